This is an optimization exercise on Yosys and OpenROAD, whose aim is small area, a short achievable clock period and few clock cycles per item, not a production implementation. RTL that was checked went through simulation tests only; none was proved equivalent to the original. Runs are listed by start time; runs that overlapped did not see each other's results, and the first one shown may already differ from the original design. Not every run is shown, and edits may drop behaviour that the tests do not exercise. The RTL of runs 5 to 9, 12 and 13 was laid out without a check of its function. Power and IR drop assume default switching activity.

File: design.v
module div_control (
    input  logic       clk,
    input  logic       rst_n,
    input  logic       valid_in,
    input  logic       ready_in,
    input  logic       last,      
    input  logic       none,      
    output logic       load,
    output logic       align,
    output logic       step,
    output logic       ready_out,
    output logic       valid_out
);
    localparam logic [1:0] IDLE = 2'd0, ALIGN = 2'd1, ITER = 2'd2, DONE = 2'd3;
    logic [1:0] state, next_state;
    always_ff @(posedge clk or negedge rst_n) begin
        if (!rst_n)
            state <= IDLE;
        else
            state <= next_state;
    end
    assign ready_out = (state == IDLE) || ((state == DONE) && ready_in);
    assign load      = ready_out && valid_in;
    assign align     = (state == ALIGN);
    assign step      = (state == ITER);
    assign valid_out = (state == DONE);
    always_comb begin
        next_state = state;
        case (state)
            IDLE:  if (valid_in) next_state = ALIGN;
            ALIGN: next_state = none ? DONE : ITER;
            ITER:  if (last) next_state = DONE;
            DONE:  if (ready_in) next_state = valid_in ? ALIGN : IDLE;
        endcase
    end
endmodule
module div_datapath (
    input  logic        clk,
    input  logic        load,
    input  logic        align,
    input  logic        step,
    input  logic [31:0] dividend,
    input  logic [31:0] divisor,
    output logic        last,
    output logic        none,
    output logic [31:0] quotient,
    output logic [31:0] remainder
);
    logic [31:0] d;       
    logic [31:0] rem;     
    logic [31:0] dq;      
    logic [5:0]  cnt;     
    function automatic logic [5:0] bitlen(input logic [31:0] x);
        bitlen = 6'd0;
        for (int i = 0; i < 32; i++)
            if (x[i]) bitlen = 6'(i + 1);
    endfunction
    logic [5:0] wa, wb, k_in;
    assign wa   = bitlen(dividend);
    assign wb   = bitlen(divisor);
    assign k_in = (wb == 6'd0 || wb > wa) ? 6'd0 : wa - wb + 6'd1;
    logic [31:0] rot, lowmask;
    logic [63:0] dd;
    assign dd      = {dq, dq} >> cnt[4:0];
    assign rot     = dd[31:0];
    assign lowmask = cnt[5] ? 32'd0 : (32'hFFFF_FFFF >> cnt[4:0]);
    logic dzero;
    assign dzero = (d == 32'd0);
    logic [32:0] rs;
    logic [33:0] diff;
    logic        qbit;
    assign rs   = {rem, dq[31]};
    assign diff = {1'b0, rs} - {2'b0, d};
    assign qbit = ~diff[33];
    always_ff @(posedge clk) begin
        if (load) begin
            d   <= divisor;
            dq  <= dividend;
            cnt <= k_in;
        end else if (align) begin
            rem <= rot & lowmask;
            dq  <= (rot & ~lowmask) | {32{dzero}};
        end else if (step) begin
            rem <= qbit ? diff[31:0] : rs[31:0];
            dq  <= {dq[30:0], qbit};
            cnt <= cnt - 6'd1;
        end
    end
    assign last      = (cnt == 6'd1);
    assign none      = (cnt == 6'd0);
    assign quotient  = dq;
    assign remainder = rem;
endmodule
module div_iterative (
    input  logic        clk,
    input  logic        rst_n,
    input  logic        valid_in,
    output logic        ready_out,
    input  logic [31:0] dividend,
    input  logic [31:0] divisor,
    output logic        valid_out,
    input  logic        ready_in,
    output logic [31:0] quotient,
    output logic [31:0] remainder
);
    logic load;
    logic align;
    logic step;
    logic last;
    logic none;
    div_control ctrl (
        .clk       (clk),
        .rst_n     (rst_n),
        .valid_in  (valid_in),
        .ready_in  (ready_in),
        .last      (last),
        .none      (none),
        .load      (load),
        .align     (align),
        .step      (step),
        .ready_out (ready_out),
        .valid_out (valid_out)
    );
    div_datapath data (
        .clk       (clk),
        .load      (load),
        .align     (align),
        .step      (step),
        .dividend  (dividend),
        .divisor   (divisor),
        .last      (last),
        .none      (none),
        .quotient  (quotient),
        .remainder (remainder)
    );
endmodule
File: run.sh
#!/bin/bash
# synth_recipe.tcl (not shown) runs the flow's synth.tcl, then flattens the netlist and writes it again
# the make line also repeats each setting of config.mk as NAME=value (left out here)
make -C /OpenROAD-flow-scripts/flow DESIGN_CONFIG=/design/flow/config.mk WORK_HOME=/design/flow/orfs CLKGATE_MAP_FILE= SYNTH_SCRIPT=/design/flow/synth_recipe.tcl finish
File: config.mk
export PLATFORM = sky130hd
export DESIGN_NAME = div_iterative
export DESIGN_NICKNAME = div_iterative
export VERILOG_FILES = /design/flow/design.v
export SDC_FILE = /design/flow/constraint.sdc
export NUM_CORES = 4
export LEC_CHECK = 0
export CAP_MARGIN = 20
export CORE_MARGIN = 2
export CORE_UTILIZATION = 40
export SLEW_MARGIN = 20
File: constraint.sdc
create_clock -name core_clock -period 4.0 [get_ports {clk}]
set_input_delay 0.8000 -clock core_clock [delete_from_list [all_inputs] [get_ports {clk}]]
set_output_delay 0.8000 -clock core_clock [all_outputs]
set_load 0.01 [all_outputs]
==> results of run 1 <==
## final cells by class
type,count,share of cell area
timing repair buffer,217,0.162
inverter,78,0.0237
tap,324,0.0328
clock inverter,7,0.00718
clock buffer,9,0.0182
sequential,104,0.252
multi-input combinational,863,0.505
## worst paths after layout
kind / cells past startpoint / endpoint
max: 17 / data.cnt[4]$_DFFE_PP_
min: 1 / ctrl.state[1]$_DFFE_PN0P_
max reg2reg: 9 / data.rem[22]$_DFFE_PP_
min reg2reg: 1 / data.rem[10]$_DFFE_PP_
max in group asynchronous: 1 / ctrl.state[0]$_DFFE_PN0P_
min in group core_clock: 1 / data.rem[10]$_DFFE_PP_
## cell usage in the layout, fill, tap and decap left out, types with 6 or more instances in the layout
cell               n
mux4_2            32
dlymetal6s2s_1    10
clkbuf_16          9
xnor2_1           17
o21bai_1           6
o22ai_1           25
o21ai_1           16
mux2_2            10
o31ai_1            9
o32ai_1            6
edfxtp_1         102
inv_1             73
or4_1             10
a21o_1             9
nand4_1           12
mux2i_1           61
o21a_1            16
or3_1              6
nand2b_1           8
nor4_1            20
o211ai_1           6
a21oi_1           62
a211oi_1           9
buf_4             80
nor2_1            63
nor2b_1           10
and3_1             6
clkdlybuf4s50_1  115
o21ai_0           91
nand3_1           17
xor2_1            10
a31oi_1           14
nand2_1          144
ha_1              53
nor3_1            20
## flip-flops by register name (all words and copies together) (netlist names)
name,count
data.cnt,6
data.d,32
data.dq,32
data.rem,32
ctrl.state,2
## routing by layer
layer / share of wire / global-route usage / up-vias / wire [um]
li1: - / - / 4519 / -
met1: 0.43 / 0.369 / 4566 / 14900
met2: 0.42 / 0.380 / 488 / 14400
met3: 0.096 / 0.0602 / 79 / 3290
met4: 0.049 / 0.128 / 2 / 1680
met5: 0.00020 / 0 / - / 7
## kinds of logic after synthesis
| logic type | share of synthesized area |
|---|---|
| flip-flops | 0.316 |
| buffers and inverters | 0.0587 |
| multiplexers | 0.147 |
| XOR/XNOR | 0.0240 |
| AO/OA/AOI/OAI | 0.212 |
| adder cells (fa/ha/maj) | 0.0752 |
| AND/OR/NAND/NOR | 0.167 |
## what timing repair did
| action | 4_1_cts | 5_1_grt |
|---|---|---|
| setup buffers | 1 | 1 |
| setup endpoints to repair | 6 | 6 |
| pin swaps | 11 | 28 |
| gates resized for setup | 13 | 37 |
## through the flow
step / instances / worst slack [ns]
2_1_floorplan: 1102 / 0.367
3_3_place_gp: 1584 / -0.523
3_5_place_dp: 1584 / -0.558
4_1_cts: 1601 / 0.0155
5_1_grt: 1602 / -0.0297
6_report: 1602 / 0.164
## critical path, stage by stage
cell and delay [ns]:
clkdlybuf4s50_1 0.42, buf_4 0.15, o31ai_1 0.25, a2111oi_1 0.12, buf_4 0.14, o21a_1 0.20, o21ba_2 0.19, o21bai_1 0.20
ha_2 0.22, nor2b_1 0.05, o21a_1 0.16, o21a_1 0.16, o21a_1 0.16, o21a_1 0.19, o22ai_2 0.14, o211ai_1 0.23
o22ai_1 0.26
## cells in the mapped netlist, drive strengths merged (11+ instances only)
| cell | number | share of area |
|---|---|---|
| clkbuf | 37 | 0.014 |
| o22ai | 26 | 0.017 |
| o31ai | 11 | 0.0084 |
| edfxtp | 102 | 0.31 |
| nor2 | 67 | 0.026 |
| mux4 | 32 | 0.073 |
| a31oi | 15 | 0.010 |
| nor3 | 21 | 0.011 |
| a211oi | 12 | 0.010 |
| nor4 | 21 | 0.013 |
| o21ai | 108 | 0.055 |
| buf | 20 | 0.015 |
| nand2 | 144 | 0.055 |
| a21oi | 65 | 0.033 |
| mux2i | 61 | 0.062 |
| nor2b | 11 | 0.0070 |
| ha | 56 | 0.071 |
| nand4 | 13 | 0.0089 |
| o21a | 16 | 0.012 |
| xnor2 | 17 | 0.015 |
| inv | 76 | 0.029 |
| nand3 | 18 | 0.0097 |
==> flow_summary.rst, run 1 <==
.. list-table::
   :header-rows: 1

   * - Metric
     - Value
   * - Status
     - no timing/DRC/antenna violations
   * - H-tree level count
     - 3
   * - Final-layout fill cell count
     - roughly 2300
   * - Required time worst endpoint
     - 4.20 ns
   * - Worst hold slack across all endpoints
     - 0.568 ns
   * - Crit path kind
     - in -> reg
   * - Final critical delay including setup and external delays
     - around 3.8 ns
   * - Number of detailed-route iterations in the first pass
     - 5
   * - Drt total wl
     - 34.3 mm
   * - Vias in the first global route
     - 9185
   * - Final core utilization
     - 0.510
   * - Multi-input gate area in the final layout
     - about 0.0062 mm2
   * - Clock input transition at the sequential cells of the worst setup and hold paths
     - 0.10 ns
   * - Initial Util
     - 0.406
   * - TritonCTS clock tree
     - built
   * - Longest Clk Path Bufs
     - 2
   * - Total nets after synthesis
     - 1228
   * - Final weighted congestion in routability-driven placement
     - 0.945
   * - Slew headroom
     - 0.293
   * - Clock latency on the worst-skew pair
     - 0.38 ns
   * - Startpoint kind of the worst setup timing path
     - primary input
   * - Sum of overflow across all layers after global routing
     - 0
   * - Wire length per cell after detailed routing
     - 21.4 um
   * - Synth Instances
     - 1102
   * - Number of buffers added to fix hold violations after cts
     - 0
   * - Number of flip-flops and latches in the synthesized netlist
     - ~100
   * - Die boundary height
     - 161 um
   * - Sequential cell area
     - 0.00311 mm2
   * - Synthesized cell area
     - 0.00985 mm2
   * - Average cell area after synthesis
     - between 8 and 9 um2
   * - Number of hold violations in the final report
     - 0
   * - Die Wd
     - around 160 um
   * - Routed via count divided by cell count
     - 6.03
   * - Relative area change from synthesis to final layout
     - 25.7%
   * - Final TNS setup
     - 0 ns
   * - Maximum fanout along the worst path
     - 6
   * - Wire length of the first global-routing pass
     - 52.2 mm
   * - GR Util All Layers
     - 0.262
   * - Final setup violating endpoints
     - 0
   * - Share of layout cells above drive strength 1
     - 0.145
   * - Number of nets at the end of the flow
     - approximately 1400
   * - Yosys synthesis warning count
     - 2
   * - Dominant synthesized flop cell
     - edfxtp_1
   * - Number of standard-cell rows in the floorplan
     - 57
   * - Yosys cell types
     - 76
   * - Final clock period utilization by the worst path
     - 0.959
   * - Fraction of the yosys area taken by sequential cells
     - 0.316
   * - Die ar.
     - 0.0259 mm2
   * - 1st-iter DRT viols
     - 1276
   * - Number of enable-type register cells in the synthesized netlist
     - between 100 and 150
   * - Number of clock buffers inserted by TritonCTS
     - 9
   * - Instance area at placement
     - 0.0120 mm2
   * - Clock Tree Root
     - clkbuf_16
   * - Clock Sink Count
     - 104
   * - Slew at the pin with the worst max-slew slack
     - 1.05 ns
   * - Initial antenna violation count
     - 1
   * - Post-route antenna net violation count
     - 0
   * - CORE AREA
     - between 0.02 and 0.025 mm2
   * - Diode insertion count for antenna repair
     - 0
   * - I/O Buffers
     - 133
   * - Number of primary I/O pins
     - 134
   * - Via total after detailed routing
     - 9654
   * - Post-route clock skew
     - 0.0226 ns
   * - Origin of the critical flop-to-flop path
     - data.rem[25]$_DFFE_PP_
   * - Largest net degree at the start of global routing
     - 47
   * - Hold WC Path Type
     - in -> async
   * - Pins Over Slew Limit
     - 0
   * - Worst setup startpoint
     - divisor[6]
   * - Maximum frequency from static timing analysis
     - roughly 260 MHz
   * - Max-cap violations
     - 0
   * - Arrival time reported for the critical path endpoint
     - 4.04 ns
   * - R2R Setup Slk
     - 0.49 ns
   * - Fin area
     - 0.0124 mm2
   * - Async SR Flop Fraction
     - 0.0192
   * - Crit. End Element
     - register
   * - HPWL after DPL
     - 26.6 mm
   * - Remaining DRCs
     - 0
Testbench counts, summed over its fixed seeds: cycles 23,992, items 3,200.
Power of run 1 is not shown: the default activity estimate is doubtful for this run.
==> run 2: changes to the inputs <==
--- a/design.v
+++ b/design.v
@@ -27,10 +27,10 @@
     always_comb begin
         next_state = state;
         case (state)
-            IDLE:  if (valid_in) next_state = ALIGN;
-            ALIGN: next_state = none ? DONE : ITER;
+            IDLE:  if (valid_in) next_state = none ? DONE : ALIGN;
+            ALIGN: next_state = ITER;
             ITER:  if (last) next_state = DONE;
-            DONE:  if (ready_in) next_state = valid_in ? ALIGN : IDLE;
+            DONE:  if (ready_in) next_state = valid_in ? (none ? DONE : ALIGN) : IDLE;
         endcase
     end
 endmodule
@@ -50,44 +50,66 @@
     logic [31:0] rem;     
     logic [31:0] dq;      
     logic [5:0]  cnt;     
+    logic        nar;     
     function automatic logic [5:0] bitlen(input logic [31:0] x);
         bitlen = 6'd0;
         for (int i = 0; i < 32; i++)
             if (x[i]) bitlen = 6'(i + 1);
     endfunction
-    logic [5:0] wa, wb, k_in;
-    assign wa   = bitlen(dividend);
-    assign wb   = bitlen(divisor);
-    assign k_in = (wb == 6'd0 || wb > wa) ? 6'd0 : wa - wb + 6'd1;
+    logic [5:0] wa, wb, k_in, k4_in;
+    logic       nar_in, bz_in;
+    assign wa     = bitlen(dividend);
+    assign wb     = bitlen(divisor);
+    assign bz_in  = (wb == 6'd0);
+    assign none   = bz_in || (wb > wa);
+    assign nar_in = (wb <= 6'd8);
+    assign k_in   = wa - wb + 6'd1;
+    assign k4_in  = nar_in ? ((k_in + 6'd3) & 6'b111100) : k_in;
     logic [31:0] rot, lowmask;
     logic [63:0] dd;
     assign dd      = {dq, dq} >> cnt[4:0];
     assign rot     = dd[31:0];
     assign lowmask = cnt[5] ? 32'd0 : (32'hFFFF_FFFF >> cnt[4:0]);
-    logic dzero;
-    assign dzero = (d == 32'd0);
     logic [32:0] rs;
     logic [33:0] diff;
     logic        qbit;
     assign rs   = {rem, dq[31]};
     assign diff = {1'b0, rs} - {2'b0, d};
     assign qbit = ~diff[33];
+    logic [7:0] nr [0:4];
+    logic [3:0] nq;
+    assign nr[0] = rem[7:0];
+    for (genvar j = 0; j < 4; j++) begin : g_nar
+        logic [8:0] nrs;
+        logic [9:0] ndiff;
+        assign nrs   = {nr[j], dq[31-j]};
+        assign ndiff = {1'b0, nrs} - {2'b0, d[7:0]};
+        assign nq[3-j] = ~ndiff[9];
+        assign nr[j+1] = nq[3-j] ? ndiff[7:0] : nrs[7:0];
+    end
     always_ff @(posedge clk) begin
         if (load) begin
             d   <= divisor;
-            dq  <= dividend;
-            cnt <= k_in;
+            rem <= dividend;
+            dq  <= none ? {32{bz_in}} : dividend;
+            cnt <= k4_in;
+            nar <= nar_in;
         end else if (align) begin
             rem <= rot & lowmask;
-            dq  <= (rot & ~lowmask) | {32{dzero}};
+            dq  <= rot & ~lowmask;
         end else if (step) begin
-            rem <= qbit ? diff[31:0] : rs[31:0];
-            dq  <= {dq[30:0], qbit};
-            cnt <= cnt - 6'd1;
+            if (nar) begin
+                rem <= {24'd0, nr[4]};
+                dq  <= {dq[27:0], nq};
+                cnt <= cnt - 6'd4;
+            end else begin
+                rem <= qbit ? diff[31:0] : rs[31:0];
+                dq  <= {dq[30:0], qbit};
+                cnt <= cnt - 6'd1;
+            end
         end
     end
-    assign last      = (cnt == 6'd1);
-    assign none      = (cnt == 6'd0);
+    assign last      = nar ? (cnt == 6'd4) : (cnt == 6'd1);
     assign quotient  = dq;
     assign remainder = rem;
 endmodule
==> run 2 against run 1 <==
Against the previous run: utilization grew 5.9 points; cell area grew 40%; cell count grew 41%; sequential share of layout area shrank 7.0 points; critical endpoint is now data.rem[3]$_DFFE_PP_; now fails the layout checks on negative setup slack; first-iteration DRC count grew 3.1%; die area grew 24%; clock skew shrank 0.0059 ns; via count grew 39%; synthesized cell count grew 35%.
==> flow_summary.rst, run 2 <==
.. list-table::
   :header-rows: 1

   * - Metric
     - Value
   * - Longest Clk Path Bufs
     - 2 (unchanged)
   * - Fraction of the yosys area taken by sequential cells
     - 0.256 (-0.0602)
   * - Yosys synthesis warning count
     - 3 (+1)
   * - Total nets after synthesis
     - 1651 (+34%)
   * - Maximum frequency from static timing analysis
     - 142 MHz (-46%)
   * - Slew headroom
     - 0.428 (+0.135)
   * - Clock Tree Root
     - clkbuf_16
   * - Final critical delay including setup and external delays
     - 7.06 ns (+3.22 ns)
   * - Max-cap violations
     - 0 (unchanged)
   * - WP buf/inv
     - 2 (-1)
   * - Via total after detailed routing
     - 13429 (+39%)
   * - Crit path kind
     - reg -> reg
   * - Layout check failures
     - negative setup slack
   * - Initial antenna violation count
     - 0 (-1)
   * - Yosys cell types
     - 83 (+9.2%)
   * - H-tree level count
     - 3 (unchanged)
   * - Number of clock buffers inserted by TritonCTS
     - 9 (unchanged)
   * - HPWL after DPL
     - 38.1 mm (+44%)
   * - Startpoint kind of the worst setup timing path
     - register
   * - Worst slack at placement
     - -3.06 ns (-2.50 ns)
   * - Pins Over Slew Limit
     - 0 (unchanged)
   * - Reg-to-reg critical path endpoint
     - data.rem[3]$_DFFE_PP_
   * - Post-route clock skew
     - 0.0166 ns (-0.00593 ns)
   * - Wire length of the first global-routing pass
     - 73.8 mm (+41%)
   * - Number of primary I/O pins
     - 134 (unchanged)
   * - R2R Setup Slk
     - -3.06 ns (-3.55 ns)
   * - I/O Buffers
     - 133 (unchanged)
   * - Number of standard-cell rows in the floorplan
     - 64 (+12%)
   * - Diode insertion count for antenna repair
     - 0 (unchanged)
   * - Number of detailed-route iterations in the first pass
     - 6 (+1)
   * - Relative area change from synthesis to final layout
     - 41.0%
   * - Vias in the first global route
     - 12674 (+38%)
   * - Final TNS setup
     - -34.65 ns (-34.65 ns)
   * - Minimum setup slack in the final design
     - -3.06 ns (-3.22 ns)
   * - Maximum fanout along the worst path
     - 6 (unchanged)
   * - Number of flip-flops and latches in the synthesized netlist
     - 105 (+0.96%)
   * - Final setup violating endpoints
     - 45 (+45)
   * - Remaining DRCs
     - 0 (unchanged)
   * - Crit path depth
     - 33 (+16)
   * - 1st-iter DRT viols
     - 1316 (+3.1%)
   * - Longest individual stage delay on the worst path
     - 0.45 ns (+0.03 ns)
   * - Wire length per cell after detailed routing
     - 21.8 um (+1.9%)
   * - Most numerous cell types in the synthesized netlist
     - 200 x nand2_1, 123 x nor2_1, 103 x edfxtp_1
   * - Final weighted congestion in routability-driven placement
     - 0.955 (+1.1%)
   * - GR Util All Layers
     - 0.303 (+0.0407)
   * - Largest net degree at the start of global routing
     - 58 (+23%)
   * - Share of layout cells above drive strength 1
     - 0.277 (+0.132)
   * - Post-route antenna net violation count
     - 0 (unchanged)
   * - Cells on worst reg2reg path
     - 33 (+24)
   * - Arrival time reported for the critical path endpoint
     - 7.19 ns (+3.15 ns)
   * - Clock Sink Count
     - 105 (+0.96%)
   * - Hold WC Path Type
     - in -> async
   * - CORE AREA
     - 0.0304 mm2 (+25%)
   * - Number of nets at the end of the flow
     - 2023 (+45%)
   * - Average cell area after synthesis
     - 8.23 um2 (-7.9%)
   * - Cell with the most instances after synthesis
     - nand2_1
   * - Async SR Flop Fraction
     - 0.0190 (-0.000183)
   * - Die boundary height
     - 179 um (+11%)
   * - Sum of overflow across all layers after global routing
     - 0 (unchanged)
   * - Required time worst endpoint
     - 4.13 ns (-0.07 ns)
   * - Status
     - complete, but fails checks
   * - Origin of the critical flop-to-flop path
     - data.rem[5]$_DFFE_PP_
   * - Top-area cell type share of the netlist area
     - 0.252 (-0.0592)
   * - Drt total wl
     - 49.4 mm (+44%)
   * - Largest registers
     - data.d: 32 flops, data.dq: 32 flops, data.rem: 32 flops
   * - Die Wd
     - 179 um (+11%)
   * - Cell repeated most along the worst path
     - a21oi_2
   * - Initial Util
     - 0.404 (-0.00244)
   * - Synthesized cell area
     - 0.0123 mm2 (+25%)
   * - Clock latency on the worst-skew pair
     - 0.37 ns (about the same)
   * - Number of hold violations in the final report
     - 0 (unchanged)
   * - Top area cells in the synthesized netlist
     - edfxtp_1 25%, ha_1 8.7%, mux2i_1 7.8%
   * - Number of enable-type register cells in the synthesized netlist
     - 103 (+0.98%)
   * - Slew at the pin with the worst max-slew slack
     - 0.853 ns (-0.199 ns)
   * - Slowest stage cell, crit path
     - edfxtp_1
   * - Dominant synthesized flop cell
     - edfxtp_1
   * - Family with the most delay on the worst path
     - compound AO/OA/AOI/OAI gates
   * - Commonest non-fill, non-tap cell in the layout
     - buf_4
   * - Routed via count divided by cell count
     - 5.93 (-1.6%)
   * - TritonCTS clock tree
     - built
   * - Die ar.
     - 0.0321 mm2 (+24%)
   * - Clock input transition at the sequential cells of the worst setup and hold paths
     - 0.09 ns (about the same)
   * - Cell taking the most area after synthesis
     - edfxtp_1
   * - Commonest non-fill, non-tap cells in the layout
     - 283 x buf_4, 179 x nand2_1, 117 x nor2_1, 108 x clkdlybuf4s50_1, 103 x edfxtp_1
   * - Setup repair after global routing missed its margin
     - true
   * - Crit. End Element
     - register
   * - Final clock period utilization by the worst path
     - 1.77 (+0.806)
   * - Synth Instances
     - 1492 (+35%)
[run 2: cell count changes in the layout (fill, tap and decap cells not counted), moves of 13 or more]
cell / change
ha_1: +17
xnor2_1: +15
buf_6: +20
o22ai_1: -17
o211ai_1: +17
a21oi_1: +20
nor2_1: +54
a31oi_1: +17
buf_4: +203
mux2i_1: +32
nand3_1: +14
a22o_1: +13
nand2_1: +35
inv_1: +14
[run 2: through the flow]
stage,utilization,hold WS [ns],cell area (um2),std cells
finish,0.569,0.592,17300,2265
CTS,0.555,0.586,16900,2249
global route,0.569,0.589,17300,2265
global placement,0.529,0.642,16100,2203
detailed placement,0.529,0.645,16100,2203
floorplan,-,0.504,12500,1492
[run 2: worst max-delay path by stage]
stage / from / end
floorplan: data.rem[5]$_DFFE_PP_ / data.rem[3]$_DFFE_PP_
global placement: data.rem[5]$_DFFE_PP_ / data.rem[3]$_DFFE_PP_
detailed placement: data.rem[3]$_DFFE_PP_ / data.rem[3]$_DFFE_PP_
CTS: data.rem[5]$_DFFE_PP_ / data.rem[3]$_DFFE_PP_
global route: data.dq[31]$_DFFE_PP_ / data.rem[3]$_DFFE_PP_
finish: data.rem[5]$_DFFE_PP_ / data.rem[3]$_DFFE_PP_
[run 2: cells by family after synthesis]
family,share of synthesized area
AND/OR/NAND/NOR,0.177
AO/OA/AOI/OAI,0.243
buffers and inverters,0.0562
multiplexers,0.137
flip-flops,0.256
adder cells (fa/ha/maj),0.0964
XOR/XNOR,0.0342
[run 2: routing by layer]
metal	vias to the layer above	global-route usage	wire, um
met3	102	0.0337	3820
li1	6287	-	-
met1	6371	0.426	21300
met2	669	0.482	22500
met5	-	0	0
met4	0	0.106	1800
[run 2: cell type report]
cell class	instances	area [um2]
Clock inverter	7	70.1
Clock buffer	9	225
Fill cell	2802	13100
Inverter	98	369
Tap cell	396	495
Timing Repair Buffer	444	3830
Sequential cell	105	3140
Multi-Input combinational cell	1206	9190
[run 2: repair_timing]
action / in CTS / in global routing
setup buffers: 30 / 17
resized for setup: 120 / 72
endpoints found under the setup margin: 45 / 45
gates cloned: 1 / 0
hold buffers: 0 / 0
pin swaps: 75 / 50
Testbench counts for the RTL of run 2, summed over its fixed seeds: cycles 12,870, items 3,200.
Power of run 2 is not shown: default switching activity piles up to over one toggle a cycle in this logic, so the estimate is an artifact.
==> run 3: changes to the inputs <==
==> design.v: back to that of run 1 <==
--- a/config.mk
+++ b/config.mk
@@ -8,4 +8,5 @@
 export CAP_MARGIN = 20
 export CORE_MARGIN = 2
 export CORE_UTILIZATION = 40
+export SETUP_SLACK_MARGIN = 1.0
 export SLEW_MARGIN = 20
==> run 3 against run 2 <==
Against the previous run: now clean on timing, DRC and antenna; cell count down 28%; maximum frequency up 92%; clock skew down 0.00095 ns; setup slack better by 3.4 ns; synthesized cell count down 26%; largest cell class unchanged; highest routed layer unchanged.
==> flow_summary.rst, run 3 <==
.. list-table::
   :header-rows: 1

   * - Metric
     - Value
   * - Status
     - no timing/DRC/antenna violations
   * - H-tree level count
     - 3 (unchanged)
   * - Crit. End Element
     - register
   * - Yosys cell types
     - 76 (-8.4%)
   * - Largest net degree at the start of global routing
     - 51 (-12%)
   * - Vias in the first global route
     - 8984 (-29%)
   * - Arrival time reported for the critical path endpoint
     - 3.87 ns (-3.32 ns)
   * - Number of hold violations in the final report
     - 0 (unchanged)
   * - Number of clock buffers inserted by TritonCTS
     - 9 (unchanged)
   * - Via total after detailed routing
     - 9826 (-27%)
   * - Async SR Flop Fraction
     - 0.0192 (+0.000183)
   * - Number of buffers added to fix hold violations after cts
     - 0 (unchanged)
   * - Total nets after synthesis
     - 1228 (-26%)
   * - Sum of overflow across all layers after global routing
     - 0 (unchanged)
   * - Routed via count divided by cell count
     - 6.04 (+1.9%)
   * - Commonest non-fill, non-tap cell in the layout
     - nand2_1
   * - Clock input transition at the sequential cells of the worst setup and hold paths
     - 0.08 ns (about the same)
   * - 1st-iter DRT viols
     - 1105 (-16%)
   * - Synthesized cell area
     - 0.00985 mm2 (-20%)
   * - Final setup violating endpoints
     - 0 (-100%)
   * - GR Util All Layers
     - 0.263 (-0.0397)
   * - Clock Sink Count
     - 104 (-0.95%)
   * - Maximum fanout along the worst path
     - 6 (unchanged)
   * - Post-route antenna net violation count
     - 0 (unchanged)
   * - Top area cells in the synthesized netlist
     - edfxtp_1 31%, mux4_2 7.3%, ha_1 7.1%
   * - Average cell area after synthesis
     - 8.94 um2 (+8.5%)
   * - Initial antenna violation count
     - 0 (unchanged)
   * - TritonCTS clock tree
     - built
   * - Clock latency on the worst-skew pair
     - 0.37 ns (about the same)
   * - I/O Buffers
     - 133 (unchanged)
   * - Slew headroom
     - 0.237 (-0.191)
   * - Crit path kind
     - in -> reg
   * - Simple logic cell fraction of the synthesized area
     - 0.167 (-0.00998)
   * - Worst hold slack across all endpoints
     - 0.596 ns (+0.00389 ns)
   * - Wire length per cell after detailed routing
     - 21.9 um (+0.64%)
   * - Cell with the most instances after synthesis
     - nand2_1
   * - Clock Tree Root
     - clkbuf_16
   * - Remaining DRCs
     - 0 (unchanged)
   * - Dominant synthesized flop cell
     - edfxtp_1
   * - Number of detailed-route iterations in the first pass
     - 7 (+1)
   * - Relative area change from synthesis to final layout
     - 33.3%
   * - Final weighted congestion in routability-driven placement
     - 0.970 (+1.6%)
   * - Number of enable-type register cells in the synthesized netlist
     - 102 (-0.97%)
   * - Post-synthesis compound-gate area fraction
     - 0.212 (-0.0308)
   * - Die boundary height
     - 161 um (-10%)
   * - Max-cap violations
     - 0 (unchanged)
   * - Drt total wl
     - 35.7 mm (-28%)
   * - Startpoint kind of the worst setup timing path
     - primary input
   * - Diode insertion count for antenna repair
     - 0 (unchanged)
   * - Top-area cell type share of the netlist area
     - 0.311 (+0.0592)
   * - Area share of xor/xnor cells in the synthesized design
     - 0.0240 (-0.0102)
   * - Multiplexer fraction of the synthesized cell area
     - 0.147 (+0.00942)
   * - Setup repair after global routing missed its margin
     - true
   * - Number of nets at the end of the flow
     - 1423 (-30%)
   * - Share of layout cells above drive strength 1
     - 0.214 (-0.0623)
   * - Hold WC Path Type
     - in -> async
   * - Number of flip-flops and latches in the synthesized netlist
     - 104 (-0.95%)
   * - Die ar.
     - 0.0259 mm2 (-19%)
   * - Post-route clock skew
     - 0.0157 ns (-0.000945 ns)
   * - Longest Clk Path Bufs
     - 2 (unchanged)
   * - Pins Over Slew Limit
     - 0 (unchanged)
   * - Die Wd
     - 161 um (-10%)
   * - Synth Instances
     - 1102 (-26%)
   * - Final TNS setup
     - 0 ns (+34.65 ns)
   * - CORE AREA
     - 0.0242 mm2 (-20%)
   * - Maximum frequency from static timing analysis
     - 273 MHz (+92%)
   * - Final critical delay including setup and external delays
     - 3.67 ns (-3.39 ns)
   * - Number of standard-cell rows in the floorplan
     - 57 (-11%)
   * - Yosys synthesis warning count
     - 2 (-1)
   * - Number of primary I/O pins
     - 134 (unchanged)
   * - Required time worst endpoint
     - 4.20 ns (+0.07 ns)
   * - Largest registers
     - data.d: 32 flops, data.dq: 32 flops, data.rem: 32 flops
   * - Initial Util
     - 0.406 (+0.00244)
   * - Adder and majority gate portion of the synthesized area
     - 0.0752 (-0.0211)
   * - Commonest non-fill, non-tap cells in the layout
     - 144 x nand2_1, 105 x clkdlybuf4s50_1, 102 x edfxtp_1, 94 x buf_4, 85 x o21ai_0
   * - Wire length of the first global-routing pass
     - 52.2 mm (-29%)
   * - Cell taking the most area after synthesis
     - edfxtp_1
   * - Most numerous cell types in the synthesized netlist
     - 144 x nand2_1, 102 x edfxtp_1, 94 x o21ai_0
   * - Final clock period utilization by the worst path
     - 0.917 (-0.848)
   * - Combinational family with the most area after synthesis
     - compound AO/OA/AOI/OAI gates
   * - Fraction of the yosys area taken by sequential cells
     - 0.316 (+0.0602)
   * - Slew at the pin with the worst max-slew slack
     - 1.14 ns (+0.283 ns)
   * - HPWL after DPL
     - 27.2 mm (-29%)
## run 3: cell count changes in the layout (fill, tap and decap cells not counted), sizes merged, moves of 17 or more
cell    change
buf       -204
nand2      -56
nor2       -56
a21oi      -35
mux2i      -35
ha         -29
a31oi      -20
o211ai     -19
inv        -18
o22ai      +17
## run 3: critical path: stages
cell and delay (ns):
clkdlybuf4s50_1 0.51, o31ai_2 0.33, a211oi_2 0.11, o311ai_1 0.25, a31o_2 0.24, ha_4 0.20
nor2b_4 0.12, o21a_1 0.16, o21a_1 0.16, o21a_1 0.16, o21a_1 0.17, o22ai_2 0.15
o211ai_1 0.25, o22ai_1 0.26
## run 3: repair_timing
item                       4_1_cts  5_1_grt
setup buffers                   11       16
gates resized for setup         94       93
cloned                           0        1
pin swaps                       38       38
setup endpoints to repair       38       46
## run 3: final timing paths
check | startpoint | endpoint | slack, ns | cells after the start
max in group asynchronous | rst_n | ctrl.state[0]$_DFFE_PN0P_ | 3.28 | 1
hold reg to reg | ctrl.state[1]$_DFFE_PN0P_ | ctrl.state[1]$_DFFE_PN0P_ | 0.66 | 2
setup / recovery | dividend[14] | data.cnt[4]$_DFFE_PP_ | 0.33 | 14
hold / removal | rst_n | ctrl.state[1]$_DFFE_PN0P_ | 0.60 | 1
min in group core_clock | ctrl.state[1]$_DFFE_PN0P_ | ctrl.state[1]$_DFFE_PN0P_ | 0.66 | 2
setup reg to reg | data.d[24]$_DFFE_PP_ | data.rem[17]$_DFFE_PP_ | 0.97 | 12
## run 3: final cells by class
cell class | instances | area [um2]
fillers | 2237 | 11100
multi-input cells | 863 | 6750
flip-flops and latches | 104 | 3110
repair buffers | 241 | 2250
well taps | 324 | 405
inverters | 78 | 297
clock buffers | 9 | 225
clock inverters | 7 | 88.8
## run 3: per-stage QoR
| step | cell area (um2) | setup slack, ns | cells | utilization |
|---|---|---|---|---|
| floorplan | 9880 | 0.486 | 1102 | - |
| global placement | 12000 | -0.398 | 1582 | 0.493 |
| detailed placement | 12000 | -0.481 | 1582 | 0.493 |
| CTS | 12500 | 0.219 | 1609 | 0.517 |
| global route | 13100 | 0.166 | 1626 | 0.541 |
| finish | 13100 | 0.332 | 1626 | 0.541 |
## run 3: cells by family (layout without fill, tap and decap cells)
| family | count (synthesis) | after routing |
|---|---|---|
| multiplexers | 103 | 103 |
| adder cells (fa/ha/maj) | 58 | 58 |
| buffers and inverters | 135 | 335 |
| AND/OR/NAND/NOR | 347 | 347 |
| AO/OA/AOI/OAI | 328 | 328 |
| flip-flops | 104 | 104 |
| XOR/XNOR | 27 | 27 |
## run 3: metal layers
layer,global-route usage,part of all wire,vias to the layer above
met5,0,0,-
met4,0.0925,0.029,0
met3,0.0467,0.093,53
met2,0.400,0.44,478
met1,0.378,0.43,4727
li1,-,-,4568
Testbench counts for the RTL of run 3, summed over its fixed seeds: cycles 23,992, items 3,200.
Power of run 3 is not shown: the default activity estimate is doubtful for this run.
==> run 4: changes to the inputs <==
--- a/config.mk
+++ b/config.mk
@@ -8,5 +8,5 @@
 export CAP_MARGIN = 20
 export CORE_MARGIN = 2
 export CORE_UTILIZATION = 40
-export SETUP_SLACK_MARGIN = 1.0
+export SETUP_SLACK_MARGIN = 2.0
 export SLEW_MARGIN = 20
==> run 4 against run 3 <==
Against the previous run: hold slack worse by 0.016 ns; first-iteration DRC count increased by 62%; synthesized cell count unchanged; critical endpoint unchanged; highest routed layer is now met5; sequential share of layout area is 4.7 points lower; count of clock-buffer cells in the layout did not move; utilization is 13 points higher.
==> flow_summary.rst, run 4 <==
.. list-table::
   :header-rows: 1

   * - Metric
     - Value
   * - Status
     - no timing/DRC/antenna violations
   * - Fraction of the yosys area taken by sequential cells
     - 0.316 (unchanged)
   * - Number of clock buffers inserted by TritonCTS
     - 9 (unchanged)
   * - Most numerous cell types in the synthesized netlist
     - 144 x nand2_1, 102 x edfxtp_1, 94 x o21ai_0
   * - Sum of overflow across all layers after global routing
     - 0 (unchanged)
   * - Startpoint kind of the worst setup timing path
     - primary input
   * - Die boundary height
     - 161 um (unchanged)
   * - Cell taking the most area after synthesis
     - edfxtp_1
   * - Final TNS setup
     - 0 ns (unchanged)
   * - Die ar.
     - 0.0259 mm2 (unchanged)
   * - Number of detailed-route iterations in the first pass
     - 6 (-1)
   * - Post-route antenna net violation count
     - 0 (unchanged)
   * - I/O Buffers
     - 133 (unchanged)
   * - Pins Over Slew Limit
     - 0 (unchanged)
   * - Wire length of the first global-routing pass
     - 62.1 mm (+19%)
   * - Worst setup startpoint
     - divisor[2]
   * - Number of enable-type register cells in the synthesized netlist
     - 102 (unchanged)
   * - Maximum frequency from static timing analysis
     - 272 MHz (-0.23%)
   * - Cell repeated most along the worst path
     - o21a_1
   * - Largest net degree at the start of global routing
     - 53 (+3.9%)
   * - Final-layout fill cell count
     - 1734 (-22%)
   * - Slew headroom
     - 0.394 (+0.157)
   * - Drt total wl
     - 45.7 mm (+28%)
   * - Capture point of the critical path
     - data.cnt[4]$_DFFE_PP_
   * - Dominant synthesized flop cell
     - edfxtp_1
   * - CORE AREA
     - 0.0242 mm2 (unchanged)
   * - Worst hold slack across all endpoints
     - 0.580 ns (-0.0159 ns)
   * - Final critical delay including setup and external delays
     - 3.68 ns (+0.00832 ns)
   * - Via total after detailed routing
     - 11655 (+19%)
   * - Share of layout cells above drive strength 1
     - 0.450 (+0.235)
   * - Remaining DRCs
     - 0 (unchanged)
   * - Synth Instances
     - 1102 (unchanged)
   * - Clock Sink Count
     - 104 (unchanged)
   * - 1st-iter DRT viols
     - 1786 (+62%)
   * - Total nets after synthesis
     - 1228 (unchanged)
   * - Crit. End Element
     - register
   * - Maximum fanout along the worst path
     - 6 (unchanged)
   * - Cells on worst reg2reg path
     - 13 (+1)
   * - Top area cells in the synthesized netlist
     - edfxtp_1 31%, mux4_2 7.3%, ha_1 7.1%
   * - Number of flip-flops and latches in the synthesized netlist
     - 104 (unchanged)
   * - Relative area change from synthesis to final layout
     - 66.2%
   * - Multi-input gate area in the final layout
     - 0.00807 mm2 (+20%)
   * - Vias in the first global route
     - 10465 (+16%)
   * - Post-route clock skew
     - 0.0151 ns (-0.000632 ns)
   * - Number of hold violations in the final report
     - 0 (unchanged)
   * - Average cell area after synthesis
     - 8.94 um2 (unchanged)
   * - Global-route layer with the greatest usage
     - met2
   * - Reg-to-reg critical path endpoint
     - data.rem[22]$_DFFE_PP_
   * - Global Route met1 Usage
     - 0.433 (+0.0543)
   * - Clock latency on the worst-skew pair
     - 0.38 ns (about the same)
   * - Required time worst endpoint
     - 4.22 ns (+0.02 ns)
   * - Slowest stage cell, crit path
     - o211ai_1
   * - Longest Clk Path Bufs
     - 2 (unchanged)
   * - Worst slack at placement
     - -0.432 ns (+0.0490 ns)
   * - Final weighted congestion in routability-driven placement
     - 0.953 (-1.8%)
   * - Top-area cell type share of the netlist area
     - 0.311 (unchanged)
   * - Crit path cell chain
     - clkdlybuf4s15_1 > o21bai_1 > a21oi_2 > o31ai_4 > a2111oi_2 > buf_4 > o21a_1 > o21ba_2 > o21bai_1 > ha_2 > nor2b_4 > o21a_1 > o21a_1 > o21a_1 > o21a_1 > o22ai_1 > o211ai_1 > o22ai_1
   * - Commonest non-fill, non-tap cell in the layout
     - buf_4
   * - Clock input transition at the sequential cells of the worst setup and hold paths
     - 0.09 ns (about the same)
   * - Cell with the most instances after synthesis
     - nand2_1
   * - Global routing usage on met2
     - 0.494 (+0.0942)
   * - Max-cap violations
     - 0 (unchanged)
   * - Largest registers
     - data.d: 32 flops, data.dq: 32 flops, data.rem: 32 flops
   * - Commonest non-fill, non-tap cells in the layout
     - 181 x buf_4, 117 x nand2_1, 107 x buf_6, 102 x edfxtp_1, 59 x inv_1
   * - HPWL after DPL
     - 27.4 mm (+0.49%)
   * - Longest individual stage delay on the worst path
     - 0.26 ns (-0.25 ns)
   * - Number of buffers added to fix hold violations after cts
     - 0 (unchanged)
   * - H-tree level count
     - 3 (unchanged)
   * - Wire length per cell after detailed routing
     - 25.2 um (+15%)
   * - Number of nets at the end of the flow
     - 1609 (+13%)
   * - Number of primary I/O pins
     - 134 (unchanged)
   * - Final clock period utilization by the worst path
     - 0.919 (+0.00208)
   * - R2R Setup Slk
     - 0.88 ns (-0.09 ns)
   * - Hold WC Path Type
     - in -> async
   * - Async SR Flop Fraction
     - 0.0192 (unchanged)
   * - Die Wd
     - 161 um (unchanged)
   * - Origin of the critical flop-to-flop path
     - data.d[22]$_DFFE_PP_
   * - Final setup violating endpoints
     - 0 (unchanged)
   * - GR Util All Layers
     - 0.315 (+0.0512)
   * - Arrival time reported for the critical path endpoint
     - 3.90 ns (+0.03 ns)
   * - Clock Tree Root
     - clkbuf_16
   * - Minimum setup slack in the final design
     - 0.324 ns (-0.00832 ns)
   * - Initial Util
     - 0.406 (unchanged)
   * - Yosys cell types
     - 76 (unchanged)
   * - Initial antenna violation count
     - 1 (+1)
   * - Slew at the pin with the worst max-slew slack
     - 0.904 ns (-0.232 ns)
   * - Synthesized cell area
     - 0.00985 mm2 (unchanged)
   * - Routed via count divided by cell count
     - 6.43 (+6.4%)
   * - Yosys synthesis warning count
     - 2 (unchanged)
   * - Crit path kind
     - in -> reg
   * - Number of standard-cell rows in the floorplan
     - 57 (unchanged)
   * - Met3 capacity usage during global routing
     - 0.0576 (+0.0108)
   * - TritonCTS clock tree
     - built
   * - Setup repair after global routing missed its margin
     - true
   * - Sequential cell area
     - 0.00311 mm2 (unchanged)
[run 4: cell counts after synthesis]
Identical to the previous run, type by type.
[run 4: how the worst min path moves through the flow]
stage / from / to / slack, ns / cells after the start
after floorplan: rst_n / ctrl.state[0]$_DFFE_PN0P_ / 0.50 / 0
after global placement: ctrl.state[1]$_DFFE_PN0P_ / ctrl.state[1]$_DFFE_PN0P_ / 0.66 / 2
after detailed placement: data.rem[29]$_DFFE_PP_ / data.rem[30]$_DFFE_PP_ / 0.66 / 2
after CTS: rst_n / ctrl.state[1]$_DFFE_PN0P_ / 0.58 / 1
after global routing: rst_n / ctrl.state[1]$_DFFE_PN0P_ / 0.59 / 1
final: rst_n / ctrl.state[1]$_DFFE_PN0P_ / 0.58 / 1
[run 4: layout make-up]
| cell class | instances | area share |
|---|---|---|
| sequential | 104 | 0.190 |
| clock buffer | 9 | 0.0138 |
| inverter | 78 | 0.0187 |
| timing repair buffer | 421 | 0.254 |
| tap | 324 | 0.0248 |
| timing repair inverter | 1 | 0.000382 |
| clock inverter | 7 | 0.00527 |
| antenna | 1 | 0.000153 |
| multi-input combinational | 868 | 0.493 |
[run 4: cells by family after synthesis]
logic type,count (synthesis),synth area share
AO/OA/AOI/OAI,328,0.212
XOR/XNOR,27,0.0240
adder cells (fa/ha/maj),58,0.0752
buffers and inverters,135,0.0587
flip-flops,104,0.316
multiplexers,103,0.147
AND/OR/NAND/NOR,347,0.167
[run 4: worst max-delay path: cells and delay by family]
family / cells / cell delay (ns)
AND/OR/NAND/NOR: 1 / 0.04
adder cells (fa/ha/maj): 1 / 0.24
AO/OA/AOI/OAI: 14 / 2.43
buffers and inverters: 2 / 0.37
[run 4: stage by stage]
stage	area (um2)	std cells	utilization
2_1_floorplan	10200	1102	-
3_3_place_gp	12200	1580	0.503
3_5_place_dp	12200	1580	0.503
4_1_cts	14900	1750	0.616
5_1_grt	16400	1812	0.675
6_report	16400	1813	0.675
[run 4: routing by layer]
layer  part of all wire  vias up
li1                   -     4968
met1               0.37     5554
met2               0.44      898
met3               0.13      233
met4              0.063        2
met5             0.0010        -
[run 4: repair_timing]
| action | in CTS | in global routing |
|---|---|---|
| resized for setup | 448 | 249 |
| endpoints found under the hold margin | 0 | 0 |
| setup buffers | 141 | 60 |
| pin swaps | 86 | 114 |
| endpoints found under the setup margin | 240 | 197 |
| cloned | 13 | 2 |
Power of run 4 is not shown: the default activity estimate is doubtful for this run.
==> run 5: changes to the inputs <==
--- a/design.v
+++ b/design.v
@@ -27,10 +27,10 @@
     always_comb begin
         next_state = state;
         case (state)
-            IDLE:  if (valid_in) next_state = ALIGN;
-            ALIGN: next_state = none ? DONE : ITER;
+            IDLE:  if (valid_in) next_state = none ? DONE : ALIGN;
+            ALIGN: next_state = ITER;
             ITER:  if (last) next_state = DONE;
-            DONE:  if (ready_in) next_state = valid_in ? ALIGN : IDLE;
+            DONE:  if (ready_in) next_state = valid_in ? (none ? DONE : ALIGN) : IDLE;
         endcase
     end
 endmodule
@@ -50,22 +50,42 @@
     logic [31:0] rem;     
     logic [31:0] dq;      
     logic [5:0]  cnt;     
-    function automatic logic [5:0] bitlen(input logic [31:0] x);
-        bitlen = 6'd0;
+    logic [4:0]  pbr;     
+    logic        qzero;   
+    logic        qones;   
+    function automatic logic [31:0] smear(input logic [31:0] x);
+        logic [31:0] t;
+        t = x;
+        t = t | (t >> 1);
+        t = t | (t >> 2);
+        t = t | (t >> 4);
+        t = t | (t >> 8);
+        t = t | (t >> 16);
+        smear = t;
+    endfunction
+    function automatic logic [4:0] enc(input logic [31:0] x);
+        logic [4:0] p;
+        p = 5'd0;
         for (int i = 0; i < 32; i++)
-            if (x[i]) bitlen = 6'(i + 1);
+            if (x[i]) p = p | 5'(i);
+        enc = p;
     endfunction
-    logic [5:0] wa, wb, k_in;
-    assign wa   = bitlen(dividend);
-    assign wb   = bitlen(divisor);
-    assign k_in = (wb == 6'd0 || wb > wa) ? 6'd0 : wa - wb + 6'd1;
+    logic [31:0] ta, tb;
+    logic [4:0]  pa, pb;
+    logic        bz;
+    assign ta   = smear(dividend);
+    assign tb   = smear(divisor);
+    assign pa   = enc(ta & ~(ta >> 1));
+    assign pb   = enc(tb & ~(tb >> 1));
+    assign bz   = ~tb[0];
+    assign none = bz | (|(tb & ~ta));
+    logic [5:0]  k;
     logic [31:0] rot, lowmask;
     logic [63:0] dd;
-    assign dd      = {dq, dq} >> cnt[4:0];
+    assign k       = {1'b0, cnt[4:0]} - {1'b0, pbr} + 6'd1;
+    assign dd      = {dq, dq} >> k[4:0];
     assign rot     = dd[31:0];
-    assign lowmask = cnt[5] ? 32'd0 : (32'hFFFF_FFFF >> cnt[4:0]);
-    logic dzero;
-    assign dzero = (d == 32'd0);
+    assign lowmask = k[5] ? 32'd0 : (32'hFFFF_FFFF >> k[4:0]);
     logic [32:0] rs;
     logic [33:0] diff;
     logic        qbit;
@@ -74,12 +94,17 @@
     assign qbit = ~diff[33];
     always_ff @(posedge clk) begin
         if (load) begin
-            d   <= divisor;
-            dq  <= dividend;
-            cnt <= k_in;
+            d     <= divisor;
+            rem   <= dividend;
+            dq    <= dividend;
+            cnt   <= {1'b0, pa};
+            pbr   <= pb;
+            qzero <= none & ~bz;
+            qones <= bz;
         end else if (align) begin
             rem <= rot & lowmask;
-            dq  <= (rot & ~lowmask) | {32{dzero}};
+            dq  <= rot & ~lowmask;
+            cnt <= k;
         end else if (step) begin
             rem <= qbit ? diff[31:0] : rs[31:0];
             dq  <= {dq[30:0], qbit};
@@ -87,8 +112,7 @@
         end
     end
     assign last      = (cnt == 6'd1);
-    assign none      = (cnt == 6'd0);
-    assign quotient  = dq;
+    assign quotient  = qones ? 32'hFFFF_FFFF : (qzero ? 32'd0 : dq);
     assign remainder = rem;
 endmodule
 module div_iterative (
--- a/config.mk
+++ b/config.mk
@@ -8,5 +8,4 @@
 export CAP_MARGIN = 20
 export CORE_MARGIN = 2
 export CORE_UTILIZATION = 40
-export SETUP_SLACK_MARGIN = 2.0
 export SLEW_MARGIN = 20
==> run 5 against run 4 <==
Against the previous run: still clean on timing, DRC and antenna; clock skew about the same; sequential share of layout area up 6.0 points; first-iteration DRC count is 17% lower; utilization decreased by 18 points; non-clock buffer count down 203; global-route usage decreased by 1.2 points; setup slack got worse by 0.15 ns; sequential cell count grew 7; largest cell class unchanged; highest routed layer is now met4.
==> flow_summary.rst, run 5 <==
.. list-table::
   :header-rows: 1

   * - Metric
     - Value
   * - Status
     - no timing/DRC/antenna violations
   * - Clock latency on the worst-skew pair
     - 0.38 ns (about the same)
   * - Final clock period utilization by the worst path
     - 0.956 (+0.0368)
   * - Post-synthesis compound-gate area fraction
     - 0.254 (+0.0420)
   * - Die Wd
     - 168 um (+4.4%)
   * - TritonCTS clock tree
     - built
   * - Average cell area after synthesis
     - 8.53 um2 (-4.6%)
   * - R2R Setup Slk
     - 0.18 ns (-0.70 ns)
   * - H-tree level count
     - 3 (unchanged)
   * - Post-route antenna net violation count
     - 0 (unchanged)
   * - Via total after detailed routing
     - 11081 (-4.9%)
   * - Origin of the critical flop-to-flop path
     - data.cnt[1]$_DFFE_PP_
   * - Cell with the most instances after synthesis
     - nand2_1
   * - Number of primary I/O pins
     - 134 (unchanged)
   * - Largest net degree at the start of global routing
     - 85 (+60%)
   * - 1st-iter DRT viols
     - 1479 (-17%)
   * - Post-route clock skew
     - 0.0147 ns (-0.000353 ns)
   * - Number of hold violations in the final report
     - 0 (unchanged)
   * - Combinational family with the most area after synthesis
     - compound AO/OA/AOI/OAI gates
   * - Die boundary height
     - 168 um (+4.4%)
   * - Slew headroom
     - 0.287 (-0.108)
   * - Slew at the pin with the worst max-slew slack
     - 1.07 ns (+0.166 ns)
   * - Dominant synthesized flop cell
     - edfxtp_1
   * - Clock input transition at the sequential cells of the worst setup and hold paths
     - 0.09 ns (about the same)
   * - Arrival time reported for the critical path endpoint
     - 4.06 ns (+0.16 ns)
   * - Largest registers
     - data.d: 32 flops, data.dq: 32 flops, data.rem: 32 flops
   * - Final TNS setup
     - 0 ns (unchanged)
   * - Clock Tree Root
     - clkbuf_16
   * - Maximum fanout along the worst path
     - 10 (+4)
   * - Routed via count divided by cell count
     - 6.30 (-2.0%)
   * - Top area cells in the synthesized netlist
     - edfxtp_1 30%, mux2i_1 6.1%, o21ai_0 5.8%
   * - Instance area at placement
     - 0.0129 mm2 (+5.8%)
   * - Yosys synthesis warning count
     - 2 (unchanged)
   * - Hold WC Path Type
     - in -> async
   * - Commonest non-fill, non-tap cell in the layout
     - clkdlybuf4s50_1
   * - Number of nets at the end of the flow
     - 1530 (-4.9%)
   * - Initial antenna violation count
     - 0 (-1)
   * - Share of layout cells above drive strength 1
     - 0.126 (-0.323)
   * - Worst slack at placement
     - -0.0713 ns (+0.361 ns)
   * - CORE AREA
     - 0.0267 mm2 (+9.9%)
   * - Commonest non-fill, non-tap cells in the layout
     - 133 x clkdlybuf4s50_1, 130 x nand2_1, 122 x o21ai_0, 118 x nor2_1, 112 x a21oi_1
   * - Wire length of the first global-routing pass
     - 64.3 mm (+3.5%)
   * - I/O Buffers
     - 133 (unchanged)
   * - Final core utilization
     - 0.497 (-0.178)
   * - Number of clock buffers inserted by TritonCTS
     - 9 (unchanged)
   * - Diode insertion count for antenna repair
     - 0 (-1)
   * - Wire length per cell after detailed routing
     - 24.7 um (-2.1%)
   * - Remaining DRCs
     - 0 (unchanged)
   * - Required time worst endpoint
     - 4.23 ns (about the same)
   * - Sum of overflow across all layers after global routing
     - 0 (unchanged)
   * - Reg-to-reg critical path endpoint
     - data.dq[7]$_DFFE_PP_
   * - Multiplexer fraction of the synthesized cell area
     - 0.129 (-0.0171)
   * - Drt total wl
     - 43.4 mm (-5.0%)
   * - Synthesized cell area
     - 0.0108 mm2 (+9.2%)
   * - Number of detailed-route iterations in the first pass
     - 6 (unchanged)
   * - Top-area cell type share of the netlist area
     - 0.302 (-0.00944)
   * - Met3 capacity usage during global routing
     - 0.0472 (-0.0103)
   * - Longest Clk Path Bufs
     - 2 (unchanged)
   * - GR Util All Layers
     - 0.302 (-0.0124)
   * - Number of standard-cell rows in the floorplan
     - 60 (+5.3%)
   * - Setup repair after global routing missed its margin
     - false
   * - Startpoint kind of the worst setup timing path
     - register
   * - Clock Sink Count
     - 111 (+6.7%)
   * - Global-route layer with the greatest usage
     - met2
   * - Relative area change from synthesis to final layout
     - 23.1%
   * - Async SR Flop Fraction
     - 0.0180 (-0.00121)
   * - Initial Util
     - 0.404 (-0.00262)
   * - Global Route met1 Usage
     - 0.425 (-0.00761)
   * - Area share of xor/xnor cells in the synthesized design
     - 0.0269 (+0.00286)
   * - Minimum setup slack in the final design
     - 0.176 ns (-0.147 ns)
   * - Most numerous cell types in the synthesized netlist
     - 131 x nand2_1, 124 x o21ai_0, 118 x nor2_1
   * - Final weighted congestion in routability-driven placement
     - 0.965 (+1.3%)
   * - Number of enable-type register cells in the synthesized netlist
     - 108 (+5.9%)
   * - Fraction of the yosys area taken by sequential cells
     - 0.308 (-0.00801)
   * - Vias in the first global route
     - 10310 (-1.5%)
   * - Final critical delay including setup and external delays
     - 3.82 ns (+0.147 ns)
   * - Yosys cell types
     - 75 (-1.3%)
   * - Pins Over Slew Limit
     - 0 (unchanged)
   * - Maximum frequency from static timing analysis
     - 262 MHz (-3.9%)
   * - Crit path kind
     - reg -> reg
   * - HPWL after DPL
     - 33.8 mm (+23%)
   * - Total nets after synthesis
     - 1379 (+12%)
   * - Cell taking the most area after synthesis
     - edfxtp_1
   * - Number of buffers added to fix hold violations after cts
     - 0 (unchanged)
   * - Number of flip-flops and latches in the synthesized netlist
     - 111 (+6.7%)
   * - Max-cap violations
     - 0 (unchanged)
   * - Die ar.
     - 0.0282 mm2 (+9.0%)
   * - Global routing usage on met2
     - 0.479 (-0.0150)
   * - Fin area
     - 0.0132 mm2 (-19%)
   * - Adder and majority gate portion of the synthesized area
     - 0.0596 (-0.0156)
   * - Final setup violating endpoints
     - 0 (unchanged)
   * - Cells on worst reg2reg path
     - 13 (unchanged)
   * - Crit. End Element
     - register
   * - Synth Instances
     - 1261 (+14%)
   * - Simple logic cell fraction of the synthesized area
     - 0.166 (-0.000566)
run 5: changes by cell type after synthesis, sizes merged, moves of 13 or more:
| cell | delta |
|---|---|
| o211ai | +19 |
| a21o | +43 |
| nand2 | -13 |
| a21oi | +48 |
| o21ai | +18 |
| nor2 | +52 |
| o22ai | -23 |
| clkbuf | +17 |
run 5: worst max-delay path, cell delays in order (launching register included):
cell	delay, ns
edfxtp_1	0.38
inv_1	0.09
ha_1	0.28
inv_1	0.04
ha_2	0.18
fa_1	0.53
a21o_1	0.23
a21oi_1	0.30
xor2_2	0.29
buf_4	0.21
nand2_1	0.29
o211ai_1	0.48
o21ai_0	0.19
o21ai_0	0.18
run 5: cell type report:
class / instances / area, um2
clock buffer: 9 / 225
clock inverter: 7 / 86.3
fill: 2537 / 13400
inverter: 72 / 272
multi-input combinational: 1000 / 6920
sequential: 111 / 3310
tap: 341 / 427
timing repair buffer: 218 / 1990
run 5: through the flow:
stage,instances,hold slack (ns)
after global routing,1758,0.566
after floorplan,1261,0.488
after global placement,1742,0.524
final,1758,0.568
after CTS,1758,0.564
after detailed placement,1742,0.544
run 5: kinds of logic after synthesis:
group | Yosys count
buf+inv | 150
compound gates | 433
flops | 111
fa+ha+maj | 50
xor+xnor | 33
simple gates | 376
mux | 108
run 5: worst max path at each step:
stage | end | slack, ns | from
finish | data.dq[7]$_DFFE_PP_ | 0.18 | data.cnt[1]$_DFFE_PP_
global route | data.dq[7]$_DFFE_PP_ | 0.006 | data.cnt[1]$_DFFE_PP_
CTS | data.dq[31]$_DFFE_PP_ | 0.11 | data.cnt[0]$_DFFE_PP_
detailed placement | data.dq[31]$_DFFE_PP_ | -0.07 | data.cnt[0]$_DFFE_PP_
global placement | data.dq[31]$_DFFE_PP_ | -0.03 | data.cnt[0]$_DFFE_PP_
floorplan | data.rem[7]$_DFFE_PP_ | 0.57 | data.cnt[1]$_DFFE_PP_
run 5: layer usage:
layer / wire [um] / vias up / share of wire
li1: - / 5054 / -
met1: 18800 / 5351 / 0.43
met2: 19900 / 588 / 0.46
met3: 3470 / 88 / 0.080
met4: 1280 / 0 / 0.030
met5: 0 / - / 0
run 5: timing repair:
item,in CTS,in global routing
resized for setup,1,5
setup buffers,0,0
gates cloned,0,0
pin swaps,0,1
endpoints found under the setup margin,1,15
Power of run 5 is left out: the tool's default activity adds up to more than one toggle a clock period on the data nets, which glitch-free logic cannot reach.
==> run 6: changes to the inputs <==
--- a/config.mk
+++ b/config.mk
@@ -5,6 +5,7 @@
 export SDC_FILE = /design/flow/constraint.sdc
 export NUM_CORES = 4
 export LEC_CHECK = 0
+export ABC_CLOCK_PERIOD_IN_PS = 3500
 export CAP_MARGIN = 20
 export CORE_MARGIN = 2
 export CORE_UTILIZATION = 40
==> run 6 against run 5 <==
Against the previous run: still clean; count of clock-buffer cells in the layout did not move; clock skew did not move; sequential share of layout area did not move; via count did not move; register-to-register slack barely moved; wire length did not move; setup slack did not move; utilization did not move; maximum frequency did not move; sequential cell count did not move; non-clock buffer count did not move; synthesized area did not move; largest cell class unchanged.
==> flow_summary.rst, run 6 <==
.. list-table::
   :header-rows: 1

   * - Metric
     - Value
   * - Status
     - no timing/DRC/antenna violations
   * - Fraction of the yosys area taken by sequential cells
     - 0.308 (unchanged)
   * - H-tree level count
     - 3 (unchanged)
   * - Number of primary I/O pins
     - 134 (unchanged)
   * - Sum of overflow across all layers after global routing
     - 0 (unchanged)
   * - Slew headroom
     - 0.287 (unchanged)
   * - Number of flip-flops and latches in the synthesized netlist
     - 111 (unchanged)
   * - Largest net degree at the start of global routing
     - 85 (unchanged)
   * - Final setup violating endpoints
     - 0 (unchanged)
   * - Clock Tree Root
     - clkbuf_16
   * - Instance area at placement
     - 0.0129 mm2 (unchanged)
   * - Longest Clk Path Bufs
     - 2 (unchanged)
   * - Die ar.
     - 0.0282 mm2 (unchanged)
   * - Share of layout cells above drive strength 1
     - 0.126 (unchanged)
   * - R2R Setup Slk
     - 0.18 ns (about the same)
   * - Cell taking the most area after synthesis
     - edfxtp_1
   * - Wire length of the first global-routing pass
     - 64.3 mm (unchanged)
   * - 1st-iter DRT viols
     - 1479 (unchanged)
   * - Synth Instances
     - 1261 (unchanged)
   * - Initial antenna violation count
     - 0 (unchanged)
   * - Drt total wl
     - 43.4 mm (unchanged)
   * - Top-area cell type share of the netlist area
     - 0.302 (unchanged)
   * - Remaining DRCs
     - 0 (unchanged)
   * - Yosys cell types
     - 75 (unchanged)
   * - Die Wd
     - 168 um (unchanged)
   * - Slew at the pin with the worst max-slew slack
     - 1.07 ns (unchanged)
   * - Largest registers
     - data.d: 32 flops, data.dq: 32 flops, data.rem: 32 flops
   * - Relative area change from synthesis to final layout
     - 23.1% (unchanged)
   * - Number of enable-type register cells in the synthesized netlist
     - 108 (unchanged)
   * - Setup repair after global routing missed its margin
     - false
   * - Post-route antenna net violation count
     - 0 (unchanged)
   * - Routed via count divided by cell count
     - 6.30 (unchanged)
   * - Required time worst endpoint
     - 4.23 ns (about the same)
   * - Wire length per cell after detailed routing
     - 24.7 um (unchanged)
   * - Crit path kind
     - reg -> reg
   * - HPWL after DPL
     - 33.8 mm (unchanged)
   * - Post-route clock skew
     - 0.0147 ns (unchanged)
   * - Number of detailed-route iterations in the first pass
     - 6 (unchanged)
   * - Hold WC Path Type
     - in -> async
   * - Total nets after synthesis
     - 1379 (unchanged)
   * - Average cell area after synthesis
     - 8.53 um2 (unchanged)
   * - Clock latency on the worst-skew pair
     - 0.38 ns (about the same)
   * - Commonest non-fill, non-tap cell in the layout
     - clkdlybuf4s50_1
   * - Crit. End Element
     - register
   * - Vias in the first global route
     - 10310 (unchanged)
   * - Diode insertion count for antenna repair
     - 0 (unchanged)
   * - Number of buffers added to fix hold violations after cts
     - 0 (unchanged)
   * - TritonCTS clock tree
     - built
   * - Dominant synthesized flop cell
     - edfxtp_1
   * - Synthesized cell area
     - 0.0108 mm2 (unchanged)
   * - Final critical delay including setup and external delays
     - 3.82 ns (unchanged)
   * - Cells on worst reg2reg path
     - 13 (unchanged)
   * - Clock Sink Count
     - 111 (unchanged)
   * - Post-CTS Setup Bufs
     - 0 (unchanged)
   * - Die boundary height
     - 168 um (unchanged)
   * - Most numerous cell types in the synthesized netlist
     - 131 x nand2_1, 124 x o21ai_0, 118 x nor2_1
   * - CORE AREA
     - 0.0267 mm2 (unchanged)
   * - Top area cells in the synthesized netlist
     - edfxtp_1 30%, mux2i_1 6.1%, o21ai_0 5.8%
   * - Origin of the critical flop-to-flop path
     - data.cnt[1]$_DFFE_PP_
   * - Final-layout fill cell count
     - 2537 (unchanged)
   * - Max-cap violations
     - 0 (unchanged)
   * - I/O Buffers
     - 133 (unchanged)
   * - Clock input transition at the sequential cells of the worst setup and hold paths
     - 0.09 ns (about the same)
   * - Initial Util
     - 0.404 (unchanged)
   * - Final weighted congestion in routability-driven placement
     - 0.965 (unchanged)
   * - Async SR Flop Fraction
     - 0.0180 (unchanged)
   * - Sequential cell area
     - 0.00331 mm2 (unchanged)
   * - Final clock period utilization by the worst path
     - 0.956 (unchanged)
   * - Cell with the most instances after synthesis
     - nand2_1
   * - Number of nets at the end of the flow
     - 1530 (unchanged)
   * - Number of standard-cell rows in the floorplan
     - 60 (unchanged)
   * - Maximum frequency from static timing analysis
     - 262 MHz (unchanged)
   * - Pins Over Slew Limit
     - 0 (unchanged)
   * - Maximum fanout along the worst path
     - 10 (unchanged)
   * - Startpoint kind of the worst setup timing path
     - register
   * - Yosys synthesis warning count
     - 2 (unchanged)
   * - Number of hold violations in the final report
     - 0 (unchanged)
   * - Arrival time reported for the critical path endpoint
     - 4.06 ns (about the same)
   * - Reg-to-reg critical path endpoint
     - data.dq[7]$_DFFE_PP_
   * - Worst setup startpoint
     - data.cnt[1]$_DFFE_PP_
   * - Via total after detailed routing
     - 11081 (unchanged)
   * - Fin area
     - 0.0132 mm2 (unchanged)
   * - Commonest non-fill, non-tap cells in the layout
     - 133 x clkdlybuf4s50_1, 130 x nand2_1, 122 x o21ai_0, 118 x nor2_1, 112 x a21oi_1
   * - Multi-input gate area in the final layout
     - 0.00692 mm2 (unchanged)
   * - GR Util All Layers
     - 0.302 (unchanged)
   * - Number of clock buffers inserted by TritonCTS
     - 9 (unchanged)
==> run 6: cell counts in the layout (fill, tap and decap cells not counted) <==
No cell type changed its count.
==> run 6: area by class of cell <==
class,instances,area share
clock buffer,9,0.0170
inverter,72,0.0205
multi-input combinational,1000,0.523
tap,341,0.0322
timing repair buffer,218,0.151
clock inverter,7,0.00652
sequential,111,0.250
==> run 6: metal layers <==
layer,share of wire,wire length (um),global-route usage
met1,0.43,18800,0.425
met2,0.46,19900,0.479
met3,0.080,3470,0.0472
met4,0.030,1280,0.0934
met5,0,0,0
==> run 6: worst max-delay path, cell delays in order (launching register included) <==
cell	delay, ns
edfxtp_1	0.38
inv_1	0.09
ha_1	0.28
inv_1	0.04
ha_2	0.18
fa_1	0.53
a21o_1	0.23
a21oi_1	0.30
xor2_2	0.29
buf_4	0.21
nand2_1	0.29
o211ai_1	0.48
o21ai_0	0.19
o21ai_0	0.18
==> run 6: worst max path at each step <==
stage	endpoint	slack [ns]	cells past startpoint
after floorplan	data.rem[7]$_DFFE_PP_	0.57	14
after global placement	data.dq[31]$_DFFE_PP_	-0.03	10
after detailed placement	data.dq[31]$_DFFE_PP_	-0.07	10
after CTS	data.dq[31]$_DFFE_PP_	0.11	10
after global routing	data.dq[7]$_DFFE_PP_	0.006	13
final	data.dq[7]$_DFFE_PP_	0.18	13
==> run 6: through the flow <==
step	util	hold slack, ns	cells	setup WS [ns]	setup TNS, ns
floorplan	-	0.488	1261	0.571	0
global placement	0.484	0.524	1742	-0.0299	-0.0299
detailed placement	0.484	0.544	1742	-0.0713	-0.0713
CTS	0.496	0.564	1758	0.108	0
global route	0.497	0.566	1758	0.00582	0
finish	0.497	0.568	1758	0.176	0
==> run 6: what timing repair did <==
action                     CTS  global route
setup endpoints to repair    1            15
pin swaps                    0             1
gates resized for setup      1             5
==> run 6: logic make-up after synthesis <==
group                    share of synthesized area
XOR/XNOR                                    0.0269
buffers and inverters                       0.0551
flip-flops                                   0.308
multiplexers                                 0.129
AO/OA/AOI/OAI                                0.254
AND/OR/NAND/NOR                              0.166
adder cells (fa/ha/maj)                     0.0596
Power of run 6 is left out for the same reason.
==> run 7: changes to the inputs <==
--- a/config.mk
+++ b/config.mk
@@ -5,7 +5,7 @@
 export SDC_FILE = /design/flow/constraint.sdc
 export NUM_CORES = 4
 export LEC_CHECK = 0
-export ABC_CLOCK_PERIOD_IN_PS = 3500
+export ABC_AREA = 1
 export CAP_MARGIN = 20
 export CORE_MARGIN = 2
 export CORE_UTILIZATION = 40
==> run 7 against run 6 <==
Against the previous run: sequential cell count stayed put; cell count is 51% higher; critical path type unchanged; cell area is 11% higher; synthesized area increased by 17%; clock skew up 0.010 ns.
==> flow_summary.rst, run 7 <==
.. list-table::
   :header-rows: 1

   * - Metric
     - Value
   * - Number of standard-cell rows in the floorplan
     - 64 (+6.7%)
   * - CORE AREA
     - 0.0308 mm2 (+16%)
   * - Number of detailed-route iterations in the first pass
     - 6 (unchanged)
   * - Cell with the most instances after synthesis
     - nand2_1
   * - Reg-to-reg critical path endpoint
     - data.dq[17]$_DFFE_PP_
   * - Number of flip-flops and latches in the synthesized netlist
     - 111 (unchanged)
   * - Longest Clk Path Bufs
     - 2 (unchanged)
   * - Die boundary height
     - 181 um (+8.1%)
   * - Top-area cell type share of the netlist area
     - 0.257 (-0.0442)
   * - Worst Hold Depth
     - 2
   * - Yosys cell types
     - 46 (-39%)
   * - Number of clock buffers inserted by TritonCTS
     - 9 (unchanged)
   * - 1st-iter DRT viols
     - 1963 (+33%)
   * - Final setup violating endpoints
     - 0 (unchanged)
   * - Origin of the critical flop-to-flop path
     - data.cnt[1]$_DFFE_PP_
   * - Status
     - no timing/DRC/antenna violations
   * - Pins Over Slew Limit
     - 0 (unchanged)
   * - Remaining DRCs
     - 0 (unchanged)
   * - Initial Util
     - 0.409 (+0.00525)
   * - Diode insertion count for antenna repair
     - 0 (unchanged)
   * - R2R Setup Slk
     - 0.52 ns (+0.35 ns)
   * - Sum of overflow across all layers after global routing
     - 0 (unchanged)
   * - Synthesized cell area
     - 0.0126 mm2 (+17%)
   * - HPWL after DPL
     - 48.2 mm (+43%)
   * - Cells on worst reg2reg path
     - 18 (+5)
   * - Final clock period utilization by the worst path
     - 0.869 (-0.0866)
   * - Slew at the pin with the worst max-slew slack
     - 0.806 ns (-0.265 ns)
   * - Via total after detailed routing
     - 15166 (+37%)
   * - Slew headroom
     - 0.457 (+0.171)
   * - Maximum frequency from static timing analysis
     - 288 MHz (+10%)
   * - Hold WC Path Type
     - reg -> reg
   * - TritonCTS clock tree
     - built
   * - Commonest non-fill, non-tap cell in the layout
     - nand2_1
   * - Dominant synthesized flop cell
     - edfxtp_1
   * - Async SR Flop Fraction
     - 0.0180 (unchanged)
   * - Top area cells in the synthesized netlist
     - edfxtp_1 26%, nand2_1 22%, nand3_1 10%
   * - Cell taking the most area after synthesis
     - edfxtp_1
   * - Commonest non-fill, non-tap cells in the layout
     - 736 x nand2_1, 282 x inv_1, 256 x nand3_1, 228 x nor2_1, 171 x o21ai_0
   * - PostCTS Resize Cnt
     - 0 (-1)
   * - Arrival time reported for the critical path endpoint
     - 3.70 ns (-0.36 ns)
   * - Number of primary I/O pins
     - 134 (unchanged)
   * - Largest net degree at the start of global routing
     - 58 (-32%)
   * - Relative area change from synthesis to final layout
     - 16.7%
   * - Wire length per cell after detailed routing
     - 22.0 um (-11%)
   * - Post-route clock skew
     - 0.0249 ns (+0.0102 ns)
   * - Vias in the first global route
     - 13792 (+34%)
   * - Clock input transition at the sequential cells of the worst setup and hold paths
     - 0.08 ns (about the same)
   * - H-tree level count
     - 3 (unchanged)
   * - Synth Instances
     - 2145 (+70%)
   * - Clock latency on the worst-skew pair
     - 0.38 ns (about the same)
   * - Required time worst endpoint
     - 4.23 ns (about the same)
   * - Post-CTS Setup Bufs
     - 0 (unchanged)
   * - Fraction of the yosys area taken by sequential cells
     - 0.263 (-0.0452)
   * - Clock Sink Count
     - 111 (unchanged)
   * - GR Util All Layers
     - 0.348 (+0.0462)
   * - Average cell area after synthesis
     - 5.88 um2 (-31%)
   * - Number of hold violations in the final report
     - 0 (unchanged)
   * - Die ar.
     - 0.0329 mm2 (+17%)
   * - Startpoint kind of the worst setup timing path
     - register
   * - Crit. End Element
     - register
   * - Largest registers
     - data.d: 32 flops, data.dq: 32 flops, data.rem: 32 flops
   * - Wire length of the first global-routing pass
     - 85.9 mm (+34%)
   * - Max-cap violations
     - 0 (unchanged)
   * - Drt total wl
     - 58.2 mm (+34%)
   * - Share of layout cells above drive strength 1
     - 0.0359 (-0.0904)
   * - Final weighted congestion in routability-driven placement
     - 1.02 (+5.8%)
   * - Total nets after synthesis
     - 2263 (+64%)
   * - Clock Tree Root
     - clkbuf_16
   * - Worst Hold Path EP
     - data.cnt[5]$_SDFFE_PP0P_
   * - Final critical delay including setup and external delays
     - 3.48 ns (-0.346 ns)
   * - Final TNS setup
     - 0 ns (unchanged)
   * - Most numerous cell types in the synthesized netlist
     - 738 x nand2_1, 282 x inv_1, 256 x nand3_1
   * - Die Wd
     - 181 um (+8.1%)
   * - Hold Path Origin
     - data.cnt[5]$_SDFFE_PP0P_
   * - Setup repair after global routing missed its margin
     - false
   * - Maximum fanout along the worst path
     - 10 (unchanged)
   * - Crit path kind
     - reg -> reg
   * - Number of nets at the end of the flow
     - 2369 (+55%)
   * - Number of buffers added to fix hold violations after cts
     - 0 (unchanged)
   * - Post-route antenna net violation count
     - 0 (unchanged)
   * - Routed via count divided by cell count
     - 5.72 (-9.3%)
   * - I/O Buffers
     - 133 (unchanged)
   * - Number of enable-type register cells in the synthesized netlist
     - 108 (unchanged)
   * - Initial antenna violation count
     - 0 (unchanged)
   * - Yosys synthesis warning count
     - 2 (unchanged)
==> run 7: cell types whose count changed in the layout (fill, tap and decap cells not counted), sizes merged, moves of 23 or more <==
| cell | before | now |
|---|---|---|
| a21o | 52 | 1 |
| a21oi | 113 | 70 |
| buf | 85 | 38 |
| inv | 74 | 287 |
| mux2i | 66 | 2 |
| mux4 | 23 | 0 |
| nand2 | 131 | 741 |
| nand3 | 20 | 258 |
| nand4 | 7 | 46 |
| nor2 | 119 | 235 |
| o21ai | 126 | 183 |
==> run 7: critical path, stage by stage, from the launching register on <==
cell,delay (ns)
edfxtp_1,0.35
inv_1,0.08
ha_1,0.27
inv_1,0.04
ha_1,0.20
fa_1,0.45
nand2_1,0.10
a21oi_1,0.07
nor2_1,0.09
nand2_1,0.05
nand2_1,0.19
clkinv_1,0.36
nand2_2,0.34
inv_1,0.12
a21oi_1,0.19
nand2_1,0.14
o21ai_0,0.12
nand2_1,0.08
nand2_1,0.08
==> run 7: final cells by class <==
type,count,area [um2]
clock buffers,9,225
flip-flops and latches,111,3310
repair buffers,171,1650
clock inverters,7,67.6
multi-input cells,1670,7880
well taps,396,495
inverters,288,1080
fillers,3302,16100
==> run 7: cell families after synthesis <==
family / synth area share
AO/OA/AOI/OAI: 0.127
XOR/XNOR: 0.0132
adder cells (fa/ha/maj): 0.0508
buffers and inverters: 0.113
flip-flops: 0.263
multiplexers: 0.00159
AND/OR/NAND/NOR: 0.432
==> run 7: how the worst max path moves through the flow <==
stage                          start                        end  cells after the start
2_1_floorplan               ready_in      data.cnt[0]$_DFFE_PP_                      5
4_1_cts        data.cnt[1]$_DFFE_PP_      data.dq[17]$_DFFE_PP_                     18
3_5_place_dp             divisor[28]  ctrl.state[1]$_DFFE_PN0P_                     15
3_3_place_gp             divisor[28]  ctrl.state[1]$_DFFE_PN0P_                     15
6_report       data.cnt[1]$_DFFE_PP_      data.dq[17]$_DFFE_PP_                     18
5_1_grt        data.cnt[1]$_DFFE_PP_      data.dq[17]$_DFFE_PP_                     18
==> run 7: routing by layer <==
layer	routed length [um]	GRT usage
met5	0	0
met4	2500	0.133
met3	5560	0.0513
met2	24700	0.531
met1	25500	0.497
==> run 7: per-stage QoR <==
stage | hold slack, ns | cell area [um2] | instances | setup WS, ns | utilization
after detailed placement | 0.524 | 14400 | 2636 | 0.523 | 0.468
after floorplan | 0.492 | 12600 | 2145 | 0.698 | -
after global placement | 0.518 | 14400 | 2636 | 0.466 | 0.468
after CTS | 0.544 | 14700 | 2652 | 0.591 | 0.477
final | 0.545 | 14700 | 2652 | 0.523 | 0.477
after global routing | 0.576 | 14700 | 2652 | 0.179 | 0.477
Power of run 7 is not shown: the default activity estimate is doubtful for this run.
==> run 8: changes to the inputs <==
==> design.v (replaced) <==
module div_control (
    input  logic       clk,
    input  logic       rst_n,
    input  logic       valid_in,
    input  logic       ready_in,
    input  logic       last,      
    input  logic       none,      
    output logic       load,
    output logic       step,
    output logic       ready_out,
    output logic       valid_out
);
    localparam logic [1:0] IDLE = 2'd0, ITER = 2'd2, DONE = 2'd3;
    logic [1:0] state, next_state;
    always_ff @(posedge clk or negedge rst_n) begin
        if (!rst_n)
            state <= IDLE;
        else
            state <= next_state;
    end
    assign ready_out = (state == IDLE) || ((state == DONE) && ready_in);
    assign load      = ready_out && valid_in;
    assign step      = (state == ITER);
    assign valid_out = (state == DONE);
    always_comb begin
        next_state = state;
        case (state)
            IDLE:    if (valid_in) next_state = none ? DONE : ITER;
            ITER:    if (last) next_state = DONE;
            DONE:    if (ready_in) next_state = valid_in ? (none ? DONE : ITER) : IDLE;
            default: next_state = IDLE;
        endcase
    end
endmodule
module div_datapath (
    input  logic        clk,
    input  logic        load,
    input  logic        step,
    input  logic [31:0] dividend,
    input  logic [31:0] divisor,
    output logic        last,
    output logic        none,
    output logic [31:0] quotient,
    output logic [31:0] remainder
);
    logic [31:0] d;       
    logic [31:0] rem;     
    logic [31:0] q;       
    logic [4:0]  cnt;     
    function automatic logic [31:0] smear(input logic [31:0] x);
        logic [31:0] t;
        t = x;
        t = t | (t >> 1);
        t = t | (t >> 2);
        t = t | (t >> 4);
        t = t | (t >> 8);
        t = t | (t >> 16);
        smear = t;
    endfunction
    function automatic logic [4:0] enc(input logic [31:0] x);
        logic [4:0] p;
        p = 5'd0;
        for (int i = 0; i < 32; i++)
            if (x[i]) p = p | 5'(i);
        enc = p;
    endfunction
    logic [31:0] ta, tb;
    logic [4:0]  pa, pb, s;
    logic        bz;
    assign ta   = smear(dividend);
    assign tb   = smear(divisor);
    assign pa   = enc(ta & ~(ta >> 1));
    assign pb   = enc(tb & ~(tb >> 1));
    assign bz   = ~tb[0];
    assign none = bz | (|(tb & ~ta));
    assign s    = pa - pb;
    logic [31:0] sh [0:5];
    assign sh[0] = divisor;
    for (genvar i = 0; i < 5; i++) begin : g_sh
        assign sh[i+1] = s[i] ? (sh[i] << (1 << i)) : sh[i];
    end
    logic [32:0] diff;
    logic        qbit;
    assign diff = {1'b0, rem} - {1'b0, d};
    assign qbit = ~diff[32];
    always_ff @(posedge clk) begin
        if (load) begin
            d   <= sh[5];
            rem <= dividend;
            q   <= {32{bz}};
            cnt <= s;
        end else if (step) begin
            d   <= d >> 1;
            if (qbit) rem <= diff[31:0];
            q   <= {q[30:0], qbit};
            cnt <= cnt - 5'd1;
        end
    end
    assign last      = (cnt == 5'd0);
    assign quotient  = q;
    assign remainder = rem;
endmodule
module div_iterative (
    input  logic        clk,
    input  logic        rst_n,
    input  logic        valid_in,
    output logic        ready_out,
    input  logic [31:0] dividend,
    input  logic [31:0] divisor,
    output logic        valid_out,
    input  logic        ready_in,
    output logic [31:0] quotient,
    output logic [31:0] remainder
);
    logic load;
    logic step;
    logic last;
    logic none;
    div_control ctrl (
        .clk       (clk),
        .rst_n     (rst_n),
        .valid_in  (valid_in),
        .ready_in  (ready_in),
        .last      (last),
        .none      (none),
        .load      (load),
        .step      (step),
        .ready_out (ready_out),
        .valid_out (valid_out)
    );
    div_datapath data (
        .clk       (clk),
        .load      (load),
        .step      (step),
        .dividend  (dividend),
        .divisor   (divisor),
        .last      (last),
        .none      (none),
        .quotient  (quotient),
        .remainder (remainder)
    );
endmodule
--- a/config.mk
+++ b/config.mk
@@ -5,7 +5,6 @@
 export SDC_FILE = /design/flow/constraint.sdc
 export NUM_CORES = 4
 export LEC_CHECK = 0
-export ABC_AREA = 1
 export CAP_MARGIN = 20
 export CORE_MARGIN = 2
 export CORE_UTILIZATION = 40
==> run 8 against run 7 <==
Against the previous run: the layout now fails its checks (negative setup slack); global-route usage fell by 9.6 points; count of clock-buffer cells in the layout did not move; register-to-register slack got worse by 0.03 ns; critical path depth did not move; first-iteration DRC count fell by 65%; setup slack got worse by 1.3 ns; cell area fell by 15%; hold slack improved by 0.0072 ns; synthesized area fell by 32%; synthesized cell count fell by 55%; largest cell class unchanged; highest routed layer unchanged.
==> flow_summary.rst, run 8 <==
.. list-table::
   :header-rows: 1

   * - Metric
     - Value
   * - Status
     - complete, but fails checks
   * - Layout check failures
     - negative setup slack
   * - DRT met1 WL
     - 13.2 mm (-48%)
   * - Setup repair after global routing missed its margin
     - true
   * - Synth Instances
     - 956 (-55%)
   * - Routed length on met3
     - 1.74 mm (-69%)
   * - Most numerous cell types in the synthesized netlist
     - 103 x nand2_1, 101 x edfxtp_1, 90 x nor2_1
   * - Fraction of power spent switching nets
     - 0.419
   * - Final clock period utilization by the worst path
     - 1.19 (+0.318)
   * - Clock input transition at the sequential cells of the worst setup and hold paths
     - 0.09 ns (about the same)
   * - Detailed-routed wire length on met2
     - 13.0 mm (-47%)
   * - Largest registers
     - data.d: 32 flops, data.q: 32 flops, data.rem: 32 flops
   * - Via total after detailed routing
     - 8654 (-43%)
   * - Fraction of the yosys area taken by sequential cells
     - 0.362 (+0.0988)
   * - Share of layout cells above drive strength 1
     - 0.301 (+0.265)
   * - Worst hold slack across all endpoints
     - 0.552 ns (+0.00722 ns)
   * - Clock Sink Count
     - 103 (-7.2%)
   * - Int Pwr
     - 5.65 mW
   * - Die boundary height
     - 150 um (-17%)
   * - Wire length per cell after detailed routing
     - 18.7 um (-15%)
   * - Sum of overflow across all layers after global routing
     - 0 (unchanged)
   * - Post-route antenna net violation count
     - 0 (unchanged)
   * - GR Util All Layers
     - 0.252 (-0.0964)
   * - Top area cells in the synthesized netlist
     - edfxtp_1 36%, ha_1 5.6%, a21oi_1 4.8%
   * - Instance area at placement
     - 0.0115 mm2 (-20%)
   * - Largest net degree at the start of global routing
     - 70 (+21%)
   * - Remaining DRCs
     - 0 (unchanged)
   * - Drt total wl
     - 28.7 mm (-51%)
   * - Diode insertion count for antenna repair
     - 0 (unchanged)
   * - Die Wd
     - 150 um (-17%)
   * - Combinational power share
     - 0.638
   * - Async SR Flop Fraction
     - 0.0194 (+0.00140)
   * - Maximum fanout along the worst path
     - 6 (-4)
   * - Clock latency on the worst-skew pair
     - 0.36 ns (-0.02 ns)
   * - Number of primary I/O pins
     - 134 (unchanged)
   * - Average cell area after synthesis
     - 8.92 um2 (+52%)
   * - Part of the total power dissipated in sequential elements
     - 0.267
   * - Die ar.
     - 0.0225 mm2 (-32%)
   * - Slew at the pin with the worst max-slew slack
     - 0.658 ns (-0.148 ns)
   * - Required time worst endpoint
     - 4.10 ns (-0.13 ns)
   * - Longest Clk Path Bufs
     - 2 (unchanged)
   * - Wire length of the first global-routing pass
     - 43.9 mm (-49%)
   * - Minimum setup slack in the final design
     - -0.751 ns (-1.27 ns)
   * - Number of hold violations in the final report
     - 0 (unchanged)
   * - Dominant synthesized flop cell
     - edfxtp_1
   * - TritonCTS clock tree
     - built
   * - Number of nets at the end of the flow
     - 1368 (-42%)
   * - 1st-iter DRT viols
     - 693 (-65%)
   * - Top-area cell type share of the netlist area
     - 0.356 (+0.0984)
   * - Final critical delay including setup and external delays
     - 4.75 ns (+1.27 ns)
   * - Maximum frequency from static timing analysis
     - 210 MHz (-27%)
   * - Cell with the most instances after synthesis
     - nand2_1
   * - Crit path kind
     - in -> reg
   * - Slew headroom
     - 0.561 (+0.104)
   * - I/O Buffers
     - 133 (unchanged)
   * - Hold WC Path Type
     - reg -> reg
   * - Fin area
     - 0.0126 mm2 (-15%)
   * - CORE AREA
     - 0.0210 mm2 (-32%)
   * - Routed via count divided by cell count
     - 5.62 (-1.7%)
   * - Total power per unit cell area
     - 775 mW/mm2
   * - Commonest non-fill, non-tap cell in the layout
     - buf_4
   * - Clock Tree Root
     - clkbuf_16
   * - HPWL after DPL
     - 21.7 mm (-55%)
   * - Relative area change from synthesis to final layout
     - 47.2%
   * - Arrival time reported for the critical path endpoint
     - 4.85 ns (+1.15 ns)
   * - Switching power
     - 4.08 mW
   * - Number of clock buffers inserted by TritonCTS
     - 9 (unchanged)
   * - Commonest non-fill, non-tap cells in the layout
     - 186 x buf_4, 111 x clkdlybuf4s50_1, 101 x edfxtp_1, 91 x nand2_1, 86 x nor2_1
   * - Number of flip-flops and latches in the synthesized netlist
     - 103 (-7.2%)
   * - Number of detailed-route iterations in the first pass
     - 5 (-1)
   * - Final-layout fill cell count
     - 1837 (-44%)
   * - Vias in the first global route
     - 8128 (-41%)
   * - Crit. End Element
     - register
   * - Final weighted congestion in routability-driven placement
     - 0.924 (-9.6%)
   * - Top layer reached by signal wires
     - met4
   * - Startpoint kind of the worst setup timing path
     - primary input
   * - Post-route clock skew
     - 0.0123 ns (-0.0126 ns)
   * - Number of enable-type register cells in the synthesized netlist
     - 101 (-6.5%)
   * - Initial antenna violation count
     - 0 (unchanged)
   * - Final setup violating endpoints
     - 34 (+34)
   * - Max-cap violations
     - 0 (unchanged)
   * - Synthesized cell area
     - 0.00852 mm2 (-32%)
   * - Peak supply drop
     - approximately 0.35 mV
   * - Initial Util
     - 0.407 (-0.00197)
   * - Number of standard-cell rows in the floorplan
     - 53 (-17%)
   * - Clock share of power
     - 0.095
   * - Pins Over Slew Limit
     - 0 (unchanged)
   * - Yosys synthesis warning count
     - 3 (+1)
   * - LEAKAGE
     - around 5.3 nW
   * - H-tree level count
     - 3 (unchanged)
   * - Total nets after synthesis
     - 1064 (-53%)
   * - Cell taking the most area after synthesis
     - edfxtp_1
   * - Yosys cell types
     - 76 (+65%)
[run 8: cell count changes in the layout (fill, tap and decap cells not counted), sizes merged, moves of 43 or more]
cell / before / now
a21o: 1 / 49
buf: 38 / 215
inv: 287 / 69
nand2: 741 / 103
nand3: 258 / 14
nand4: 46 / 3
nor2: 235 / 91
o21ai: 183 / 59
[run 8: power groups by stage]
stage	clock (mW)	combinational [mW]	sequential, mW
6_report	0.920	6.21	2.60
3_5_place_dp	0	5.89	2.63
3_3_place_gp	0	5.82	2.62
5_1_grt	0.971	6.85	2.68
2_1_floorplan	0	3.73	2.77
4_1_cts	0.936	6.09	2.61
[run 8: area by class of cell]
| class | count | area [um2] | area share |
|---|---|---|---|
| clock inverters | 7 | 72.6 | 0.00578 |
| flip-flops and latches | 103 | 3080 | 0.246 |
| repair buffers | 345 | 3170 | 0.253 |
| multi-input cells | 736 | 5410 | 0.431 |
| clock buffers | 9 | 225 | 0.0179 |
| well taps | 275 | 344 | 0.0274 |
| inverters | 65 | 249 | 0.0198 |
[run 8: final timing paths]
path | start | endpoint | slack, ns | cells after the start
setup / recovery | divisor[23] | data.d[26]$_DFFE_PP_ | -0.75 | 18
hold / removal | data.q[0]$_DFFE_PP_ | data.q[1]$_DFFE_PP_ | 0.55 | 1
setup reg to reg | data.rem[2]$_DFFE_PP_ | data.rem[0]$_DFFE_PP_ | 0.49 | 10
hold reg to reg | data.q[0]$_DFFE_PP_ | data.q[1]$_DFFE_PP_ | 0.55 | 1
max in group asynchronous | rst_n | ctrl.state[0]$_DFFE_PN0P_ | 3.27 | 1
min in group asynchronous | rst_n | ctrl.state[1]$_DFFE_PN0P_ | 0.60 | 1
[run 8: through the flow]
stage / std cells / utilization / worst slack, ns / setup TNS [ns] / power, mW
finish: 1540 / 0.599 / -0.751 / -19.81 / 9.73
global route: 1540 / 0.599 / -0.818 / -22.99 / 10.5
CTS: 1531 / 0.588 / -0.648 / -17.25 / 9.64
detailed placement: 1487 / 0.549 / -1.55 / -56.58 / 8.52
global placement: 1487 / 0.549 / -1.47 / -53.50 / 8.45
floorplan: 956 / - / -0.954 / -42.61 / 6.50
[run 8: cells by family after synthesis]
logic type / synth area share
adder cells (fa/ha/maj): 0.0605
flip-flops: 0.362
AND/OR/NAND/NOR: 0.176
AO/OA/AOI/OAI: 0.235
XOR/XNOR: 0.0298
multiplexers: 0.0810
buffers and inverters: 0.0555
[run 8: what timing repair did]
| action | 4_1_cts | 5_1_grt |
|---|---|---|
| resized for setup | 110 | 50 |
| cloned | 4 | 1 |
| endpoints found under the setup margin | 36 | 35 |
| setup buffers | 26 | 10 |
| pin swaps | 59 | 31 |
| hold buffers | 0 | 0 |
[run 8: per-layer routing]
metal  up-vias  global-route usage
met4         0              0.0910
met1      4127               0.368
met3        43              0.0280
li1       4177                   -
met5         -                   0
met2       307               0.384
[run 8: critical path, cell delays in order]
cell and delay (ns):
buf_6 0.09, or4_4 0.54, nor3_4 0.22, nand3_2 0.11
or4_4 0.43, or4_4 0.43, o2111ai_2 0.19, ha_2 0.22
fa_2 0.45, buf_12 0.16, buf_16 0.13, buf_8 0.12
o211ai_1 0.20, o21ai_1 0.16, buf_4 0.17, mux2i_1 0.17
mux2_2 0.18, o21ai_0 0.06
==> run 9: changes to the inputs <==
--- a/design.v
+++ b/design.v
@@ -32,7 +32,9 @@
         endcase
     end
 endmodule
-module div_datapath (
+module div_datapath #(
+    parameter int NW = 8
+) (
     input  logic        clk,
     input  logic        load,
     input  logic        step,
@@ -43,10 +45,12 @@
     output logic [31:0] quotient,
     output logic [31:0] remainder
 );
-    logic [31:0] d;       
-    logic [31:0] rem;     
-    logic [31:0] q;       
-    logic [4:0]  cnt;     
+    logic [31:0]   d;       
+    logic [NW+1:0] d3;      
+    logic          nar;     
+    logic [31:0]   rem;     
+    logic [31:0]   dq;      
+    logic [4:0]    cnt;     
     function automatic logic [31:0] smear(input logic [31:0] x);
         logic [31:0] t;
         t = x;
@@ -65,39 +69,67 @@
         enc = p;
     endfunction
     logic [31:0] ta, tb;
-    logic [4:0]  pa, pb, s;
-    logic        bz;
-    assign ta   = smear(dividend);
-    assign tb   = smear(divisor);
-    assign pa   = enc(ta & ~(ta >> 1));
-    assign pb   = enc(tb & ~(tb >> 1));
-    assign bz   = ~tb[0];
-    assign none = bz | (|(tb & ~ta));
-    assign s    = pa - pb;
-    logic [31:0] sh [0:5];
-    assign sh[0] = divisor;
-    for (genvar i = 0; i < 5; i++) begin : g_sh
-        assign sh[i+1] = s[i] ? (sh[i] << (1 << i)) : sh[i];
+    logic [4:0]  pa, pb;
+    logic        bz, nar_in;
+    assign ta     = smear(dividend);
+    assign tb     = smear(divisor);
+    assign pa     = enc(ta & ~(ta >> 1));
+    assign pb     = enc(tb & ~(tb >> 1));
+    assign bz     = ~tb[0];
+    assign none   = bz | (|(tb & ~ta));
+    assign nar_in = ~tb[NW];
+    logic [5:0] k1, k2, k;
+    assign k1 = {1'b0, pa} - {1'b0, pb} + 6'd1;
+    assign k2 = {1'b0, pa} - {1'b0, pb} + 6'd2;
+    assign k  = nar_in ? {k2[5:1], 1'b0} : k1;
+    logic [31:0] rt [0:5];
+    assign rt[0] = dividend;
+    for (genvar i = 0; i < 5; i++) begin : g_rt
+        assign rt[i+1] = k[i] ? {rt[i][(1<<i)-1:0], rt[i][31:(1<<i)]} : rt[i];
     end
-    logic [32:0] diff;
+    logic [31:0] lowmask;
+    assign lowmask = k[5] ? 32'd0 : (32'hFFFF_FFFF >> k[4:0]);
+    logic [32:0] rs;
+    logic [33:0] diff;
     logic        qbit;
-    assign diff = {1'b0, rem} - {1'b0, d};
-    assign qbit = ~diff[32];
+    assign rs   = {rem, dq[31]};
+    assign diff = {1'b0, rs} - {2'b0, d};
+    assign qbit = ~diff[33];
+    logic [NW+1:0] nrs;
+    logic [NW+2:0] e1, e2, e3;
+    logic [1:0]    nq;
+    logic [NW-1:0] nrem;
+    assign nrs = {rem[NW-1:0], dq[31:30]};
+    assign e1  = {1'b0, nrs} - {3'b0, d[NW-1:0]};
+    assign e2  = {1'b0, nrs} - {2'b0, d[NW-1:0], 1'b0};
+    assign e3  = {1'b0, nrs} - {1'b0, d3};
+    always_comb begin
+        if (!e3[NW+2])      begin nq = 2'd3; nrem = e3[NW-1:0];  end
+        else if (!e2[NW+2]) begin nq = 2'd2; nrem = e2[NW-1:0];  end
+        else if (!e1[NW+2]) begin nq = 2'd1; nrem = e1[NW-1:0];  end
+        else                begin nq = 2'd0; nrem = nrs[NW-1:0]; end
+    end
     always_ff @(posedge clk) begin
         if (load) begin
-            d   <= sh[5];
-            rem <= dividend;
-            q   <= {32{bz}};
-            cnt <= s;
+            d   <= divisor;
+            d3  <= {2'b0, divisor[NW-1:0]} + {1'b0, divisor[NW-1:0], 1'b0};
+            nar <= nar_in;
+            rem <= none ? dividend : (rt[5] & lowmask);
+            dq  <= none ? {32{bz}} : (rt[5] & ~lowmask);
+            cnt <= (nar_in ? k[5:1] : k[4:0]) - 5'd1;
         end else if (step) begin
-            d   <= d >> 1;
-            if (qbit) rem <= diff[31:0];
-            q   <= {q[30:0], qbit};
+            if (nar) begin
+                rem[NW-1:0] <= nrem;
+                dq          <= {dq[29:0], nq};
+            end else begin
+                rem <= qbit ? diff[31:0] : rs[31:0];
+                dq  <= {dq[30:0], qbit};
+            end
             cnt <= cnt - 5'd1;
         end
     end
     assign last      = (cnt == 5'd0);
-    assign quotient  = q;
+    assign quotient  = dq;
     assign remainder = rem;
 endmodule
 module div_iterative (
==> run 9 against run 8 <==
Against the previous run: still fails the layout checks on negative setup slack; wire length up 93%; maximum frequency is 13% lower; cell area grew 56%; largest cell class unchanged.
==> flow_summary.rst, run 9 <==
.. list-table::
   :header-rows: 1

   * - Metric
     - Value
   * - Status
     - complete, but fails checks
   * - Layout check failures
     - negative setup slack
   * - Maximum fanout along the worst path
     - 8 (+2)
   * - Total nets after synthesis
     - 1534 (+44%)
   * - Number of primary I/O pins
     - 134 (unchanged)
   * - Post-route antenna net violation count
     - 0 (unchanged)
   * - Longest Clk Path Bufs
     - 2 (unchanged)
   * - Multi-input gate area in the final layout
     - 0.00972 mm2 (+80%)
   * - TritonCTS clock tree
     - built
   * - H-tree level count
     - 4 (+1)
   * - 1st-iter DRT viols
     - 1319 (+90%)
   * - Clock Sink Count
     - 113 (+9.7%)
   * - GR Util All Layers
     - 0.349 (+0.0968)
   * - Peak supply drop
     - 0.398 mV (+14%)
   * - Number of detailed-route iterations in the first pass
     - 5 (unchanged)
   * - Cell taking the most area after synthesis
     - edfxtp_1
   * - Number of hold violations in the final report
     - 0 (unchanged)
   * - R2R Setup Slk
     - 0.31 ns (-0.18 ns)
   * - Pins Over Slew Limit
     - 0 (unchanged)
   * - Total power per unit cell area
     - 746 mW/mm2 (-3.8%)
   * - Via total after detailed routing
     - 13798 (+59%)
   * - Setup repair after global routing missed its margin
     - true
   * - Final critical delay including setup and external delays
     - 5.47 ns (+0.722 ns)
   * - Top area cells in the synthesized netlist
     - edfxtp_1 28%, mux2i_1 13%, ha_1 7.6%
   * - Cell with the most instances after synthesis
     - mux2i_1
   * - Synth Instances
     - 1388 (+45%)
   * - Yosys cell types
     - 85 (+12%)
   * - Number of clock buffers inserted by TritonCTS
     - 17 (+8)
   * - Final weighted congestion in routability-driven placement
     - 1.02 (+10%)
   * - I/O Buffers
     - 133 (unchanged)
   * - Final-layout fill cell count
     - 2403 (+31%)
   * - Vias in the first global route
     - 13661 (+68%)
   * - Final core utilization
     - 0.658 (+0.0589)
   * - Required time worst endpoint
     - 4.16 ns (+0.06 ns)
   * - Dominant synthesized flop cell
     - edfxtp_1
   * - Clock Tree Root
     - clkbuf_16
   * - Drt total wl
     - 55.4 mm (+93%)
   * - Crit. End Element
     - register
   * - Async SR Flop Fraction
     - 0.0177 (-0.00172)
   * - Top-area cell type share of the netlist area
     - 0.276 (-0.0802)
   * - Final setup violating endpoints
     - 68 (+100%)
   * - Startpoint kind of the worst setup timing path
     - primary input
   * - CORE AREA
     - 0.0297 mm2 (+42%)
   * - Origin of the critical flop-to-flop path
     - data.dq[31]$_DFFE_PP_
   * - Clock input transition at the sequential cells of the worst setup and hold paths
     - 0.07 ns (-0.02 ns)
   * - Hold WC Path Type
     - in -> async
   * - Number of nets at the end of the flow
     - 2038 (+49%)
   * - Crit path kind
     - in -> reg
   * - Max-cap violations
     - 0 (unchanged)
   * - Cells on worst reg2reg path
     - 13 (+3)
   * - Relative area change from synthesis to final layout
     - 61.7%
   * - Final clock period utilization by the worst path
     - 1.37 (+0.180)
   * - Slew at the pin with the worst max-slew slack
     - 0.916 ns (+0.258 ns)
   * - Initial antenna violation count
     - 0 (unchanged)
   * - Sum of overflow across all layers after global routing
     - 0 (unchanged)
   * - Routed via count divided by cell count
     - 6.01 (+7.0%)
   * - Fin area
     - 0.0196 mm2 (+56%)
   * - Maximum frequency from static timing analysis
     - 183 MHz (-13%)
   * - Minimum setup slack in the final design
     - -1.47 ns (-0.722 ns)
   * - Largest net degree at the start of global routing
     - 46 (-34%)
   * - Number of flip-flops and latches in the synthesized netlist
     - 113 (+9.7%)
   * - Die boundary height
     - 178 um (+19%)
   * - Instance area at placement
     - 0.0167 mm2 (+45%)
   * - Clock latency on the worst-skew pair
     - 0.44 ns (+0.08 ns)
   * - Sequential cell area
     - 0.00338 mm2 (+9.7%)
   * - HPWL after DPL
     - 42.7 mm (+96%)
   * - Post-route clock skew
     - 0.0156 ns (+0.00332 ns)
   * - Average cell area after synthesis
     - 8.71 um2 (-2.3%)
   * - Initial Util
     - 0.407 (about the same)
   * - LEAKAGE
     - 8.06 nW (+51%)
   * - Reg-to-reg critical path endpoint
     - data.rem[30]$_DFFE_PP_
   * - Slew headroom
     - 0.387 (-0.174)
   * - Synthesized cell area
     - 0.0121 mm2 (+42%)
   * - Number of standard-cell rows in the floorplan
     - 63 (+19%)
   * - Most numerous cell types in the synthesized netlist
     - 161 x mux2i_1, 114 x a21oi_1, 111 x edfxtp_1
   * - Fraction of the yosys area taken by sequential cells
     - 0.280 (-0.0819)
   * - Number of enable-type register cells in the synthesized netlist
     - 111 (+9.9%)
   * - Die Wd
     - 178 um (+19%)
   * - Yosys synthesis warning count
     - 3 (unchanged)
   * - Commonest non-fill, non-tap cell in the layout
     - buf_4
   * - Wire length per cell after detailed routing
     - 24.1 um (+29%)
   * - Largest registers
     - data.dq: 32 flops, data.rem: 32 flops, data.d: 31 flops
   * - Die ar.
     - 0.0316 mm2 (+41%)
   * - Diode insertion count for antenna repair
     - 0 (unchanged)
   * - Arrival time reported for the critical path endpoint
     - 5.63 ns (+0.78 ns)
   * - Remaining DRCs
     - 0 (unchanged)
   * - Wire length of the first global-routing pass
     - 81.9 mm (+87%)
   * - Number of buffers added to fix hold violations after cts
     - 0 (unchanged)
   * - Commonest non-fill, non-tap cells in the layout
     - 362 x buf_4, 113 x clkdlybuf4s50_1, 111 x edfxtp_1, 96 x a21oi_1, 94 x nand2_1
   * - Share of layout cells above drive strength 1
     - 0.379 (+0.0780)
-- run 9: where the power goes --
group / switching (mW) / total (mW) / internal (mW)
clock: 0.611 / 1.45 / 0.836
sequential: 0.531 / 2.71 / 2.18
combinational: 5.46 / 10.4 / 4.96
-- run 9: through the flow --
step	hold slack, ns	TNS [ns]	std cells	power (mW)	setup WS [ns]
after floorplan	0.504	-87.85	1388	7.79	-1.47
after global placement	0.554	-153.24	2206	11.4	-2.57
after global routing	0.518	-101.98	2294	15.4	-1.67
final	0.521	-88.39	2294	14.6	-1.47
after detailed placement	0.580	-156.20	2206	11.5	-2.59
after CTS	0.512	-84.15	2274	14.0	-1.40
-- run 9: cell type report --
| cell class | instances | area share |
|---|---|---|
| Clock buffer | 18 | 0.0220 |
| Clock inverter | 13 | 0.00499 |
| Inverter | 92 | 0.0179 |
| Multi-Input combinational cell | 1104 | 0.497 |
| Sequential cell | 113 | 0.173 |
| Tap cell | 390 | 0.0250 |
| Timing Repair Buffer | 564 | 0.260 |
-- run 9: logic make-up (layout without fill, tap and decap cells) --
| kind of cell | Yosys count | in the layout | share of synthesized area |
|---|---|---|---|
| flip-flops | 113 | 113 | 0.280 |
| AO/OA/AOI/OAI | 429 | 429 | 0.235 |
| buffers and inverters | 171 | 687 | 0.0648 |
| multiplexers | 174 | 174 | 0.147 |
| AND/OR/NAND/NOR | 374 | 374 | 0.153 |
| XOR/XNOR | 49 | 49 | 0.0361 |
| adder cells (fa/ha/maj) | 78 | 78 | 0.0838 |
-- run 9: timing repair --
item,4_1_cts,5_1_grt
setup endpoints to repair,70,70
pin swaps,89,65
gates cloned,5,0
hold endpoints to repair,0,0
gates resized for setup,286,106
setup buffers,45,27
-- run 9: worst max path at each step --
| stage | from | endpoint | slack (ns) | cells after the start |
|---|---|---|---|---|
| 2_1_floorplan | divisor[23] | data.rem[12]$_DFFE_PP_ | -1.47 | 22 |
| 3_3_place_gp | divisor[16] | data.rem[15]$_DFFE_PP_ | -2.57 | 23 |
| 3_5_place_dp | divisor[16] | data.rem[15]$_DFFE_PP_ | -2.59 | 24 |
| 4_1_cts | divisor[23] | data.rem[15]$_DFFE_PP_ | -1.40 | 24 |
| 5_1_grt | divisor[19] | data.rem[0]$_DFFE_PP_ | -1.67 | 24 |
| 6_report | divisor[23] | data.rem[0]$_DFFE_PP_ | -1.47 | 23 |
-- run 9: critical path: stages --
cell      delay [ns]
buf_6           0.09
or4_4           0.56
buf_6           0.14
or4b_4          0.55
nor3_4          0.17
buf_6           0.14
nor2_1          0.04
a31oi_1         0.24
nor3_2          0.07
buf_4           0.16
fa_2            0.58
ha_4            0.22
o21ai_4         0.07
o21ai_4         0.10
buf_12          0.14
buf_16          0.15
buf_8           0.13
mux2i_2         0.17
mux2i_1         0.22
mux2i_1         0.11
buf_4           0.19
a222oi_1        0.38
o221ai_1        0.20
-- run 9: per-layer routing --
metal,up-vias,wire [um],GRT usage
li1,6286,-,-
met1,6659,22800,0.450
met2,703,25800,0.562
met3,150,4170,0.0615
met4,0,2580,0.171
met5,-,0,0
==> run 10: changes to the inputs <==
--- a/design.v
+++ b/design.v
@@ -6,11 +6,12 @@
     input  logic       last,      
     input  logic       none,      
     output logic       load,
+    output logic       align,
     output logic       step,
     output logic       ready_out,
     output logic       valid_out
 );
-    localparam logic [1:0] IDLE = 2'd0, ITER = 2'd2, DONE = 2'd3;
+    localparam logic [1:0] IDLE = 2'd0, ALIGN = 2'd1, ITER = 2'd2, DONE = 2'd3;
     logic [1:0] state, next_state;
     always_ff @(posedge clk or negedge rst_n) begin
         if (!rst_n)
@@ -20,15 +21,16 @@
     end
     assign ready_out = (state == IDLE) || ((state == DONE) && ready_in);
     assign load      = ready_out && valid_in;
+    assign align     = (state == ALIGN);
     assign step      = (state == ITER);
     assign valid_out = (state == DONE);
     always_comb begin
         next_state = state;
         case (state)
-            IDLE:    if (valid_in) next_state = none ? DONE : ITER;
-            ITER:    if (last) next_state = DONE;
-            DONE:    if (ready_in) next_state = valid_in ? (none ? DONE : ITER) : IDLE;
-            default: next_state = IDLE;
+            IDLE:  if (valid_in) next_state = none ? DONE : ALIGN;
+            ALIGN: next_state = ITER;
+            ITER:  if (last) next_state = DONE;
+            DONE:  if (ready_in) next_state = valid_in ? (none ? DONE : ALIGN) : IDLE;
         endcase
     end
 endmodule
@@ -37,6 +39,7 @@
 ) (
     input  logic        clk,
     input  logic        load,
+    input  logic        align,
     input  logic        step,
     input  logic [31:0] dividend,
     input  logic [31:0] divisor,
@@ -51,6 +54,29 @@
     logic [31:0]   rem;     
     logic [31:0]   dq;      
     logic [4:0]    cnt;     
+    function automatic logic [4:0] lead(input logic [31:0] x);
+        logic [15:0] v1; logic [15:0]     p1;
+        logic [7:0]  v2; logic [7:0][1:0] p2;
+        logic [3:0]  v3; logic [3:0][2:0] p3;
+        logic [1:0]  v4; logic [1:0][3:0] p4;
+        for (int i = 0; i < 16; i++) begin
+            v1[i] = x[2*i+1] | x[2*i];
+            p1[i] = x[2*i+1];
+        end
+        for (int i = 0; i < 8; i++) begin
+            v2[i] = v1[2*i+1] | v1[2*i];
+            p2[i] = v1[2*i+1] ? {1'b1, p1[2*i+1]} : {1'b0, p1[2*i]};
+        end
+        for (int i = 0; i < 4; i++) begin
+            v3[i] = v2[2*i+1] | v2[2*i];
+            p3[i] = v2[2*i+1] ? {1'b1, p2[2*i+1]} : {1'b0, p2[2*i]};
+        end
+        for (int i = 0; i < 2; i++) begin
+            v4[i] = v3[2*i+1] | v3[2*i];
+            p4[i] = v3[2*i+1] ? {1'b1, p3[2*i+1]} : {1'b0, p3[2*i]};
+        end
+        lead = v4[1] ? {1'b1, p4[1]} : {1'b0, p4[0]};
+    endfunction
     function automatic logic [31:0] smear(input logic [31:0] x);
         logic [31:0] t;
         t = x;
@@ -61,34 +87,34 @@
         t = t | (t >> 16);
         smear = t;
     endfunction
-    function automatic logic [4:0] enc(input logic [31:0] x);
-        logic [4:0] p;
-        p = 5'd0;
-        for (int i = 0; i < 32; i++)
-            if (x[i]) p = p | 5'(i);
-        enc = p;
+    function automatic logic [4:0] sub5(input logic [4:0] x, input logic [4:0] y);
+        logic [4:0] g, p, c;
+        g = x & ~y;                  
+        p = x ^ ~y;                  
+        c[0] = 1'b1;
+        c[1] = g[0] | p[0];
+        c[2] = g[1] | (p[1] & g[0]) | (p[1] & p[0]);
+        c[3] = g[2] | (p[2] & g[1]) | (p[2] & p[1] & g[0]) | (p[2] & p[1] & p[0]);
+        c[4] = g[3] | (p[3] & g[2]) | (p[3] & p[2] & g[1]) | (p[3] & p[2] & p[1] & g[0])
+             | (p[3] & p[2] & p[1] & p[0]);
+        sub5 = p ^ c;
     endfunction
-    logic [31:0] ta, tb;
-    logic [4:0]  pa, pb;
-    logic        bz, nar_in;
-    assign ta     = smear(dividend);
-    assign tb     = smear(divisor);
-    assign pa     = enc(ta & ~(ta >> 1));
-    assign pb     = enc(tb & ~(tb >> 1));
-    assign bz     = ~tb[0];
-    assign none   = bz | (|(tb & ~ta));
-    assign nar_in = ~tb[NW];
-    logic [5:0] k1, k2, k;
-    assign k1 = {1'b0, pa} - {1'b0, pb} + 6'd1;
-    assign k2 = {1'b0, pa} - {1'b0, pb} + 6'd2;
-    assign k  = nar_in ? {k2[5:1], 1'b0} : k1;
+    logic [4:0]  pa, pb, s;
+    logic        bz;
+    assign pa   = lead(dividend);
+    assign pb   = lead(divisor);
+    assign bz   = (divisor == 32'd0);
+    assign none = bz | (|(divisor & ~smear(dividend)));
+    assign s    = sub5(pa, pb);
+    logic [4:0]  ss;
+    assign ss = nar ? {cnt[4:1], 1'b1} : cnt;
     logic [31:0] rt [0:5];
-    assign rt[0] = dividend;
+    assign rt[0] = {rem[0], rem[31:1]};
     for (genvar i = 0; i < 5; i++) begin : g_rt
-        assign rt[i+1] = k[i] ? {rt[i][(1<<i)-1:0], rt[i][31:(1<<i)]} : rt[i];
+        assign rt[i+1] = ss[i] ? {rt[i][(1<<i)-1:0], rt[i][31:(1<<i)]} : rt[i];
     end
     logic [31:0] lowmask;
-    assign lowmask = k[5] ? 32'd0 : (32'hFFFF_FFFF >> k[4:0]);
+    assign lowmask = 32'h7FFF_FFFF >> ss;
     logic [32:0] rs;
     logic [33:0] diff;
     logic        qbit;
@@ -113,10 +139,14 @@
         if (load) begin
             d   <= divisor;
             d3  <= {2'b0, divisor[NW-1:0]} + {1'b0, divisor[NW-1:0], 1'b0};
-            nar <= nar_in;
-            rem <= none ? dividend : (rt[5] & lowmask);
-            dq  <= none ? {32{bz}} : (rt[5] & ~lowmask);
-            cnt <= (nar_in ? k[5:1] : k[4:0]) - 5'd1;
+            nar <= (divisor[31:NW] == '0);
+            rem <= dividend;
+            dq  <= {32{bz}};
+            cnt <= s;
+        end else if (align) begin
+            rem <= rt[5] & lowmask;
+            dq  <= rt[5] & ~lowmask;
+            cnt <= nar ? {1'b0, ss[4:1]} : ss;
         end else if (step) begin
             if (nar) begin
                 rem[NW-1:0] <= nrem;
@@ -145,6 +175,7 @@
     output logic [31:0] remainder
 );
     logic load;
+    logic align;
     logic step;
     logic last;
     logic none;
@@ -156,6 +187,7 @@
         .last      (last),
         .none      (none),
         .load      (load),
+        .align     (align),
         .step      (step),
         .ready_out (ready_out),
         .valid_out (valid_out)
@@ -163,6 +195,7 @@
     div_datapath data (
         .clk       (clk),
         .load      (load),
+        .align     (align),
         .step      (step),
         .dividend  (dividend),
         .divisor   (divisor),
==> run 10 against run 9 <==
Against the previous run: now clean on timing, DRC and antenna; hold slack improved by 0.031 ns; synthesized area fell by 6.4%; first-iteration DRC count down 13%; cell area fell by 27%; count of clock-buffer cells in the layout fell by 1; critical path type is now reg -> reg; critical endpoint is now data.rem[28]$_DFFE_PP_; largest cell class unchanged.
==> flow_summary.rst, run 10 <==
.. list-table::
   :header-rows: 1

   * - Metric
     - Value
   * - Post-route antenna net violation count
     - 0 (unchanged)
   * - Startpoint kind of the worst setup timing path
     - register
   * - Average cell area after synthesis
     - 9.02 um2 (+3.5%)
   * - Maximum frequency from static timing analysis
     - 268 MHz (+47%)
   * - TritonCTS clock tree
     - built
   * - Final weighted congestion in routability-driven placement
     - 0.960 (-5.7%)
   * - Number of clock buffers inserted by TritonCTS
     - 17 (unchanged)
   * - WP buf/inv
     - 2 (-6)
   * - Number of flip-flops and latches in the synthesized netlist
     - 113 (unchanged)
   * - Arrival time reported for the critical path endpoint
     - 3.91 ns (-1.72 ns)
   * - Reg-to-reg critical path endpoint
     - data.rem[28]$_DFFE_PP_
   * - CORE AREA
     - 0.0279 mm2 (-6.3%)
   * - Die boundary height
     - 172 um (-3.2%)
   * - Family with the most delay on the worst path
     - compound AO/OA/AOI/OAI gates
   * - Via total after detailed routing
     - 11134 (-19%)
   * - Number of standard-cell rows in the floorplan
     - 61 (-3.2%)
   * - Crit path kind
     - reg -> reg
   * - Hold WC Path Type
     - in -> async
   * - Relative area change from synthesis to final layout
     - 26.3%
   * - Cells on worst reg2reg path
     - 13 (unchanged)
   * - Clock latency on the worst-skew pair
     - 0.43 ns (about the same)
   * - Wire length per cell after detailed routing
     - 22.5 um (-6.8%)
   * - Cell repeated most along the worst path
     - inv_1
   * - Total nets after synthesis
     - 1400 (-8.7%)
   * - Async SR Flop Fraction
     - 0.0177 (unchanged)
   * - Sequential cell area
     - 0.00338 mm2 (unchanged)
   * - Worst hold slack across all endpoints
     - 0.552 ns (+0.0308 ns)
   * - Wire length of the first global-routing pass
     - 62.5 mm (-24%)
   * - Number of detailed-route iterations in the first pass
     - 5 (unchanged)
   * - Crit path cell chain
     - inv_1 > ha_1 > inv_1 > fa_1 > a211oi_1 > o21ai_1 > a311oi_2 > a211oi_2 > o2111ai_2 > o21ai_0 > a31oi_1 > mux2i_1 > nand2b_1
   * - Commonest non-fill, non-tap cell in the layout
     - mux2i_1
   * - Clock Tree Root
     - clkbuf_16
   * - Largest registers
     - data.d: 32 flops, data.dq: 32 flops, data.rem: 32 flops
   * - Final-layout fill cell count
     - 2637 (+9.7%)
   * - Dominant synthesized flop cell
     - edfxtp_1
   * - Post-CTS Setup Bufs
     - 0 (-100%)
   * - Die Wd
     - 172 um (-3.2%)
   * - Top area cells in the synthesized netlist
     - edfxtp_1 29%, mux2i_1 12%, ha_1 8.1%
   * - Final setup violating endpoints
     - 0 (-100%)
   * - Multi-input gate area in the final layout
     - 0.00735 mm2 (-24%)
   * - HPWL after DPL
     - 32.9 mm (-23%)
   * - Initial Util
     - 0.406 (-0.000687)
   * - Largest net degree at the start of global routing
     - 78 (+70%)
   * - Yosys cell types
     - 76 (-11%)
   * - Pins Over Slew Limit
     - 0 (unchanged)
   * - Worst setup startpoint
     - data.dq[31]$_DFFE_PP_
   * - Origin of the critical flop-to-flop path
     - data.dq[31]$_DFFE_PP_
   * - Longest Clk Path Bufs
     - 2 (unchanged)
   * - H-tree level count
     - 4 (unchanged)
   * - Status
     - no timing/DRC/antenna violations
   * - Capture point of the critical path
     - data.rem[28]$_DFFE_PP_
   * - Cell with the most instances after synthesis
     - mux2i_1
   * - Number of hold violations in the final report
     - 0 (unchanged)
   * - Clock Sink Count
     - 113 (unchanged)
   * - Commonest non-fill, non-tap cells in the layout
     - 141 x mux2i_1, 133 x clkdlybuf4s50_1, 112 x buf_4, 111 x edfxtp_1, 100 x a21oi_1
   * - Slew headroom
     - 0.422 (+0.0351)
   * - Crit path depth
     - 13 (-43%)
   * - Slowest stage cell, crit path
     - fa_1
   * - Placed cells
     - 1815 (-18%)
   * - Drt total wl
     - 41.5 mm (-25%)
   * - Post-route clock skew
     - 0.0116 ns (-0.00398 ns)
   * - Diode insertion count for antenna repair
     - 0 (unchanged)
   * - Yosys synthesis warning count
     - 3 (unchanged)
   * - Synth Instances
     - 1255 (-9.6%)
   * - Synthesized cell area
     - 0.0113 mm2 (-6.4%)
   * - GR Util All Layers
     - 0.282 (-0.0669)
   * - Routed via count divided by cell count
     - 6.03 (+0.33%)
   * - Max-cap violations
     - 0 (unchanged)
   * - Final clock period utilization by the worst path
     - 0.932 (-0.436)
   * - Slew at the pin with the worst max-slew slack
     - 0.863 ns (-0.0524 ns)
   * - Top-area cell type share of the netlist area
     - 0.295 (+0.0189)
   * - Number of nets at the end of the flow
     - 1601 (-21%)
   * - Required time worst endpoint
     - 4.18 ns (+0.02 ns)
   * - Maximum fanout along the worst path
     - 3 (-5)
   * - Initial antenna violation count
     - 0 (unchanged)
   * - Remaining DRCs
     - 0 (unchanged)
   * - PostCTS Resize Cnt
     - 0 (-100%)
   * - Most numerous cell types in the synthesized netlist
     - 141 x mux2i_1, 111 x edfxtp_1, 101 x a21oi_1
   * - Number of enable-type register cells in the synthesized netlist
     - 111 (unchanged)
   * - Number of primary I/O pins
     - 134 (unchanged)
   * - Die ar.
     - 0.0297 mm2 (-6.3%)
   * - Vias in the first global route
     - 10547 (-23%)
   * - Sum of overflow across all layers after global routing
     - 0 (unchanged)
   * - Final critical delay including setup and external delays
     - 3.73 ns (-1.75 ns)
   * - Post-Layout Cell Count
     - 1845 (-20%)
   * - I/O Buffers
     - 133 (unchanged)
   * - R2R Setup Slk
     - 0.27 ns (-0.04 ns)
   * - Share of layout cells above drive strength 1
     - 0.132 (-0.248)
   * - Crit. End Element
     - register
   * - Cell taking the most area after synthesis
     - edfxtp_1
   * - Setup repair after global routing missed its margin
     - false
   * - Clock input transition at the sequential cells of the worst setup and hold paths
     - 0.06 ns (about the same)
   * - 1st-iter DRT viols
     - 1148 (-13%)
   * - Fraction of the yosys area taken by sequential cells
     - 0.299 (+0.0192)
   * - Number of buffers added to fix hold violations after cts
     - 0 (unchanged)
   * - Longest individual stage delay on the worst path
     - 0.46 ns (-0.12 ns)
[run 10: changes by cell type after synthesis, moves of 14 or more]
cell / change
a211oi_1: -23
o221ai_1: +23
nand2_1: -21
mux2i_1: -20
a221oi_1: -15
nor2b_1: -15
mux4_2: +14
o211ai_1: +14
[run 10: how the worst min path moves through the flow]
stage	depth (start not counted)	from	endpoint	slack, ns
2_1_floorplan	0	rst_n	ctrl.state[0]$_DFFE_PN0P_	0.50
3_3_place_gp	2	ctrl.state[0]$_DFFE_PN0P_	ctrl.state[0]$_DFFE_PN0P_	0.61
3_5_place_dp	2	ctrl.state[0]$_DFFE_PN0P_	ctrl.state[0]$_DFFE_PN0P_	0.63
4_1_cts	1	rst_n	ctrl.state[1]$_DFFE_PN0P_	0.54
5_1_grt	1	rst_n	ctrl.state[1]$_DFFE_PN0P_	0.55
6_report	1	rst_n	ctrl.state[0]$_DFFE_PN0P_	0.55
[run 10: kinds of logic after synthesis]
| logic type | Yosys count | share of synthesized area |
|---|---|---|
| flip-flops | 113 | 0.299 |
| multiplexers | 164 | 0.164 |
| XOR/XNOR | 48 | 0.0371 |
| AND/OR/NAND/NOR | 313 | 0.131 |
| AO/OA/AOI/OAI | 386 | 0.228 |
| adder cells (fa/ha/maj) | 77 | 0.0878 |
| buffers and inverters | 154 | 0.0536 |
[run 10: final cells by class]
class	instances	share of cell area
multi-input cells	988	0.514
flip-flops and latches	113	0.237
repair buffers	246	0.153
well taps	378	0.0331
clock buffers	17	0.0298
inverters	90	0.0236
clock inverters	13	0.00989
[run 10: per-stage QoR]
step	util	cell area, um2	TNS (ns)	setup slack, ns
5_1_grt	0.513	14300	0	0.00776
6_report	0.513	14300	0	0.272
4_1_cts	0.513	14300	0	0.216
3_5_place_dp	0.492	13700	-0.378	-0.232
2_1_floorplan	-	11300	0	0.435
3_3_place_gp	0.492	13700	-0.316	-0.218
[run 10: per-layer routing]
metal	vias to the layer above	global-route usage	wire length, um
met5	-	0	0
met2	591	0.431	18400
met3	66	0.0501	3850
li1	5177	-	-
met1	5300	0.407	18300
met4	0	0.0829	950
[run 10: worst reg2reg max path, delay by kind of cell (launching register included)]
family,cells,cell delay (ns)
adders and majority gates,2,0.63
DFF,1,0.40
and+or+nand+nor,1,0.14
buffers and inverters,2,0.17
muxes,1,0.10
AOI/OAI and AO/OA,7,2.06
Testbench counts for the RTL of run 10, summed over its fixed seeds: cycles 16,103, items 3,200.
Power of run 10 is not shown: the default activity estimate is doubtful for this run.
==> run 11: changes to the inputs <==
--- a/design.v
+++ b/design.v
@@ -34,9 +34,7 @@
         endcase
     end
 endmodule
-module div_datapath #(
-    parameter int NW = 8
-) (
+module div_datapath (
     input  logic        clk,
     input  logic        load,
     input  logic        align,
@@ -48,12 +46,11 @@
     output logic [31:0] quotient,
     output logic [31:0] remainder
 );
-    logic [31:0]   d;       
-    logic [NW+1:0] d3;      
-    logic          nar;     
-    logic [31:0]   rem;     
-    logic [31:0]   dq;      
-    logic [4:0]    cnt;     
+    logic [31:0] d;       
+    logic [31:0] rem;     
+    logic [31:0] q;       
+    logic [4:0]  cnt;     
+    logic [4:0]  pbr;     
     function automatic logic [4:0] lead(input logic [31:0] x);
         logic [15:0] v1; logic [15:0]     p1;
         logic [7:0]  v2; logic [7:0][1:0] p2;
@@ -105,61 +102,35 @@
     assign pb   = lead(divisor);
     assign bz   = (divisor == 32'd0);
     assign none = bz | (|(divisor & ~smear(dividend)));
-    assign s    = sub5(pa, pb);
-    logic [4:0]  ss;
-    assign ss = nar ? {cnt[4:1], 1'b1} : cnt;
-    logic [31:0] rt [0:5];
-    assign rt[0] = {rem[0], rem[31:1]};
-    for (genvar i = 0; i < 5; i++) begin : g_rt
-        assign rt[i+1] = ss[i] ? {rt[i][(1<<i)-1:0], rt[i][31:(1<<i)]} : rt[i];
+    assign s    = sub5(cnt, pbr);
+    logic [31:0] sh [0:5];
+    assign sh[0] = d;
+    for (genvar i = 0; i < 5; i++) begin : g_sh
+        assign sh[i+1] = s[i] ? (sh[i] << (1 << i)) : sh[i];
     end
-    logic [31:0] lowmask;
-    assign lowmask = 32'h7FFF_FFFF >> ss;
-    logic [32:0] rs;
-    logic [33:0] diff;
+    logic [32:0] diff;
     logic        qbit;
-    assign rs   = {rem, dq[31]};
-    assign diff = {1'b0, rs} - {2'b0, d};
-    assign qbit = ~diff[33];
-    logic [NW+1:0] nrs;
-    logic [NW+2:0] e1, e2, e3;
-    logic [1:0]    nq;
-    logic [NW-1:0] nrem;
-    assign nrs = {rem[NW-1:0], dq[31:30]};
-    assign e1  = {1'b0, nrs} - {3'b0, d[NW-1:0]};
-    assign e2  = {1'b0, nrs} - {2'b0, d[NW-1:0], 1'b0};
-    assign e3  = {1'b0, nrs} - {1'b0, d3};
-    always_comb begin
-        if (!e3[NW+2])      begin nq = 2'd3; nrem = e3[NW-1:0];  end
-        else if (!e2[NW+2]) begin nq = 2'd2; nrem = e2[NW-1:0];  end
-        else if (!e1[NW+2]) begin nq = 2'd1; nrem = e1[NW-1:0];  end
-        else                begin nq = 2'd0; nrem = nrs[NW-1:0]; end
-    end
+    assign diff = {1'b0, rem} - {1'b0, d};
+    assign qbit = ~diff[32];
     always_ff @(posedge clk) begin
         if (load) begin
             d   <= divisor;
-            d3  <= {2'b0, divisor[NW-1:0]} + {1'b0, divisor[NW-1:0], 1'b0};
-            nar <= (divisor[31:NW] == '0);
             rem <= dividend;
-            dq  <= {32{bz}};
+            q   <= {32{bz}};
+            cnt <= pa;
+            pbr <= pb;
+        end else if (align) begin
+            d   <= sh[5];
             cnt <= s;
-        end else if (align) begin
-            rem <= rt[5] & lowmask;
-            dq  <= rt[5] & ~lowmask;
-            cnt <= nar ? {1'b0, ss[4:1]} : ss;
         end else if (step) begin
-            if (nar) begin
-                rem[NW-1:0] <= nrem;
-                dq          <= {dq[29:0], nq};
-            end else begin
-                rem <= qbit ? diff[31:0] : rs[31:0];
-                dq  <= {dq[30:0], qbit};
-            end
+            d   <= d >> 1;
+            if (qbit) rem <= diff[31:0];
+            q   <= {q[30:0], qbit};
             cnt <= cnt - 5'd1;
         end
     end
     assign last      = (cnt == 5'd0);
-    assign quotient  = dq;
+    assign quotient  = q;
     assign remainder = rem;
 endmodule
 module div_iterative (
==> run 11 against run 10 <==
Against the previous run: still clean on timing, DRC and antenna; setup slack better by 0.24 ns; global-route usage down 1.5 points; non-clock buffer count decreased by 81; hold slack got worse by 0.0022 ns; critical path type unchanged.
==> flow_summary.rst, run 11 <==
.. list-table::
   :header-rows: 1

   * - Metric
     - Value
   * - Post-route antenna net violation count
     - 0 (unchanged)
   * - Final weighted congestion in routability-driven placement
     - 0.938 (-2.3%)
   * - Maximum fanout along the worst path
     - 16 (+13)
   * - Wire length per cell after detailed routing
     - 22.4 um (-0.47%)
   * - Commonest non-fill, non-tap cell in the layout
     - clkdlybuf4s50_1
   * - Crit path kind
     - reg -> reg
   * - Average cell area after synthesis
     - 8.73 um2 (-3.2%)
   * - Combinational family with the most area after synthesis
     - compound AO/OA/AOI/OAI gates
   * - Routed via count divided by cell count
     - 6.10 (+1.1%)
   * - Setup repair after global routing missed its margin
     - false
   * - Maximum frequency from static timing analysis
     - 287 MHz (+6.9%)
   * - Final setup violating endpoints
     - 0 (unchanged)
   * - Arrival time reported for the critical path endpoint
     - 3.57 ns (-0.34 ns)
   * - Yosys cell types
     - 83 (+9.2%)
   * - Cell with the most instances after synthesis
     - edfxtp_1
   * - Top area cells in the synthesized netlist
     - edfxtp_1 33%, mux2i_1 7.3%, ha_1 5.7%
   * - Clock Sink Count
     - 108 (-4.4%)
   * - Dominant synthesized flop cell
     - edfxtp_1
   * - Vias in the first global route
     - 8846 (-16%)
   * - Yosys synthesis warning count
     - 3 (unchanged)
   * - Synth Instances
     - 1103 (-12%)
   * - Post-Layout Cell Count
     - 1536 (-17%)
   * - Drt total wl
     - 34.4 mm (-17%)
   * - TritonCTS clock tree
     - built
   * - Clock input transition at the sequential cells of the worst setup and hold paths
     - 0.08 ns (+0.02 ns)
   * - I/O Buffers
     - 133 (unchanged)
   * - Post-route clock skew
     - 0.0117 ns (+0.0000231 ns)
   * - Top-area cell type share of the netlist area
     - 0.331 (+0.0360)
   * - Number of hold violations in the final report
     - 0 (unchanged)
   * - Async SR Flop Fraction
     - 0.0185 (+0.000819)
   * - 1st-iter DRT viols
     - 942 (-18%)
   * - Post-synthesis compound-gate area fraction
     - 0.268 (+0.0403)
   * - Most numerous cell types in the synthesized netlist
     - 106 x edfxtp_1, 100 x nor2_1, 91 x a21oi_1
   * - Relative area change from synthesis to final layout
     - 20.8%
   * - Simple logic cell fraction of the synthesized area
     - 0.166 (+0.0347)
   * - Initial Util
     - 0.409 (+0.00277)
   * - Pins Over Slew Limit
     - 0 (unchanged)
   * - Number of buffers added to fix hold violations after cts
     - 0 (unchanged)
   * - Required time worst endpoint
     - 4.08 ns (-0.10 ns)
   * - Clock Tree Root
     - clkbuf_16
   * - Final-layout fill cell count
     - 2308 (-12%)
   * - Area share of xor/xnor cells in the synthesized design
     - 0.0292 (-0.00791)
   * - HPWL after DPL
     - 27.0 mm (-18%)
   * - PostCTS Resize Cnt
     - 0 (unchanged)
   * - Adder and majority gate portion of the synthesized area
     - 0.0593 (-0.0285)
   * - Number of enable-type register cells in the synthesized netlist
     - 106 (-4.5%)
   * - Number of flip-flops and latches in the synthesized netlist
     - 108 (-4.4%)
   * - CORE AREA
     - 0.0235 mm2 (-15%)
   * - GR Util All Layers
     - 0.266 (-0.0155)
   * - Final critical delay including setup and external delays
     - 3.49 ns (-0.240 ns)
   * - Largest net degree at the start of global routing
     - 55 (-29%)
   * - Slew at the pin with the worst max-slew slack
     - 0.832 ns (-0.0315 ns)
   * - Multiplexer fraction of the synthesized cell area
     - 0.0821 (-0.0817)
   * - Die boundary height
     - 159 um (-7.6%)
   * - Longest Clk Path Bufs
     - 2 (unchanged)
   * - Crit. End Element
     - register
   * - Remaining DRCs
     - 0 (unchanged)
   * - Crit path cell chain
     - ha_1 > xnor2_4 > buf_4 > mux2i_1 > mux2i_1 > nand2_1 > a311oi_1 > nor4_1 > a311oi_1
   * - Synthesized cell area
     - 0.00963 mm2 (-15%)
   * - Placed cells
     - 1520 (-16%)
   * - Sum of overflow across all layers after global routing
     - 0 (unchanged)
   * - Slowest stage cell, crit path
     - xnor2_4
   * - Final core utilization
     - 0.494 (-0.0193)
   * - Commonest non-fill, non-tap cells in the layout
     - 133 x clkdlybuf4s50_1, 106 x edfxtp_1, 98 x nor2_1, 91 x a21oi_1, 89 x nand2_1
   * - Die Wd
     - 159 um (-7.6%)
   * - Cell taking the most area after synthesis
     - edfxtp_1
   * - Final clock period utilization by the worst path
     - 0.872 (-0.0599)
   * - Post-CTS Setup Bufs
     - 0 (unchanged)
   * - Die ar.
     - 0.0253 mm2 (-15%)
   * - Number of detailed-route iterations in the first pass
     - 6 (+1)
   * - Final TNS setup
     - 0 ns (unchanged)
   * - Longest individual stage delay on the worst path
     - 0.61 ns (+0.15 ns)
   * - Total nets after synthesis
     - 1216 (-13%)
   * - Status
     - no timing/DRC/antenna violations
   * - Slew headroom
     - 0.438 (+0.0159)
   * - Number of primary I/O pins
     - 134 (unchanged)
   * - Max-cap violations
     - 0 (unchanged)
   * - Via total after detailed routing
     - 9371 (-16%)
   * - Clock latency on the worst-skew pair
     - 0.37 ns (-0.06 ns)
   * - Number of clock buffers inserted by TritonCTS
     - 9 (-8)
   * - Initial antenna violation count
     - 0 (unchanged)
   * - Startpoint kind of the worst setup timing path
     - register
   * - Largest registers
     - data.d: 32 flops, data.q: 32 flops, data.rem: 32 flops
   * - Hold WC Path Type
     - reg -> reg
   * - Fraction of the yosys area taken by sequential cells
     - 0.336 (+0.0368)
   * - Number of standard-cell rows in the floorplan
     - 56 (-8.2%)
   * - Diode insertion count for antenna repair
     - 0 (unchanged)
   * - Share of layout cells above drive strength 1
     - 0.0600 (-0.0716)
   * - Number of nets at the end of the flow
     - 1325 (-17%)
   * - Wire length of the first global-routing pass
     - 52.6 mm (-16%)
   * - H-tree level count
     - 3 (-1)
[run 11: cell count changes after synthesis, moves of 18 or more]
cell	delta
a21o_1	+40
ha_1	-29
inv_1	-20
mux2i_1	-71
nand2b_1	-18
nor3_1	+26
o21ai_0	-29
o221ai_1	-22
[run 11: worst paths after layout]
| path | start | slack [ns] | end | cells after the start |
|---|---|---|---|---|
| worst max-delay path | data.cnt[1]$_DFFE_PP_ | 0.51 | data.d[17]$_DFFE_PP_ | 9 |
| worst min-delay path | data.q[26]$_DFFE_PP_ | 0.55 | data.q[27]$_DFFE_PP_ | 1 |
| worst max register to register | data.cnt[1]$_DFFE_PP_ | 0.51 | data.d[17]$_DFFE_PP_ | 9 |
| worst min register to register | data.q[26]$_DFFE_PP_ | 0.55 | data.q[27]$_DFFE_PP_ | 1 |
| max in group asynchronous | rst_n | 3.29 | ctrl.state[0]$_DFFE_PN0P_ | 1 |
| min in group asynchronous | rst_n | 0.59 | ctrl.state[1]$_DFFE_PN0P_ | 1 |
[run 11: stage by stage]
step	area, um2	hold WS [ns]	setup slack [ns]
6_report	11600	0.550	0.512
5_1_grt	11600	0.567	0.330
4_1_cts	11600	0.552	0.572
3_5_place_dp	11300	0.534	0.435
3_3_place_gp	11300	0.531	0.428
2_1_floorplan	9630	0.504	0.244
[run 11: cells by family after synthesis]
group | count (synthesis)
mux | 75
xor+xnor | 27
fa+ha+maj | 45
flops | 108
simple gates | 340
buf+inv | 136
compound gates | 372
[run 11: final cells by class]
class,count,area (um2),area share
Multi-Input combinational cell,859,5830,0.501
Tap cell,319,399,0.0343
Inverter,69,259,0.0223
Sequential cell,108,3230,0.278
Clock inverter,6,82.6,0.00710
Timing Repair Buffer,165,1600,0.137
Clock buffer,10,229,0.0197
[run 11: worst max-delay path, delay by kind of cell, from the launching register on]
kind / cells / cell delay, ns
flops: 1 / 0.42
compound gates: 2 / 0.19
xor+xnor: 1 / 0.61
mux: 2 / 0.51
simple gates: 2 / 0.70
fa+ha+maj: 1 / 0.45
buf+inv: 1 / 0.32
[run 11: layer usage]
metal | vias up | part of all wire | track usage
met2 | 456 | 0.43 | 0.400
met4 | 0 | 0.026 | 0.0744
li1 | 4408 | - | -
met3 | 60 | 0.092 | 0.0690
met5 | - | 0 | 0
met1 | 4447 | 0.45 | 0.379
Testbench counts for the RTL of run 11, summed over its fixed seeds: cycles 22,561, items 3,200.
Power of run 11 is not shown: the default activity estimate is doubtful for this run.
==> run 12: changes to the inputs <==
--- a/design.v
+++ b/design.v
@@ -4,15 +4,17 @@
     input  logic       valid_in,
     input  logic       ready_in,
     input  logic       last,      
+    input  logic       neg,       
     input  logic       none,      
     output logic       load,
     output logic       align,
     output logic       step,
+    output logic       fix,
     output logic       ready_out,
     output logic       valid_out
 );
-    localparam logic [1:0] IDLE = 2'd0, ALIGN = 2'd1, ITER = 2'd2, DONE = 2'd3;
-    logic [1:0] state, next_state;
+    localparam logic [2:0] IDLE = 3'd0, ALIGN = 3'd1, ITER = 3'd2, DONE = 3'd3, FIX = 3'd4;
+    logic [2:0] state, next_state;
     always_ff @(posedge clk or negedge rst_n) begin
         if (!rst_n)
             state <= IDLE;
@@ -23,34 +25,43 @@
     assign load      = ready_out && valid_in;
     assign align     = (state == ALIGN);
     assign step      = (state == ITER);
+    assign fix       = state[2];
     assign valid_out = (state == DONE);
     always_comb begin
         next_state = state;
         case (state)
-            IDLE:  if (valid_in) next_state = none ? DONE : ALIGN;
-            ALIGN: next_state = ITER;
-            ITER:  if (last) next_state = DONE;
-            DONE:  if (ready_in) next_state = valid_in ? (none ? DONE : ALIGN) : IDLE;
+            IDLE:    if (valid_in) next_state = none ? DONE : ALIGN;
+            ALIGN:   next_state = ITER;
+            ITER:    if (last) next_state = neg ? FIX : DONE;
+            FIX:     next_state = DONE;
+            DONE:    if (ready_in) next_state = valid_in ? (none ? DONE : ALIGN) : IDLE;
+            default: next_state = IDLE;
         endcase
     end
 endmodule
-module div_datapath (
+module div_datapath #(
+    parameter int NW = 8
+) (
     input  logic        clk,
     input  logic        load,
     input  logic        align,
     input  logic        step,
+    input  logic        fix,
     input  logic [31:0] dividend,
     input  logic [31:0] divisor,
     output logic        last,
+    output logic        neg,
     output logic        none,
     output logic [31:0] quotient,
     output logic [31:0] remainder
 );
-    logic [31:0] d;       
-    logic [31:0] rem;     
-    logic [31:0] q;       
-    logic [4:0]  cnt;     
-    logic [4:0]  pbr;     
+    logic [31:0]   d;       
+    logic [NW+1:0] d3;      
+    logic          nar;     
+    logic [32:0]   rem;     
+    logic [31:0]   dq;      
+    logic [4:0]    cnt;     
+    logic [4:0]    pbr;     
     function automatic logic [4:0] lead(input logic [31:0] x);
         logic [15:0] v1; logic [15:0]     p1;
         logic [7:0]  v2; logic [7:0][1:0] p2;
@@ -103,35 +114,64 @@
     assign bz   = (divisor == 32'd0);
     assign none = bz | (|(divisor & ~smear(dividend)));
     assign s    = sub5(cnt, pbr);
-    logic [31:0] sh [0:5];
-    assign sh[0] = d;
-    for (genvar i = 0; i < 5; i++) begin : g_sh
-        assign sh[i+1] = s[i] ? (sh[i] << (1 << i)) : sh[i];
-    end
-    logic [32:0] diff;
-    logic        qbit;
-    assign diff = {1'b0, rem} - {1'b0, d};
-    assign qbit = ~diff[32];
+    logic [4:0]  ss;
+    assign ss = nar ? {s[4:1], 1'b1} : s;
+    logic [31:0] rt [0:5];
+    assign rt[0] = {rem[0], rem[31:1]};
+    for (genvar i = 0; i < 5; i++) begin : g_rt
+        assign rt[i+1] = ss[i] ? {rt[i][(1<<i)-1:0], rt[i][31:(1<<i)]} : rt[i];
+    end
+    logic [31:0] lowmask;
+    assign lowmask = 32'h7FFF_FFFF >> ss;
+    logic [33:0] x, sum;
+    logic        sub;
+    assign x    = fix ? {rem[32], rem} : {rem, dq[31]};
+    assign sub  = ~rem[32];          
+    assign sum  = x + ({2'b0, d} ^ {34{sub}}) + {33'd0, sub};
+    assign neg  = sum[32] & ~nar;
+    logic [NW+1:0] nrs;
+    logic [NW+2:0] e1, e2, e3;
+    logic [1:0]    nq;
+    logic [NW-1:0] nrem;
+    assign nrs = {rem[NW-1:0], dq[31:30]};
+    assign e1  = {1'b0, nrs} - {3'b0, d[NW-1:0]};
+    assign e2  = {1'b0, nrs} - {2'b0, d[NW-1:0], 1'b0};
+    assign e3  = {1'b0, nrs} - {1'b0, d3};
+    always_comb begin
+        if (!e3[NW+2])      begin nq = 2'd3; nrem = e3[NW-1:0];  end
+        else if (!e2[NW+2]) begin nq = 2'd2; nrem = e2[NW-1:0];  end
+        else if (!e1[NW+2]) begin nq = 2'd1; nrem = e1[NW-1:0];  end
+        else                begin nq = 2'd0; nrem = nrs[NW-1:0]; end
+    end
     always_ff @(posedge clk) begin
         if (load) begin
             d   <= divisor;
-            rem <= dividend;
-            q   <= {32{bz}};
+            d3  <= {2'b0, divisor[NW-1:0]} + {1'b0, divisor[NW-1:0], 1'b0};
+            nar <= (divisor[31:NW] == '0);
+            rem <= {1'b0, dividend};
+            dq  <= {32{bz}};
             cnt <= pa;
             pbr <= pb;
         end else if (align) begin
-            d   <= sh[5];
-            cnt <= s;
+            rem <= {1'b0, rt[5] & lowmask};
+            dq  <= rt[5] & ~lowmask;
+            cnt <= nar ? {1'b0, ss[4:1]} : ss;
         end else if (step) begin
-            d   <= d >> 1;
-            if (qbit) rem <= diff[31:0];
-            q   <= {q[30:0], qbit};
+            if (nar) begin
+                rem[NW-1:0] <= nrem;
+                dq          <= {dq[29:0], nq};
+            end else begin
+                rem <= sum[32:0];
+                dq  <= {dq[30:0], ~sum[32]};
+            end
             cnt <= cnt - 5'd1;
+        end else if (fix) begin
+            rem <= sum[32:0];
         end
     end
     assign last      = (cnt == 5'd0);
-    assign quotient  = q;
-    assign remainder = rem;
+    assign quotient  = dq;
+    assign remainder = rem[31:0];
 endmodule
 module div_iterative (
     input  logic        clk,
@@ -148,7 +188,9 @@
     logic load;
     logic align;
     logic step;
+    logic fix;
     logic last;
+    logic neg;
     logic none;
     div_control ctrl (
         .clk       (clk),
@@ -156,10 +198,12 @@
         .valid_in  (valid_in),
         .ready_in  (ready_in),
         .last      (last),
+        .neg       (neg),
         .none      (none),
         .load      (load),
         .align     (align),
         .step      (step),
+        .fix       (fix),
         .ready_out (ready_out),
         .valid_out (valid_out)
     );
@@ -168,9 +212,11 @@
         .load      (load),
         .align     (align),
         .step      (step),
+        .fix       (fix),
         .dividend  (dividend),
         .divisor   (divisor),
         .last      (last),
+        .neg       (neg),
         .none      (none),
         .quotient  (quotient),
         .remainder (remainder)
==> run 12 against run 11 <==
Against the previous run: still clean on timing, DRC and antenna; count of clock-buffer cells in the layout rose by 9; utilization fell by 1.7 points; cell count grew 27%; sequential share of layout area shrank 3.9 points; sequential cell count rose by 12; critical endpoint is now data.dq[0]$_DFFE_PP_; largest cell class unchanged; highest routed layer unchanged.
==> flow_summary.rst, run 12 <==
.. list-table::
   :header-rows: 1

   * - Metric
     - Value
   * - Status
     - no timing/DRC/antenna violations
   * - Instance area at placement
     - 0.0144 mm2 (+27%)
   * - HPWL after DPL
     - 36.1 mm (+34%)
   * - Synthesized cell area
     - 0.0127 mm2 (+31%)
   * - I/O Buffers
     - 133 (unchanged)
   * - Vias in the first global route
     - 11261 (+27%)
   * - Number of flip-flops and latches in the synthesized netlist
     - 120 (+11%)
   * - Crit. End Element
     - register
   * - Clock Sink Count
     - 120 (+11%)
   * - Dominant synthesized flop cell
     - edfxtp_1
   * - Pins Over Slew Limit
     - 0 (unchanged)
   * - Number of primary I/O pins
     - 134 (unchanged)
   * - Final core utilization
     - 0.477 (-0.0172)
   * - Post-route clock skew
     - 0.00969 ns (-0.00197 ns)
   * - Post-CTS Setup Bufs
     - 0 (unchanged)
   * - Number of buffers added to fix hold violations after cts
     - 0 (unchanged)
   * - Number of standard-cell rows in the floorplan
     - 65 (+16%)
   * - Most numerous cell types in the synthesized netlist
     - 134 x nand2_1, 126 x nor2_1, 116 x a21oi_1, 116 x edfxtp_1, 104 x mux2i_1
   * - Slew headroom
     - 0.495 (+0.0568)
   * - Largest registers
     - data.rem: 33 flops, data.dq: 32 flops, data.d: 31 flops
   * - 1st-iter DRT viols
     - 1224 (+30%)
   * - Fraction of the yosys area taken by sequential cells
     - 0.283 (-0.0531)
   * - Die Wd
     - 182 um (+14%)
   * - Number of nets at the end of the flow
     - 1686 (+27%)
   * - Die boundary height
     - 182 um (+14%)
   * - Max-cap violations
     - 0 (unchanged)
   * - Commonest non-fill, non-tap cell in the layout
     - nand2_1
   * - Final clock period utilization by the worst path
     - 0.922 (+0.0496)
   * - Final weighted congestion in routability-driven placement
     - 1.02 (+8.8%)
   * - Top area cells in the synthesized netlist
     - edfxtp_1 28%, mux2i_1 8.2%, ha_1 7.5%
   * - Maximum frequency from static timing analysis
     - 271 MHz (-5.4%)
   * - Share of layout cells above drive strength 1
     - 0.114 (+0.0542)
   * - Relative area change from synthesis to final layout
     - 18.2%
   * - Fin area
     - 0.0150 mm2 (+29%)
   * - Maximum fanout along the worst path
     - 41 (+25)
   * - Average cell area after synthesis
     - 8.82 um2 (+1.0%)
   * - Register containing the most flip-flops in the final layout
     - data.rem
   * - Combinational family with the most area after synthesis
     - compound AO/OA/AOI/OAI gates
   * - Crit path cell chain
     - buf_12 > mux2_2 > ha_1 > a21oi_1 > o21bai_1 > a21o_1 > o311ai_2 > o221ai_1 > nand3_1 > nand3b_1 > nor2_1 > o221ai_1
   * - Top-area cell type share of the netlist area
     - 0.275 (-0.0554)
   * - R2R Setup Slk
     - 0.31 ns (-0.20 ns)
   * - Longest individual stage delay on the worst path
     - 0.56 ns (-0.05 ns)
   * - Clock Tree Root
     - clkbuf_16
   * - Number of detailed-route iterations in the first pass
     - 6 (unchanged)
   * - Post-synthesis compound-gate area fraction
     - 0.211 (-0.0573)
   * - Cell taking the most area after synthesis
     - edfxtp_1
   * - Number of hold violations in the final report
     - 0 (unchanged)
   * - Die ar.
     - 0.0331 mm2 (+31%)
   * - Slowest stage cell, crit path
     - o311ai_2
   * - Commonest non-fill, non-tap cells in the layout
     - 134 x nand2_1, 133 x clkdlybuf4s50_1, 126 x nor2_1, 116 x a21oi_1, 116 x edfxtp_1
   * - Synth Instances
     - 1435 (+30%)
   * - Simple logic cell fraction of the synthesized area
     - 0.149 (-0.0167)
   * - Final setup violating endpoints
     - 0 (unchanged)
   * - Final TNS setup
     - 0 ns (unchanged)
   * - Clock latency on the worst-skew pair
     - 0.43 ns (+0.06 ns)
   * - Placed cells
     - 1920 (+26%)
   * - Yosys cell types
     - 84 (+1.2%)
   * - Routed via count divided by cell count
     - 6.05 (-0.83%)
   * - Largest net degree at the start of global routing
     - 59 (+7.3%)
   * - Required time worst endpoint
     - 4.16 ns (+0.08 ns)
   * - Clock input transition at the sequential cells of the worst setup and hold paths
     - 0.06 ns (-0.02 ns)
   * - Hold WC Path Type
     - in -> async
   * - Wire length of the first global-routing pass
     - 69.7 mm (+32%)
   * - Initial Util
     - 0.403 (-0.00579)
   * - Adder and majority gate portion of the synthesized area
     - 0.0830 (+0.0238)
   * - H-tree level count
     - 4 (+1)
   * - Multiplexer fraction of the synthesized cell area
     - 0.142 (+0.0600)
   * - Final critical delay including setup and external delays
     - 3.69 ns (+0.198 ns)
   * - CORE AREA
     - 0.0314 mm2 (+33%)
   * - Capture point of the critical path
     - data.dq[0]$_DFFE_PP_
   * - Worst setup startpoint
     - ctrl.state[2]$_DFFE_PN0P_
   * - Crit path kind
     - reg -> reg
   * - Arrival time reported for the critical path endpoint
     - 3.84 ns (+0.27 ns)
   * - Sum of overflow across all layers after global routing
     - 0 (unchanged)
   * - Startpoint kind of the worst setup timing path
     - register
   * - Drt total wl
     - 46.0 mm (+34%)
   * - Number of enable-type register cells in the synthesized netlist
     - 116 (+9.4%)
   * - Area share of xor/xnor cells in the synthesized design
     - 0.0589 (+0.0297)
   * - Initial antenna violation count
     - 0 (unchanged)
   * - Setup repair after global routing missed its margin
     - false
   * - Final-layout fill cell count
     - 3041 (+32%)
   * - Origin of the critical flop-to-flop path
     - ctrl.state[2]$_DFFE_PN0P_
   * - Yosys synthesis warning count
     - 3 (unchanged)
   * - Async SR Flop Fraction
     - 0.0250 (+0.00648)
   * - Cell with the most instances after synthesis
     - nand2_1
   * - Flip-flop count of the largest register, all copies and words added
     - 33
   * - PostCTS Resize Cnt
     - 0 (unchanged)
   * - Slew at the pin with the worst max-slew slack
     - 0.750 ns (-0.0813 ns)
   * - Remaining DRCs
     - 0 (unchanged)
   * - Diode insertion count for antenna repair
     - 0 (unchanged)
   * - Post-Layout Cell Count
     - 1952 (+27%)
   * - TritonCTS clock tree
     - built
   * - Cells on worst reg2reg path
     - 12 (+3)
   * - Cell repeated most along the worst path
     - o221ai_1
   * - Longest Clk Path Bufs
     - 2 (unchanged)
   * - Total nets after synthesis
     - 1584 (+30%)
   * - Reg-to-reg critical path endpoint
     - data.dq[0]$_DFFE_PP_
   * - Wire length per cell after detailed routing
     - 23.6 um (+5.3%)
   * - Post-route antenna net violation count
     - 0 (unchanged)
   * - GR Util All Layers
     - 0.277 (+0.0108)
   * - Via total after detailed routing
     - 11810 (+26%)
   * - Number of clock buffers inserted by TritonCTS
     - 17 (+8)
==> run 12: cell types whose count changed after synthesis, sizes merged, moves of 30 or more <==
cell | before | now
o21ai | 47 | 82
a21o | 56 | 22
mux2i | 71 | 104
ha | 44 | 76
buf | 21 | 71
mux2 | 2 | 39
nor2 | 100 | 130
nand2 | 91 | 134
xnor2 | 16 | 61
==> run 12: logic make-up after synthesis <==
| family | count (synthesis) |
|---|---|
| flip-flops | 120 |
| AO/OA/AOI/OAI | 401 |
| AND/OR/NAND/NOR | 409 |
| adder cells (fa/ha/maj) | 81 |
| buffers and inverters | 184 |
| XOR/XNOR | 83 |
| multiplexers | 157 |
==> run 12: metal layers <==
metal,vias to the layer above,global-route usage,wire length [um]
li1,5511,-,-
met1,5688,0.393,20500
met2,544,0.424,20300
met3,67,0.0558,3860
met4,0,0.0887,1290
met5,-,0,0
==> run 12: worst min-delay path by stage <==
stage	cells after the start	slack [ns]	to	start
2_1_floorplan	0	0.50	ctrl.state[0]$_DFFE_PN0P_	rst_n
3_3_place_gp	2	0.68	data.dq[24]$_DFFE_PP_	data.dq[23]$_DFFE_PP_
3_5_place_dp	2	0.68	data.dq[24]$_DFFE_PP_	data.dq[22]$_DFFE_PP_
4_1_cts	1	0.59	ctrl.state[0]$_DFFE_PN0P_	rst_n
5_1_grt	1	0.60	ctrl.state[0]$_DFFE_PN0P_	rst_n
6_report	1	0.61	ctrl.state[0]$_DFFE_PN0P_	rst_n
==> run 12: layout make-up <==
type | instances | area [um2] | share of cell area
inverter | 74 | 278 | 0.0186
multi-input combinational | 1131 | 8170 | 0.546
timing repair buffer | 193 | 1840 | 0.123
clock buffer | 19 | 433 | 0.0289
tap | 402 | 503 | 0.0336
sequential | 120 | 3580 | 0.239
clock inverter | 13 | 155 | 0.0104
==> run 12: critical path: cells and delay by family, from the launching register on <==
kind	cells	cell delay (ns)
multiplexers	1	0.37
AND/OR/NAND/NOR	3	0.51
flip-flops	1	0.47
buffers and inverters	1	0.26
AO/OA/AOI/OAI	6	1.42
adder cells (fa/ha/maj)	1	0.37
==> run 12: metrics by stage <==
stage	setup slack (ns)	hold slack, ns
finish	0.314	0.607
global route	0.128	0.595
CTS	0.363	0.590
detailed placement	0.348	0.682
global placement	0.359	0.680
floorplan	0.190	0.504
Power of run 12 is not shown: the default activity estimate is doubtful for this run.
==> run 13: changes to the inputs <==
==> design.v (replaced) <==
module div_control (
    input  logic       clk,
    input  logic       rst_n,
    input  logic       valid_in,
    input  logic       ready_in,
    input  logic       last,      
    input  logic       none,      
    output logic       load,
    output logic       align,
    output logic       step,
    output logic       ready_out,
    output logic       valid_out
);
    localparam logic [1:0] IDLE = 2'd0, ALIGN = 2'd1, ITER = 2'd2, DONE = 2'd3;
    logic [1:0] state, next_state;
    always_ff @(posedge clk or negedge rst_n) begin
        if (!rst_n)
            state <= IDLE;
        else
            state <= next_state;
    end
    assign ready_out = (state == IDLE) || ((state == DONE) && ready_in);
    assign load      = ready_out && valid_in;
    assign align     = (state == ALIGN);
    assign step      = (state == ITER);
    assign valid_out = (state == DONE);
    always_comb begin
        next_state = state;
        case (state)
            IDLE:  if (valid_in) next_state = none ? DONE : ALIGN;
            ALIGN: next_state = ITER;
            ITER:  if (last) next_state = DONE;
            DONE:  if (ready_in) next_state = valid_in ? (none ? DONE : ALIGN) : IDLE;
        endcase
    end
endmodule
module div_datapath #(
    parameter int NW = 8
) (
    input  logic        clk,
    input  logic        load,
    input  logic        align,
    input  logic        step,
    input  logic [31:0] dividend,
    input  logic [31:0] divisor,
    output logic        last,
    output logic        none,
    output logic [31:0] quotient,
    output logic [31:0] remainder
);
    logic [31:0]   d;       
    logic [NW+1:0] d3;      
    logic          nar;     
    logic [31:0]   rem;     
    logic [31:0]   dq;      
    logic [4:0]    cnt;     
    function automatic logic [4:0] lead(input logic [31:0] x);
        logic [15:0] v1; logic [15:0]     p1;
        logic [7:0]  v2; logic [7:0][1:0] p2;
        logic [3:0]  v3; logic [3:0][2:0] p3;
        logic [1:0]  v4; logic [1:0][3:0] p4;
        for (int i = 0; i < 16; i++) begin
            v1[i] = x[2*i+1] | x[2*i];
            p1[i] = x[2*i+1];
        end
        for (int i = 0; i < 8; i++) begin
            v2[i] = v1[2*i+1] | v1[2*i];
            p2[i] = v1[2*i+1] ? {1'b1, p1[2*i+1]} : {1'b0, p1[2*i]};
        end
        for (int i = 0; i < 4; i++) begin
            v3[i] = v2[2*i+1] | v2[2*i];
            p3[i] = v2[2*i+1] ? {1'b1, p2[2*i+1]} : {1'b0, p2[2*i]};
        end
        for (int i = 0; i < 2; i++) begin
            v4[i] = v3[2*i+1] | v3[2*i];
            p4[i] = v3[2*i+1] ? {1'b1, p3[2*i+1]} : {1'b0, p3[2*i]};
        end
        lead = v4[1] ? {1'b1, p4[1]} : {1'b0, p4[0]};
    endfunction
    function automatic logic [31:0] smear(input logic [31:0] x);
        logic [31:0] t;
        t = x;
        t = t | (t >> 1);
        t = t | (t >> 2);
        t = t | (t >> 4);
        t = t | (t >> 8);
        t = t | (t >> 16);
        smear = t;
    endfunction
    function automatic logic [4:0] sub5(input logic [4:0] x, input logic [4:0] y);
        logic [4:0] g, p, c;
        g = x & ~y;                  
        p = x ^ ~y;                  
        c[0] = 1'b1;
        c[1] = g[0] | p[0];
        c[2] = g[1] | (p[1] & g[0]) | (p[1] & p[0]);
        c[3] = g[2] | (p[2] & g[1]) | (p[2] & p[1] & g[0]) | (p[2] & p[1] & p[0]);
        c[4] = g[3] | (p[3] & g[2]) | (p[3] & p[2] & g[1]) | (p[3] & p[2] & p[1] & g[0])
             | (p[3] & p[2] & p[1] & p[0]);
        sub5 = p ^ c;
    endfunction
    logic [4:0]  pa, pb, s;
    logic        bz;
    assign pa   = lead(dividend);
    assign pb   = lead(divisor);
    assign bz   = (divisor == 32'd0);
    assign none = bz | (|(divisor & ~smear(dividend)));
    assign s    = sub5(pa, pb);
    logic [4:0]  ss;
    assign ss = nar ? {cnt[4:2], 2'b11} : cnt;
    logic [31:0] rt [0:5];
    assign rt[0] = {rem[0], rem[31:1]};
    for (genvar i = 0; i < 5; i++) begin : g_rt
        assign rt[i+1] = ss[i] ? {rt[i][(1<<i)-1:0], rt[i][31:(1<<i)]} : rt[i];
    end
    logic [31:0] lowmask;
    assign lowmask = 32'h7FFF_FFFF >> ss;
    logic [32:0] rs;
    logic [33:0] diff;
    logic        qbit;
    assign rs   = {rem, dq[31]};
    assign diff = {1'b0, rs} - {2'b0, d};
    assign qbit = ~diff[33];
    function automatic logic [NW+1:0] r4(input logic [NW-1:0] r, input logic [1:0] bits,
                                         input logic [NW-1:0] dv, input logic [NW+1:0] dv3);
        logic [NW+1:0] rs;
        logic [NW+2:0] e1, e2, e3;
        rs = {r, bits};
        e1 = {1'b0, rs} - {3'b0, dv};
        e2 = {1'b0, rs} - {2'b0, dv, 1'b0};
        e3 = {1'b0, rs} - {1'b0, dv3};
        if (!e3[NW+2])      r4 = {2'd3, e3[NW-1:0]};
        else if (!e2[NW+2]) r4 = {2'd2, e2[NW-1:0]};
        else if (!e1[NW+2]) r4 = {2'd1, e1[NW-1:0]};
        else                r4 = {2'd0, rs[NW-1:0]};
    endfunction
    logic [NW+1:0] n1, n2;
    assign n1 = r4(rem[NW-1:0], dq[31:30], d[NW-1:0], d3);
    assign n2 = r4(n1[NW-1:0], dq[29:28], d[NW-1:0], d3);
    always_ff @(posedge clk) begin
        if (load) begin
            d   <= divisor;
            d3  <= {2'b0, divisor[NW-1:0]} + {1'b0, divisor[NW-1:0], 1'b0};
            nar <= (divisor[31:NW] == '0);
            rem <= dividend;
            dq  <= {32{bz}};
            cnt <= s;
        end else if (align) begin
            rem <= rt[5] & lowmask;
            dq  <= rt[5] & ~lowmask;
            cnt <= nar ? {2'b0, ss[4:2]} : ss;
        end else if (step) begin
            if (nar) begin
                rem[NW-1:0] <= n2[NW-1:0];
                dq          <= {dq[27:0], n1[NW+1:NW], n2[NW+1:NW]};
            end else begin
                rem <= qbit ? diff[31:0] : rs[31:0];
                dq  <= {dq[30:0], qbit};
            end
            cnt <= cnt - 5'd1;
        end
    end
    assign last      = (cnt == 5'd0);
    assign quotient  = dq;
    assign remainder = rem;
endmodule
module div_iterative (
    input  logic        clk,
    input  logic        rst_n,
    input  logic        valid_in,
    output logic        ready_out,
    input  logic [31:0] dividend,
    input  logic [31:0] divisor,
    output logic        valid_out,
    input  logic        ready_in,
    output logic [31:0] quotient,
    output logic [31:0] remainder
);
    logic load;
    logic align;
    logic step;
    logic last;
    logic none;
    div_control ctrl (
        .clk       (clk),
        .rst_n     (rst_n),
        .valid_in  (valid_in),
        .ready_in  (ready_in),
        .last      (last),
        .none      (none),
        .load      (load),
        .align     (align),
        .step      (step),
        .ready_out (ready_out),
        .valid_out (valid_out)
    );
    div_datapath data (
        .clk       (clk),
        .load      (load),
        .align     (align),
        .step      (step),
        .dividend  (dividend),
        .divisor   (divisor),
        .last      (last),
        .none      (none),
        .quotient  (quotient),
        .remainder (remainder)
    );
endmodule
==> run 13 against run 12 <==
Against the previous run: now fails the layout checks on negative setup slack; count of clock-buffer cells in the layout fell by 1; synthesized area fell by 1.8%; setup slack got worse by 0.78 ns; clock skew rose by 0.0053 ns; sequential cell count fell by 7; wire length rose by 14%; register-to-register slack got worse by 0.78 ns; largest cell class unchanged; highest routed layer unchanged.
==> flow_summary.rst, run 13 <==
.. list-table::
   :header-rows: 1

   * - Metric
     - Value
   * - Pins Over Slew Limit
     - 0 (unchanged)
   * - Routed via count divided by cell count
     - 6.06 (+0.19%)
   * - Worst hold slack across all endpoints
     - 0.535 ns (-0.0713 ns)
   * - Average cell area after synthesis
     - 8.93 um2 (+1.2%)
   * - GR Util All Layers
     - 0.315 (+0.0379)
   * - Startpoint kind of the worst setup timing path
     - register
   * - Number of detailed-route iterations in the first pass
     - 7 (+1)
   * - Wire length of the first global-routing pass
     - 78.9 mm (+13%)
   * - Crit path cell chain
     - inv_2 > ha_4 > fa_2 > nor2b_4 > o2111a_1 > o211ai_1 > nand2_2 > buf_6 > mux2_4 > a221oi_4 > inv_2 > ha_4 > o21ai_1 > nand2b_1 > a31oi_2 > o211ai_1 > buf_4 > buf_6 > mux2i_1 > a21o_1 > o211ai_1
   * - HPWL after DPL
     - 41.5 mm (+15%)
   * - Setup repair after global routing missed its margin
     - true
   * - Most numerous cell types in the synthesized netlist
     - 111 x edfxtp_1, 111 x nor2_1, 107 x a21oi_1
   * - Fraction of the yosys area taken by sequential cells
     - 0.272 (-0.0106)
   * - Clock Tree Root
     - clkbuf_16
   * - Max-cap violations
     - 0 (unchanged)
   * - Detailed-routed wire length on met2
     - 24.1 mm (+18%)
   * - Number of clock buffers inserted by TritonCTS
     - 17 (unchanged)
   * - Largest net degree at the start of global routing
     - 76 (+29%)
   * - Sum of overflow across all layers after global routing
     - 0 (unchanged)
   * - Initial Util
     - 0.406 (+0.00319)
   * - Total nets after synthesis
     - 1565 (-1.2%)
   * - Fin area
     - 0.0178 mm2 (+19%)
   * - Cells on worst reg2reg path
     - 21 (+9)
   * - Yosys cell types
     - 79 (-6.0%)
   * - Clock input transition at the sequential cells of the worst setup and hold paths
     - 0.06 ns (about the same)
   * - H-tree level count
     - 4 (unchanged)
   * - Final critical delay including setup and external delays
     - 4.47 ns (+0.780 ns)
   * - TritonCTS clock tree
     - built
   * - Largest registers
     - data.d: 32 flops, data.dq: 32 flops, data.rem: 32 flops
   * - Origin of the critical flop-to-flop path
     - data.dq[30]$_DFFE_PP_
   * - Final weighted congestion in routability-driven placement
     - 1.02 (+0.11%)
   * - Commonest non-fill, non-tap cells in the layout
     - 315 x buf_4, 133 x clkdlybuf4s50_1, 111 x edfxtp_1, 107 x nor2_1
   * - Cell repeated most along the worst path
     - o211ai_1
   * - Slew at the pin with the worst max-slew slack
     - 0.805 ns (+0.0548 ns)
   * - Die Wd
     - 180 um (-0.88%)
   * - Synthesized cell area
     - 0.0124 mm2 (-1.8%)
   * - Top layer reached by signal wires
     - met4
   * - Top area cells in the synthesized netlist
     - edfxtp_1 27%, ha_1 9.9%, mux2i_1 8.1%
   * - Drt total wl
     - 52.6 mm (+14%)
   * - Longest individual stage delay on the worst path
     - 0.43 ns (-0.13 ns)
   * - Synth Instances
     - 1392 (-3.0%)
   * - Number of flip-flops and latches in the synthesized netlist
     - 113 (-5.8%)
   * - Instance area at placement
     - 0.0165 mm2 (+15%)
   * - Yosys synthesis warning count
     - 3 (unchanged)
   * - Remaining DRCs
     - 0 (unchanged)
   * - Longest Clk Path Bufs
     - 2 (unchanged)
   * - Final clock period utilization by the worst path
     - 1.12 (+0.195)
   * - Cell taking the most area after synthesis
     - edfxtp_1
   * - R2R Setup Slk
     - -0.47 ns (-0.78 ns)
   * - Required time worst endpoint
     - 4.16 ns (about the same)
   * - Minimum setup slack in the final design
     - -0.467 ns (-0.780 ns)
   * - Diode insertion count for antenna repair
     - 0 (unchanged)
   * - Slew headroom
     - 0.462 (-0.0327)
   * - Post-route antenna net violation count
     - 0 (unchanged)
   * - Number of nets at the end of the flow
     - 1997 (+18%)
   * - Post-route clock skew
     - 0.0150 ns (+0.00529 ns)
   * - Die ar.
     - 0.0325 mm2 (-1.8%)
   * - 1st-iter DRT viols
     - 1416 (+16%)
   * - Top-area cell type share of the netlist area
     - 0.268 (-0.00706)
   * - Routed length on met3
     - 4.92 mm (+27%)
   * - Vias in the first global route
     - 13274 (+18%)
   * - Number of buffers added to fix hold violations after cts
     - 0 (unchanged)
   * - Clock latency on the worst-skew pair
     - 0.44 ns (about the same)
   * - Async SR Flop Fraction
     - 0.0177 (-0.00730)
   * - Wire length per cell after detailed routing
     - 23.5 um (-0.19%)
   * - Share of layout cells above drive strength 1
     - 0.284 (+0.170)
   * - Crit. End Element
     - register
   * - Final-layout fill cell count
     - 2745 (-9.7%)
   * - Arrival time reported for the critical path endpoint
     - 4.63 ns (+0.79 ns)
   * - Status
     - complete, but fails checks
   * - Slowest stage cell, crit path
     - edfxtp_1
   * - Crit path kind
     - reg -> reg
   * - Number of standard-cell rows in the floorplan
     - 64 (-1.5%)
   * - Via total after detailed routing
     - 13536 (+15%)
   * - CORE AREA
     - 0.0306 mm2 (-2.6%)
   * - Layout check failures
     - negative setup slack
   * - Number of hold violations in the final report
     - 0 (unchanged)
   * - Commonest non-fill, non-tap cell in the layout
     - buf_4
   * - Initial antenna violation count
     - 0 (unchanged)
   * - Maximum frequency from static timing analysis
     - 224 MHz (-17%)
   * - Number of primary I/O pins
     - 134 (unchanged)
   * - DRT met1 WL
     - 22.5 mm (+9.7%)
   * - Relative area change from synthesis to final layout
     - 43.4%
   * - Die boundary height
     - 180 um (-0.88%)
   * - Maximum fanout along the worst path
     - 5 (-88%)
   * - Hold WC Path Type
     - in -> async
   * - Number of enable-type register cells in the synthesized netlist
     - 111 (-4.3%)
   * - Clock Sink Count
     - 113 (-5.8%)
   * - Dominant synthesized flop cell
     - edfxtp_1
   * - I/O Buffers
     - 133 (unchanged)
   * - Final setup violating endpoints
     - 10 (+10)
   * - Reg-to-reg critical path endpoint
     - data.rem[2]$_DFFE_PP_
-- run 13: routing by layer --
layer / vias to the layer above / track usage
li1: 6191 / -
met1: 6542 / 0.444
met2: 734 / 0.509
met3: 69 / 0.0461
met4: 0 / 0.0748
met5: - / 0
-- run 13: worst max-delay path, delay by kind of cell, from the launching register on --
| kind | cells | cell delay [ns] |
|---|---|---|
| multiplexers | 2 | 0.52 |
| buffers and inverters | 5 | 0.72 |
| AO/OA/AOI/OAI | 8 | 1.59 |
| AND/OR/NAND/NOR | 3 | 0.30 |
| adder cells (fa/ha/maj) | 3 | 0.64 |
| flip-flops | 1 | 0.43 |
-- run 13: worst max path at each step --
stage / startpoint / endpoint / slack (ns) / depth (start not counted)
after floorplan: data.dq[30]$_DFFE_PP_ / data.rem[6]$_DFFE_PP_ / -0.32 / 20
after global placement: data.d[0]$_DFFE_PP_ / data.rem[0]$_DFFE_PP_ / -0.58 / 21
after detailed placement: data.dq[30]$_DFFE_PP_ / data.rem[0]$_DFFE_PP_ / -0.67 / 22
after CTS: data.d[0]$_DFFE_PP_ / data.rem[0]$_DFFE_PP_ / -0.35 / 21
after global routing: data.d[0]$_DFFE_PP_ / data.rem[2]$_DFFE_PP_ / -0.61 / 20
final: data.dq[30]$_DFFE_PP_ / data.rem[2]$_DFFE_PP_ / -0.47 / 21
-- run 13: cell type report --
cell class,count,area (um2),share of cell area
clock inverter,14,163,0.00912
multi-input combinational,1121,9010,0.505
clock buffer,18,429,0.0241
timing repair buffer,471,3970,0.223
sequential,113,3380,0.190
inverter,100,375,0.0211
tap,396,495,0.0278
-- run 13: stage by stage --
stage / util / std cells / setup TNS (ns) / setup WS [ns]
floorplan: - / 1392 / -2.24 / -0.321
global placement: 0.539 / 2170 / -6.51 / -0.576
detailed placement: 0.539 / 2170 / -7.32 / -0.673
CTS: 0.571 / 2223 / -3.01 / -0.354
global route: 0.583 / 2233 / -5.37 / -0.613
finish: 0.583 / 2233 / -3.56 / -0.467
-- run 13: repair_timing --
item                       CTS  global route
setup endpoints to repair   12            28
buffers inserted            26            10
pin swaps                   31            29
resized for setup           55            62
-- run 13: logic make-up (layout without fill, tap and decap cells) --
group | after synthesis | count (layout) | synth area share
AOI/OAI and AO/OA | 436 | 436 | 0.235
and+or+nand+nor | 375 | 375 | 0.144
buffers and inverters | 158 | 603 | 0.0492
muxes | 146 | 146 | 0.149
DFF | 113 | 113 | 0.272
adders and majority gates | 105 | 105 | 0.110
xor gates and xnor gates | 59 | 59 | 0.0416
Power of run 13 is not shown: default switching activity piles up to over one toggle a cycle in this logic, so the estimate is an artifact.
==> run 14: changes to the inputs <==
==> design.v: back to that of run 10 <==
==> flow/run.sh (new file) <==
#!/bin/bash
# The standard layout, with buf_2 cells (not the default delay buffers) as
# the port buffers. Everything else is the standard flow.
set -euo pipefail
export BUFFER_PORTS_ARGS="-buffer_cell sky130_fd_sc_hd__buf_2"
bash standard.sh > standard.log 2>&1
==> standard.sh (new file) <==
#!/bin/bash
# synth_recipe.tcl (not shown) runs the flow's synth.tcl, then flattens the netlist and writes it again
# the make line also repeats each setting of config.mk as NAME=value (left out here)
make -C /OpenROAD-flow-scripts/flow DESIGN_CONFIG=/design/flow/config.mk WORK_HOME=/design/flow/orfs CLKGATE_MAP_FILE= SYNTH_SCRIPT=/design/flow/synth_recipe.tcl "${@:-finish}"
removed: run.sh
==> run 14 against run 13 <==
Against the previous run: the run now finishes clean; register-to-register slack improved by 0.85 ns; first-iteration DRC count decreased by 18%; sequential cell count unchanged; die area decreased by 8.8%; highest routed layer unchanged; cell count decreased by 20%; synthesized cell count decreased by 9.8%; utilization decreased by 11 points; critical path type is now in -> reg.
==> flow_summary.rst, run 14 <==
.. list-table::
   :header-rows: 1

   * - Metric
     - Value
   * - Status
     - no timing/DRC/antenna violations
   * - Slew headroom
     - 0.349 (-0.113)
   * - Number of standard-cell rows in the floorplan
     - 61 (-4.7%)
   * - Most numerous cell types in the synthesized netlist
     - 141 x mux2i_1, 111 x edfxtp_1, 101 x a21oi_1
   * - Relative area change from synthesis to final layout
     - 17.1%
   * - Yosys synthesis warning count
     - 3 (unchanged)
   * - Sum of overflow across all layers after global routing
     - 0 (unchanged)
   * - TritonCTS clock tree
     - built
   * - Cell taking the most area after synthesis
     - edfxtp_1
   * - Startpoint kind of the worst setup timing path
     - primary input
   * - Arrival time reported for the critical path endpoint
     - 3.88 ns (-0.75 ns)
   * - Number of detailed-route iterations in the first pass
     - 5 (-2)
   * - Pins Over Slew Limit
     - 0 (unchanged)
   * - 1st-iter DRT viols
     - 1164 (-18%)
   * - Clock latency on the worst-skew pair
     - 0.43 ns (about the same)
   * - Commonest non-fill, non-tap cell in the layout
     - mux2i_1
   * - Number of primary I/O pins
     - 134 (unchanged)
   * - Async SR Flop Fraction
     - 0.0177 (unchanged)
   * - Fin area
     - 0.0132 mm2 (-26%)
   * - CORE AREA
     - 0.0279 mm2 (-8.9%)
   * - Fraction of the yosys area taken by sequential cells
     - 0.299 (+0.0268)
   * - Cell with the most instances after synthesis
     - mux2i_1
   * - Family with the most delay on the worst path
     - simple AND/OR/NAND/NOR gates
   * - WP buf/inv
     - 2 (-3)
   * - Slew at the pin with the worst max-slew slack
     - 0.976 ns (+0.171 ns)
   * - Routed via count divided by cell count
     - 6.16 (+1.6%)
   * - Die ar.
     - 0.0297 mm2 (-8.8%)
   * - Wire length per cell after detailed routing
     - 22.8 um (-3.1%)
   * - Setup repair after global routing missed its margin
     - false
   * - Final clock period utilization by the worst path
     - 0.929 (-0.187)
   * - H-tree level count
     - 4 (unchanged)
   * - Origin of the critical flop-to-flop path
     - data.dq[31]$_DFFE_PP_
   * - Yosys cell types
     - 76 (-3.8%)
   * - Remaining DRCs
     - 0 (unchanged)
   * - Longest Clk Path Bufs
     - 2 (unchanged)
   * - Number of flip-flops and latches in the synthesized netlist
     - 113 (unchanged)
   * - Max-cap violations
     - 0 (unchanged)
   * - Longest individual stage delay on the worst path
     - 0.73 ns (+0.30 ns)
   * - Crit path cell chain
     - buf_2 > nor4_1 > nand3_1 > nor3_1 > and3_1 > a21oi_1 > a32oi_1 > ha_1 > o21ai_0 > nand2b_1 > a21oi_1 > inv_1 > a21oi_1 > xnor2_1 > o22ai_1
   * - Vias in the first global route
     - 10416 (-22%)
   * - Initial antenna violation count
     - 0 (unchanged)
   * - Required time worst endpoint
     - 4.16 ns (about the same)
   * - Largest registers
     - data.d: 32 flops, data.dq: 32 flops, data.rem: 32 flops
   * - Synthesized cell area
     - 0.0113 mm2 (-9.0%)
   * - HPWL after DPL
     - 32.0 mm (-23%)
   * - Via total after detailed routing
     - 11056 (-18%)
   * - Commonest non-fill, non-tap cells in the layout
     - 141 x mux2i_1, 133 x buf_2, 111 x edfxtp_1, 101 x a21oi_1, 94 x nor2_1
   * - GR Util All Layers
     - 0.277 (-0.0380)
   * - Largest net degree at the start of global routing
     - 78 (+2.6%)
   * - Number of clock buffers inserted by TritonCTS
     - 17 (unchanged)
   * - Clock Sink Count
     - 113 (unchanged)
   * - Final setup violating endpoints
     - 0 (-10)
   * - Crit path kind
     - in -> reg
   * - Synth Instances
     - 1255 (-9.8%)
   * - Top area cells in the synthesized netlist
     - edfxtp_1 29%, mux2i_1 12%, ha_1 8.1%
   * - Final critical delay including setup and external delays
     - 3.72 ns (-0.749 ns)
   * - Post-route antenna net violation count
     - 0 (unchanged)
   * - Number of hold violations in the final report
     - 0 (unchanged)
   * - Total nets after synthesis
     - 1400 (-11%)
   * - Clock input transition at the sequential cells of the worst setup and hold paths
     - 0.06 ns (about the same)
   * - Top-area cell type share of the netlist area
     - 0.295 (+0.0264)
   * - Clock Tree Root
     - clkbuf_16
   * - Die Wd
     - 172 um (-4.5%)
   * - Initial Util
     - 0.406 (about the same)
   * - Hold WC Path Type
     - in -> async
   * - Wire length of the first global-routing pass
     - 61.5 mm (-22%)
   * - I/O Buffers
     - 133 (unchanged)
   * - Drt total wl
     - 41.0 mm (-22%)
   * - Slowest stage cell, crit path
     - nor4_1
   * - Instance area at placement
     - 0.0126 mm2 (-23%)
   * - Dominant synthesized flop cell
     - edfxtp_1
   * - Diode insertion count for antenna repair
     - 0 (unchanged)
   * - Share of layout cells above drive strength 1
     - 0.191 (-0.0929)
   * - Worst setup startpoint
     - dividend[30]
   * - Number of nets at the end of the flow
     - 1549 (-22%)
   * - Post-CTS Setup Bufs
     - 0 (-100%)
   * - Maximum fanout along the worst path
     - 4 (-1)
   * - Final weighted congestion in routability-driven placement
     - 0.984 (-3.7%)
   * - Post-route clock skew
     - 0.0139 ns (-0.00103 ns)
   * - Average cell area after synthesis
     - 9.02 um2 (+0.97%)
   * - Crit. End Element
     - register
   * - Die boundary height
     - 172 um (-4.5%)
   * - Cell repeated most along the worst path
     - a21oi_1
   * - Number of enable-type register cells in the synthesized netlist
     - 111 (unchanged)
   * - Maximum frequency from static timing analysis
     - 269 MHz (+20%)
## run 14: timing repair
action / CTS / global route
resized for setup: 0 / 1
endpoints found under the setup margin: 0 / 1
hold buffers: 0 / 0
## run 14: cell type report
cell class	count	area, um2
multi-input combinational	988	7330
clock buffer	19	433
sequential	113	3380
clock inverter	13	163
inverter	90	338
fill	2733	14600
tap	378	473
timing repair buffer	194	1120
## run 14: per-layer routing
metal	track usage	part of all wire
met4	0.100	0.029
met2	0.423	0.44
met3	0.0472	0.096
met5	0	0
met1	0.393	0.43
## run 14: cell families (layout without fill, tap and decap cells)
kind of cell | Yosys count | count (layout) | share of synthesized area
xor+xnor | 48 | 48 | 0.0371
mux | 164 | 164 | 0.164
flops | 113 | 113 | 0.299
compound gates | 386 | 386 | 0.228
buf+inv | 154 | 316 | 0.0536
fa+ha+maj | 77 | 77 | 0.0878
simple gates | 313 | 313 | 0.131
## run 14: worst register-to-register path, stage by stage (launching register included)
cell,delay (ns)
edfxtp_1,0.40
inv_1,0.17
ha_1,0.19
inv_1,0.06
fa_1,0.47
a211oi_2,0.28
o21ai_1,0.18
a311oi_2,0.39
a211oi_2,0.17
o2111ai_2,0.31
o21ai_0,0.24
a31oi_1,0.25
mux2i_1,0.11
nand2b_1,0.15
## run 14: final timing paths
path / end / slack [ns] / depth (start not counted)
min in group core_clock: data.d[16]$_DFFE_PP_ / 0.59 / 1
worst min-delay path: ctrl.state[0]$_DFFE_PN0P_ / 0.17 / 1
worst max-delay path: data.cnt[4]$_DFFE_PP_ / 0.28 / 15
max in group asynchronous: ctrl.state[1]$_DFFE_PN0P_ / 3.71 / 1
worst min register to register: data.dq[29]$_DFFE_PP_ / 0.64 / 2
worst max register to register: data.rem[28]$_DFFE_PP_ / 0.38 / 13
## run 14: metrics by stage
stage | setup slack, ns | cells | utilization | setup TNS (ns) | hold WS, ns
after floorplan | 0.435 | 1255 | - | 0 | 0.504
after global placement | -0.0404 | 1763 | 0.454 | -0.0404 | 0.600
after detailed placement | -0.0675 | 1763 | 0.454 | -0.0675 | 0.604
after CTS | 0.339 | 1795 | 0.475 | 0 | 0.152
after global routing | 0.0725 | 1795 | 0.476 | 0 | 0.155
final | 0.282 | 1795 | 0.476 | 0 | 0.166
Testbench counts for the RTL of run 14, summed over its fixed seeds: cycles 16,103, items 3,200.
Power of run 14 is not shown: the default activity estimate is doubtful for this run.
==> run 15: changes to the inputs <==
==> flow/run.sh (replaced) <==
#!/bin/bash
# The standard layout, with buf_2 cells (not the default delay buffers) as
# the port buffers, and without mapping adders to full/half-adder cells
# before ABC. Everything else is the standard flow.
set -euo pipefail
export BUFFER_PORTS_ARGS="-buffer_cell sky130_fd_sc_hd__buf_2"
export ADDER_MAP_FILE=
bash standard.sh > standard.log 2>&1
==> run 15 against run 14 <==
Against the previous run: cell count decreased by 5.8%; register-to-register slack got worse by 0.16 ns; synthesized area decreased by 7.2%; non-clock buffer count increased by 3; critical path depth decreased by 1; sequential cell count unchanged; setup slack got worse by 0.065 ns; die area decreased by 7.0%; sequential share of layout area increased by 1.7 points.
==> flow_summary.rst, run 15 <==
.. list-table::
   :header-rows: 1

   * - Metric
     - Value
   * - 1st-iter DRT viols
     - 948 (-19%)
   * - Number of flip-flops and latches in the synthesized netlist
     - 113 (unchanged)
   * - Via total after detailed routing
     - 9912 (-10%)
   * - Final core utilization
     - 0.479 (+0.00318)
   * - H-tree level count
     - 4 (unchanged)
   * - Maximum fanout along the worst path
     - 6 (+2)
   * - Clock input transition at the sequential cells of the worst setup and hold paths
     - 0.06 ns (about the same)
   * - Required time worst endpoint
     - 4.28 ns (+0.12 ns)
   * - Die ar.
     - 0.0276 mm2 (-7.0%)
   * - Startpoint kind of the worst setup timing path
     - register
   * - Relative area change from synthesis to final layout
     - 18.1%
   * - Die boundary height
     - 166 um (-3.6%)
   * - Max-cap violations
     - 0 (unchanged)
   * - Slew headroom
     - 0.350 (about the same)
   * - Initial antenna violation count
     - 0 (unchanged)
   * - Top area cells in the synthesized netlist
     - edfxtp_1 32%, mux2i_1 15%, xnor2_1 6.4%
   * - PostCTS Resize Cnt
     - 0 (unchanged)
   * - TritonCTS clock tree
     - built
   * - Vias in the first global route
     - 9789 (-6.0%)
   * - Die Wd
     - 166 um (-3.6%)
   * - Most numerous cell types in the synthesized netlist
     - 153 x mux2i_1, 115 x nor2_1, 111 x edfxtp_1
   * - Wire length of the first global-routing pass
     - 56.8 mm (-7.6%)
   * - Fraction of the yosys area taken by sequential cells
     - 0.322 (+0.0231)
   * - Instance area at placement
     - 0.0118 mm2 (-6.7%)
   * - Number of clock buffers inserted by TritonCTS
     - 17 (unchanged)
   * - Final clock period utilization by the worst path
     - 0.946 (+0.0162)
   * - Commonest non-fill, non-tap cells in the layout
     - 153 x mux2i_1, 133 x buf_2, 114 x nor2_1, 111 x edfxtp_1, 100 x nand2_1
   * - Longest Clk Path Bufs
     - 2 (unchanged)
   * - Number of nets at the end of the flow
     - 1410 (-9.0%)
   * - Clock latency on the worst-skew pair
     - 0.43 ns (about the same)
   * - Number of hold violations in the final report
     - 0 (unchanged)
   * - Initial Util
     - 0.405 (-0.000767)
   * - Fin area
     - 0.0124 mm2 (-6.4%)
   * - Post-route antenna net violation count
     - 0 (unchanged)
   * - GR Util All Layers
     - 0.264 (-0.0131)
   * - Post-route clock skew
     - 0.0126 ns (-0.00130 ns)
   * - Post-CTS Setup Bufs
     - 0 (unchanged)
   * - Number of detailed-route iterations in the first pass
     - 5 (unchanged)
   * - Top-area cell type share of the netlist area
     - 0.317 (+0.0227)
   * - Dominant synthesized flop cell
     - edfxtp_1
   * - Wire length per cell after detailed routing
     - 21.7 um (-5.0%)
   * - Hold WC Path Type
     - in -> async
   * - Number of standard-cell rows in the floorplan
     - 59 (-3.3%)
   * - Number of primary I/O pins
     - 134 (unchanged)
   * - Cell taking the most area after synthesis
     - edfxtp_1
   * - Clock Sink Count
     - 113 (unchanged)
   * - HPWL after DPL
     - 28.6 mm (-11%)
   * - CORE AREA
     - 0.0259 mm2 (-7.0%)
   * - Number of buffers added to fix hold violations after cts
     - 0 (unchanged)
   * - Largest net degree at the start of global routing
     - 48 (-38%)
   * - Routed via count divided by cell count
     - 5.87 (-4.8%)
   * - Maximum frequency from static timing analysis
     - 264 MHz (-1.7%)
   * - Pins Over Slew Limit
     - 0 (unchanged)
   * - Async SR Flop Fraction
     - 0.0177 (unchanged)
   * - Drt total wl
     - 36.6 mm (-11%)
   * - I/O Buffers
     - 133 (unchanged)
   * - Crit path kind
     - reg -> reg
   * - Share of layout cells above drive strength 1
     - 0.198 (+0.00654)
   * - Largest registers
     - data.d: 32 flops, data.dq: 32 flops, data.rem: 32 flops
   * - Status
     - no timing/DRC/antenna violations
   * - Commonest non-fill, non-tap cell in the layout
     - mux2i_1
   * - Number of enable-type register cells in the synthesized netlist
     - 111 (unchanged)
   * - Total nets after synthesis
     - 1268 (-9.4%)
   * - Remaining DRCs
     - 0 (unchanged)
   * - Crit. End Element
     - register
   * - Cell with the most instances after synthesis
     - mux2i_1
   * - Minimum setup slack in the final design
     - 0.217 ns (-0.0649 ns)
   * - Synth Instances
     - 1200 (-4.4%)
   * - Slew at the pin with the worst max-slew slack
     - 0.951 ns (-0.0250 ns)
   * - Synthesized cell area
     - 0.0105 mm2 (-7.2%)
   * - Average cell area after synthesis
     - 8.76 um2 (-2.9%)
   * - Final weighted congestion in routability-driven placement
     - 0.970 (-1.4%)
   * - Sum of overflow across all layers after global routing
     - 0 (unchanged)
   * - Yosys cell types
     - 75 (-1.3%)
   * - Final setup violating endpoints
     - 0 (unchanged)
   * - Diode insertion count for antenna repair
     - 0 (unchanged)
   * - Arrival time reported for the critical path endpoint
     - 4.07 ns (+0.19 ns)
   * - Yosys synthesis warning count
     - 3 (unchanged)
   * - Worst slack at placement
     - -0.00570 ns (+0.0618 ns)
   * - Clock Tree Root
     - clkbuf_16
   * - Final critical delay including setup and external delays
     - 3.78 ns (+0.0649 ns)
   * - Setup repair after global routing missed its margin
     - false
run 15: routing by layer:
layer / wire (um) / up-vias / global-route usage
met2: 17900 / 356 / 0.450
met5: 0 / - / 0
li1: - / 4710 / -
met1: 15700 / 4795 / 0.343
met4: 874 / 0 / 0.0790
met3: 2180 / 51 / 0.0453
run 15: cell families after synthesis:
family | count (synthesis) | share of synthesized area
AOI/OAI and AO/OA | 290 | 0.185
xor gates and xnor gates | 111 | 0.0925
adders and majority gates | 30 | 0.0292
buffers and inverters | 129 | 0.0479
DFF | 113 | 0.322
muxes | 161 | 0.154
and+or+nand+nor | 366 | 0.169
run 15: path summary, 6_finish.rpt:
| check | to | startpoint | cells after the start | slack, ns |
|---|---|---|---|---|
| max in group asynchronous | ctrl.state[1]$_DFFE_PN0P_ | rst_n | 1 | 3.76 |
| worst max register to register | data.rem[31]$_DFFE_PP_ | data.rem[6]$_DFFE_PP_ | 14 | 0.22 |
| worst min-delay path | ctrl.state[0]$_DFFE_PN0P_ | rst_n | 1 | 0.15 |
| min in group core_clock | data.d[9]$_DFFE_PP_ | divisor[9] | 1 | 0.60 |
| worst min register to register | ctrl.state[1]$_DFFE_PN0P_ | ctrl.state[1]$_DFFE_PN0P_ | 2 | 0.61 |
| worst max-delay path | data.rem[31]$_DFFE_PP_ | data.rem[6]$_DFFE_PP_ | 14 | 0.22 |
run 15: critical path: stages, from the launching register on:
cell and delay, ns:
edfxtp_1 0.45, xor2_1 0.19, or4_1 0.52, and4bb_1 0.28, a21oi_1 0.07, buf_4 0.16
a21oi_4 0.22, nor3_4 0.10, o31ai_2 0.25, nand2_1 0.11, o21a_1 0.26, o31ai_1 0.32
xor2_1 0.13, or4_1 0.48, nand3_1 0.09
run 15: cell type report:
class	instances	area (um2)
multi-input combinational	958	6660
inverter	55	206
tap	335	419
fill	2520	13500
clock buffer	19	433
sequential	113	3380
timing repair buffer	197	1160
clock inverter	13	144
run 15: through the flow:
step / setup TNS, ns / hold slack (ns) / instances
detailed placement: -0.00570 / 0.588 / 1658
global route: 0 / 0.137 / 1690
global placement: 0 / 0.587 / 1658
CTS: 0 / 0.140 / 1690
floorplan: 0 / 0.504 / 1200
finish: 0 / 0.147 / 1690
Power of run 15 is not shown: the default activity estimate is doubtful for this run.
==> run 16: changes to the inputs <==
--- a/design.v
+++ b/design.v
@@ -49,7 +49,6 @@
     output logic [31:0] remainder
 );
     logic [31:0]   d;       
-    logic [NW+1:0] d3;      
     logic          nar;     
     logic [31:0]   rem;     
     logic [31:0]   dq;      
@@ -125,6 +124,8 @@
     logic [NW+2:0] e1, e2, e3;
     logic [1:0]    nq;
     logic [NW-1:0] nrem;
+    logic [NW+1:0] d3;
+    assign d3  = {2'b0, d[NW-1:0]} + {1'b0, d[NW-1:0], 1'b0};
     assign nrs = {rem[NW-1:0], dq[31:30]};
     assign e1  = {1'b0, nrs} - {3'b0, d[NW-1:0]};
     assign e2  = {1'b0, nrs} - {2'b0, d[NW-1:0], 1'b0};
@@ -138,7 +139,6 @@
     always_ff @(posedge clk) begin
         if (load) begin
             d   <= divisor;
-            d3  <= {2'b0, divisor[NW-1:0]} + {1'b0, divisor[NW-1:0], 1'b0};
             nar <= (divisor[31:NW] == '0);
             rem <= dividend;
             dq  <= {32{bz}};
==> run 16 against run 15 <==
Against the previous run: synthesized area up 11%; setup slack gained 0.087 ns; die area increased by 11%; register-to-register slack gained 0.09 ns; highest routed layer unchanged; synthesized cell count up 16%; via count is 19% higher; sequential cell count shrank 9; critical path depth decreased by 3.
==> flow_summary.rst, run 16 <==
.. list-table::
   :header-rows: 1

   * - Metric
     - Value
   * - I/O Buffers
     - 133 (unchanged)
   * - Commonest non-fill, non-tap cell in the layout
     - mux2i_1
   * - Synth Instances
     - 1395 (+16%)
   * - Total nets after synthesis
     - 1463 (+15%)
   * - Number of flip-flops and latches in the synthesized netlist
     - 104 (-8.0%)
   * - Share of layout cells above drive strength 1
     - 0.171 (-0.0272)
   * - Final-layout fill cell count
     - 2912 (+16%)
   * - Number of standard-cell rows in the floorplan
     - 62 (+5.1%)
   * - Sequential cell area
     - 0.00311 mm2 (-8.0%)
   * - Number of detailed-route iterations in the first pass
     - 6 (+1)
   * - Largest registers
     - data.d: 32 flops, data.dq: 32 flops, data.rem: 32 flops
   * - Fraction of the yosys area taken by sequential cells
     - 0.267 (-0.0548)
   * - Global routing usage on met2
     - 0.428 (-0.0229)
   * - Wire length of the first global-routing pass
     - 65.5 mm (+15%)
   * - PostCTS Resize Cnt
     - 0 (unchanged)
   * - Fin area
     - 0.0132 mm2 (+6.4%)
   * - Via total after detailed routing
     - 11816 (+19%)
   * - Number of primary I/O pins
     - 134 (unchanged)
   * - Number of hold violations in the final report
     - 0 (unchanged)
   * - Synthesized cell area
     - 0.0116 mm2 (+11%)
   * - Final core utilization
     - 0.460 (-0.0187)
   * - TritonCTS clock tree
     - built
   * - HPWL after DPL
     - 34.0 mm (+19%)
   * - Number of enable-type register cells in the synthesized netlist
     - 102 (-8.1%)
   * - Maximum frequency from static timing analysis
     - 271 MHz (+2.3%)
   * - Async SR Flop Fraction
     - 0.0192 (+0.00153)
   * - Drt total wl
     - 43.6 mm (+19%)
   * - Hold WC Path Type
     - in -> async
   * - Final clock period utilization by the worst path
     - 0.924 (-0.0217)
   * - Post-route clock skew
     - 0.0103 ns (-0.00236 ns)
   * - Yosys synthesis warning count
     - 3 (unchanged)
   * - Max-cap violations
     - 0 (unchanged)
   * - Slew headroom
     - 0.273 (-0.0766)
   * - Post-CTS Setup Bufs
     - 0 (unchanged)
   * - Remaining DRCs
     - 0 (unchanged)
   * - Initial Util
     - 0.406 (about the same)
   * - Sum of overflow across all layers after global routing
     - 0 (unchanged)
   * - Met3 capacity usage during global routing
     - 0.0363 (-0.00895)
   * - Setup repair after global routing missed its margin
     - false
   * - Required time worst endpoint
     - 4.11 ns (-0.17 ns)
   * - Crit. End Element
     - register
   * - Slowest stage cell, crit path
     - edfxtp_1
   * - Clock latency on the worst-skew pair
     - 0.37 ns (-0.06 ns)
   * - Final weighted congestion in routability-driven placement
     - 0.947 (-2.4%)
   * - Crit path kind
     - reg -> reg
   * - Vias in the first global route
     - 10865 (+11%)
   * - Top area cells in the synthesized netlist
     - edfxtp_1 26%, mux2i_1 14%, xnor2_1 6.0%
   * - Commonest non-fill, non-tap cells in the layout
     - 158 x mux2i_1, 133 x buf_2, 126 x nor2_1, 102 x edfxtp_1, 83 x a21oi_1
   * - Wire length per cell after detailed routing
     - 23.0 um (+6.0%)
   * - Yosys cell types
     - 90 (+20%)
   * - Longest Clk Path Bufs
     - 2 (unchanged)
   * - Final TNS setup
     - 0 ns (unchanged)
   * - Instance area at placement
     - 0.0129 mm2 (+9.4%)
   * - Average cell area after synthesis
     - 8.35 um2 (-4.6%)
   * - Slew at the pin with the worst max-slew slack
     - 1.09 ns (+0.139 ns)
   * - H-tree level count
     - 3 (-1)
   * - Routed via count divided by cell count
     - 6.23 (+6.3%)
   * - Die boundary height
     - 175 um (+5.2%)
   * - Maximum fanout along the worst path
     - 6 (unchanged)
   * - Global-route layer with the greatest usage
     - met2
   * - Clock input transition at the sequential cells of the worst setup and hold paths
     - 0.09 ns (+0.03 ns)
   * - Longest individual stage delay on the worst path
     - 0.51 ns (about the same)
   * - Largest net degree at the start of global routing
     - 43 (-10%)
   * - Cell taking the most area after synthesis
     - edfxtp_1
   * - Relative area change from synthesis to final layout
     - 13.4%
   * - Post-route antenna net violation count
     - 0 (unchanged)
   * - Dominant synthesized flop cell
     - edfxtp_1
   * - Multi-input gate area in the final layout
     - 0.00791 mm2 (+19%)
   * - CORE AREA
     - 0.0287 mm2 (+11%)
   * - Final setup violating endpoints
     - 0 (unchanged)
   * - Status
     - no timing/DRC/antenna violations
   * - Crit path cell chain
     - xor2_1 > nor4_1 > nand4_1 > a311oi_1 > buf_4 > o21ai_2 > a221oi_1 > o21ai_0 > a31oi_1 > mux2i_1 > o211ai_1
   * - Number of buffers added to fix hold violations after cts
     - 0 (unchanged)
   * - 1st-iter DRT viols
     - 1228 (+30%)
   * - Pins Over Slew Limit
     - 0 (unchanged)
   * - Arrival time reported for the critical path endpoint
     - 3.80 ns (-0.27 ns)
   * - Initial antenna violation count
     - 0 (unchanged)
   * - Die Wd
     - 175 um (+5.2%)
   * - Global Route met1 Usage
     - 0.402 (+0.0598)
   * - Clock Tree Root
     - clkbuf_16
   * - Cell with the most instances after synthesis
     - mux2i_1
   * - Number of clock buffers inserted by TritonCTS
     - 9 (-8)
   * - Top-area cell type share of the netlist area
     - 0.263 (-0.0543)
   * - Most numerous cell types in the synthesized netlist
     - 158 x mux2i_1, 127 x nor2_1, 102 x edfxtp_1
   * - Diode insertion count for antenna repair
     - 0 (unchanged)
   * - Startpoint kind of the worst setup timing path
     - register
   * - GR Util All Layers
     - 0.278 (+0.0136)
   * - Final critical delay including setup and external delays
     - 3.70 ns (-0.0867 ns)
   * - Die ar.
     - 0.0305 mm2 (+11%)
   * - Clock Sink Count
     - 104 (-8.0%)
   * - Number of nets at the end of the flow
     - 1575 (+12%)
-- run 16: changes by cell type in the layout (fill, tap and decap cells not counted), moves of 10 or more --
cell,change
nand2b_1,+22
nand2_1,-19
a21oi_1,+16
nor3_1,+16
nor2_1,+12
a31oi_1,+11
nor2b_1,+10
-- run 16: layer usage --
layer,wire [um],vias up
li1,-,5472
met1,19600,5720
met2,19100,559
met3,3530,65
met4,1330,0
met5,0,-
-- run 16: per-stage QoR --
step                instances  setup slack [ns]  hold slack [ns]
finish                   1896             0.304            0.198
global placement         1880             0.368            0.527
floorplan                1395             0.586            0.500
CTS                      1896             0.378            0.198
global route             1896             0.216            0.195
detailed placement       1880             0.346            0.540
-- run 16: kinds of logic (layout without fill, tap and decap cells) --
family / count (synthesis) / after routing / share of synthesized area
muxes: 168 / 168 / 0.150
xor gates and xnor gates: 107 / 107 / 0.0805
DFF: 104 / 104 / 0.267
adders and majority gates: 26 / 26 / 0.0227
and+or+nand+nor: 445 / 445 / 0.195
AOI/OAI and AO/OA: 389 / 389 / 0.229
buffers and inverters: 156 / 273 / 0.0549
-- run 16: final cells by class --
| cell class | instances | share of cell area |
|---|---|---|
| Multi-Input combinational cell | 1135 | 0.599 |
| Sequential cell | 104 | 0.236 |
| Timing Repair Buffer | 200 | 0.0904 |
| Tap cell | 384 | 0.0364 |
| Clock buffer | 9 | 0.0171 |
| Inverter | 57 | 0.0162 |
| Clock inverter | 7 | 0.00531 |
-- run 16: critical path: cells and delay by family, from the launching register on --
kind                   cells  cell delay (ns)
AO/OA/AOI/OAI              6             1.65
AND/OR/NAND/NOR            2             0.61
flip-flops                 1             0.51
multiplexers               1             0.26
XOR/XNOR                   1             0.21
buffers and inverters      1             0.18
-- run 16: worst paths after layout --
check | start | to | slack (ns) | cells past startpoint
setup / recovery | data.d[9]$_DFFE_PP_ | data.rem[1]$_DFFE_PP_ | 0.30 | 11
max in group asynchronous | rst_n | ctrl.state[1]$_DFFE_PN0P_ | 3.70 | 1
hold / removal | rst_n | ctrl.state[0]$_DFFE_PN0P_ | 0.20 | 1
min in group core_clock | ctrl.state[0]$_DFFE_PN0P_ | ctrl.state[0]$_DFFE_PN0P_ | 0.56 | 1
setup reg to reg | data.d[9]$_DFFE_PP_ | data.rem[1]$_DFFE_PP_ | 0.30 | 11
hold reg to reg | ctrl.state[0]$_DFFE_PN0P_ | ctrl.state[0]$_DFFE_PN0P_ | 0.56 | 1
Testbench counts for the RTL of run 16, summed over its fixed seeds: cycles 16,103, items 3,200.
Power of run 16 is not shown: the default activity estimate is doubtful for this run.
==> run 17: changes to the inputs <==
==> flow/run.sh (replaced) <==
#!/bin/bash
# The standard layout, with buf_2 cells (not the default delay buffers) as
# the port buffers. Everything else is the standard flow.
set -euo pipefail
export BUFFER_PORTS_ARGS="-buffer_cell sky130_fd_sc_hd__buf_2"
bash standard.sh > standard.log 2>&1
==> run 17 against run 16 <==
Against the previous run: clock skew up 0.0034 ns; sequential cell count unchanged; synthesized area fell by 5.7%; synthesized cell count is 13% lower; first-iteration DRC count shrank 4.7%; cell area down 5.1%; die area shrank 5.6%; utilization increased by 0.49 points; non-clock buffer count is 8 lower; critical path type is now in -> reg.
==> flow_summary.rst, run 17 <==
.. list-table::
   :header-rows: 1

   * - Metric
     - Value
   * - Clock Sink Count
     - 104 (unchanged)
   * - Number of primary I/O pins
     - 134 (unchanged)
   * - Die Wd
     - 170 um (-2.8%)
   * - Slowest stage cell, crit path
     - a21boi_0
   * - Final critical delay including setup and external delays
     - 3.59 ns (-0.102 ns)
   * - Maximum frequency from static timing analysis
     - 278 MHz (+2.8%)
   * - Hold WC Path Type
     - in -> async
   * - HPWL after DPL
     - 31.3 mm (-7.9%)
   * - Max-cap violations
     - 0 (unchanged)
   * - Combinational family with the most area after synthesis
     - compound AO/OA/AOI/OAI gates
   * - Post-route clock skew
     - 0.0137 ns (+0.00342 ns)
   * - Wire length of the first global-routing pass
     - 60.0 mm (-8.4%)
   * - Clock Tree Root
     - clkbuf_16
   * - Initial Util
     - 0.408 (+0.00182)
   * - Async SR Flop Fraction
     - 0.0192 (unchanged)
   * - TritonCTS clock tree
     - built
   * - Initial antenna violation count
     - 1 (+1)
   * - Post-route antenna net violation count
     - 0 (unchanged)
   * - Final-layout fill cell count
     - 2652 (-8.9%)
   * - Slew at the pin with the worst max-slew slack
     - 0.814 ns (-0.276 ns)
   * - Commonest non-fill, non-tap cells in the layout
     - 133 x buf_2, 117 x mux2i_1, 107 x a21oi_1, 102 x edfxtp_1, 101 x nor2_1
   * - Slew headroom
     - 0.457 (+0.184)
   * - Number of buffers added to fix hold violations after cts
     - 0 (unchanged)
   * - Vias in the first global route
     - 9896 (-8.9%)
   * - Number of detailed-route iterations in the first pass
     - 5 (-1)
   * - Final weighted congestion in routability-driven placement
     - 0.943 (-0.39%)
   * - Share of layout cells above drive strength 1
     - 0.191 (+0.0208)
   * - H-tree level count
     - 3 (unchanged)
   * - Via total after detailed routing
     - 10558 (-11%)
   * - Longest individual stage delay on the worst path
     - 0.41 ns (-0.10 ns)
   * - Simple logic cell fraction of the synthesized area
     - 0.136 (-0.0591)
   * - Crit path kind
     - in -> reg
   * - Status
     - no timing/DRC/antenna violations
   * - I/O Buffers
     - 133 (unchanged)
   * - Synthesized cell area
     - 0.0110 mm2 (-5.7%)
   * - Area share of xor/xnor cells in the synthesized design
     - 0.0351 (-0.0454)
   * - Remaining DRCs
     - 0 (unchanged)
   * - WP buf/inv
     - 2 (+1)
   * - Cell taking the most area after synthesis
     - edfxtp_1
   * - Longest Clk Path Bufs
     - 2 (unchanged)
   * - Family with the most delay on the worst path
     - compound AO/OA/AOI/OAI gates
   * - Number of flip-flops and latches in the synthesized netlist
     - 104 (unchanged)
   * - Final clock period utilization by the worst path
     - 0.899 (-0.0254)
   * - Synth Instances
     - 1213 (-13%)
   * - Cell with the most instances after synthesis
     - mux2i_1
   * - Routed via count divided by cell count
     - 6.23 (about the same)
   * - DRT met1 WL
     - 17.5 mm (-11%)
   * - Adder and majority gate portion of the synthesized area
     - 0.0870 (+0.0643)
   * - PostCTS Resize Cnt
     - 0 (unchanged)
   * - Clock latency on the worst-skew pair
     - 0.37 ns (about the same)
   * - Detailed-routed wire length on met2
     - 18.4 mm (-3.9%)
   * - Die boundary height
     - 170 um (-2.8%)
   * - Multiplexer fraction of the synthesized cell area
     - 0.173 (+0.0235)
   * - Yosys synthesis warning count
     - 3 (unchanged)
   * - Routed length on met3
     - 2.90 mm (-18%)
   * - Commonest non-fill, non-tap cell in the layout
     - buf_2
   * - Post-synthesis compound-gate area fraction
     - 0.229 (-0.000527)
   * - Number of clock buffers inserted by TritonCTS
     - 9 (unchanged)
   * - Number of standard-cell rows in the floorplan
     - 60 (-3.2%)
   * - Dominant synthesized flop cell
     - edfxtp_1
   * - Post-CTS Setup Bufs
     - 0 (unchanged)
   * - Final setup violating endpoints
     - 0 (unchanged)
   * - Cell repeated most along the worst path
     - o31ai_1
   * - Required time worst endpoint
     - 4.10 ns (about the same)
   * - Crit. End Element
     - register
   * - Largest net degree at the start of global routing
     - 64 (+49%)
   * - Drt total wl
     - 39.6 mm (-9.0%)
   * - Yosys cell types
     - 76 (-16%)
   * - Final TNS setup
     - 0 ns (unchanged)
   * - Setup repair after global routing missed its margin
     - false
   * - Largest registers
     - data.d: 32 flops, data.dq: 32 flops, data.rem: 32 flops
   * - Top-area cell type share of the netlist area
     - 0.279 (+0.0158)
   * - Relative area change from synthesis to final layout
     - 14.1%
   * - Wire length per cell after detailed routing
     - 23.4 um (+1.8%)
   * - Crit path cell chain
     - buf_2 > nor2_1 > o31ai_1 > a21boi_0 > o31ai_1 > a21boi_0 > o31ai_1 > a21boi_0 > o31ai_1 > ha_1 > o21ai_0 > nand2b_1 > a21oi_1 > inv_1 > a21oi_1 > xnor2_1 > o22ai_1
   * - Total nets after synthesis
     - 1352 (-7.6%)
   * - Most numerous cell types in the synthesized netlist
     - 117 x mux2i_1, 107 x a21oi_1, 102 x edfxtp_1
   * - CORE AREA
     - 0.0270 mm2 (-6.1%)
   * - Pins Over Slew Limit
     - 0 (unchanged)
   * - 1st-iter DRT viols
     - 1170 (-4.7%)
   * - Arrival time reported for the critical path endpoint
     - 3.70 ns (-0.10 ns)
   * - Clock input transition at the sequential cells of the worst setup and hold paths
     - 0.08 ns (about the same)
   * - Number of hold violations in the final report
     - 0 (unchanged)
   * - Top area cells in the synthesized netlist
     - edfxtp_1 28%, mux2i_1 11%, ha_1 7.1%
   * - Number of enable-type register cells in the synthesized netlist
     - 102 (unchanged)
   * - Top layer reached by signal wires
     - met4
   * - GR Util All Layers
     - 0.274 (-0.00374)
   * - Number of nets at the end of the flow
     - 1487 (-5.6%)
   * - Fraction of the yosys area taken by sequential cells
     - 0.283 (+0.0161)
   * - Maximum fanout along the worst path
     - 4 (-2)
   * - Die ar.
     - 0.0288 mm2 (-5.6%)
   * - Startpoint kind of the worst setup timing path
     - primary input
   * - Average cell area after synthesis
     - 9.06 um2 (+8.5%)
   * - Sum of overflow across all layers after global routing
     - 0 (unchanged)
run 17: metrics by stage:
step	area (um2)	utilization	setup WS [ns]	hold WS (ns)	instances
after CTS	12500	0.465	0.486	0.192	1694
final	12500	0.465	0.405	0.193	1695
after global placement	12300	0.455	0.0735	0.587	1678
after detailed placement	12300	0.455	0.103	0.588	1678
after global routing	12500	0.465	0.151	0.191	1694
after floorplan	11000	-	0.536	0.504	1213
run 17: layout make-up:
type	instances	area, um2	area share
antenna	1	2.50	0.000200
clock buffer	10	229	0.0183
clock inverter	6	42.5	0.00339
inverter	79	297	0.0237
multi-input combinational	962	7270	0.581
sequential	104	3110	0.248
tap	341	427	0.0340
timing repair buffer	192	1150	0.0915
run 17: path summary, 6_finish.rpt:
kind / from / end / slack (ns) / depth (start not counted)
max: dividend[6] / data.cnt[4]$_DFFE_PP_ / 0.41 / 17
min: rst_n / ctrl.state[1]$_DFFE_PN0P_ / 0.19 / 1
max reg2reg: data.d[2]$_DFFE_PP_ / data.rem[0]$_DFFE_PP_ / 0.43 / 11
min reg2reg: ctrl.state[0]$_DFFE_PN0P_ / ctrl.state[0]$_DFFE_PN0P_ / 0.63 / 2
max in group asynchronous: rst_n / ctrl.state[0]$_DFFE_PN0P_ / 3.72 / 1
min in group core_clock: divisor[18] / data.d[18]$_DFFE_PP_ / 0.63 / 1
run 17: kinds of logic after synthesis:
family	after synthesis
buffers and inverters	147
AND/OR/NAND/NOR	319
XOR/XNOR	44
flip-flops	104
adder cells (fa/ha/maj)	71
AO/OA/AOI/OAI	375
multiplexers	153
run 17: routing by layer:
| layer | track usage | vias to the layer above |
|---|---|---|
| met5 | 0 | - |
| met4 | 0.0695 | 0 |
| met3 | 0.0310 | 52 |
| met2 | 0.446 | 510 |
| met1 | 0.388 | 5080 |
| li1 | - | 4916 |
Power of run 17 is not shown: the default activity estimate is doubtful for this run.
==> run 18: changes to the inputs <==
--- a/config.mk
+++ b/config.mk
@@ -7,5 +7,6 @@
 export LEC_CHECK = 0
 export CAP_MARGIN = 20
 export CORE_MARGIN = 2
-export CORE_UTILIZATION = 40
+export CORE_UTILIZATION = 50
+export GPL_TIMING_DRIVEN = 1
 export SLEW_MARGIN = 20
==> run 18 against run 17 <==
Against the previous run: critical path type unchanged; still clean on timing, DRC and antenna; cell count decreased by 3.7%; cell area fell by 0.47%; critical endpoint unchanged; clock skew grew 0.0014 ns; hold slack improved by 0.0019 ns; via count up 1.2%; utilization grew 11 points; non-clock buffer count shrank 1; global-route usage rose by 6.0 points; setup slack worse by 0.0078 ns; synthesized cell count unchanged; register-to-register slack got worse by 0.02 ns.
==> flow_summary.rst, run 18 <==
.. list-table::
   :header-rows: 1

   * - Metric
     - Value
   * - Wire length of the first global-routing pass
     - 60.6 mm (+0.96%)
   * - Slowest stage cell, crit path
     - o41ai_1
   * - Capture point of the critical path
     - data.cnt[4]$_DFFE_PP_
   * - Die Wd
     - 152 um (-10%)
   * - Family with the most delay on the worst path
     - compound AO/OA/AOI/OAI gates
   * - Crit path cell chain
     - buf_2 > or4_1 > buf_4 > nor2_1 > nand2_1 > o41ai_1 > ha_1 > o21ai_0 > nand2b_1 > a21oi_1 > inv_1 > a21oi_1 > xnor2_1 > o22ai_1
   * - Relative area change from synthesis to final layout
     - 13.5%
   * - Number of clock buffers inserted by TritonCTS
     - 9 (unchanged)
   * - Pins Over Slew Limit
     - 0 (unchanged)
   * - Drt total wl
     - 39.1 mm (-1.3%)
   * - Worst setup startpoint
     - divisor[21]
   * - Multi-input gate area in the final layout
     - 0.00727 mm2 (unchanged)
   * - Most numerous cell types in the synthesized netlist
     - 117 x mux2i_1, 107 x a21oi_1, 102 x edfxtp_1
   * - Diode insertion count for antenna repair
     - 0 (-1)
   * - Fraction of the yosys area taken by sequential cells
     - 0.283 (unchanged)
   * - Number of detailed-route iterations in the first pass
     - 5 (unchanged)
   * - Total nets after synthesis
     - 1352 (unchanged)
   * - Largest registers
     - data.d: 32 flops, data.dq: 32 flops, data.rem: 32 flops
   * - Initial Util
     - 0.507 (+0.0989)
   * - Longest Clk Path Bufs
     - 2 (unchanged)
   * - Number of nets at the end of the flow
     - 1486 (-0.067%)
   * - Required time worst endpoint
     - 4.10 ns (about the same)
   * - Worst hold slack across all endpoints
     - 0.195 ns (+0.00193 ns)
   * - Async SR Flop Fraction
     - 0.0192 (unchanged)
   * - Yosys synthesis warning count
     - 3 (unchanged)
   * - Vias in the first global route
     - 10301 (+4.1%)
   * - Final weighted congestion in routability-driven placement
     - 0.962 (+2.0%)
   * - Number of flip-flops and latches in the synthesized netlist
     - 104 (unchanged)
   * - Clock latency on the worst-skew pair
     - 0.38 ns (about the same)
   * - Cell taking the most area after synthesis
     - edfxtp_1
   * - CORE AREA
     - 0.0217 mm2 (-20%)
   * - Cell with the most instances after synthesis
     - mux2i_1
   * - Longest individual stage delay on the worst path
     - 0.56 ns (+0.15 ns)
   * - Setup repair after global routing missed its margin
     - false
   * - Crit path depth
     - 14 (-3)
   * - Average cell area after synthesis
     - 9.06 um2 (unchanged)
   * - Largest net degree at the start of global routing
     - 64 (unchanged)
   * - Wire length per cell after detailed routing
     - 24.0 um (+2.5%)
   * - Slew at the pin with the worst max-slew slack
     - 0.952 ns (+0.138 ns)
   * - Initial antenna violation count
     - 0 (-1)
   * - Sum of overflow across all layers after global routing
     - 0 (unchanged)
   * - PostCTS Resize Cnt
     - 0 (unchanged)
   * - Origin of the critical flop-to-flop path
     - data.dq[31]$_DFFE_PP_
   * - Maximum frequency from static timing analysis
     - 278 MHz (-0.22%)
   * - Sequential cell area
     - 0.00311 mm2 (unchanged)
   * - Reg-to-reg critical path endpoint
     - data.rem[28]$_DFFE_PP_
   * - Cell repeated most along the worst path
     - a21oi_1
   * - I/O Buffers
     - 133 (unchanged)
   * - GR Util All Layers
     - 0.334 (+0.0604)
   * - Cells on worst reg2reg path
     - 13 (+2)
   * - Max-cap violations
     - 0 (unchanged)
   * - 1st-iter DRT viols
     - 1113 (-4.9%)
   * - Synth Instances
     - 1213 (unchanged)
   * - Die boundary height
     - 152 um (-10%)
   * - Post-route clock skew
     - 0.0151 ns (+0.00143 ns)
   * - Remaining DRCs
     - 0 (unchanged)
   * - Via total after detailed routing
     - 10685 (+1.2%)
   * - Number of enable-type register cells in the synthesized netlist
     - 102 (unchanged)
   * - Crit. End Element
     - register
   * - R2R Setup Slk
     - 0.41 ns (-0.02 ns)
   * - Post-route antenna net violation count
     - 0 (unchanged)
   * - Number of primary I/O pins
     - 134 (unchanged)
   * - TritonCTS clock tree
     - built
   * - Hold WC Path Type
     - in -> async
   * - Die ar.
     - 0.0232 mm2 (-20%)
   * - Clock Sink Count
     - 104 (unchanged)
   * - Routed via count divided by cell count
     - 6.55 (+5.1%)
   * - Final critical delay including setup and external delays
     - 3.60 ns (+0.00775 ns)
   * - Slew headroom
     - 0.363 (-0.0936)
   * - Final TNS setup
     - 0 ns (unchanged)
   * - Commonest non-fill, non-tap cells in the layout
     - 133 x buf_2, 117 x mux2i_1, 107 x a21oi_1, 102 x edfxtp_1, 101 x nor2_1
   * - Final setup violating endpoints
     - 0 (unchanged)
   * - WP buf/inv
     - 3 (+1)
   * - Arrival time reported for the critical path endpoint
     - 3.70 ns (about the same)
   * - Share of layout cells above drive strength 1
     - 0.192 (+0.000881)
   * - Final-layout fill cell count
     - 2062 (-22%)
   * - H-tree level count
     - 3 (unchanged)
   * - Crit path kind
     - in -> reg
   * - Number of standard-cell rows in the floorplan
     - 54 (-10%)
   * - Final clock period utilization by the worst path
     - 0.901 (+0.00194)
   * - Post-CTS Setup Bufs
     - 0 (unchanged)
   * - Top-area cell type share of the netlist area
     - 0.279 (unchanged)
   * - Clock Tree Root
     - clkbuf_16
   * - HPWL after DPL
     - 30.6 mm (-2.2%)
   * - Status
     - no timing/DRC/antenna violations
   * - Maximum fanout along the worst path
     - 5 (+1)
   * - Dominant synthesized flop cell
     - edfxtp_1
   * - Number of hold violations in the final report
     - 0 (unchanged)
   * - Top area cells in the synthesized netlist
     - edfxtp_1 28%, mux2i_1 11%, ha_1 7.1%
   * - Commonest non-fill, non-tap cell in the layout
     - buf_2
   * - Clock input transition at the sequential cells of the worst setup and hold paths
     - 0.08 ns (about the same)
   * - Number of buffers added to fix hold violations after cts
     - 0 (unchanged)
   * - Startpoint kind of the worst setup timing path
     - primary input
   * - Yosys cell types
     - 76 (unchanged)
   * - Synthesized cell area
     - 0.0110 mm2 (unchanged)
## run 18: cell counts after synthesis
Identical to the previous run, type by type.
## run 18: how the worst min path moves through the flow
| stage | slack (ns) | from | end |
|---|---|---|---|
| floorplan | 0.50 | rst_n | ctrl.state[0]$_DFFE_PN0P_ |
| global placement | 0.59 | rst_n | ctrl.state[1]$_DFFE_PN0P_ |
| detailed placement | 0.59 | rst_n | ctrl.state[1]$_DFFE_PN0P_ |
| CTS | 0.19 | rst_n | ctrl.state[0]$_DFFE_PN0P_ |
| global route | 0.19 | rst_n | ctrl.state[0]$_DFFE_PN0P_ |
| finish | 0.19 | rst_n | ctrl.state[0]$_DFFE_PN0P_ |
## run 18: per-stage QoR
step / instance area (um2) / util / worst slack [ns] / instances
2_1_floorplan: 11000 / - / 0.536 / 1213
3_3_place_gp: 12200 / 0.561 / 0.123 / 1616
3_5_place_dp: 12200 / 0.561 / 0.0633 / 1616
4_1_cts: 12500 / 0.575 / 0.440 / 1632
5_1_grt: 12500 / 0.575 / 0.0849 / 1632
6_report: 12500 / 0.575 / 0.398 / 1632
## run 18: cell type report
type	instances	share of cell area
multi-input combinational	962	0.583
inverter	79	0.0238
tap	280	0.0281
clock inverter	7	0.00592
timing repair buffer	191	0.0913
sequential	104	0.250
clock buffer	9	0.0181
## run 18: metal layers
layer  global-route usage  vias up  part of all wire
met5                    0        -                 0
met4                0.121        0             0.034
met3               0.0592       86             0.082
met2                0.543      546              0.47
met1                0.450     5137              0.42
li1                     -     4916                 -
## run 18: cells by family (layout without fill, tap and decap cells)
group / Yosys count / after routing / share of synthesized area
AOI/OAI and AO/OA: 375 / 375 / 0.229
buffers and inverters: 147 / 286 / 0.0559
adders and majority gates: 71 / 71 / 0.0870
xor gates and xnor gates: 44 / 44 / 0.0351
and+or+nand+nor: 319 / 319 / 0.136
DFF: 104 / 104 / 0.283
muxes: 153 / 153 / 0.173
## run 18: worst register-to-register path, delay by kind of cell (launching register included)
kind | cells | cell delay [ns]
compound gates | 6 | 1.43
fa+ha+maj | 2 | 0.60
flops | 1 | 0.52
buf+inv | 3 | 0.41
xor+xnor | 1 | 0.22
simple gates | 1 | 0.17
Power of run 18 is not shown: the default activity estimate is doubtful for this run.
==> run 19: changes to the inputs <==
--- a/config.mk
+++ b/config.mk
@@ -7,6 +7,6 @@
 export LEC_CHECK = 0
 export CAP_MARGIN = 20
 export CORE_MARGIN = 2
-export CORE_UTILIZATION = 50
-export GPL_TIMING_DRIVEN = 1
+export CORE_UTILIZATION = 40
+export SETUP_SLACK_MARGIN = 1.0
 export SLEW_MARGIN = 20
==> run 19 against run 18 <==
Against the previous run: via count grew 2.7%; global-route usage shrank 5.6 points; highest routed layer unchanged; setup slack gained 0.36 ns; critical path depth grew 1; die area grew 24%; clock skew shrank 0.0045 ns; synthesized cell count is the same; non-clock buffer count grew 57; cell area grew 11%.
==> flow_summary.rst, run 19 <==
.. list-table::
   :header-rows: 1

   * - Metric
     - Value
   * - Final core utilization
     - 0.512 (-0.0631)
   * - Multiplexer fraction of the synthesized cell area
     - 0.173 (unchanged)
   * - Required time worst endpoint
     - 4.11 ns (about the same)
   * - Post-Layout Cell Count
     - 1750 (+7.2%)
   * - Slew headroom
     - 0.426 (+0.0629)
   * - Routed via count divided by cell count
     - 6.27 (-4.3%)
   * - Max-cap violations
     - 0 (unchanged)
   * - Longest Clk Path Bufs
     - 2 (unchanged)
   * - Clock latency on the worst-skew pair
     - 0.37 ns (about the same)
   * - GR Util All Layers
     - 0.278 (-0.0558)
   * - HPWL after DPL
     - 30.4 mm (-0.73%)
   * - Pins Over Slew Limit
     - 0 (unchanged)
   * - Final critical delay including setup and external delays
     - 3.25 ns (-0.357 ns)
   * - Startpoint kind of the worst setup timing path
     - primary input
   * - TritonCTS clock tree
     - built
   * - Maximum fanout along the worst path
     - 6 (+1)
   * - Largest net degree at the start of global routing
     - 64 (unchanged)
   * - Adder and majority gate portion of the synthesized area
     - 0.0870 (unchanged)
   * - Cell repeated most along the worst path
     - a21oi_2
   * - Commonest non-fill, non-tap cell in the layout
     - buf_2
   * - Fraction of the yosys area taken by sequential cells
     - 0.283 (unchanged)
   * - Commonest non-fill, non-tap cells in the layout
     - 128 x buf_2, 112 x mux2i_1, 102 x edfxtp_1, 97 x buf_4, 94 x nor2_1
   * - Number of clock buffers inserted by TritonCTS
     - 9 (unchanged)
   * - Yosys cell types
     - 76 (unchanged)
   * - Drt total wl
     - 40.7 mm (+4.1%)
   * - Setup repair after global routing missed its margin
     - true
   * - Slew at the pin with the worst max-slew slack
     - 0.858 ns (-0.0941 ns)
   * - Top area cells in the synthesized netlist
     - edfxtp_1 28%, mux2i_1 11%, ha_1 7.1%
   * - Crit. End Element
     - register
   * - Fin area
     - 0.0138 mm2 (+11%)
   * - Diode insertion count for antenna repair
     - 0 (unchanged)
   * - Yosys synthesis warning count
     - 3 (unchanged)
   * - Post-synthesis compound-gate area fraction
     - 0.229 (unchanged)
   * - Combinational family with the most area after synthesis
     - compound AO/OA/AOI/OAI gates
   * - Synthesized cell area
     - 0.0110 mm2 (unchanged)
   * - Number of primary I/O pins
     - 134 (unchanged)
   * - Placed cells
     - 1665 (+3.0%)
   * - Wire length per cell after detailed routing
     - 23.3 um (-2.9%)
   * - Slowest stage cell, crit path
     - nor4_2
   * - Sum of overflow across all layers after global routing
     - 0 (unchanged)
   * - Number of hold violations in the final report
     - 0 (unchanged)
   * - Hold WC Path Type
     - in -> async
   * - Number of nets at the end of the flow
     - 1543 (+3.8%)
   * - Status
     - no timing/DRC/antenna violations
   * - Final weighted congestion in routability-driven placement
     - 0.947 (-1.5%)
   * - I/O Buffers
     - 133 (unchanged)
   * - Clock Tree Root
     - clkbuf_16
   * - Dominant synthesized flop cell
     - edfxtp_1
   * - 1st-iter DRT viols
     - 1157 (+4.0%)
   * - Crit path cell chain
     - buf_2 > nor4_2 > and3_2 > nand3_1 > nor2_4 > a21oi_1 > a32oi_2 > ha_4 > o21ai_2 > nand2b_1 > a21oi_2 > inv_1 > a21oi_2 > xnor2_1 > o22ai_1
   * - Cell with the most instances after synthesis
     - mux2i_1
   * - Synth Instances
     - 1213 (unchanged)
   * - Clock input transition at the sequential cells of the worst setup and hold paths
     - 0.08 ns (about the same)
   * - Largest registers
     - data.d: 32 flops, data.dq: 32 flops, data.rem: 32 flops
   * - Longest individual stage delay on the worst path
     - 0.30 ns (-0.26 ns)
   * - Cell taking the most area after synthesis
     - edfxtp_1
   * - Clock Sink Count
     - 104 (unchanged)
   * - H-tree level count
     - 3 (unchanged)
   * - Area share of xor/xnor cells in the synthesized design
     - 0.0351 (unchanged)
   * - Maximum frequency from static timing analysis
     - 308 MHz (+11%)
   * - Final setup violating endpoints
     - 0 (unchanged)
   * - Number of buffers added to fix hold violations after cts
     - 0 (unchanged)
   * - Remaining DRCs
     - 0 (unchanged)
   * - Final-layout fill cell count
     - 2561 (+24%)
   * - Number of enable-type register cells in the synthesized netlist
     - 102 (unchanged)
   * - CORE AREA
     - 0.0270 mm2 (+24%)
   * - Total nets after synthesis
     - 1352 (unchanged)
   * - Vias in the first global route
     - 10256 (-0.44%)
   * - Die ar.
     - 0.0288 mm2 (+24%)
   * - Most numerous cell types in the synthesized netlist
     - 117 x mux2i_1, 107 x a21oi_1, 102 x edfxtp_1
   * - Die boundary height
     - 170 um (+11%)
   * - Crit path kind
     - in -> reg
   * - Top-area cell type share of the netlist area
     - 0.279 (unchanged)
   * - Number of detailed-route iterations in the first pass
     - 7 (+2)
   * - Via total after detailed routing
     - 10969 (+2.7%)
   * - Post-route antenna net violation count
     - 0 (unchanged)
   * - Number of standard-cell rows in the floorplan
     - 60 (+11%)
   * - Arrival time reported for the critical path endpoint
     - 3.35 ns (-0.35 ns)
   * - Final TNS setup
     - 0 ns (unchanged)
   * - Share of layout cells above drive strength 1
     - 0.305 (+0.113)
   * - Initial Util
     - 0.408 (-0.0989)
   * - Simple logic cell fraction of the synthesized area
     - 0.136 (unchanged)
   * - Wire length of the first global-routing pass
     - 61.3 mm (+1.2%)
   * - Relative area change from synthesis to final layout
     - 25.6%
   * - Async SR Flop Fraction
     - 0.0192 (unchanged)
   * - Post-route clock skew
     - 0.0107 ns (-0.00446 ns)
   * - Initial antenna violation count
     - 0 (unchanged)
   * - Average cell area after synthesis
     - 9.06 um2 (unchanged)
   * - Final clock period utilization by the worst path
     - 0.811 (-0.0893)
   * - Instance area at placement
     - 0.0122 mm2 (about the same)
   * - Die Wd
     - 170 um (+11%)
   * - Number of flip-flops and latches in the synthesized netlist
     - 104 (unchanged)
run 19: area by class of cell:
class                      count  area, um2  share of cell area
clock buffer                   9        225              0.0163
inverter                      79        302              0.0219
clock inverter                 7       93.8             0.00680
timing repair buffer         248       1710               0.124
sequential                   104       3110               0.226
tap                          341        427              0.0309
multi-input combinational    962       7930               0.575
run 19: routing by layer:
metal	routed length, um	part of all wire	vias up	track usage
met1	17800	0.44	5304	0.396
li1	-	-	5049	-
met5	0	0	-	0
met4	1290	0.032	0	0.0792
met3	3240	0.079	75	0.0434
met2	18400	0.45	541	0.439
run 19: repair_timing:
action                                 CTS  global route
setup endpoints to repair               66            66
endpoints found under the hold margin    0             0
resized for setup                       80           105
buffers inserted                        37            30
pin swaps                               30            45
gates cloned                             1             1
run 19: cells by family (layout without fill, tap and decap cells):
family	after synthesis	in the layout
AO/OA/AOI/OAI	375	375
XOR/XNOR	44	44
adder cells (fa/ha/maj)	71	71
buffers and inverters	147	343
flip-flops	104	104
multiplexers	153	153
AND/OR/NAND/NOR	319	319
run 19: path summary, 6_finish.rpt:
check                                          start  depth (start not counted)  slack (ns)                        end
min                                            rst_n                          1        0.20  ctrl.state[0]$_DFFE_PN0P_
max reg2reg                      data.d[0]$_DFFE_PP_                         12        0.92     data.rem[28]$_DFFE_PP_
max                                     dividend[30]                         15        0.75      data.cnt[4]$_DFFE_PP_
min in group core_clock                  divisor[21]                          1        0.60       data.d[21]$_DFFE_PP_
min reg2reg                ctrl.state[0]$_DFFE_PN0P_                          2        0.65  ctrl.state[0]$_DFFE_PN0P_
max in group asynchronous                      rst_n                          1        3.70  ctrl.state[0]$_DFFE_PN0P_
run 19: critical path, delay by kind of cell:
kind	cells	cell delay [ns]
AO/OA/AOI/OAI	6	0.88
XOR/XNOR	1	0.13
adder cells (fa/ha/maj)	1	0.25
buffers and inverters	2	0.20
AND/OR/NAND/NOR	5	1.10
run 19: through the flow:
step	setup slack (ns)	hold WS, ns
floorplan	0.702	0.504
global placement	0.121	0.587
detailed placement	0.123	0.591
CTS	0.718	0.203
global route	0.585	0.200
finish	0.755	0.199
Power of run 19 is not shown: the default activity estimate is doubtful for this run.
==> run 20: changes to the inputs <==
--- a/config.mk
+++ b/config.mk
@@ -8,5 +8,5 @@
 export CAP_MARGIN = 20
 export CORE_MARGIN = 2
 export CORE_UTILIZATION = 40
-export SETUP_SLACK_MARGIN = 1.0
+export SETUP_SLACK_MARGIN = 0.6
 export SLEW_MARGIN = 20
==> run 20 against run 19 <==
Against the previous run: register-to-register slack worse by 0.22 ns; non-clock buffer count decreased by 52; utilization fell by 4.0 points; first-iteration DRC count fell by 11%; wire length decreased by 2.6%; cell count shrank 3.0%; global-route usage is 0.44 points lower; critical endpoint is now data.rem[27]$_DFFE_PP_; highest routed layer unchanged.
==> flow_summary.rst, run 20 <==
.. list-table::
   :header-rows: 1

   * - Metric
     - Value
   * - Maximum fanout along the worst path
     - 9 (+3)
   * - Commonest non-fill, non-tap cell in the layout
     - buf_2
   * - Synthesized cell area
     - 0.0110 mm2 (unchanged)
   * - Post-synthesis compound-gate area fraction
     - 0.229 (unchanged)
   * - WP buf/inv
     - 2 (unchanged)
   * - Number of hold violations in the final report
     - 0 (unchanged)
   * - Startpoint kind of the worst setup timing path
     - register
   * - Clock Tree Root
     - clkbuf_16
   * - Commonest non-fill, non-tap cells in the layout
     - 132 x buf_2, 117 x mux2i_1, 102 x a21oi_1, 102 x edfxtp_1, 98 x nor2_1
   * - Max-cap violations
     - 0 (unchanged)
   * - Slowest stage cell, crit path
     - edfxtp_1
   * - Sum of overflow across all layers after global routing
     - 0 (unchanged)
   * - H-tree level count
     - 3 (unchanged)
   * - Crit path cell chain
     - ha_1 > nand2_1 > nor4_2 > o21ai_4 > a31oi_4 > a2bb2oi_4 > buf_12 > buf_4 > or2_2 > o21a_1
   * - Simple logic cell fraction of the synthesized area
     - 0.136 (unchanged)
   * - Number of buffers added to fix hold violations after cts
     - 0 (unchanged)
   * - Drt total wl
     - 39.7 mm (-2.6%)
   * - 1st-iter DRT viols
     - 1028 (-11%)
   * - Number of enable-type register cells in the synthesized netlist
     - 102 (unchanged)
   * - Yosys cell types
     - 76 (unchanged)
   * - Routed via count divided by cell count
     - 6.24 (-0.38%)
   * - Clock Sink Count
     - 104 (unchanged)
   * - Initial Util
     - 0.408 (unchanged)
   * - Die Wd
     - 170 um (unchanged)
   * - Die boundary height
     - 170 um (unchanged)
   * - Adder and majority gate portion of the synthesized area
     - 0.0870 (unchanged)
   * - GR Util All Layers
     - 0.274 (-0.00445)
   * - Number of flip-flops and latches in the synthesized netlist
     - 104 (unchanged)
   * - Final weighted congestion in routability-driven placement
     - 0.937 (-1.0%)
   * - Largest registers
     - data.d: 32 flops, data.dq: 32 flops, data.rem: 32 flops
   * - Post-route clock skew
     - 0.0157 ns (+0.00497 ns)
   * - Required time worst endpoint
     - 4.13 ns (+0.02 ns)
   * - Maximum frequency from static timing analysis
     - 303 MHz (-1.7%)
   * - Average cell area after synthesis
     - 9.06 um2 (unchanged)
   * - Crit path kind
     - reg -> reg
   * - Fraction of the yosys area taken by sequential cells
     - 0.283 (unchanged)
   * - Wire length per cell after detailed routing
     - 23.4 um (+0.46%)
   * - Status
     - no timing/DRC/antenna violations
   * - Number of clock buffers inserted by TritonCTS
     - 9 (unchanged)
   * - Top-area cell type share of the netlist area
     - 0.279 (unchanged)
   * - Wire length of the first global-routing pass
     - 60.5 mm (-1.4%)
   * - Dominant synthesized flop cell
     - edfxtp_1
   * - Final clock period utilization by the worst path
     - 0.825 (+0.0137)
   * - CORE AREA
     - 0.0270 mm2 (unchanged)
   * - Slew at the pin with the worst max-slew slack
     - 0.949 ns (+0.0912 ns)
   * - Final critical delay including setup and external delays
     - 3.30 ns (+0.0549 ns)
   * - I/O Buffers
     - 133 (unchanged)
   * - Initial antenna violation count
     - 0 (unchanged)
   * - Largest net degree at the start of global routing
     - 64 (unchanged)
   * - Crit. End Element
     - register
   * - Yosys synthesis warning count
     - 3 (unchanged)
   * - Total nets after synthesis
     - 1352 (unchanged)
   * - Diode insertion count for antenna repair
     - 0 (unchanged)
   * - Vias in the first global route
     - 10095 (-1.6%)
   * - Share of layout cells above drive strength 1
     - 0.211 (-0.0943)
   * - Remaining DRCs
     - 0 (unchanged)
   * - Cell taking the most area after synthesis
     - edfxtp_1
   * - Slew headroom
     - 0.351 (-0.0750)
   * - Final-layout fill cell count
     - 2631 (+2.7%)
   * - Arrival time reported for the critical path endpoint
     - 3.43 ns (+0.08 ns)
   * - Number of nets at the end of the flow
     - 1491 (-3.4%)
   * - Final setup violating endpoints
     - 0 (unchanged)
   * - Number of primary I/O pins
     - 134 (unchanged)
   * - Clock latency on the worst-skew pair
     - 0.37 ns (about the same)
   * - Die ar.
     - 0.0288 mm2 (unchanged)
   * - Multiplexer fraction of the synthesized cell area
     - 0.173 (unchanged)
   * - Final TNS setup
     - 0 ns (unchanged)
   * - Area share of xor/xnor cells in the synthesized design
     - 0.0351 (unchanged)
   * - Hold WC Path Type
     - in -> async
   * - Synth Instances
     - 1213 (unchanged)
   * - Number of detailed-route iterations in the first pass
     - 5 (-2)
   * - Relative area change from synthesis to final layout
     - 15.9%
   * - HPWL after DPL
     - 31.0 mm (+2.0%)
   * - Async SR Flop Fraction
     - 0.0192 (unchanged)
   * - Longest individual stage delay on the worst path
     - 0.56 ns (+0.26 ns)
   * - Family with the most delay on the worst path
     - simple AND/OR/NAND/NOR gates
   * - Clock input transition at the sequential cells of the worst setup and hold paths
     - 0.08 ns (about the same)
   * - TritonCTS clock tree
     - built
   * - Post-route antenna net violation count
     - 0 (unchanged)
   * - Most numerous cell types in the synthesized netlist
     - 117 x mux2i_1, 107 x a21oi_1, 102 x edfxtp_1
   * - R2R Setup Slk
     - 0.70 ns (-0.22 ns)
   * - Longest Clk Path Bufs
     - 2 (unchanged)
   * - Combinational family with the most area after synthesis
     - compound AO/OA/AOI/OAI gates
   * - Pins Over Slew Limit
     - 0 (unchanged)
   * - Number of standard-cell rows in the floorplan
     - 60 (unchanged)
   * - Cell with the most instances after synthesis
     - mux2i_1
   * - Via total after detailed routing
     - 10596 (-3.4%)
   * - Setup repair after global routing missed its margin
     - true
   * - Top area cells in the synthesized netlist
     - edfxtp_1 28%, mux2i_1 11%, ha_1 7.1%
-- run 20: layer usage --
layer	track usage	wire (um)	up-vias	share of wire
li1	-	-	4926	-
met1	0.387	17800	5115	0.45
met2	0.433	17900	483	0.45
met3	0.0343	2740	72	0.069
met4	0.0940	1240	0	0.031
met5	0	0	-	0
-- run 20: stage by stage --
step / utilization / worst slack (ns) / hold WS [ns] / area (um2) / cells
final: 0.472 / 0.700 / 0.210 / 12700 / 1697
after global routing: 0.472 / 0.553 / 0.209 / 12700 / 1697
after global placement: 0.453 / 0.116 / 0.598 / 12200 / 1671
after CTS: 0.466 / 0.606 / 0.208 / 12600 / 1687
after floorplan: - / 0.618 / 0.504 / 11000 / 1213
after detailed placement: 0.453 / 0.116 / 0.594 / 12200 / 1671
-- run 20: cell type report --
| type | instances | area, um2 | area share |
|---|---|---|---|
| clock buffer | 9 | 225 | 0.0177 |
| tap | 341 | 427 | 0.0335 |
| clock inverter | 6 | 109 | 0.00855 |
| sequential | 104 | 3110 | 0.245 |
| multi-input combinational | 962 | 7370 | 0.579 |
| timing repair buffer | 196 | 1190 | 0.0936 |
| inverter | 79 | 297 | 0.0233 |
-- run 20: path summary, 6_finish.rpt --
kind / startpoint / end / cells after the start
max in group asynchronous: rst_n / ctrl.state[0]$_DFFE_PN0P_ / 1
hold reg to reg: ctrl.state[0]$_DFFE_PN0P_ / ctrl.state[0]$_DFFE_PN0P_ / 2
min in group core_clock: divisor[21] / data.d[21]$_DFFE_PP_ / 1
setup reg to reg: data.rem[12]$_DFFE_PP_ / data.rem[27]$_DFFE_PP_ / 10
setup / recovery: data.rem[12]$_DFFE_PP_ / data.rem[27]$_DFFE_PP_ / 10
hold / removal: rst_n / ctrl.state[1]$_DFFE_PN0P_ / 1
-- run 20: cells by family after synthesis --
family                     Yosys count
muxes                              153
AOI/OAI and AO/OA                  375
DFF                                104
adders and majority gates           71
xor gates and xnor gates            44
buffers and inverters              147
and+or+nand+nor                    319
-- run 20: what timing repair did --
action / CTS / global route
pin swaps: 2 / 16
endpoints found under the hold margin: 0 / 0
resized for setup: 3 / 30
setup endpoints to repair: 26 / 23
setup buffers: 1 / 10
Power of run 20 is not shown: the default activity estimate is doubtful for this run.
==> run 21: changes to the inputs <==
==> flow/run.sh (replaced) <==
#!/bin/bash
# The standard layout, with buf_2 cells (not the default delay buffers) as
# the port buffers, and without mapping adders to full/half-adder cells
# before ABC. Everything else is the standard flow.
set -euo pipefail
export BUFFER_PORTS_ARGS="-buffer_cell sky130_fd_sc_hd__buf_2"
export ADDER_MAP_FILE=
bash standard.sh > standard.log 2>&1
==> run 21 against run 20 <==
Against the previous run: via count up 13%; setup slack worse by 0.037 ns; critical path depth unchanged; wire length up 11%; non-clock buffer count up 38; synthesized cell count up 15%; die area up 5.9%; critical endpoint is now data.rem[31]$_DFFE_PP_; global-route usage up 0.68 points; hold slack worse by 0.015 ns; highest routed layer unchanged; sequential share of layout area down 1.8 points; maximum frequency down 1.1%.
==> flow_summary.rst, run 21 <==
.. list-table::
   :header-rows: 1

   * - Metric
     - Value
   * - Commonest non-fill, non-tap cell in the layout
     - mux2i_1
   * - Crit path kind
     - reg -> reg
   * - Die ar.
     - 0.0305 mm2 (+5.9%)
   * - Cell with the most instances after synthesis
     - mux2i_1
   * - CORE AREA
     - 0.0287 mm2 (+6.5%)
   * - Final clock period utilization by the worst path
     - 0.834 (+0.00922)
   * - Dominant synthesized flop cell
     - edfxtp_1
   * - Placed cells
     - 1876 (+12%)
   * - Sum of overflow across all layers after global routing
     - 0 (unchanged)
   * - 1st-iter DRT viols
     - 1531 (+49%)
   * - Wire length per cell after detailed routing
     - 22.9 um (-2.1%)
   * - Post-Layout Cell Count
     - 1930 (+14%)
   * - Via total after detailed routing
     - 12017 (+13%)
   * - Share of layout cells above drive strength 1
     - 0.212 (+0.00125)
   * - Die Wd
     - 175 um (+2.9%)
   * - Required time worst endpoint
     - 4.11 ns (-0.02 ns)
   * - Longest individual stage delay on the worst path
     - 0.52 ns (-0.04 ns)
   * - Crit. End Element
     - register
   * - Clock Tree Root
     - clkbuf_16
   * - Yosys cell types
     - 90 (+18%)
   * - Slowest stage cell, crit path
     - a2111o_1
   * - Longest Clk Path Bufs
     - 2 (unchanged)
   * - Commonest non-fill, non-tap cells in the layout
     - 158 x mux2i_1, 133 x buf_2, 125 x nor2_1, 102 x edfxtp_1, 97 x buf_4
   * - Arrival time reported for the critical path endpoint
     - 3.44 ns (about the same)
   * - Final TNS setup
     - 0 ns (unchanged)
   * - Routed via count divided by cell count
     - 6.23 (-0.28%)
   * - Wire length of the first global-routing pass
     - 66.3 mm (+9.6%)
   * - Slew at the pin with the worst max-slew slack
     - 1.05 ns (+0.0996 ns)
   * - Final weighted congestion in routability-driven placement
     - 0.959 (+2.4%)
   * - Initial antenna violation count
     - 0 (unchanged)
   * - Number of enable-type register cells in the synthesized netlist
     - 102 (unchanged)
   * - GR Util All Layers
     - 0.281 (+0.00679)
   * - Yosys synthesis warning count
     - 3 (unchanged)
   * - Final setup violating endpoints
     - 0 (unchanged)
   * - H-tree level count
     - 3 (unchanged)
   * - Most numerous cell types in the synthesized netlist
     - 158 x mux2i_1, 127 x nor2_1, 102 x edfxtp_1
   * - Max-cap violations
     - 0 (unchanged)
   * - Status
     - no timing/DRC/antenna violations
   * - TritonCTS clock tree
     - built
   * - Top area cells in the synthesized netlist
     - edfxtp_1 26%, mux2i_1 14%, xnor2_1 6.0%
   * - Startpoint kind of the worst setup timing path
     - register
   * - Cell repeated most along the worst path
     - maj3_2
   * - Maximum fanout along the worst path
     - 6 (-3)
   * - Worst hold slack across all endpoints
     - 0.195 ns (-0.0150 ns)
   * - Initial Util
     - 0.406 (-0.00182)
   * - Number of primary I/O pins
     - 134 (unchanged)
   * - Average cell area after synthesis
     - 8.35 um2 (-7.8%)
   * - Die boundary height
     - 175 um (+2.9%)
   * - Number of buffers added to fix hold violations after cts
     - 0 (unchanged)
   * - Drt total wl
     - 44.2 mm (+11%)
   * - Number of hold violations in the final report
     - 0 (unchanged)
   * - Setup repair after global routing missed its margin
     - true
   * - Synth Instances
     - 1395 (+15%)
   * - Number of clock buffers inserted by TritonCTS
     - 9 (unchanged)
   * - Final critical delay including setup and external delays
     - 3.34 ns (+0.0369 ns)
   * - Clock latency on the worst-skew pair
     - 0.37 ns (about the same)
   * - R2R Setup Slk
     - 0.66 ns (-0.04 ns)
   * - HPWL after DPL
     - 33.8 mm (+9.0%)
   * - Pins Over Slew Limit
     - 0 (unchanged)
   * - I/O Buffers
     - 133 (unchanged)
   * - Hold WC Path Type
     - in -> async
   * - Number of flip-flops and latches in the synthesized netlist
     - 104 (unchanged)
   * - Slew headroom
     - 0.298 (-0.0526)
   * - Maximum frequency from static timing analysis
     - 300 MHz (-1.1%)
   * - Top-area cell type share of the netlist area
     - 0.263 (-0.0158)
   * - Remaining DRCs
     - 0 (unchanged)
   * - Post-route clock skew
     - 0.0102 ns (-0.00543 ns)
   * - Clock Sink Count
     - 104 (unchanged)
   * - Number of standard-cell rows in the floorplan
     - 62 (+3.3%)
   * - Post-route antenna net violation count
     - 0 (unchanged)
   * - Relative area change from synthesis to final layout
     - 17.9%
   * - Async SR Flop Fraction
     - 0.0192 (unchanged)
   * - Crit path cell chain
     - buf_4 > maj3_2 > maj3_2 > a2111o_1 > a211oi_4 > a221oi_1 > or3_1 > a21oi_1 > xnor2_1 > o21ai_1
   * - Total nets after synthesis
     - 1463 (+8.2%)
   * - Clock input transition at the sequential cells of the worst setup and hold paths
     - 0.08 ns (about the same)
   * - Fraction of the yosys area taken by sequential cells
     - 0.267 (-0.0161)
   * - Number of detailed-route iterations in the first pass
     - 6 (+1)
   * - Largest registers
     - data.d: 32 flops, data.dq: 32 flops, data.rem: 32 flops
   * - Cell taking the most area after synthesis
     - edfxtp_1
   * - Number of nets at the end of the flow
     - 1609 (+7.9%)
   * - Synthesized cell area
     - 0.0116 mm2 (+6.0%)
   * - Largest net degree at the start of global routing
     - 45 (-30%)
   * - Vias in the first global route
     - 10946 (+8.4%)
   * - Diode insertion count for antenna repair
     - 0 (unchanged)
[run 21: final cells by class]
type	count	area, um2
clock buffers	9	225
multi-input cells	1135	8210
inverters	57	214
repair buffers	234	1440
fillers	2829	15000
clock inverters	7	51.3
well taps	384	480
flip-flops and latches	104	3110
[run 21: what timing repair did]
action                                  in CTS  in global routing
endpoints found under the setup margin       7                 32
setup buffers                                3                 35
resized for setup                            4                 51
pin swaps                                    0                  8
[run 21: logic make-up after synthesis]
family,count (synthesis),share of synthesized area
XOR/XNOR,107,0.0805
adder cells (fa/ha/maj),26,0.0227
flip-flops,104,0.267
buffers and inverters,156,0.0549
AO/OA/AOI/OAI,389,0.229
AND/OR/NAND/NOR,445,0.195
multiplexers,168,0.150
[run 21: routing by layer]
metal,global-route usage,share of wire
met1,0.409,0.45
met2,0.425,0.44
met3,0.0400,0.078
met4,0.0941,0.030
met5,0,0
[run 21: final timing paths]
| kind | cells after the start | start | end |
|---|---|---|---|
| max | 10 | data.rem[22]$_DFFE_PP_ | data.rem[31]$_DFFE_PP_ |
| min | 1 | rst_n | ctrl.state[1]$_DFFE_PN0P_ |
| max reg2reg | 10 | data.rem[22]$_DFFE_PP_ | data.rem[31]$_DFFE_PP_ |
| min reg2reg | 1 | ctrl.state[0]$_DFFE_PN0P_ | ctrl.state[0]$_DFFE_PN0P_ |
| max in group asynchronous | 1 | rst_n | ctrl.state[0]$_DFFE_PN0P_ |
| min in group core_clock | 1 | ctrl.state[0]$_DFFE_PN0P_ | ctrl.state[0]$_DFFE_PN0P_ |
[run 21: stage by stage]
stage	cell area, um2	worst slack [ns]	utilization
floorplan	11600	0.694	-
global placement	12900	0.296	0.448
detailed placement	12900	0.332	0.448
CTS	13200	0.512	0.459
global route	13700	0.503	0.478
finish	13700	0.663	0.478
[run 21: worst max-delay path, delay by kind of cell, from the launching register on]
family / cells / cell delay (ns)
DFF: 1 / 0.51
xor gates and xnor gates: 1 / 0.14
AOI/OAI and AO/OA: 5 / 1.22
and+or+nand+nor: 1 / 0.38
adders and majority gates: 2 / 0.65
buffers and inverters: 1 / 0.19
Power of run 21 is not shown: the default activity estimate is doubtful for this run.
==> run 22: changes to the inputs <==
==> flow/run.sh (replaced) <==
#!/bin/bash
# The standard layout, with buf_2 cells (not the default delay buffers) as
# the port buffers. Everything else is the standard flow.
set -euo pipefail
export BUFFER_PORTS_ARGS="-buffer_cell sky130_fd_sc_hd__buf_2"
bash standard.sh > standard.log 2>&1
--- a/config.mk
+++ b/config.mk
@@ -8,5 +8,5 @@
 export CAP_MARGIN = 20
 export CORE_MARGIN = 2
 export CORE_UTILIZATION = 40
-export SETUP_SLACK_MARGIN = 0.6
+export SETUP_SLACK_MARGIN = 0.8
 export SLEW_MARGIN = 20
==> run 22 against run 21 <==
Against the previous run: sequential share of layout area grew 0.97 points; critical path depth increased by 6; via count is 11% lower; count of clock-buffer cells in the layout is the same; sequential cell count did not move; critical path type is now in -> reg; highest routed layer unchanged.
==> flow_summary.rst, run 22 <==
.. list-table::
   :header-rows: 1

   * - Metric
     - Value
   * - CORE AREA
     - 0.0270 mm2 (-6.1%)
   * - Clock input transition at the sequential cells of the worst setup and hold paths
     - 0.08 ns (about the same)
   * - Commonest non-fill, non-tap cell in the layout
     - buf_2
   * - Crit path cell chain
     - buf_2 > o31ai_4 > a21boi_2 > o31ai_2 > a21boi_1 > o31ai_2 > a21boi_1 > o31ai_1 > ha_1 > o21ai_2 > nand2b_1 > a21oi_2 > inv_1 > a21oi_2 > xnor2_1 > o22ai_1
   * - Maximum frequency from static timing analysis
     - 313 MHz (+4.4%)
   * - Longest Clk Path Bufs
     - 2 (unchanged)
   * - Startpoint kind of the worst setup timing path
     - primary input
   * - Synth Instances
     - 1213 (-13%)
   * - Hold WC Path Type
     - in -> async
   * - Wire length per cell after detailed routing
     - 23.0 um (+0.48%)
   * - Number of clock buffers inserted by TritonCTS
     - 9 (unchanged)
   * - Drt total wl
     - 39.7 mm (-10%)
   * - Fraction of the yosys area taken by sequential cells
     - 0.283 (+0.0161)
   * - Yosys synthesis warning count
     - 3 (unchanged)
   * - Number of primary I/O pins
     - 134 (unchanged)
   * - Slew at the pin with the worst max-slew slack
     - 0.903 ns (-0.146 ns)
   * - Number of buffers added to fix hold violations after cts
     - 0 (unchanged)
   * - Number of nets at the end of the flow
     - 1517 (-5.7%)
   * - Total nets after synthesis
     - 1352 (-7.6%)
   * - Initial Util
     - 0.408 (+0.00182)
   * - Post-route clock skew
     - 0.0162 ns (+0.00597 ns)
   * - Minimum setup slack in the final design
     - 0.803 ns (+0.140 ns)
   * - H-tree level count
     - 3 (unchanged)
   * - Initial antenna violation count
     - 0 (unchanged)
   * - Final setup violating endpoints
     - 0 (unchanged)
   * - Async SR Flop Fraction
     - 0.0192 (unchanged)
   * - Worst hold slack across all endpoints
     - 0.203 ns (+0.00761 ns)
   * - GR Util All Layers
     - 0.273 (-0.00797)
   * - Family with the most delay on the worst path
     - compound AO/OA/AOI/OAI gates
   * - Die ar.
     - 0.0288 mm2 (-5.6%)
   * - Post-route antenna net violation count
     - 0 (unchanged)
   * - Diode insertion count for antenna repair
     - 0 (unchanged)
   * - Top-area cell type share of the netlist area
     - 0.279 (+0.0158)
   * - 1st-iter DRT viols
     - 1120 (-27%)
   * - Vias in the first global route
     - 10097 (-7.8%)
   * - Die Wd
     - 170 um (-2.8%)
   * - Multi-input gate area in the final layout
     - 0.00763 mm2 (-7.0%)
   * - Remaining DRCs
     - 0 (unchanged)
   * - HPWL after DPL
     - 30.4 mm (-10%)
   * - Number of flip-flops and latches in the synthesized netlist
     - 104 (unchanged)
   * - Cell taking the most area after synthesis
     - edfxtp_1
   * - Slowest stage cell, crit path
     - ha_1
   * - Number of hold violations in the final report
     - 0 (unchanged)
   * - Slew headroom
     - 0.397 (+0.0992)
   * - Cell with the most instances after synthesis
     - mux2i_1
   * - Largest net degree at the start of global routing
     - 64 (+42%)
   * - Wire length of the first global-routing pass
     - 60.0 mm (-9.5%)
   * - Final weighted congestion in routability-driven placement
     - 0.951 (-0.92%)
   * - Max-cap violations
     - 0 (unchanged)
   * - Via total after detailed routing
     - 10712 (-11%)
   * - Most numerous cell types in the synthesized netlist
     - 117 x mux2i_1, 107 x a21oi_1, 102 x edfxtp_1
   * - Pins Over Slew Limit
     - 0 (unchanged)
   * - Sequential cell area
     - 0.00311 mm2 (unchanged)
   * - Final TNS setup
     - 0 ns (unchanged)
   * - WP buf/inv
     - 2 (+1)
   * - Synthesized cell area
     - 0.0110 mm2 (-5.7%)
   * - Worst slack at placement
     - 0.121 ns (-0.211 ns)
   * - Longest individual stage delay on the worst path
     - 0.32 ns (-0.20 ns)
   * - Yosys cell types
     - 76 (-16%)
   * - Arrival time reported for the critical path endpoint
     - 3.30 ns (-0.14 ns)
   * - Largest registers
     - data.d: 32 flops, data.dq: 32 flops, data.rem: 32 flops
   * - Required time worst endpoint
     - 4.10 ns (about the same)
   * - Setup repair after global routing missed its margin
     - true
   * - Crit path kind
     - in -> reg
   * - I/O Buffers
     - 133 (unchanged)
   * - Final-layout fill cell count
     - 2594 (-8.3%)
   * - Commonest non-fill, non-tap cells in the layout
     - 130 x buf_2, 115 x mux2i_1, 102 x edfxtp_1, 100 x nor2_1, 95 x a21oi_1
   * - Top area cells in the synthesized netlist
     - edfxtp_1 28%, mux2i_1 11%, ha_1 7.1%
   * - Number of enable-type register cells in the synthesized netlist
     - 102 (unchanged)
   * - Share of layout cells above drive strength 1
     - 0.255 (+0.0431)
   * - Average cell area after synthesis
     - 9.06 um2 (+8.5%)
   * - Dominant synthesized flop cell
     - edfxtp_1
   * - Clock Sink Count
     - 104 (unchanged)
   * - Clock latency on the worst-skew pair
     - 0.37 ns (about the same)
   * - Number of detailed-route iterations in the first pass
     - 7 (+1)
   * - Final clock period utilization by the worst path
     - 0.799 (-0.0350)
   * - Number of standard-cell rows in the floorplan
     - 60 (-3.2%)
   * - Die boundary height
     - 170 um (-2.8%)
   * - Crit. End Element
     - register
   * - Maximum fanout along the worst path
     - 5 (-1)
   * - Sum of overflow across all layers after global routing
     - 0 (unchanged)
   * - Final critical delay including setup and external delays
     - 3.20 ns (-0.140 ns)
   * - Relative area change from synthesis to final layout
     - 19.9%
   * - Clock Tree Root
     - clkbuf_16
   * - Status
     - no timing/DRC/antenna violations
   * - TritonCTS clock tree
     - built
   * - Routed via count divided by cell count
     - 6.21 (-0.21%)
run 22: logic make-up after synthesis:
logic type	synth area share
adder cells (fa/ha/maj)	0.0870
AND/OR/NAND/NOR	0.136
flip-flops	0.283
AO/OA/AOI/OAI	0.229
XOR/XNOR	0.0351
multiplexers	0.173
buffers and inverters	0.0559
run 22: per-layer routing:
| layer | vias to the layer above | track usage | wire (um) |
|---|---|---|---|
| li1 | 4979 | - | - |
| met1 | 5122 | 0.383 | 17300 |
| met2 | 536 | 0.431 | 17900 |
| met3 | 75 | 0.0364 | 3170 |
| met4 | 0 | 0.0996 | 1290 |
| met5 | - | 0 | 0 |
run 22: through the flow:
| stage | area (um2) | std cells | utilization |
|---|---|---|---|
| floorplan | 11000 | 1213 | - |
| global placement | 12200 | 1662 | 0.451 |
| detailed placement | 12200 | 1662 | 0.451 |
| CTS | 12700 | 1691 | 0.469 |
| global route | 13200 | 1724 | 0.489 |
| finish | 13200 | 1724 | 0.489 |
run 22: worst paths after layout:
check                                       endpoint                 startpoint  slack, ns  depth (start not counted)
max                            data.cnt[4]$_DFFE_PP_                dividend[4]       0.80                         16
min                        ctrl.state[1]$_DFFE_PN0P_                      rst_n       0.20                          1
max reg2reg                    data.rem[3]$_DFFE_PP_      data.rem[9]$_DFFE_PP_       0.85                         10
min reg2reg                ctrl.state[0]$_DFFE_PN0P_  ctrl.state[0]$_DFFE_PN0P_       0.66                          2
max in group asynchronous  ctrl.state[0]$_DFFE_PN0P_                      rst_n       3.70                          1
min in group core_clock         data.d[21]$_DFFE_PP_                divisor[21]       0.61                          1
run 22: timing repair:
item | in CTS | in global routing
pin swaps | 11 | 20
buffers inserted | 12 | 33
endpoints found under the setup margin | 35 | 37
gates resized for setup | 21 | 66
gates cloned | 1 | 0
run 22: worst register-to-register path, delay by kind of cell (launching register included):
family                   cells  cell delay (ns)
adder cells (fa/ha/maj)      1             0.44
flip-flops                   1             0.54
AO/OA/AOI/OAI                6             1.37
multiplexers                 1             0.35
buffers and inverters        2             0.29
run 22: area by class of cell:
cell class / instances / area share
clock buffers: 9 / 0.0171
multi-input cells: 963 / 0.580
repair buffers: 221 / 0.107
clock inverters: 7 / 0.00466
inverters: 79 / 0.0225
well taps: 341 / 0.0324
flip-flops and latches: 104 / 0.236
Power of run 22 is not shown: the default activity estimate is doubtful for this run.
==> run 23: changes to the inputs <==
--- a/config.mk
+++ b/config.mk
@@ -5,8 +5,9 @@
 export SDC_FILE = /design/flow/constraint.sdc
 export NUM_CORES = 4
 export LEC_CHECK = 0
+export ABC_AREA = 1
 export CAP_MARGIN = 20
 export CORE_MARGIN = 2
 export CORE_UTILIZATION = 40
-export SETUP_SLACK_MARGIN = 0.8
+export SETUP_SLACK_MARGIN = 0.6
 export SLEW_MARGIN = 20
==> run 23 against run 22 <==
Against the previous run: via count is 30% higher; first-iteration DRC count is 29% higher; register-to-register slack better by 0.02 ns; cell area is 4.2% higher; sequential cell count stayed put; setup slack better by 0.064 ns; critical path depth is 3 higher; maximum frequency is 2.0% higher; utilization is 4.0 points lower; count of clock-buffer cells in the layout is 2 higher; cell count is 40% higher; critical path type unchanged; critical endpoint unchanged; highest routed layer unchanged.
==> flow_summary.rst, run 23 <==
.. list-table::
   :header-rows: 1

   * - Metric
     - Value
   * - Status
     - no timing/DRC/antenna violations
   * - Adder and majority gate portion of the synthesized area
     - 0.0771 (-0.00994)
   * - Simple logic cell fraction of the synthesized area
     - 0.391 (+0.255)
   * - Longest Clk Path Bufs
     - 2 (unchanged)
   * - Clock latency on the worst-skew pair
     - 0.37 ns (about the same)
   * - Cell taking the most area after synthesis
     - edfxtp_1
   * - Slew headroom
     - 0.424 (+0.0269)
   * - Top area cells in the synthesized netlist
     - edfxtp_1 25%, nand2_1 16%, nand3_1 12%
   * - Commonest non-fill, non-tap cells in the layout
     - 518 x nand2_1, 294 x nand3_1, 234 x inv_1, 153 x nor2_1, 133 x buf_2
   * - Maximum fanout along the worst path
     - 6 (+1)
   * - Cell with the most instances after synthesis
     - nand2_1
   * - Number of buffers added to fix hold violations after cts
     - 0 (unchanged)
   * - Multiplexer fraction of the synthesized cell area
     - 0 (-0.173)
   * - Number of clock buffers inserted by TritonCTS
     - 9 (unchanged)
   * - Post-route antenna net violation count
     - 0 (unchanged)
   * - Drt total wl
     - 52.9 mm (+33%)
   * - Final critical delay including setup and external delays
     - 3.13 ns (-0.0638 ns)
   * - Maximum frequency from static timing analysis
     - 319 MHz (+2.0%)
   * - Largest net degree at the start of global routing
     - 63 (-1.6%)
   * - Largest registers
     - data.d: 32 flops, data.dq: 32 flops, data.rem: 32 flops
   * - Number of standard-cell rows in the floorplan
     - 64 (+6.7%)
   * - Total nets after synthesis
     - 2053 (+52%)
   * - Area share of xor/xnor cells in the synthesized design
     - 0.0169 (-0.0181)
   * - Max-cap violations
     - 0 (unchanged)
   * - Arrival time reported for the critical path endpoint
     - 3.25 ns (-0.05 ns)
   * - Number of detailed-route iterations in the first pass
     - 6 (-1)
   * - Post-synthesis compound-gate area fraction
     - 0.161 (-0.0681)
   * - Setup repair after global routing missed its margin
     - false
   * - I/O Buffers
     - 133 (unchanged)
   * - Final setup violating endpoints
     - 0 (unchanged)
   * - Average cell area after synthesis
     - 6.48 um2 (-28%)
   * - Number of nets at the end of the flow
     - 2158 (+42%)
   * - Number of enable-type register cells in the synthesized netlist
     - 102 (unchanged)
   * - Yosys cell types
     - 55 (-28%)
   * - CORE AREA
     - 0.0306 mm2 (+14%)
   * - Instance area at placement
     - 0.0134 mm2 (+10%)
   * - Relative area change from synthesis to final layout
     - 10.6%
   * - Top-area cell type share of the netlist area
     - 0.247 (-0.0319)
   * - Final TNS setup
     - 0 ns (unchanged)
   * - Initial antenna violation count
     - 2 (+2)
   * - Final weighted congestion in routability-driven placement
     - 1.01 (+6.2%)
   * - Routed via count divided by cell count
     - 5.76 (-7.3%)
   * - Dominant synthesized flop cell
     - edfxtp_1
   * - Most numerous cell types in the synthesized netlist
     - 518 x nand2_1, 294 x nand3_1, 235 x inv_1
   * - Hold WC Path Type
     - in -> async
   * - Crit path kind
     - in -> reg
   * - Pins Over Slew Limit
     - 0 (unchanged)
   * - Commonest non-fill, non-tap cell in the layout
     - nand2_1
   * - Slew at the pin with the worst max-slew slack
     - 0.864 ns (-0.0394 ns)
   * - Synthesized cell area
     - 0.0124 mm2 (+13%)
   * - Via total after detailed routing
     - 13938 (+30%)
   * - TritonCTS clock tree
     - built
   * - Final core utilization
     - 0.449 (-0.0400)
   * - HPWL after DPL
     - 43.2 mm (+42%)
   * - Required time worst endpoint
     - 4.12 ns (+0.02 ns)
   * - Async SR Flop Fraction
     - 0.0192 (unchanged)
   * - Combinational family with the most area after synthesis
     - simple AND/OR/NAND/NOR gates
   * - Vias in the first global route
     - 13106 (+30%)
   * - Sum of overflow across all layers after global routing
     - 0 (unchanged)
   * - Wire length per cell after detailed routing
     - 21.8 um (-5.1%)
   * - H-tree level count
     - 3 (unchanged)
   * - Fraction of the yosys area taken by sequential cells
     - 0.251 (-0.0324)
   * - Die Wd
     - 180 um (+6.1%)
   * - Fin area
     - 0.0137 mm2 (+4.2%)
   * - Yosys synthesis warning count
     - 3 (unchanged)
   * - Initial Util
     - 0.406 (-0.00215)
   * - Wire length of the first global-routing pass
     - 78.7 mm (+31%)
   * - Number of primary I/O pins
     - 134 (unchanged)
   * - Synth Instances
     - 1914 (+58%)
   * - 1st-iter DRT viols
     - 1448 (+29%)
   * - Share of layout cells above drive strength 1
     - 0.133 (-0.122)
   * - Clock Sink Count
     - 104 (unchanged)
   * - Die boundary height
     - 180 um (+6.1%)
   * - GR Util All Layers
     - 0.318 (+0.0452)
   * - Startpoint kind of the worst setup timing path
     - primary input
   * - Number of hold violations in the final report
     - 0 (unchanged)
   * - Die ar.
     - 0.0324 mm2 (+13%)
   * - Crit. End Element
     - register
   * - Clock input transition at the sequential cells of the worst setup and hold paths
     - 0.07 ns (about the same)
   * - Remaining DRCs
     - 0 (unchanged)
   * - Post-route clock skew
     - 0.00948 ns (-0.00672 ns)
   * - Number of flip-flops and latches in the synthesized netlist
     - 104 (unchanged)
   * - Clock Tree Root
     - clkbuf_16
   * - Final clock period utilization by the worst path
     - 0.783 (-0.0160)
run 23: changes by cell type in the layout (fill, tap and decap cells not counted), sizes merged, moves of 16 or more:
cell	delta
a31oi	-18
buf	-63
inv	+160
mux2i	-118
mux4	-29
nand2	+449
nand2b	-16
nand3	+282
nand4	+32
nor2	+72
o21ai	+66
o221ai	-30
run 23: layer usage:
layer | GRT usage | vias to the layer above | share of wire
li1 | - | 6699 | -
met1 | 0.436 | 6528 | 0.44
met3 | 0.0586 | 74 | 0.085
met4 | 0.116 | 0 | 0.035
met5 | 0 | - | 0
met2 | 0.500 | 637 | 0.44
run 23: kinds of logic (layout without fill, tap and decap cells):
kind of cell / Yosys count / after routing
buf+inv: 310 / 419
simple gates: 1088 / 1088
flops: 104 / 104
other cells: 0 / 2
fa+ha+maj: 71 / 71
compound gates: 317 / 317
xor+xnor: 24 / 24
run 23: final cells by class:
cell class	count	area [um2]
well taps	396	495
clock buffers	11	233
diodes	2	5.00
repair buffers	158	891
clock inverters	4	22.5
inverters	246	931
flip-flops and latches	104	3110
multi-input cells	1500	8030
fillers	3324	16900
run 23: worst max-delay path: stages:
cell      delay (ns)
buf_2           0.10
inv_1           0.08
nand2_1         0.08
nor2_1          0.22
nand2_1         0.16
nor2_4          0.20
inv_1           0.13
nor2_1          0.14
nand2_1         0.07
o311ai_1        0.10
ha_1            0.33
a21oi_1         0.14
nand2_1         0.09
a21o_1          0.18
nand2_1         0.07
inv_1           0.05
nor2_1          0.11
xnor2_1         0.12
o21ai_0         0.08
run 23: stage by stage:
stage / instances / hold slack, ns / worst slack (ns)
after floorplan: 1914 / 0.504 / 0.844
after global placement: 2404 / 0.586 / 0.495
after detailed placement: 2404 / 0.588 / 0.436
after CTS: 2419 / 0.191 / 0.791
after global routing: 2421 / 0.193 / 0.603
final: 2421 / 0.200 / 0.867
run 23: final timing paths:
path	start	end	slack, ns	cells after the start
min	rst_n	ctrl.state[0]$_DFFE_PN0P_	0.20	1
max reg2reg	data.dq[31]$_DFFE_PP_	data.rem[28]$_DFFE_PP_	0.87	16
min reg2reg	ctrl.state[0]$_DFFE_PN0P_	ctrl.state[0]$_DFFE_PN0P_	0.62	2
max	divisor[26]	data.cnt[4]$_DFFE_PP_	0.87	19
min in group core_clock	divisor[26]	data.d[26]$_DFFE_PP_	0.62	1
max in group asynchronous	rst_n	ctrl.state[1]$_DFFE_PN0P_	3.71	1
run 23: repair_timing:
action / in CTS / in global routing
setup buffers: 0 / 0
endpoints found under the setup margin: 0 / 15
resized for setup: 0 / 6
Power of run 23 is not shown: the default activity estimate is doubtful for this run.
==> run 24: changes to the inputs <==
--- a/config.mk
+++ b/config.mk
@@ -5,9 +5,8 @@
 export SDC_FILE = /design/flow/constraint.sdc
 export NUM_CORES = 4
 export LEC_CHECK = 0
-export ABC_AREA = 1
-export CAP_MARGIN = 20
+export CAP_MARGIN = 0
 export CORE_MARGIN = 2
 export CORE_UTILIZATION = 40
 export SETUP_SLACK_MARGIN = 0.6
-export SLEW_MARGIN = 20
+export SLEW_MARGIN = 0
==> run 24 against run 23 <==
Against the previous run: clock skew increased by 0.0061 ns; non-clock buffer count grew 38; global-route usage fell by 4.4 points; cell area decreased by 7.2%; synthesized cell count is 37% lower; cell count shrank 30%; critical endpoint is now data.rem[27]$_DFFE_PP_; still clean; wire length decreased by 25%; first-iteration DRC count decreased by 29%; via count is 24% lower.
==> flow_summary.rst, run 24 <==
.. list-table::
   :header-rows: 1

   * - Metric
     - Value
   * - Status
     - no timing/DRC/antenna violations
   * - Origin of the critical flop-to-flop path
     - data.rem[12]$_DFFE_PP_
   * - Cell taking the most area after synthesis
     - edfxtp_1
   * - Synth Instances
     - 1213 (-37%)
   * - R2R Setup Slk
     - 0.70 ns (-0.16 ns)
   * - Final critical delay including setup and external delays
     - 3.30 ns (+0.165 ns)
   * - 1st-iter DRT viols
     - 1028 (-29%)
   * - H-tree level count
     - 3 (unchanged)
   * - Slew headroom
     - 0.213 (-0.211)
   * - Clock Sink Count
     - 104 (unchanged)
   * - Slew at the pin with the worst max-slew slack
     - 1.18 ns (+0.316 ns)
   * - Max-cap violations
     - 0 (unchanged)
   * - Final setup violating endpoints
     - 0 (unchanged)
   * - Worst setup startpoint
     - data.rem[12]$_DFFE_PP_
   * - Sum of overflow across all layers after global routing
     - 0 (unchanged)
   * - Simple logic cell fraction of the synthesized area
     - 0.136 (-0.255)
   * - Wire length per cell after detailed routing
     - 23.4 um (+7.2%)
   * - Vias in the first global route
     - 10095 (-23%)
   * - Largest net degree at the start of global routing
     - 64 (+1.6%)
   * - Number of primary I/O pins
     - 134 (unchanged)
   * - Clock Tree Root
     - clkbuf_16
   * - Final clock period utilization by the worst path
     - 0.824 (+0.0412)
   * - Initial antenna violation count
     - 0 (-2)
   * - Remaining DRCs
     - 0 (unchanged)
   * - Initial Util
     - 0.408 (+0.00215)
   * - Clock latency on the worst-skew pair
     - 0.37 ns (about the same)
   * - Multiplexer fraction of the synthesized cell area
     - 0.173 (+0.173)
   * - Async SR Flop Fraction
     - 0.0192 (unchanged)
   * - Commonest non-fill, non-tap cell in the layout
     - buf_2
   * - TritonCTS clock tree
     - built
   * - Largest registers
     - data.d: 32 flops, data.dq: 32 flops, data.rem: 32 flops
   * - Post-route clock skew
     - 0.0156 ns (+0.00609 ns)
   * - HPWL after DPL
     - 31.0 mm (-28%)
   * - Number of detailed-route iterations in the first pass
     - 5 (-1)
   * - Final-layout fill cell count
     - 2632 (-21%)
   * - Area share of xor/xnor cells in the synthesized design
     - 0.0351 (+0.0181)
   * - Number of nets at the end of the flow
     - 1491 (-31%)
   * - Diode insertion count for antenna repair
     - 0 (-2)
   * - Commonest non-fill, non-tap cells in the layout
     - 132 x buf_2, 117 x mux2i_1, 102 x a21oi_1, 102 x edfxtp_1, 98 x nor2_1
   * - I/O Buffers
     - 133 (unchanged)
   * - Number of flip-flops and latches in the synthesized netlist
     - 104 (unchanged)
   * - Relative area change from synthesis to final layout
     - 15.9%
   * - Crit. End Element
     - register
   * - Wire length of the first global-routing pass
     - 60.5 mm (-23%)
   * - Sequential cell area
     - 0.00311 mm2 (unchanged)
   * - Most numerous cell types in the synthesized netlist
     - 117 x mux2i_1, 107 x a21oi_1, 102 x edfxtp_1
   * - Maximum frequency from static timing analysis
     - 303 MHz (-5.0%)
   * - Synthesized cell area
     - 0.0110 mm2 (-11%)
   * - Yosys synthesis warning count
     - 3 (unchanged)
   * - Post-synthesis compound-gate area fraction
     - 0.229 (+0.0681)
   * - Share of layout cells above drive strength 1
     - 0.210 (+0.0772)
   * - Number of hold violations in the final report
     - 0 (unchanged)
   * - Post-route antenna net violation count
     - 0 (unchanged)
   * - Required time worst endpoint
     - 4.13 ns (about the same)
   * - Dominant synthesized flop cell
     - edfxtp_1
   * - Die ar.
     - 0.0288 mm2 (-11%)
   * - Arrival time reported for the critical path endpoint
     - 3.42 ns (+0.17 ns)
   * - Via total after detailed routing
     - 10587 (-24%)
   * - Routed via count divided by cell count
     - 6.24 (+8.4%)
   * - Number of standard-cell rows in the floorplan
     - 60 (-6.3%)
   * - Total nets after synthesis
     - 1352 (-34%)
   * - Combinational family with the most area after synthesis
     - compound AO/OA/AOI/OAI gates
   * - Crit path kind
     - reg -> reg
   * - Drt total wl
     - 39.7 mm (-25%)
   * - Clock input transition at the sequential cells of the worst setup and hold paths
     - 0.08 ns (about the same)
   * - Average cell area after synthesis
     - 9.06 um2 (+40%)
   * - Maximum fanout along the worst path
     - 9 (+3)
   * - GR Util All Layers
     - 0.274 (-0.0440)
   * - CORE AREA
     - 0.0270 mm2 (-12%)
   * - Pins Over Slew Limit
     - 0 (unchanged)
   * - Final TNS setup
     - 0 ns (unchanged)
   * - Number of clock buffers inserted by TritonCTS
     - 9 (unchanged)
   * - Die boundary height
     - 170 um (-5.8%)
   * - Die Wd
     - 170 um (-5.8%)
   * - Multi-input gate area in the final layout
     - 0.00737 mm2 (-8.3%)
   * - Fraction of the yosys area taken by sequential cells
     - 0.283 (+0.0324)
   * - Adder and majority gate portion of the synthesized area
     - 0.0870 (+0.00994)
   * - Cell with the most instances after synthesis
     - mux2i_1
   * - Top-area cell type share of the netlist area
     - 0.279 (+0.0319)
   * - Number of buffers added to fix hold violations after cts
     - 0 (unchanged)
   * - Setup repair after global routing missed its margin
     - true
   * - Yosys cell types
     - 76 (+38%)
   * - Top area cells in the synthesized netlist
     - edfxtp_1 28%, mux2i_1 11%, ha_1 7.1%
   * - Longest Clk Path Bufs
     - 2 (unchanged)
   * - Hold WC Path Type
     - in -> async
   * - Final weighted congestion in routability-driven placement
     - 0.937 (-7.2%)
   * - Startpoint kind of the worst setup timing path
     - register
   * - Number of enable-type register cells in the synthesized netlist
     - 102 (unchanged)
run 24: cell families (layout without fill, tap and decap cells):
| kind of cell | count (synthesis) | count (layout) |
|---|---|---|
| simple gates | 319 | 319 |
| buf+inv | 147 | 290 |
| compound gates | 375 | 375 |
| flops | 104 | 104 |
| fa+ha+maj | 71 | 71 |
| mux | 153 | 153 |
| xor+xnor | 44 | 44 |
run 24: worst paths after layout:
check / depth (start not counted) / to
max in group asynchronous: 1 / ctrl.state[0]$_DFFE_PN0P_
worst min register to register: 2 / ctrl.state[0]$_DFFE_PN0P_
worst max register to register: 10 / data.rem[27]$_DFFE_PP_
worst max-delay path: 10 / data.rem[27]$_DFFE_PP_
min in group core_clock: 1 / data.d[21]$_DFFE_PP_
worst min-delay path: 1 / ctrl.state[1]$_DFFE_PN0P_
run 24: final cells by class:
type,count,area share
multi-input cells,962,0.579
well taps,341,0.0335
inverters,79,0.0233
clock inverters,6,0.00855
clock buffers,9,0.0177
repair buffers,196,0.0936
flip-flops and latches,104,0.245
run 24: per-stage QoR:
stage | instances | utilization | instance area [um2] | hold slack, ns | setup WS [ns]
6_report | 1697 | 0.472 | 12700 | 0.211 | 0.702
5_1_grt | 1697 | 0.472 | 12700 | 0.209 | 0.553
4_1_cts | 1687 | 0.466 | 12600 | 0.208 | 0.606
3_5_place_dp | 1671 | 0.453 | 12200 | 0.594 | 0.116
3_3_place_gp | 1671 | 0.453 | 12200 | 0.598 | 0.116
2_1_floorplan | 1213 | - | 11000 | 0.504 | 0.618
run 24: worst max-delay path: stages, from the launching register on:
cell and delay, ns:
edfxtp_1 0.56, ha_1 0.51, nand2_1 0.13, nor4_2 0.36
o21ai_4 0.14, a31oi_4 0.39, a2bb2oi_4 0.11, buf_12 0.15
buf_4 0.17, or2_2 0.34, o21a_1 0.20
run 24: what timing repair did:
action / in CTS / in global routing
setup buffers: 1 / 10
gates resized for setup: 3 / 30
setup endpoints to repair: 26 / 23
pin swaps: 2 / 16
run 24: per-layer routing:
| metal | up-vias | wire length [um] | track usage |
|---|---|---|---|
| met5 | - | 0 | 0 |
| met4 | 0 | 1220 | 0.0940 |
| met3 | 68 | 2720 | 0.0343 |
| met2 | 479 | 17900 | 0.433 |
| met1 | 5112 | 17800 | 0.387 |
| li1 | 4928 | - | - |
Power of run 24 is not shown: the default activity estimate is doubtful for this run.
==> run 25: changes to the inputs <==
==> flow/run.sh (replaced) <==
#!/bin/bash
# The standard layout, with buf_1 cells (not the default delay buffers) as
# the port buffers. Everything else is the standard flow.
set -euo pipefail
export BUFFER_PORTS_ARGS="-buffer_cell sky130_fd_sc_hd__buf_1"
bash standard.sh > standard.log 2>&1
--- a/config.mk
+++ b/config.mk
@@ -5,8 +5,8 @@
 export SDC_FILE = /design/flow/constraint.sdc
 export NUM_CORES = 4
 export LEC_CHECK = 0
-export CAP_MARGIN = 0
+export CAP_MARGIN = 20
 export CORE_MARGIN = 2
 export CORE_UTILIZATION = 40
 export SETUP_SLACK_MARGIN = 0.6
-export SLEW_MARGIN = 0
+export SLEW_MARGIN = 20
==> run 25 against run 24 <==
Against the previous run: wire length grew 0.96%; via count grew 2.4%; cell count grew 1.2%; hold slack gained 0.011 ns; first-iteration DRC count grew 21%; sequential share of layout area grew 0.077 points; sequential cell count is the same; maximum frequency shrank 0.54%; count of clock-buffer cells in the layout grew 2; still clean; global-route usage grew 0.063 points; die area is the same; cell area shrank 0.31%.
==> flow_summary.rst, run 25 <==
.. list-table::
   :header-rows: 1

   * - Metric
     - Value
   * - Synthesized cell area
     - 0.0110 mm2 (unchanged)
   * - Via total after detailed routing
     - 10843 (+2.4%)
   * - Initial Util
     - 0.408 (unchanged)
   * - Dominant synthesized flop cell
     - edfxtp_1
   * - Arrival time reported for the critical path endpoint
     - 3.43 ns (about the same)
   * - Cell with the most instances after synthesis
     - mux2i_1
   * - CORE AREA
     - 0.0270 mm2 (unchanged)
   * - Post-route clock skew
     - 0.0131 ns (-0.00251 ns)
   * - Final weighted congestion in routability-driven placement
     - 0.960 (+2.5%)
   * - Commonest non-fill, non-tap cell in the layout
     - buf_1
   * - Cell taking the most area after synthesis
     - edfxtp_1
   * - Number of flip-flops and latches in the synthesized netlist
     - 104 (unchanged)
   * - Diode insertion count for antenna repair
     - 0 (unchanged)
   * - 1st-iter DRT viols
     - 1244 (+21%)
   * - Final TNS setup
     - 0 ns (unchanged)
   * - Worst setup startpoint
     - data.rem[9]$_DFFE_PP_
   * - I/O Buffers
     - 133 (unchanged)
   * - Slew at the pin with the worst max-slew slack
     - 1.02 ns (-0.165 ns)
   * - Capture point of the critical path
     - data.rem[9]$_DFFE_PP_
   * - Largest net degree at the start of global routing
     - 57 (-11%)
   * - Most numerous cell types in the synthesized netlist
     - 117 x mux2i_1, 107 x a21oi_1, 102 x edfxtp_1
   * - Detailed-routed wire length on met2
     - 17.7 mm (-1.1%)
   * - Cells on worst reg2reg path
     - 9 (-1)
   * - Number of clock buffers inserted by TritonCTS
     - 9 (unchanged)
   * - Final critical delay including setup and external delays
     - 3.32 ns (+0.0178 ns)
   * - HPWL after DPL
     - 31.2 mm (+0.47%)
   * - Relative area change from synthesis to final layout
     - 15.5%
   * - Max-cap violations
     - 0 (unchanged)
   * - Initial antenna violation count
     - 0 (unchanged)
   * - Share of layout cells above drive strength 1
     - 0.128 (-0.0823)
   * - Wire length of the first global-routing pass
     - 61.0 mm (+0.89%)
   * - Final clock period utilization by the worst path
     - 0.829 (+0.00444)
   * - Final setup violating endpoints
     - 0 (unchanged)
   * - Largest registers
     - data.d: 32 flops, data.dq: 32 flops, data.rem: 32 flops
   * - Origin of the critical flop-to-flop path
     - data.rem[9]$_DFFE_PP_
   * - Pins Over Slew Limit
     - 0 (unchanged)
   * - Startpoint kind of the worst setup timing path
     - register
   * - Commonest non-fill, non-tap cells in the layout
     - 131 x buf_1, 117 x mux2i_1, 102 x edfxtp_1, 101 x a21oi_1, 98 x nor2_1
   * - Clock input transition at the sequential cells of the worst setup and hold paths
     - 0.08 ns (about the same)
   * - Longest Clk Path Bufs
     - 2 (unchanged)
   * - Maximum fanout along the worst path
     - 7 (-2)
   * - Slew headroom
     - 0.317 (+0.104)
   * - Sum of overflow across all layers after global routing
     - 0 (unchanged)
   * - R2R Setup Slk
     - 0.68 ns (-0.02 ns)
   * - Number of detailed-route iterations in the first pass
     - 5 (unchanged)
   * - DRT met1 WL
     - 17.7 mm (-0.80%)
   * - GR Util All Layers
     - 0.274 (+0.000627)
   * - Total nets after synthesis
     - 1352 (unchanged)
   * - Die boundary height
     - 170 um (unchanged)
   * - Top area cells in the synthesized netlist
     - edfxtp_1 28%, mux2i_1 11%, ha_1 7.1%
   * - Number of standard-cell rows in the floorplan
     - 60 (unchanged)
   * - Required time worst endpoint
     - 4.12 ns (about the same)
   * - Routed length on met3
     - 3.26 mm (+20%)
   * - Async SR Flop Fraction
     - 0.0192 (unchanged)
   * - Wire length per cell after detailed routing
     - 23.3 um (-0.21%)
   * - Number of hold violations in the final report
     - 0 (unchanged)
   * - Clock Tree Root
     - clkbuf_16
   * - Clock Sink Count
     - 104 (unchanged)
   * - Status
     - no timing/DRC/antenna violations
   * - Top layer reached by signal wires
     - met4
   * - Die ar.
     - 0.0288 mm2 (unchanged)
   * - Hold WC Path Type
     - in -> async
   * - Setup repair after global routing missed its margin
     - true
   * - Crit. End Element
     - register
   * - Clock latency on the worst-skew pair
     - 0.37 ns (about the same)
   * - Average cell area after synthesis
     - 9.06 um2 (unchanged)
   * - Placed cells
     - 1689 (+1.1%)
   * - Die Wd
     - 170 um (unchanged)
   * - Number of buffers added to fix hold violations after cts
     - 0 (unchanged)
   * - Post-route antenna net violation count
     - 0 (unchanged)
   * - Yosys synthesis warning count
     - 3 (unchanged)
   * - Top-area cell type share of the netlist area
     - 0.279 (unchanged)
   * - TritonCTS clock tree
     - built
   * - Routed via count divided by cell count
     - 6.32 (+1.2%)
   * - Number of enable-type register cells in the synthesized netlist
     - 102 (unchanged)
   * - Maximum frequency from static timing analysis
     - 302 MHz (-0.54%)
   * - Remaining DRCs
     - 0 (unchanged)
   * - Fraction of the yosys area taken by sequential cells
     - 0.283 (unchanged)
   * - Vias in the first global route
     - 10109 (+0.14%)
   * - Post-Layout Cell Count
     - 1717 (+1.2%)
   * - Reg-to-reg critical path endpoint
     - data.rem[9]$_DFFE_PP_
   * - Final-layout fill cell count
     - 2624 (-0.30%)
   * - Number of nets at the end of the flow
     - 1510 (+1.3%)
   * - Number of primary I/O pins
     - 134 (unchanged)
   * - Synth Instances
     - 1213 (unchanged)
   * - Drt total wl
     - 40.1 mm (+0.96%)
   * - Crit path kind
     - reg -> reg
   * - H-tree level count
     - 3 (unchanged)
   * - Yosys cell types
     - 76 (unchanged)
[run 25: kinds of logic after synthesis]
group | count (synthesis) | synth area share
fa+ha+maj | 71 | 0.0870
flops | 104 | 0.283
mux | 153 | 0.173
buf+inv | 147 | 0.0559
simple gates | 319 | 0.136
compound gates | 375 | 0.229
xor+xnor | 44 | 0.0351
[run 25: area by class of cell]
type,instances,area (um2),share of cell area
timing repair buffer,215,1150,0.0910
inverter,79,297,0.0234
multi-input combinational,962,7380,0.582
clock buffer,11,253,0.0199
sequential,104,3110,0.245
tap,341,427,0.0336
clock inverter,5,62.6,0.00493
[run 25: how the worst min path moves through the flow]
stage	from	endpoint	slack (ns)	cells past startpoint
floorplan	rst_n	ctrl.state[0]$_DFFE_PN0P_	0.50	0
global placement	rst_n	ctrl.state[1]$_DFFE_PN0P_	0.61	1
finish	rst_n	ctrl.state[1]$_DFFE_PN0P_	0.22	1
CTS	rst_n	ctrl.state[1]$_DFFE_PN0P_	0.22	1
detailed placement	rst_n	ctrl.state[1]$_DFFE_PN0P_	0.61	1
global route	rst_n	ctrl.state[1]$_DFFE_PN0P_	0.23	1
[run 25: routing by layer]
layer / up-vias / GRT usage
li1: 4953 / -
met1: 5232 / 0.391
met2: 556 / 0.426
met3: 102 / 0.0403
met4: 0 / 0.0948
met5: - / 0
[run 25: per-stage QoR]
step,cell area [um2],util,setup slack (ns),hold WS [ns]
after floorplan,11000,-,0.618,0.504
after global placement,12200,0.452,0.0854,0.611
after detailed placement,12200,0.452,0.0718,0.612
after CTS,12500,0.464,0.501,0.224
after global routing,12700,0.471,0.446,0.227
final,12700,0.471,0.684,0.222
[run 25: timing repair]
item,CTS,global route
buffers inserted,2,10
pin swaps,1,15
setup endpoints to repair,21,40
resized for setup,2,28
[run 25: critical path, cell delays in order, from the launching register on]
cell and delay (ns):
edfxtp_1 0.55, ha_1 0.44, a21oi_1 0.31, o21ai_0 0.20, a21oi_2 0.27, a31oi_4 0.21, a2bb2oi_4 0.34, buf_4 0.18
mux2_2 0.32, o221a_2 0.23
Power of run 25 is not shown: the default activity estimate is doubtful for this run.

==> what the ideal ports hide <==
In the flow no input, the clock included, has a driving cell. The finished layouts below were timed again as built, in two steps. Step 1 assumes that a clkbuf_16 drives the clock port and a buf_2 every other input. Step 2, shift: input delay + t, output delay - t, t = (earliest + latest rising clock arrival at the registers) / 2. This alone moves slack from input paths to output paths. Slacks: no drivers / after step 1 / after step 2; pairs: no drivers / after step 1.
run	shift t [ns]	setup slack, ns	worst hold slack (ns)	slew at the worst register clock pin (ns)	worst data-port slew with drivers (ns)
run 1	0.418	0.164 / 0.186 / -0.233	0.568 / 0.546 / 0.656	0.10 / 0.10	0.05
run 2	0.419	-3.060 / -3.060 / -3.060	0.592 / 0.562 / 0.665	0.09 / 0.09	0.05
run 3	0.407	0.332 / 0.358 / -0.049	0.596 / 0.571 / 0.665	0.09 / 0.09	0.05
run 4	0.418	0.324 / 0.343 / -0.076	0.580 / 0.559 / 0.618	0.09 / 0.09	0.05
run 5	0.422	0.176 / 0.176 / 0.131	0.568 / 0.543 / 0.575	0.09 / 0.09	0.08
run 6	0.422	0.176 / 0.176 / 0.131	0.568 / 0.543 / 0.575	0.09 / 0.09	0.08
run 7	0.415	0.523 / 0.523 / 0.517	0.545 / 0.545 / 0.545	0.10 / 0.10	0.06
run 8	0.407	-0.751 / -0.733 / -1.140	0.552 / 0.552 / 0.552	0.09 / 0.09	0.05
run 9	0.487	-1.473 / -1.454 / -1.941	0.521 / 0.502 / 0.604	0.07 / 0.07	0.05
run 10	0.475	0.272 / 0.272 / -0.172	0.552 / 0.531 / 0.636	0.07 / 0.07	0.04
run 11	0.407	0.512 / 0.512 / 0.325	0.550 / 0.550 / 0.550	0.08 / 0.08	0.06
run 12	0.472	0.314 / 0.314 / 0.302	0.607 / 0.581 / 0.691	0.06 / 0.06	0.05
run 13	0.481	-0.467 / -0.467 / -0.467	0.535 / 0.524 / 0.626	0.07 / 0.07	0.06
run 14	0.474	0.282 / 0.312 / -0.162	0.166 / 0.138 / 0.612	0.07 / 0.07	0.06
run 15	0.473	0.217 / 0.217 / -0.100	0.147 / 0.122 / 0.594	0.06 / 0.06	0.04
run 16	0.415	0.304 / 0.304 / 0.304	0.198 / 0.170 / 0.559	0.09 / 0.09	0.04
run 17	0.415	0.405 / 0.431 / 0.020	0.193 / 0.185 / 0.600	0.08 / 0.08	0.04
run 18	0.418	0.398 / 0.410 / 0.005	0.195 / 0.177 / 0.595	0.09 / 0.09	0.04
run 19	0.416	0.755 / 0.775 / 0.359	0.199 / 0.171 / 0.587	0.08 / 0.08	0.05
run 20	0.412	0.700 / 0.700 / 0.362	0.210 / 0.188 / 0.600	0.08 / 0.08	0.04
run 21	0.420	0.663 / 0.663 / 0.410	0.195 / 0.176 / 0.545	0.08 / 0.08	0.04
run 22	0.413	0.803 / 0.835 / 0.422	0.203 / 0.176 / 0.589	0.08 / 0.08	0.05
run 23	0.415	0.867 / 0.869 / 0.477	0.200 / 0.177 / 0.592	0.08 / 0.08	0.06
run 24	0.412	0.702 / 0.702 / 0.367	0.211 / 0.188 / 0.601	0.08 / 0.08	0.04
run 25	0.410	0.684 / 0.684 / 0.302	0.222 / 0.197 / 0.607	0.08 / 0.08	0.06
Met with ideal ports but missed after step 2: setup timing in 6 of these runs. The setup slack of run 9, which loses most, moves by +0.019 ns with the drivers and by -0.468 ns with both steps.
